What follows belongs to an exercise in optimizing a design on an open flow for small area; a production flow would make more cautious choices. At most, simulation tests tie the RTL to the original design; equivalence was not proved. The runs stand in the order in which they began. Some may have run side by side, so a run need not build on the results above it, and the first need not be the original design. The series may have gaps, and a smaller design here may also do less where the tests do not look. Only the layout flow was run in runs 1 and 2; the RTL was not checked for function there. The clock cells of runs 14, 15 and 17 to 23 come from the design's own scripts or RTL, not from TritonCTS. The flow treats the clock pin as an ideal source. Dropping or thinning the clock tree relies on that and would not hold on a real chip.

### flow/constraint.sdc
create_clock -name core_clock -period 5.0 [get_ports {clk}]
set_input_delay 1.0000 -clock core_clock [delete_from_list [all_inputs] [get_ports {clk}]]
set_output_delay 1.0000 -clock core_clock [all_outputs]
set_load 0.01 [all_outputs]
### flow/config.mk
export PLATFORM = sky130hd
export DESIGN_NAME = DigitalSystemDesigning
export DESIGN_NICKNAME = DigitalSystemDesigning
export VERILOG_FILES = /design/flow/design.v
export SDC_FILE = /design/flow/constraint.sdc
export NUM_CORES = 4
export LEC_CHECK = 0
export CAP_MARGIN = 20
export CORE_MARGIN = 2
export CORE_UTILIZATION = 40
export PLACE_DENSITY = 0.6
export SLEW_MARGIN = 20
### flow/run.sh
#!/bin/bash
# synth_recipe.tcl (not shown) runs the flow's synth.tcl, then flattens the netlist and writes it again
# the make line also repeats each setting of config.mk as NAME=value (left out here)
make -C /OpenROAD-flow-scripts/flow DESIGN_CONFIG=/design/flow/config.mk WORK_HOME=/design/flow/orfs CLKGATE_MAP_FILE= SYNTH_SCRIPT=/design/flow/synth_recipe.tcl finish
### flow/design.v
module divide(
	clk,
	rst,
	clkout,
	tick
);
	input clk,rst;
	output clkout;
	output tick;
	reg clk_p;
	parameter WIDTH = 24;
	parameter N = 1000000;
	reg[WIDTH - 1:0] cnt_p;
	always@(posedge clk)
		begin
			if(!rst)
				begin
					if(cnt_p == (N - 1))
						cnt_p <= 0;
					else
						cnt_p <= cnt_p + 1;
				end
			else
				cnt_p <= 0;
		end
	always@(posedge clk)
		begin
			if(!rst)
				begin
					if(cnt_p < (N >> 1))
						clk_p <= 0;
					else
						clk_p <= 1;
				end
			else
				clk_p <= 0;
		end
	assign clkout = clk_p;
	assign tick = !rst && (cnt_p == (N >> 1));
endmodule
module DigitalSystemDesigning(
	clk,
	rst,
	sw,
	state_in,
	row,
	col_r,
	col_g,
	seg_row,
	seg_col
);
	input clk,rst,sw;
	output reg[7:0] row;
	output reg[7:0] col_r;
	output reg[7:0] col_g;
	output reg[7:0] seg_row;
	output reg[7:0] seg_col;
	input[3:0] state_in;
	wire[3:0] next_state;
	reg[3:0] current_state;
	reg[3:0] previous_state;
	reg[1:0] is_pending;
	reg[6:0] second_cnt;
	reg[6:0] second_cnt_ext;
	localparam GO = 4'b0000;
	localparam LEFT = 4'b0001;
	localparam RIGHT = 4'b0010;
	localparam STOP = 4'b0100;
	localparam OFF = 4'b1111;
	reg[31:0] cnt_breathing_1;
	reg[31:0] cnt_breathing_2;
	reg flag;
	localparam cnt_breathing_loop = 240;
	reg[2:0] cnt_decimalHz;
	reg[2:0] cnt_1Hz;
	reg[2:0] cnt_8Hz;
	reg[2:0] cnt_60Hz;
	reg[2:0] cnt_1000Hz;
	reg[2:0] cnt_2000Hz;
	reg[2:0] cnt_ultimate;
	reg[2:0] cnt_5s;
	reg[3:0] cnt_10s_l;
	reg[3:0] cnt_10s_r;
	parameter dp_decimalHz = 50_0000;
	parameter dp_1Hz = 5_0000;
	parameter dp_8Hz = 6250;
	parameter dp_60Hz = 833;
	parameter dp_1000Hz = 50;
	parameter dp_2000Hz = 25;
	wire clkout_decimalHz, tick_decimalHz;
	wire clkout_1Hz, tick_1Hz;
	wire clkout_8Hz, tick_8Hz;
	wire clkout_60Hz, tick_60Hz;
	wire clkout_1000Hz, tick_1000Hz;  
	wire clkout_2000Hz, tick_2000Hz;
	divide #(.WIDTH(22), .N(dp_decimalHz)) divide_decimalHz(
			.clk(clk), .rst(rst), .clkout(clkout_decimalHz), .tick(tick_decimalHz));
	divide #(.WIDTH(18), .N(dp_1Hz)) divide_1Hz(
			.clk(clk), .rst(rst), .clkout(clkout_1Hz), .tick(tick_1Hz));
	divide #(.WIDTH(18), .N(dp_8Hz)) divide_8Hz(
			.clk(clk), .rst(rst), .clkout(clkout_8Hz), .tick(tick_8Hz));
	divide #(.WIDTH(16), .N(dp_60Hz)) divide_60Hz(
			.clk(clk), .rst(rst), .clkout(clkout_60Hz), .tick(tick_60Hz));
	divide #(.WIDTH(6), .N(dp_1000Hz)) divide_1000Hz(
			.clk(clk), .rst(rst), .clkout(clkout_1000Hz), .tick(tick_1000Hz));
	divide #(.WIDTH(5), .N(dp_2000Hz)) divide_2000Hz(
			.clk(clk), .rst(rst), .clkout(clkout_2000Hz), .tick(tick_2000Hz));
	assign next_state = sw ? state_in : OFF;
	always@(posedge clk)
		if(rst)
			second_cnt <= 0;
		else if(tick_1Hz)
			begin
				if(!sw)
					second_cnt <= 0;
				else
					begin
						second_cnt <= second_cnt + 1;
						if(second_cnt == 99)
							second_cnt <= 0;
					end
			end
	always@(posedge clk)
		if(rst)
			second_cnt_ext <= 0;
		else if(tick_1Hz)
			begin
				if(!sw)
					second_cnt_ext <= 0;
				else if(is_pending == 2'b11)
					second_cnt_ext <= second_cnt_ext + 1;
				else if(is_pending == 2'b00)
					second_cnt_ext <= 0;
			end
	always@(posedge clk)
		if(rst)
			cnt_breathing_1 <= 0;
		else if(cnt_breathing_1 >= cnt_breathing_loop)
			cnt_breathing_1 <= 0;
		else
			cnt_breathing_1 <= cnt_breathing_1 + 1;
	always@(posedge clk)
		if(rst)
			begin
				cnt_breathing_2 <= 0;
				flag <= 1'b0;
			end
		else if(cnt_breathing_1 == cnt_breathing_loop)
			begin
				if(flag == 1'b0)
					begin
						if(cnt_breathing_2 >= cnt_breathing_loop - 1)
							flag <= 1'b1;
						else
							cnt_breathing_2 <= cnt_breathing_2 + 1'b1;
					end
				else
					begin
						if(cnt_breathing_2 <= 0)
							flag <= 1'b0;
						else
							cnt_breathing_2 <= cnt_breathing_2 - 1'b1;
					end
			end
	always@(posedge clk)
		if(rst)
			cnt_decimalHz <= 0;
		else if(tick_decimalHz)
			cnt_decimalHz <= cnt_decimalHz + 1;
	always@(posedge clk)
		if(rst)
			cnt_1Hz <= 0;
		else if(tick_1Hz)
			cnt_1Hz <= cnt_1Hz + 1;
	always@(posedge clk)
		if(rst)
			cnt_10s_l <= 0;
		else if(tick_1Hz)
			begin
				if(previous_state == LEFT)
					begin
						cnt_10s_l <= cnt_10s_l + 1;
						if(cnt_10s_l == 10)
							cnt_10s_l <= 0;
					end
				if(is_pending == 2'b00)
					cnt_10s_l <= 0;
			end
	always@(posedge clk)
		if(rst)
			cnt_10s_r <= 0;
		else if(tick_1Hz)
			begin
				if(previous_state == RIGHT)
					begin
						cnt_10s_r <= cnt_10s_r + 1;
						if(cnt_10s_r == 10)
							cnt_10s_r <= 0;
					end
				if(is_pending == 2'b00)
					cnt_10s_r <= 0;
			end
	always@(posedge clk)
		if(rst)
			cnt_5s <= 0;
		else if(tick_1Hz)
			begin
				if(previous_state == STOP)
					begin
						cnt_5s <= cnt_5s + 1;
						if(cnt_5s == 5)
							cnt_5s <= 0;
					end
				if(is_pending == 2'b00)
					cnt_5s <= 0;
			end
	always@(posedge clk)
		if(rst)
			cnt_8Hz <= 0;
		else if(tick_8Hz)
			cnt_8Hz <= cnt_8Hz + 1;
	always@(posedge clk)
		if(rst)
			cnt_60Hz <= 0;
		else if(tick_60Hz)
			cnt_60Hz <= cnt_60Hz + 1;
	always@(posedge clk)
		if(rst)
			cnt_1000Hz <= 0;
		else if(tick_1000Hz)
			cnt_1000Hz <= cnt_1000Hz + 1;
	always@(posedge clk)
		if(rst)
			cnt_2000Hz <= 0;
		else if(tick_2000Hz)
			cnt_2000Hz <= cnt_2000Hz + 1;
	always@(posedge clk)
		if(rst)
			cnt_ultimate <= 0;
		else
			cnt_ultimate <= cnt_ultimate + 1;
	always@(posedge clk)
		if(rst)
			begin
				previous_state <= GO;
				current_state <= GO;
				is_pending <= 2'b00;
			end
		else
		begin
			case(next_state)
				LEFT:
					begin
						previous_state <= LEFT;
						is_pending <= 2'b11;
					end
				RIGHT:
					begin
						previous_state <= RIGHT;
						is_pending <= 2'b11;
					end
				STOP:
					begin
						previous_state <= STOP;
						is_pending <= 2'b11;
					end
			endcase
			case(next_state)
				GO:
					begin
						case(previous_state)
							LEFT:
								begin
									if(is_pending == 2'b11 && cnt_10s_l != 10)
										current_state <= LEFT;
										previous_state <= LEFT;
									if(cnt_10s_l == 10 || is_pending == 2'b00)
										begin
											is_pending <= 2'b00;
											current_state <= GO;
										end
								end
							RIGHT:
								begin
									if(is_pending == 2'b11 && cnt_10s_r != 10)
										current_state <= RIGHT;
										previous_state <= RIGHT;
									if(cnt_10s_r == 10 || is_pending == 2'b00)
										begin
											is_pending <= 2'b00;
											current_state <= GO;
										end
								end
							STOP:
								begin
									if(is_pending == 2'b11 && cnt_5s != 5)
										current_state <= STOP;
										previous_state <= STOP;
									if(cnt_5s == 5 || is_pending == 2'b00)
										begin
											is_pending <= 2'b00;
											current_state <= GO;
										end
								end
							default:
								begin
									current_state <= GO;
								end
						endcase
					end
				LEFT:
					begin
						current_state <= LEFT;
					end
				RIGHT:
					begin
						current_state <= RIGHT;
					end
				STOP:
					begin
						current_state <= STOP;
						previous_state <= STOP;
					end
				OFF:
				   begin
						current_state <= OFF;
					end
			endcase
		end
	always@(posedge clk)
		if(rst)
			begin
				row <= 8'b1111_1111;
				col_r <= 8'b0000_0000;
				col_g <= 8'b0000_0000;
			end
		else
		begin
				case(current_state)
				GO:
					begin
						case(cnt_ultimate[2:0])
							default:
								col_r <= 8'b0000_0000;
						endcase
						if(cnt_breathing_1 > cnt_breathing_2)
							begin
								case(cnt_2000Hz[2:0])
									3'b000: row <= 8'b1111_1110;
									3'b001: row <= 8'b1111_1101;
									3'b010: row <= 8'b1111_1011;
									3'b011: row <= 8'b1111_0111;
									3'b100: row <= 8'b1110_1111;
									3'b101: row <= 8'b1101_1111;
									3'b110: row <= 8'b1011_1111;
									3'b111: row <= 8'b0111_1111;
								endcase
							case(cnt_8Hz[2:0])
								3'b000:
									case(row)
										8'b1111_1110: col_g <= 8'b1100_0011;
										8'b1111_1101: col_g <= 8'b0110_0110;
										8'b1111_1011: col_g <= 8'b0011_1100;
										8'b1111_0111: col_g <= 8'b0001_1000;
										8'b1110_1111: col_g <= 8'b1100_0011;
										8'b1101_1111: col_g <= 8'b0110_0110;
										8'b1011_1111: col_g <= 8'b0011_1100;
										8'b0111_1111: col_g <= 8'b0001_1000;
									endcase
								3'b001:
									case(row)
										8'b1111_1110: col_g <= 8'b0001_1000;
										8'b1111_1101: col_g <= 8'b1100_0011;
										8'b1111_1011: col_g <= 8'b0110_0110;
										8'b1111_0111: col_g <= 8'b0011_1100;
										8'b1110_1111: col_g <= 8'b0001_1000;
										8'b1101_1111: col_g <= 8'b1100_0011;
										8'b1011_1111: col_g <= 8'b0110_0110;
										8'b0111_1111: col_g <= 8'b0011_1100;
									endcase
								3'b010:
									case(row)
										8'b1111_1110: col_g <= 8'b0011_1100;
										8'b1111_1101: col_g <= 8'b0001_1000;
										8'b1111_1011: col_g <= 8'b1100_0011;
										8'b1111_0111: col_g <= 8'b0110_0110;
										8'b1110_1111: col_g <= 8'b0011_1100;
										8'b1101_1111: col_g <= 8'b0001_1000;
										8'b1011_1111: col_g <= 8'b1100_0011;
										8'b0111_1111: col_g <= 8'b0110_0110;
									endcase
								3'b011:
									case(row)
										8'b1111_1110: col_g <= 8'b0110_0110;
										8'b1111_1101: col_g <= 8'b0011_1100;
										8'b1111_1011: col_g <= 8'b0001_1000;
										8'b1111_0111: col_g <= 8'b1100_0011;
										8'b1110_1111: col_g <= 8'b0110_0110;
										8'b1101_1111: col_g <= 8'b0011_1100;
										8'b1011_1111: col_g <= 8'b0001_1000;
										8'b0111_1111: col_g <= 8'b1100_0011;
									endcase
								3'b100:
									case(row)
										8'b1111_1110: col_g <= 8'b1100_0011;
										8'b1111_1101: col_g <= 8'b0110_0110;
										8'b1111_1011: col_g <= 8'b0011_1100;
										8'b1111_0111: col_g <= 8'b0001_1000;
										8'b1110_1111: col_g <= 8'b1100_0011;
										8'b1101_1111: col_g <= 8'b0110_0110;
										8'b1011_1111: col_g <= 8'b0011_1100;
										8'b0111_1111: col_g <= 8'b0001_1000;
									endcase
								3'b101:
									case(row)
										8'b1111_1110: col_g <= 8'b0001_1000;
										8'b1111_1101: col_g <= 8'b1100_0011;
										8'b1111_1011: col_g <= 8'b0110_0110;
										8'b1111_0111: col_g <= 8'b0011_1100;
										8'b1110_1111: col_g <= 8'b0001_1000;
										8'b1101_1111: col_g <= 8'b1100_0011;
										8'b1011_1111: col_g <= 8'b0110_0110;
										8'b0111_1111: col_g <= 8'b0011_1100;
									endcase
								3'b110:
									case(row)
										8'b1111_1110: col_g <= 8'b0011_1100;
										8'b1111_1101: col_g <= 8'b0001_1000;
										8'b1111_1011: col_g <= 8'b1100_0011;
										8'b1111_0111: col_g <= 8'b0110_0110;
										8'b1110_1111: col_g <= 8'b0011_1100;
										8'b1101_1111: col_g <= 8'b0001_1000;
										8'b1011_1111: col_g <= 8'b1100_0011;
										8'b0111_1111: col_g <= 8'b0110_0110;
									endcase
								3'b111:
									case(row)
										8'b1111_1110: col_g <= 8'b0110_0110;
										8'b1111_1101: col_g <= 8'b0011_1100;
										8'b1111_1011: col_g <= 8'b0001_1000;
										8'b1111_0111: col_g <= 8'b1100_0011;
										8'b1110_1111: col_g <= 8'b0110_0110;
										8'b1101_1111: col_g <= 8'b0011_1100;
										8'b1011_1111: col_g <= 8'b0001_1000;
										8'b0111_1111: col_g <= 8'b1100_0011;
									endcase
							endcase
						end
					else
						begin
							case(cnt_2000Hz[2:0])
								3'b000: row <= 8'b1111_1110;
								3'b001: row <= 8'b1111_1101;
								3'b010: row <= 8'b1111_1011;
								3'b011: row <= 8'b1111_0111;
								3'b100: row <= 8'b1110_1111;
								3'b101: row <= 8'b1101_1111;
								3'b110: row <= 8'b1011_1111;
								3'b111: row <= 8'b0111_1111;
							endcase
							case(row)
								default: col_g <= 8'b0000_0000;
							endcase
						end
				end
			LEFT:
				begin
					case(cnt_1000Hz[2:0])
						default:
							col_r <= 8'b0000_0000;
					endcase
					case(cnt_1000Hz[2:0])
						3'b000: row <= 8'b1111_1110;
						3'b001: row <= 8'b1111_1101;
						3'b010: row <= 8'b1111_1011;
						3'b011: row <= 8'b1111_0111;
						3'b100: row <= 8'b1110_1111;
						3'b101: row <= 8'b1101_1111;
						3'b110: row <= 8'b1011_1111;
						3'b111: row <= 8'b0111_1111;
					endcase
					case(cnt_8Hz[2:0])
						3'b000:
							case(row)
								8'b1111_1110: col_g <= 8'b0000_1000;
								8'b1111_1101: col_g <= 8'b0000_1100;
								8'b1111_1011: col_g <= 8'b0000_0110;
								8'b1111_0111: col_g <= 8'b0111_1111;
								8'b1110_1111: col_g <= 8'b0111_1111;
								8'b1101_1111: col_g <= 8'b0000_0110;
								8'b1011_1111: col_g <= 8'b0000_1100;
								8'b0111_1111: col_g <= 8'b0000_1000;
							endcase
						3'b001:
							case(row)
								8'b1111_1110: col_g <= 8'b0000_0100;
								8'b1111_1101: col_g <= 8'b0000_0110;
								8'b1111_1011: col_g <= 8'b0000_0011;
								8'b1111_0111: col_g <= 8'b1011_1111;
								8'b1110_1111: col_g <= 8'b1011_1111;
								8'b1101_1111: col_g <= 8'b0000_0011;
								8'b1011_1111: col_g <= 8'b0000_0110;
								8'b0111_1111: col_g <= 8'b0000_0100;
							endcase
						3'b010:
							case(row)
								8'b1111_1110: col_g <= 8'b0000_0010;
								8'b1111_1101: col_g <= 8'b0000_0011;
								8'b1111_1011: col_g <= 8'b1000_0001;
								8'b1111_0111: col_g <= 8'b1101_1111;
								8'b1110_1111: col_g <= 8'b1101_1111;
								8'b1101_1111: col_g <= 8'b1000_0001;
								8'b1011_1111: col_g <= 8'b0000_0011;
								8'b0111_1111: col_g <= 8'b0000_0010;
							endcase
						3'b011:
							case(row)
								8'b1111_1110: col_g <= 8'b0000_0001;
								8'b1111_1101: col_g <= 8'b1000_0001;
								8'b1111_1011: col_g <= 8'b1100_0000;
								8'b1111_0111: col_g <= 8'b1110_1111;
								8'b1110_1111: col_g <= 8'b1110_1111;
								8'b1101_1111: col_g <= 8'b1100_0000;
								8'b1011_1111: col_g <= 8'b1000_0001;
								8'b0111_1111: col_g <= 8'b0000_0001;
							endcase
						3'b100:
							case(row)
								8'b1111_1110: col_g <= 8'b1000_0000;
								8'b1111_1101: col_g <= 8'b1100_0000;
								8'b1111_1011: col_g <= 8'b0110_0000;
								8'b1111_0111: col_g <= 8'b1111_0111;
								8'b1110_1111: col_g <= 8'b1111_0111;
								8'b1101_1111: col_g <= 8'b0110_0000;
								8'b1011_1111: col_g <= 8'b1100_0000;
								8'b0111_1111: col_g <= 8'b1000_0000;
							endcase
						3'b101:
							case(row)
								8'b1111_1110: col_g <= 8'b0100_0000;
								8'b1111_1101: col_g <= 8'b0110_0000;
								8'b1111_1011: col_g <= 8'b0011_0000;
								8'b1111_0111: col_g <= 8'b1111_1011;
								8'b1110_1111: col_g <= 8'b1111_1011;
								8'b1101_1111: col_g <= 8'b0011_0000;
								8'b1011_1111: col_g <= 8'b0110_0000;
								8'b0111_1111: col_g <= 8'b0100_0000;
							endcase
						3'b110:
							case(row)
								8'b1111_1110: col_g <= 8'b0010_0000;
								8'b1111_1101: col_g <= 8'b0011_0000;
								8'b1111_1011: col_g <= 8'b0001_1000;
								8'b1111_0111: col_g <= 8'b1111_1101;
								8'b1110_1111: col_g <= 8'b1111_1101;
								8'b1101_1111: col_g <= 8'b0001_1000;
								8'b1011_1111: col_g <= 8'b0011_0000;
								8'b0111_1111: col_g <= 8'b0010_0000;
							endcase
						3'b111:
							case(row)
								8'b1111_1110: col_g <= 8'b0001_0000;
								8'b1111_1101: col_g <= 8'b0001_1000;
								8'b1111_1011: col_g <= 8'b0000_1100;
								8'b1111_0111: col_g <= 8'b1111_1110;
								8'b1110_1111: col_g <= 8'b1111_1110;
								8'b1101_1111: col_g <= 8'b0000_1100;
								8'b1011_1111: col_g <= 8'b0001_1000;
								8'b0111_1111: col_g <= 8'b0001_0000;
							endcase
					endcase
				end
			RIGHT:
				begin
					case(cnt_1000Hz[2:0])
						default:
							col_r <= 8'b0000_0000;
					endcase
					case(cnt_1000Hz[2:0])
						3'b000: row <= 8'b1111_1110;
						3'b001: row <= 8'b1111_1101;
						3'b010: row <= 8'b1111_1011;
						3'b011: row <= 8'b1111_0111;
						3'b100: row <= 8'b1110_1111;
						3'b101: row <= 8'b1101_1111;
						3'b110: row <= 8'b1011_1111;
						3'b111: row <= 8'b0111_1111;
					endcase
					case(cnt_8Hz[2:0])
						3'b000:
							case(row)
								8'b1111_1110: col_g <= 8'b0001_0000;
								8'b1111_1101: col_g <= 8'b0011_0000;
								8'b1111_1011: col_g <= 8'b0110_0000;
								8'b1111_0111: col_g <= 8'b1111_1110;
								8'b1110_1111: col_g <= 8'b1111_1110;
								8'b1101_1111: col_g <= 8'b0110_0000;
								8'b1011_1111: col_g <= 8'b0011_0000;
								8'b0111_1111: col_g <= 8'b0001_0000;
							endcase
						3'b001:
							case(row)
								8'b1111_1110: col_g <= 8'b0010_0000;
								8'b1111_1101: col_g <= 8'b0110_0000;
								8'b1111_1011: col_g <= 8'b1100_0000;
								8'b1111_0111: col_g <= 8'b1111_1101;
								8'b1110_1111: col_g <= 8'b1111_1101;
								8'b1101_1111: col_g <= 8'b1100_0000;
								8'b1011_1111: col_g <= 8'b0110_0000;
								8'b0111_1111: col_g <= 8'b0010_0000;
							endcase
						3'b010:
							case(row)
								8'b1111_1110: col_g <= 8'b0100_0000;
								8'b1111_1101: col_g <= 8'b1100_0000;
								8'b1111_1011: col_g <= 8'b1000_0001;
								8'b1111_0111: col_g <= 8'b1111_1011;
								8'b1110_1111: col_g <= 8'b1111_1011;
								8'b1101_1111: col_g <= 8'b1000_0001;
								8'b1011_1111: col_g <= 8'b1100_0000;
								8'b0111_1111: col_g <= 8'b0100_0000;
							endcase
						3'b011:
							case(row)
								8'b1111_1110: col_g <= 8'b1000_0000;
								8'b1111_1101: col_g <= 8'b1000_0001;
								8'b1111_1011: col_g <= 8'b0000_0011;
								8'b1111_0111: col_g <= 8'b1111_0111;
								8'b1110_1111: col_g <= 8'b1111_0111;
								8'b1101_1111: col_g <= 8'b0000_0011;
								8'b1011_1111: col_g <= 8'b1000_0001;
								8'b0111_1111: col_g <= 8'b1000_0000;
							endcase
						3'b100:
							case(row)
								8'b1111_1110: col_g <= 8'b0000_0001;
								8'b1111_1101: col_g <= 8'b0000_0011;
								8'b1111_1011: col_g <= 8'b0000_0110;
								8'b1111_0111: col_g <= 8'b1110_1111;
								8'b1110_1111: col_g <= 8'b1110_1111;
								8'b1101_1111: col_g <= 8'b0000_0110;
								8'b1011_1111: col_g <= 8'b0000_0011;
								8'b0111_1111: col_g <= 8'b0000_0001;
							endcase
						3'b101:
							case(row)
								8'b1111_1110: col_g <= 8'b0000_0010;
								8'b1111_1101: col_g <= 8'b0000_0110;
								8'b1111_1011: col_g <= 8'b0000_1100;
								8'b1111_0111: col_g <= 8'b1101_1111;
								8'b1110_1111: col_g <= 8'b1101_1111;
								8'b1101_1111: col_g <= 8'b0000_1100;
								8'b1011_1111: col_g <= 8'b0000_0110;
								8'b0111_1111: col_g <= 8'b0000_0010;
							endcase
						3'b110:
							case(row)
								8'b1111_1110: col_g <= 8'b0000_0100;
								8'b1111_1101: col_g <= 8'b0000_1100;
								8'b1111_1011: col_g <= 8'b0001_1000;
								8'b1111_0111: col_g <= 8'b1011_1111;
								8'b1110_1111: col_g <= 8'b1011_1111;
								8'b1101_1111: col_g <= 8'b0001_1000;
								8'b1011_1111: col_g <= 8'b0000_1100;
								8'b0111_1111: col_g <= 8'b0000_0100;
							endcase
						3'b111:
							case(row)
								8'b1111_1110: col_g <= 8'b0000_1000;
								8'b1111_1101: col_g <= 8'b0001_1000;
								8'b1111_1011: col_g <= 8'b0011_0000;
								8'b1111_0111: col_g <= 8'b0111_1111;
								8'b1110_1111: col_g <= 8'b0111_1111;
								8'b1101_1111: col_g <= 8'b0011_0000;
								8'b1011_1111: col_g <= 8'b0001_1000;
								8'b0111_1111: col_g <= 8'b0000_1000;
							endcase
					endcase
				end
			STOP:
				begin
					case(cnt_1000Hz[2:0])
						3'b000: row <= 8'b1111_1110;
						3'b001: row <= 8'b1111_1101;
						3'b010: row <= 8'b1111_1011;
						3'b011: row <= 8'b1111_0111;
						3'b100: row <= 8'b1110_1111;
						3'b101: row <= 8'b1101_1111;
						3'b110: row <= 8'b1011_1111;
						3'b111: row <= 8'b0111_1111;
					endcase
					case(row)
						8'b1111_1110: col_r <= 8'b1000_0001;
						8'b1111_1101: col_r <= 8'b0100_0010;
						8'b1111_1011: col_r <= 8'b0010_0100;
						8'b1111_0111: col_r <= 8'b0001_1000;
						8'b1110_1111: col_r <= 8'b0001_1000;
						8'b1101_1111: col_r <= 8'b0010_0100;
						8'b1011_1111: col_r <= 8'b0100_0010;
						8'b0111_1111: col_r <= 8'b1000_0001;
					endcase
					case(row)
						8'b1111_1110: col_g <= 8'b0000_0000;
						8'b1111_1101: col_g <= 8'b0000_0000;
						8'b1111_1011: col_g <= 8'b0000_0000;
						8'b1111_0111: col_g <= 8'b0000_0000;
						8'b1110_1111: col_g <= 8'b0000_0000;
						8'b1101_1111: col_g <= 8'b0000_0000;
						8'b1011_1111: col_g <= 8'b0000_0000;
						8'b0111_1111: col_g <= 8'b0000_0000;
					endcase
				end
			OFF:
				begin
					case(cnt_1000Hz[2:0])
						3'b000: row <= 8'b1111_1110;
						3'b001: row <= 8'b1111_1101;
						3'b010: row <= 8'b1111_1011;
						3'b011: row <= 8'b1111_0111;
						3'b100: row <= 8'b1110_1111;
						3'b101: row <= 8'b1101_1111;
						3'b110: row <= 8'b1011_1111;
						3'b111: row <= 8'b0111_1111;
					endcase
					case(row)
						8'b1111_1110: col_r <= 8'b0000_0000;
						8'b1111_1101: col_r <= 8'b0000_0000;
						8'b1111_1011: col_r <= 8'b0000_0000;
						8'b1111_0111: col_r <= 8'b0000_0000;
						8'b1110_1111: col_r <= 8'b0000_0000;
						8'b1101_1111: col_r <= 8'b0000_0000;
						8'b1011_1111: col_r <= 8'b0000_0000;
						8'b0111_1111: col_r <= 8'b0000_0000;
					endcase
					case(row)
						8'b1111_1110: col_g <= 8'b0000_0000;
						8'b1111_1101: col_g <= 8'b0000_0000;
						8'b1111_1011: col_g <= 8'b0000_0000;
						8'b1111_0111: col_g <= 8'b0000_0000;
						8'b1110_1111: col_g <= 8'b0000_0000;
						8'b1101_1111: col_g <= 8'b0000_0000;
						8'b1011_1111: col_g <= 8'b0000_0000;
						8'b0111_1111: col_g <= 8'b0000_0000;
					endcase
				end
			endcase
		end
	reg[7:0] seg_row_n;
	reg[7:0] seg_col_n;
	always@(*)
		begin
			seg_row_n = clkout_1000Hz ? 8'b1011_1111 : 8'b0111_1111;
			seg_col_n = seg_col;
				case(seg_row_n)
					8'b0111_1111:
						case(second_cnt)
							7'b000_0000: seg_col_n = 8'b0000_0000;
							7'b000_0001: seg_col_n = 8'b0000_0000;
							7'b000_0010: seg_col_n = 8'b0000_0000;
							7'b000_0011: seg_col_n = 8'b0000_0000;
							7'b000_0100: seg_col_n = 8'b0000_0000;
							7'b000_0101: seg_col_n = 8'b0000_0000;
							7'b000_0110: seg_col_n = 8'b0000_0000;
							7'b000_0111: seg_col_n = 8'b0000_0000;
							7'b000_1000: seg_col_n = 8'b0000_0000;
							7'b000_1001: seg_col_n = 8'b0000_0000;
							7'b000_1010: seg_col_n = 8'b0110_0000;
							7'b000_1011: seg_col_n = 8'b0110_0000;
							7'b000_1100: seg_col_n = 8'b0110_0000;
							7'b000_1101: seg_col_n = 8'b0110_0000;
							7'b000_1110: seg_col_n = 8'b0110_0000;
							7'b000_1111: seg_col_n = 8'b0110_0000;
							7'b001_0000: seg_col_n = 8'b0110_0000;
							7'b001_0001: seg_col_n = 8'b0110_0000;
							7'b001_0010: seg_col_n = 8'b0110_0000;
							7'b001_0011: seg_col_n = 8'b0110_0000;
							7'b001_0100: seg_col_n = 8'b1101_1010;
							7'b001_0101: seg_col_n = 8'b1101_1010;
							7'b001_0110: seg_col_n = 8'b1101_1010;
							7'b001_0111: seg_col_n = 8'b1101_1010;
							7'b001_1000: seg_col_n = 8'b1101_1010;
							7'b001_1001: seg_col_n = 8'b1101_1010;
							7'b001_1010: seg_col_n = 8'b1101_1010;
							7'b001_1011: seg_col_n = 8'b1101_1010;
							7'b001_1100: seg_col_n = 8'b1101_1010;
							7'b001_1101: seg_col_n = 8'b1101_1010;
							7'b001_1110: seg_col_n = 8'b1111_0010;
							7'b001_1111: seg_col_n = 8'b1111_0010;
							7'b010_0000: seg_col_n = 8'b1111_0010;
							7'b010_0001: seg_col_n = 8'b1111_0010;
							7'b010_0010: seg_col_n = 8'b1111_0010;
							7'b010_0011: seg_col_n = 8'b1111_0010;
							7'b010_0100: seg_col_n = 8'b1111_0010;
							7'b010_0101: seg_col_n = 8'b1111_0010;
							7'b010_0110: seg_col_n = 8'b1111_0010;
							7'b010_0111: seg_col_n = 8'b1111_0010;
							7'b010_1000: seg_col_n = 8'b0110_0110;
							7'b010_1001: seg_col_n = 8'b0110_0110;
							7'b010_1010: seg_col_n = 8'b0110_0110;
							7'b010_1011: seg_col_n = 8'b0110_0110;
							7'b010_1100: seg_col_n = 8'b0110_0110;
							7'b010_1101: seg_col_n = 8'b0110_0110;
							7'b010_1110: seg_col_n = 8'b0110_0110;
							7'b010_1111: seg_col_n = 8'b0110_0110;
							7'b011_0000: seg_col_n = 8'b0110_0110;
							7'b011_0001: seg_col_n = 8'b0110_0110;
							7'b011_0010: seg_col_n = 8'b1011_0110;
							7'b011_0011: seg_col_n = 8'b1011_0110;
							7'b011_0100: seg_col_n = 8'b1011_0110;
							7'b011_0101: seg_col_n = 8'b1011_0110;
							7'b011_0110: seg_col_n = 8'b1011_0110;
							7'b011_0111: seg_col_n = 8'b1011_0110;
							7'b011_1000: seg_col_n = 8'b1011_0110;
							7'b011_1001: seg_col_n = 8'b1011_0110;
							7'b011_1010: seg_col_n = 8'b1011_0110;
							7'b011_1011: seg_col_n = 8'b1011_0110;
							7'b011_1100: seg_col_n = 8'b1011_1110;
							7'b011_1101: seg_col_n = 8'b1011_1110;
							7'b011_1110: seg_col_n = 8'b1011_1110;
							7'b011_1111: seg_col_n = 8'b1011_1110;
							7'b100_0000: seg_col_n = 8'b1011_1110;
							7'b100_0001: seg_col_n = 8'b1011_1110;
							7'b100_0010: seg_col_n = 8'b1011_1110;
							7'b100_0011: seg_col_n = 8'b1011_1110;
							7'b100_0100: seg_col_n = 8'b1011_1110;
							7'b100_0101: seg_col_n = 8'b1011_1110;
							7'b100_0110: seg_col_n = 8'b1110_0000;
							7'b100_0111: seg_col_n = 8'b1110_0000;
							7'b100_1000: seg_col_n = 8'b1110_0000;
							7'b100_1001: seg_col_n = 8'b1110_0000;
							7'b100_1010: seg_col_n = 8'b1110_0000;
							7'b100_1011: seg_col_n = 8'b1110_0000;
							7'b100_1100: seg_col_n = 8'b1110_0000;
							7'b100_1101: seg_col_n = 8'b1110_0000;
							7'b100_1110: seg_col_n = 8'b1110_0000;
							7'b100_1111: seg_col_n = 8'b1110_0000;
							7'b101_0000: seg_col_n = 8'b1111_1110;
							7'b101_0001: seg_col_n = 8'b1111_1110;
							7'b101_0010: seg_col_n = 8'b1111_1110;
							7'b101_0011: seg_col_n = 8'b1111_1110;
							7'b101_0100: seg_col_n = 8'b1111_1110;
							7'b101_0101: seg_col_n = 8'b1111_1110;
							7'b101_0110: seg_col_n = 8'b1111_1110;
							7'b101_0111: seg_col_n = 8'b1111_1110;
							7'b101_1000: seg_col_n = 8'b1111_1110;
							7'b101_1001: seg_col_n = 8'b1111_1110;
							7'b101_1010: seg_col_n = 8'b1111_0110;
							7'b101_1011: seg_col_n = 8'b1111_0110;
							7'b101_1100: seg_col_n = 8'b1111_0110;
							7'b101_1101: seg_col_n = 8'b1111_0110;
							7'b101_1110: seg_col_n = 8'b1111_0110;
							7'b101_1111: seg_col_n = 8'b1111_0110;
							7'b110_0000: seg_col_n = 8'b1111_0110;
							7'b110_0001: seg_col_n = 8'b1111_0110;
							7'b110_0010: seg_col_n = 8'b1111_0110;
							7'b110_0011: seg_col_n = 8'b1111_0110;	
						endcase
					8'b1011_1111:
						case(second_cnt)
							7'b000_0000: seg_col_n = 8'b1111_1100;
							7'b000_0001: seg_col_n = 8'b0110_0000;
							7'b000_0010: seg_col_n = 8'b1101_1010;
							7'b000_0011: seg_col_n = 8'b1111_0010;
							7'b000_0100: seg_col_n = 8'b0110_0110;
							7'b000_0101: seg_col_n = 8'b1011_0110;
							7'b000_0110: seg_col_n = 8'b1011_1110;
							7'b000_0111: seg_col_n = 8'b1110_0000;
							7'b000_1000: seg_col_n = 8'b1111_1110;
							7'b000_1001: seg_col_n = 8'b1111_0110;
							7'b000_1010: seg_col_n = 8'b1111_1100;
							7'b000_1011: seg_col_n = 8'b0110_0000;
							7'b000_1100: seg_col_n = 8'b1101_1010;
							7'b000_1101: seg_col_n = 8'b1111_0010;
							7'b000_1110: seg_col_n = 8'b0110_0110;
							7'b000_1111: seg_col_n = 8'b1011_0110;
							7'b001_0000: seg_col_n = 8'b1011_1110;
							7'b001_0001: seg_col_n = 8'b1110_0000;
							7'b001_0010: seg_col_n = 8'b1111_1110;
							7'b001_0011: seg_col_n = 8'b1111_0110;
							7'b001_0100: seg_col_n = 8'b1111_1100;
							7'b001_0101: seg_col_n = 8'b0110_0000;
							7'b001_0110: seg_col_n = 8'b1101_1010;
							7'b001_0111: seg_col_n = 8'b1111_0010;
							7'b001_1000: seg_col_n = 8'b0110_0110;
							7'b001_1001: seg_col_n = 8'b1011_0110;
							7'b001_1010: seg_col_n = 8'b1011_1110;
							7'b001_1011: seg_col_n = 8'b1110_0000;
							7'b001_1100: seg_col_n = 8'b1111_1110;
							7'b001_1101: seg_col_n = 8'b1111_0110;
							7'b001_1110: seg_col_n = 8'b1111_1100;
							7'b001_1111: seg_col_n = 8'b0110_0000;
							7'b010_0000: seg_col_n = 8'b1101_1010;
							7'b010_0001: seg_col_n = 8'b1111_0010;
							7'b010_0010: seg_col_n = 8'b0110_0110;
							7'b010_0011: seg_col_n = 8'b1011_0110;
							7'b010_0100: seg_col_n = 8'b1011_1110;
							7'b010_0101: seg_col_n = 8'b1110_0000;
							7'b010_0110: seg_col_n = 8'b1111_1110;
							7'b010_0111: seg_col_n = 8'b1111_0110;
							7'b010_1000: seg_col_n = 8'b1111_1100;
							7'b010_1001: seg_col_n = 8'b0110_0000;
							7'b010_1010: seg_col_n = 8'b1101_1010;
							7'b010_1011: seg_col_n = 8'b1111_0010;
							7'b010_1100: seg_col_n = 8'b0110_0110;
							7'b010_1101: seg_col_n = 8'b1011_0110;
							7'b010_1110: seg_col_n = 8'b1011_1110;
							7'b010_1111: seg_col_n = 8'b1110_0000;
							7'b011_0000: seg_col_n = 8'b1111_1110;
							7'b011_0001: seg_col_n = 8'b1111_0110;
							7'b011_0010: seg_col_n = 8'b1111_1100;
							7'b011_0011: seg_col_n = 8'b0110_0000;
							7'b011_0100: seg_col_n = 8'b1101_1010;
							7'b011_0101: seg_col_n = 8'b1111_0010;
							7'b011_0110: seg_col_n = 8'b0110_0110;
							7'b011_0111: seg_col_n = 8'b1011_0110;
							7'b011_1000: seg_col_n = 8'b1011_1110;
							7'b011_1001: seg_col_n = 8'b1110_0000;
							7'b011_1010: seg_col_n = 8'b1111_1110;
							7'b011_1011: seg_col_n = 8'b1111_0110;
							7'b011_1100: seg_col_n = 8'b1111_1100;
							7'b011_1101: seg_col_n = 8'b0110_0000;
							7'b011_1110: seg_col_n = 8'b1101_1010;
							7'b011_1111: seg_col_n = 8'b1111_0010;
							7'b100_0000: seg_col_n = 8'b0110_0110;
							7'b100_0001: seg_col_n = 8'b1011_0110;
							7'b100_0010: seg_col_n = 8'b1011_1110;
							7'b100_0011: seg_col_n = 8'b1110_0000;
							7'b100_0100: seg_col_n = 8'b1111_1110;
							7'b100_0101: seg_col_n = 8'b1111_0110;
							7'b100_0110: seg_col_n = 8'b1111_1100;
							7'b100_0111: seg_col_n = 8'b0110_0000;
							7'b100_1000: seg_col_n = 8'b1101_1010;
							7'b100_1001: seg_col_n = 8'b1111_0010;
							7'b100_1010: seg_col_n = 8'b0110_0110;
							7'b100_1011: seg_col_n = 8'b1011_0110;
							7'b100_1100: seg_col_n = 8'b1011_1110;
							7'b100_1101: seg_col_n = 8'b1110_0000;
							7'b100_1110: seg_col_n = 8'b1111_1110;
							7'b100_1111: seg_col_n = 8'b1111_0110;
							7'b101_0000: seg_col_n = 8'b1111_1100;
							7'b101_0001: seg_col_n = 8'b0110_0000;
							7'b101_0010: seg_col_n = 8'b1101_1010;
							7'b101_0011: seg_col_n = 8'b1111_0010;
							7'b101_0100: seg_col_n = 8'b0110_0110;
							7'b101_0101: seg_col_n = 8'b1011_0110;
							7'b101_0110: seg_col_n = 8'b1011_1110;
							7'b101_0111: seg_col_n = 8'b1110_0000;
							7'b101_1000: seg_col_n = 8'b1111_1110;
							7'b101_1001: seg_col_n = 8'b1111_0110;
							7'b101_1010: seg_col_n = 8'b1111_1100;
							7'b101_1011: seg_col_n = 8'b0110_0000;
							7'b101_1100: seg_col_n = 8'b1101_1010;
							7'b101_1101: seg_col_n = 8'b1111_0010;
							7'b101_1110: seg_col_n = 8'b0110_0110;
							7'b101_1111: seg_col_n = 8'b1011_0110;
							7'b110_0000: seg_col_n = 8'b1011_1110;
							7'b110_0001: seg_col_n = 8'b1110_0000;
							7'b110_0010: seg_col_n = 8'b1111_1110;
							7'b110_0011: seg_col_n = 8'b1111_0110;
						endcase
				endcase
		end
	always@(posedge clk)
		if(rst)
			begin
				seg_row <= 8'b1111_1111;
				seg_col <= 8'b0000_0000;
			end
		else if(!sw)
			begin
				seg_row <= 8'b1111_1111;
				seg_col <= 8'b0000_0000;
			end
		else
			begin
				seg_row <= seg_row_n;
				seg_col <= seg_col_n;
			end
endmodule
==> results of run 1 <==
layer usage:
layer | GRT usage | share of wire | up-vias
li1 | - | - | 5823
met1 | 0.263 | 0.48 | 5373
met2 | 0.311 | 0.45 | 290
met3 | 0.0323 | 0.042 | 52
met4 | 0.0681 | 0.024 | 0
met5 | 0 | 0 | -
layout by cell type (no fill, tap or decap), types with 15 or more instances in the layout:
cell / netlist / final
dfxtp_1: 195 / 195
nor2_1: 191 / 191
nand2_1: 151 / 151
a21oi_1: 115 / 115
ha_1: 89 / 89
inv_1: 82 / 82
o21ai_0: 76 / 75
nand3_1: 64 / 64
xor2_1: 41 / 41
xnor2_1: 39 / 39
clkdlybuf4s50_1: 0 / 38
nor3_1: 34 / 34
conb_1: 2 / 31
nand4_1: 29 / 29
nor4_1: 24 / 24
a21o_1: 24 / 24
and3_1: 23 / 23
nor2b_1: 22 / 22
a211oi_1: 17 / 17
clkbuf_16: 0 / 17
o21a_1: 15 / 15
flip-flops by register name, summed over array words and instances (netlist names), 2 cells and up, named ones only:
| register | count |
|---|---|
| col_g | 8 |
| divide_1Hz.cnt_p | 18 |
| seg_row | 2 |
| cnt_8Hz | 3 |
| cnt_2000Hz | 3 |
| divide_1000Hz.cnt_p | 6 |
| divide_2000Hz.cnt_p | 5 |
| current_state | 4 |
| col_r | 4 |
| seg_col | 7 |
| cnt_breathing_2 | 32 |
| second_cnt | 7 |
| cnt_breathing_1 | 32 |
| is_pending | 2 |
| cnt_1000Hz | 3 |
| row | 8 |
| cnt_10s_r | 4 |
| cnt_10s_l | 4 |
| divide_8Hz.cnt_p | 18 |
| cnt_5s | 3 |
| previous_state | 4 |
layout make-up:
cell class                 instances  area (um^2)
inverter                          84          315
timing repair buffer              50          470
tap                              402          503
clock inverter                    14          215
clock buffer                      18          429
multi-input combinational       1277         8160
sequential                       195         3900
fill                            3110        17500
tightest hold or removal path, stage by stage, from the launching register on:
cell      delay (ns)
dfxtp_1         0.31
a221oi_1        0.07
nand2_1         0.05
worst paths after layout:
check | startpoint | slack [ns] | end
worst min-delay path | flop | 0.45 | row[1]
worst max register to register | second_cnt[3] | 1.15 | seg_col[4]
worst max-delay path | second_cnt[3] | 1.15 | seg_col[4]
worst min register to register | flop | 0.45 | row[1]
cell families after synthesis:
family / count (synthesis) / synth area share
XOR/XNOR: 80 / 0.0550
buffers and inverters: 169 / 0.0641
AO/OA/AOI/OAI: 409 / 0.214
AND/OR/NAND/NOR: 656 / 0.261
flip-flops: 195 / 0.306
adder cells (fa/ha/maj): 90 / 0.0889
multiplexers: 11 / 0.00942
other: 2 / 0.000589
metrics by stage:
| step | cell area, um^2 | utilization | std cells |
|---|---|---|---|
| detailed placement | 13300 | 0.424 | 2008 |
| floorplan | 12900 | - | 1641 |
| global route | 14000 | 0.445 | 2040 |
| CTS | 14000 | 0.445 | 2040 |
| global placement | 13300 | 0.424 | 2008 |
| finish | 14000 | 0.445 | 2040 |
==> metrics.md, run 1 <==
| Metric | Value |
|---|---|
| Area leader, netlist | `dfxtp_1` |
| Area growth from synthesis to layout | `9.83%` |
| Delay-heaviest family, CP | `compound AO/OA/AOI/OAI gates` |
| Top cells by instance count after synthesis | `dfxtp_1, nor2_1, nand2_1` |
| CP Capture Type | `flop` |
| Synthesized instance count | `1,612` |
| Hold/Removal Path Class | `reg2reg` |
| Number of setup violations in the final report | `0` |
| Most common cell in the netlist | `dfxtp_1` |
| Clock sink total | `195` |
| Die outline width | `183 um` |
| Routability Congestion | `0.907` |
| Setup CP Type | `reg2reg` |
| CP max-delay cell | `dfxtp_1` |
| Initial core utilization | `0.405` |
| Synth area leaders | `dfxtp_1, ha_1, nor2_1, a21oi_1, nand2_1` |
| Dpl hpwl | `23,200 um` |
| WP data arrival | `4.20 ns` |
| Setup ws final | `1.15 ns` |
| Worst hold path depth | `2` |
| DRC viols | `0` |
| Crit path cell chain | `buf_4 -> or2_2 -> a21oi_1 -> o21bai_1 -> a221o_1 -> nand4bb_4 -> o41ai_2 -> a2111oi_0 -> a31o_1` |
| Maxcap violations | `0` |
| Pin slew with the least headroom to its limit | `1.08 ns` |
| Num CTS Buffers | `17` |
| Worst path buffer plus inverter count | `1` |
| Gr usage total | `0.194` |
| Crit path largest cell delay | `1.04 ns` |
| Register area share after synthesis | `0.306` |
| Routed WL per cell | `15.7 um` |
| Initial DRC count | `908` |
| Vias per cell | `5.66` |
| Final min period | `3.85 ns` |
| Row count | `65` |
| Hold Slack | `0.451 ns` |
| Layout cell share with drive strength beyond 1 | `0.0458` |
| Post-CTS Setup Bufs | `0` |
| Die Ht | `183 um` |
| DRT antenna net count | `0` |
| Tcrit/Tclk final | `0.770` |
| Critical Path RT | `5.35 ns` |
| DIE AREA | `33,300 um^2` |
| Top-area cell type share of the netlist area | `0.306` |
| F_max | `260 MHz` |
| DP Worst Slack | `1.20 ns` |
| Status | `timing/DRC/antenna clean` |
| FF-to-FF path depth | `9` |
| Post-synth EDFFs | `0` |
| Gr ovfl total | `0` |
| Drt pass-1 iters | `6` |
| Final Hold Viols | `0` |
| Post-synth cell types | `97` |
| Crit path depth | `9` |
| Post-Syn Area | `12,700 um^2` |
| Clock Pin Slew Worst Setup and Hold Paths | `0.08 ns` |
| CTS tree | `yes` |
| Synth warn | `7` |
| H-Tree Depth | `4` |
| CTS Hold Buffers Added | `0` |
| Clock latency (worst-skew pair) | `0.45 ns` |
| Post_cts resized | `0` |
| Core area | `31,500 um^2` |
| Startpoint types | `flop` |
| First-pass GRT wire length | `53,200 um` |
| Slew Limit Fails | `0` |
| N_diodes | `0` |
| CTS Buffer Depth | `2` |
| Total negative setup slack | `0 ns` |
| Total Wirelength | `32,000 um` |
| Via count | `11,500` |
| Most used flip-flop cell after synthesis | `dfxtp_1` |
| Largest net degree at the start of global routing | `67` |
| RSZ-0062 raised after global routing | `no` |
| # nets final | `1,722` |
| Initial antenna violation count | `0` |
| Async S/R FF share, synth | `0` |
| Vias in the first global route | `10,700` |
| Number of synthesized register bits | `195` |
| Port buffer count | `39` |
| Mapped Avg Cell Area | `7.91 um^2` |
| Slew margin rel. | `0.276` |
| CP max FO | `30` |
| Top-level port count | `47` |
| Root Buffer Master | `clkbuf_16` |
| Clk_skew | `0.0133 ns` |
Power of run 1 is not shown: the default activity estimate is doubtful for this run.
==> inputs of run 2 (changes only) <==
==> flow/design.v (replaced) <==
module DigitalSystemDesigning(
	clk,
	rst,
	sw,
	state_in,
	row,
	col_r,
	col_g,
	seg_row,
	seg_col
);
	input clk,rst,sw;
	input[3:0] state_in;
	output[7:0] row;
	output[7:0] col_r;
	output[7:0] col_g;
	output[7:0] seg_row;
	output[7:0] seg_col;
	localparam GO = 3'd0, LEFT = 3'd1, RIGHT = 3'd2, STOP = 3'd3, OFF = 3'd4, BLANK = 3'd5;
	localparam P_GO = 2'd0, P_L = 2'd1, P_R = 2'd2, P_S = 2'd3;
	reg[4:0] a;
	reg[7:0] c;
	reg[2:0] c8d;
	reg[2:0] e2;
	reg[2:0] e1;
	wire a_wrap = (a == 5'd24);
	always@(posedge clk)
		if(rst)
			a <= 0;
		else if(a_wrap)
			a <= 0;
		else
			a <= a + 1'b1;
	always@(posedge clk)
		if(rst)
			c <= 0;
		else if(a_wrap)
			c <= (c == 8'd249) ? 8'd0 : c + 1'b1;
	always@(posedge clk)
		if(rst)
			c8d <= 0;
		else if(a == 5'd1 && c == 8'd125)
			c8d <= c8d + 1'b1;
	always@(posedge clk)
		if(rst)
			e2 <= 0;
		else if(a == 5'd13)
			e2 <= e2 + 1'b1;
	always@(posedge clk)
		if(rst)
			e1 <= 0;
		else if(a == 5'd1 && c[0])
			e1 <= e1 + 1'b1;
	wire sec_base = (c == 8'd0) && (c8d == 3'd4);
	wire tick_1Hz = sec_base && (a == 5'd0);
	wire tick_1Hz_d = sec_base && (a == 5'd1);
	reg[7:0] b1d;
	reg[7:0] b2d;
	reg flagd;
	always@(posedge clk)
		if(rst)
			b1d <= 8'd240;
		else if(b1d == 8'd240)
			b1d <= 0;
		else
			b1d <= b1d + 1'b1;
	always@(posedge clk)
		if(rst)
			begin
				b2d <= 0;
				flagd <= 1'b1;
			end
		else if(b1d == 8'd240)
			begin
				if(!flagd)
					begin
						if(b2d == 8'd239)
							flagd <= 1'b1;
						else
							b2d <= b2d + 1'b1;
					end
				else
					begin
						if(b2d == 8'd0)
							flagd <= 1'b0;
						else
							b2d <= b2d - 1'b1;
					end
			end
	wire on_d = (b1d > b2d);
	wire[3:0] ns = sw ? state_in : 4'b1111;
	reg[2:0] cur;
	reg[1:0] prev;
	reg pend;
	reg[3:0] c10l;
	reg[3:0] c10r;
	reg[2:0] c5s;
	always@(posedge clk)
		if(rst)
			c10l <= 0;
		else if(tick_1Hz)
			begin
				if(!pend)
					c10l <= 0;
				else if(prev == P_L)
					c10l <= (c10l == 4'd10) ? 4'd0 : c10l + 1'b1;
			end
	always@(posedge clk)
		if(rst)
			c10r <= 0;
		else if(tick_1Hz)
			begin
				if(!pend)
					c10r <= 0;
				else if(prev == P_R)
					c10r <= (c10r == 4'd10) ? 4'd0 : c10r + 1'b1;
			end
	always@(posedge clk)
		if(rst)
			c5s <= 0;
		else if(tick_1Hz)
			begin
				if(!pend)
					c5s <= 0;
				else if(prev == P_S)
					c5s <= (c5s == 3'd5) ? 3'd0 : c5s + 1'b1;
			end
	reg keep;
	always@(*)
		case(prev)
			P_L: keep = pend && (c10l != 4'd10);
			P_R: keep = pend && (c10r != 4'd10);
			P_S: keep = pend && (c5s != 3'd5);
			default: keep = 1'b0;
		endcase
	always@(posedge clk)
		if(rst)
			begin
				cur <= GO;
				prev <= P_GO;
				pend <= 1'b0;
			end
		else
			case(ns)
				4'b0001:
					begin
						cur <= LEFT;
						prev <= P_L;
						pend <= 1'b1;
					end
				4'b0010:
					begin
						cur <= RIGHT;
						prev <= P_R;
						pend <= 1'b1;
					end
				4'b0100:
					begin
						cur <= STOP;
						prev <= P_S;
						pend <= 1'b1;
					end
				4'b1111:
					cur <= OFF;
				4'b0000:
					begin
						cur <= keep ? {1'b0, prev} : GO;
						pend <= keep;
					end
				default:
					;
			endcase
	reg[2:0] cur_d;
	always@(posedge clk)
		if(rst)
			cur_d <= BLANK;
		else
			cur_d <= cur;
	wire[2:0] idx = (cur_d == GO) ? e2 : e1;
	reg[2:0] rid;
	always@(posedge clk)
		if(rst)
			rid <= 0;
		else
			rid <= idx;
	assign row = (cur_d == BLANK) ? 8'hFF : ~(8'd1 << idx);
	reg[7:0] pat_go;
	always@(*)
		case(rid[1:0] - c8d[1:0])
			2'd0: pat_go = 8'b1100_0011;
			2'd1: pat_go = 8'b0110_0110;
			2'd2: pat_go = 8'b0011_1100;
			default: pat_go = 8'b0001_1000;
		endcase
	reg[7:0] pat_l;
	always@(*)
		case(rid[2] ? ~rid[1:0] : rid[1:0])
			2'd0: pat_l = 8'b0000_1000;
			2'd1: pat_l = 8'b0000_1100;
			2'd2: pat_l = 8'b0000_0110;
			default: pat_l = 8'b0111_1111;
		endcase
	wire[15:0] pat_l2 = {pat_l, pat_l} >> c8d;
	wire[7:0] arrow = pat_l2[7:0];
	wire[7:0] arrow_rev = {arrow[0], arrow[1], arrow[2], arrow[3], arrow[4], arrow[5], arrow[6], arrow[7]};
	reg[7:0] pat_x;
	always@(*)
		case(rid[2] ? ~rid[1:0] : rid[1:0])
			2'd0: pat_x = 8'b1000_0001;
			2'd1: pat_x = 8'b0100_0010;
			2'd2: pat_x = 8'b0010_0100;
			default: pat_x = 8'b0001_1000;
		endcase
	assign col_r = (cur_d == STOP) ? pat_x : 8'd0;
	assign col_g = (cur_d == GO) ? (on_d ? pat_go : 8'd0) :
		(cur_d == LEFT) ? arrow :
		(cur_d == RIGHT) ? arrow_rev : 8'd0;
	reg sr7, sr6;
	wire clk_p = (a == 5'd0) ? (!c[0] && cur_d != BLANK) : c[0];
	always@(posedge clk)
		if(rst || !sw)
			begin
				sr7 <= 1'b1;
				sr6 <= 1'b1;
			end
		else
			begin
				sr7 <= clk_p;
				sr6 <= !clk_p;
			end
	assign seg_row = {sr7, sr6, 6'b11_1111};
	wire swd = !(sr7 && sr6);
	reg[3:0] uni;
	reg[3:0] ten;
	always@(posedge clk)
		if(rst)
			begin
				uni <= 0;
				ten <= 0;
			end
		else if(tick_1Hz_d)
			begin
				if(!swd)
					begin
						uni <= 0;
						ten <= 0;
					end
				else if(uni == 4'd9)
					begin
						uni <= 0;
						ten <= (ten == 4'd9) ? 4'd0 : ten + 1'b1;
					end
				else
					uni <= uni + 1'b1;
			end
	wire[3:0] digit = sr6 ? ten : uni;
	reg[7:0] seg;
	always@(*)
		case(digit)
			4'd0: seg = sr6 ? 8'b0000_0000 : 8'b1111_1100;
			4'd1: seg = 8'b0110_0000;
			4'd2: seg = 8'b1101_1010;
			4'd3: seg = 8'b1111_0010;
			4'd4: seg = 8'b0110_0110;
			4'd5: seg = 8'b1011_0110;
			4'd6: seg = 8'b1011_1110;
			4'd7: seg = 8'b1110_0000;
			4'd8: seg = 8'b1111_1110;
			default: seg = 8'b1111_0110;
		endcase
	assign seg_col = swd ? seg : 8'd0;
endmodule
==> metrics.md, run 2 <==
| Metric | Value |
|---|---|
| Register area share after synthesis | `0.296` |
| Post-synth EDFFs | `0` |
| Final min period | `4.02 ns` |
| Hold/Removal Path Class | `reg2reg` |
| DP Worst Slack | `1.38 ns` |
| Most common cell in the netlist | `nor2_1` |
| Dpl hpwl | `7510 um` |
| Core area | `12,000 um^2` |
| Initial DRC count | `194` |
| Clock sink total | `72` |
| Number of synthesized register bits | `72` |
| Final Hold Viols | `0` |
| Most used flip-flop cell after synthesis | `dfxtp_1` |
| Post-CTS Setup Bufs | `0` |
| Via count | `4,182` |
| Synth area leaders | `dfxtp_1, ha_1, nor2_1, a21oi_1, xor2_1` |
| Mapped Avg Cell Area | `8.02 um^2` |
| Placed instance area | `5270 um^2` |
| Clock Pin Slew Worst Setup and Hold Paths | `0.06 ns` |
| Sequential Area | `1440 um^2` |
| WP data arrival | `3.02 ns` |
| DRT antenna net count | `0` |
| CP max FO | `8` |
| Vias per cell | `5.38` |
| Die outline width | `114 um` |
| Synth warn | `1` |
| Pin slew with the least headroom to its limit | `1.01 ns` |
| Top-level port count | `47` |
| Root Buffer Master | `clkbuf_16` |
| RSZ-0062 raised after global routing | `no` |
| CTS tree | `yes` |
| Gr ovfl total | `0` |
| Post_cts resized | `0` |
| Die Ht | `114 um` |
| DRC viols | `0` |
| Gr usage total | `0.161` |
| Total negative setup slack | `0 ns` |
| Area leader, netlist | `dfxtp_1` |
| N_diodes | `0` |
| Final Instance Area | `5560 um^2` |
| H-Tree Depth | `3` |
| Port buffer count | `39` |
| First-pass GRT wire length | `17,300 um` |
| Largest net degree at the start of global routing | `55` |
| Initial antenna violation count | `0` |
| Layout cell share with drive strength beyond 1 | `0.0618` |
| CTS Buffer Depth | `2` |
| Startpoint types | `flop` |
| Row count | `40` |
| Num CTS Buffers | `9` |
| Tcrit/Tclk final | `0.804` |
| Routability Congestion | `0.855` |
| Area of the multi-input gates | `3110 um^2` |
| Top cells by instance count after synthesis | `nor2_1, dfxtp_1, a21oi_1` |
| Vias in the first global route | `3,926` |
| Initial core utilization | `0.407` |
| Top-area cell type share of the netlist area | `0.296` |
| Synthesized instance count | `608` |
| DIE AREA | `13,100 um^2` |
| Slew Limit Fails | `0` |
| Setup CP Type | `reg2out` |
| Total Wirelength | `10,200 um` |
| Maxcap violations | `0` |
| Slew margin rel. | `0.328` |
| Async S/R FF share, synth | `0` |
| Post-synth cell types | `67` |
| Largest regs | `b1d (8), b2d (8), c (8)` |
| Most common cell after layout, fill and taps aside | `nor2_1` |
| CTS Hold Buffers Added | `0` |
| Hold Slack | `0.473 ns` |
| CP Capture Type | `output port` |
| F_max | `249 MHz` |
| Routed WL per cell | `13.0 um` |
| Clock latency (worst-skew pair) | `0.34 ns` |
| Status | `timing/DRC/antenna clean` |
| Fillcell total | `1,181` |
| Number of setup violations in the final report | `0` |
| Setup ws final | `0.978 ns` |
| Drt pass-1 iters | `4` |
| Commonest non-fill, non-tap cells in the layout | `nor2_1, dfxtp_1, a21oi_1, ha_1, clkdlybuf4s50_1` |
| Area growth from synthesis to layout | `14.1%` |
| # nets final | `674` |
| Clk_skew | `0.00648 ns` |
| Critical Path RT | `4.00 ns` |
| Post-Syn Area | `4870 um^2` |
==> run 2: cell count changes after synthesis, moves of 20 or more <==
cell | before | now
ha_1 | 89 | 40
a21oi_1 | 115 | 48
and3_1 | 23 | 2
xnor2_1 | 39 | 19
o21ai_0 | 76 | 31
nand2_1 | 151 | 33
inv_1 | 82 | 37
nor2_1 | 191 | 79
a21o_1 | 24 | 4
nand3_1 | 64 | 24
xor2_1 | 41 | 21
dfxtp_1 | 195 | 72
clkbuf_1 | 41 | 21
==> run 2: kinds of logic (layout without fill, tap and decap cells) <==
kind of cell               Yosys count  count (layout)  synth area share
and+or+nand+nor                    230             230             0.249
DFF                                 72              72             0.296
muxes                               10              10            0.0208
buffers and inverters               75              93            0.0696
AOI/OAI and AO/OA                  138             138             0.185
other                                2               7           0.00154
adders and majority gates           41              41             0.107
xor gates and xnor gates            40              40            0.0719
==> run 2: stage by stage <==
step           instances   util
4_1_cts              778  0.465
6_report             778  0.465
5_1_grt              778  0.465
3_3_place_gp         762  0.440
2_1_floorplan        613      -
3_5_place_dp         762  0.440
==> run 2: final timing paths <==
| path | endpoint | startpoint | slack [ns] | cells past startpoint |
|---|---|---|---|---|
| worst max-delay path | col_g[6] | cur_d[2] | 0.98 | 6 |
| worst min-delay path | cur_d[0] | cur[0] | 0.47 | 1 |
| worst max register to register | b2d[7] | flagd | 2.48 | 7 |
| worst min register to register | cur_d[0] | cur[0] | 0.47 | 1 |
==> run 2: area by class of cell <==
cell class              instances  share of cell area
well taps                     147              0.0331
clock inverters                 7              0.0128
clock buffers                   9              0.0405
inverters                      38              0.0256
repair buffers                 39              0.0693
multi-input cells             466               0.560
flip-flops and latches         72               0.259
==> run 2: critical path, stage by stage, from the launching register on <==
cell	delay [ns]
dfxtp_1	0.36
nor3_1	0.70
o21ai_0	0.19
a211oi_1	0.48
o21ai_0	0.25
o221ai_1	0.14
clkdlybuf4s50_1	0.57
==> run 2: per-layer routing <==
layer,vias to the layer above,share of wire,global-route usage
met5,-,0,0
met1,1942,0.49,0.203
met3,17,0.032,0.0371
met2,66,0.47,0.267
li1,2157,-,-
met4,0,0.016,0.0593
Power of run 2 is not shown: the default activity estimate is doubtful for this run.
==> inputs of run 3 (changes only) <==
--- a/flow/design.v
+++ b/flow/design.v
@@ -19,75 +19,89 @@
 	localparam GO = 3'd0, LEFT = 3'd1, RIGHT = 3'd2, STOP = 3'd3, OFF = 3'd4, BLANK = 3'd5;
 	localparam P_GO = 2'd0, P_L = 2'd1, P_R = 2'd2, P_S = 2'd3;
 	reg[4:0] a;
-	reg[7:0] c;
+	reg p;
+	reg[6:0] c;
 	reg[2:0] c8d;
 	reg[2:0] e2;
 	reg[2:0] e1;
-	wire a_wrap = (a == 5'd24);
+	wire a_0 = (a == 5'b00000);
+	wire a_1 = (a == 5'b00001);
+	wire a_13 = (a == 5'b10111);
+	wire a_24 = (a == 5'b10000);
+	wire c_0 = (c == 7'b0000000);
+	wire c_62 = (c == 7'b0000010);
 	always@(posedge clk)
 		if(rst)
 			a <= 0;
-		else if(a_wrap)
-			a <= 0;
-		else
-			a <= a + 1'b1;
+		else
+			a <= {a[3:0], a[4] ^ a[1] ^ (!a[2] && !a[3])};
 	always@(posedge clk)
 		if(rst)
 			c <= 0;
-		else if(a_wrap)
-			c <= (c == 8'd249) ? 8'd0 : c + 1'b1;
+		else if(a_24 && p)
+			c <= {c[5:0], c[6] ^ c[0] ^ (!c[0] && !c[1])};
 	always@(posedge clk)
 		if(rst)
 			c8d <= 0;
-		else if(a == 5'd1 && c == 8'd125)
+		else if(a_1 && p && c_62)
 			c8d <= c8d + 1'b1;
 	always@(posedge clk)
 		if(rst)
 			e2 <= 0;
-		else if(a == 5'd13)
+		else if(a_13)
 			e2 <= e2 + 1'b1;
 	always@(posedge clk)
 		if(rst)
 			e1 <= 0;
-		else if(a == 5'd1 && c[0])
+		else if(a_1 && p)
 			e1 <= e1 + 1'b1;
-	wire sec_base = (c == 8'd0) && (c8d == 3'd4);
-	wire tick_1Hz = sec_base && (a == 5'd0);
-	wire tick_1Hz_d = sec_base && (a == 5'd1);
+	wire sec_base = c_0 && (c8d == 3'd4);
+	wire tick_1Hz = sec_base && a_0 && p;
+	wire tick_1Hz_d = sec_base && a_1 && !p;
+	function [7:0] b_fwd(input [7:0] s);
+		b_fwd = {s[6:0], s[7] ^ s[0] ^ (s[1] && s[3] && !s[6])};
+	endfunction
+	function [7:0] b_bwd(input [7:0] s);
+		b_bwd = {s[0] ^ s[1] ^ (s[2] && s[4] && !s[7]), s[7:1]};
+	endfunction
 	reg[7:0] b1d;
 	reg[7:0] b2d;
 	reg flagd;
-	always@(posedge clk)
-		if(rst)
-			b1d <= 8'd240;
-		else if(b1d == 8'd240)
-			b1d <= 0;
-		else
-			b1d <= b1d + 1'b1;
-	always@(posedge clk)
-		if(rst)
-			begin
-				b2d <= 0;
+	reg on_d;
+	wire b_wrap = (b1d == 8'h80);
+	always@(posedge clk)
+		if(rst)
+			b1d <= 8'h80;
+		else
+			b1d <= b_fwd(b1d);
+	always@(posedge clk)
+		if(rst)
+			begin
+				b2d <= 8'h01;
 				flagd <= 1'b1;
 			end
-		else if(b1d == 8'd240)
+		else if(b_wrap)
 			begin
 				if(!flagd)
 					begin
-						if(b2d == 8'd239)
+						if(b2d == 8'h40)
 							flagd <= 1'b1;
 						else
-							b2d <= b2d + 1'b1;
+							b2d <= b_fwd(b2d);
 					end
 				else
 					begin
-						if(b2d == 8'd0)
+						if(b2d == 8'h01)
 							flagd <= 1'b0;
 						else
-							b2d <= b2d - 1'b1;
-					end
-			end
-	wire on_d = (b1d > b2d);
+							b2d <= b_bwd(b2d);
+					end
+			end
+	always@(posedge clk)
+		if(rst || b_wrap)
+			on_d <= 1'b0;
+		else if(b1d == b2d)
+			on_d <= 1'b1;
 	wire[3:0] ns = sw ? state_in : 4'b1111;
 	reg[2:0] cur;
 	reg[1:0] prev;
@@ -176,6 +190,11 @@
 			cur_d <= BLANK;
 		else
 			cur_d <= cur;
+	always@(posedge clk)
+		if(rst)
+			p <= 1'b0;
+		else if(a_0 && cur_d != BLANK)
+			p <= !p;
 	wire[2:0] idx = (cur_d == GO) ? e2 : e1;
 	reg[2:0] rid;
 	always@(posedge clk)
@@ -184,39 +203,25 @@
 		else
 			rid <= idx;
 	assign row = (cur_d == BLANK) ? 8'hFF : ~(8'd1 << idx);
-	reg[7:0] pat_go;
-	always@(*)
-		case(rid[1:0] - c8d[1:0])
-			2'd0: pat_go = 8'b1100_0011;
-			2'd1: pat_go = 8'b0110_0110;
-			2'd2: pat_go = 8'b0011_1100;
-			default: pat_go = 8'b0001_1000;
-		endcase
-	reg[7:0] pat_l;
-	always@(*)
-		case(rid[2] ? ~rid[1:0] : rid[1:0])
-			2'd0: pat_l = 8'b0000_1000;
-			2'd1: pat_l = 8'b0000_1100;
-			2'd2: pat_l = 8'b0000_0110;
-			default: pat_l = 8'b0111_1111;
-		endcase
-	wire[15:0] pat_l2 = {pat_l, pat_l} >> c8d;
-	wire[7:0] arrow = pat_l2[7:0];
+	wire[1:0] rm = rid[1:0] ^ {2{rid[2]}};
+	wire[1:0] gd = rid[1:0] - c8d[1:0];
+	wire g0 = (gd == 2'd0);
+	wire g1 = !gd[1];
+	wire g2 = gd[0] ^ gd[1];
+	wire g3 = gd[1];
+	wire[7:0] pat_go = {g0, g1, g2, g3, g3, g2, g1, g0};
+	wire tx = (rm == 2'd3);
+	wire[7:0] tl = {1'b0, tx, tx, tx, rm != 2'd2, rm != 2'd0, rm[1], tx};
+	wire[15:0] tl2 = {tl, tl} >> c8d;
+	wire[7:0] arrow = tl2[7:0];
 	wire[7:0] arrow_rev = {arrow[0], arrow[1], arrow[2], arrow[3], arrow[4], arrow[5], arrow[6], arrow[7]};
-	reg[7:0] pat_x;
-	always@(*)
-		case(rid[2] ? ~rid[1:0] : rid[1:0])
-			2'd0: pat_x = 8'b1000_0001;
-			2'd1: pat_x = 8'b0100_0010;
-			2'd2: pat_x = 8'b0010_0100;
-			default: pat_x = 8'b0001_1000;
-		endcase
+	wire[3:0] xr = 4'b0001 << rm;
+	wire[7:0] pat_x = {xr[0], xr[1], xr[2], xr[3], xr[3], xr[2], xr[1], xr[0]};
 	assign col_r = (cur_d == STOP) ? pat_x : 8'd0;
 	assign col_g = (cur_d == GO) ? (on_d ? pat_go : 8'd0) :
 		(cur_d == LEFT) ? arrow :
 		(cur_d == RIGHT) ? arrow_rev : 8'd0;
 	reg sr7, sr6;
-	wire clk_p = (a == 5'd0) ? (!c[0] && cur_d != BLANK) : c[0];
 	always@(posedge clk)
 		if(rst || !sw)
 			begin
@@ -225,8 +230,8 @@
 			end
 		else
 			begin
-				sr7 <= clk_p;
-				sr6 <= !clk_p;
+				sr7 <= p;
+				sr6 <= !p;
 			end
 	assign seg_row = {sr7, sr6, 6'b11_1111};
 	wire swd = !(sr7 && sr6);
--- a/flow/config.mk
+++ b/flow/config.mk
@@ -8,5 +8,6 @@
 export CAP_MARGIN = 20
 export CORE_MARGIN = 2
 export CORE_UTILIZATION = 40
+export CTS_BUF_LIST = sky130_fd_sc_hd__clkbuf_2 sky130_fd_sc_hd__clkbuf_4
 export PLACE_DENSITY = 0.6
 export SLEW_MARGIN = 20
==> metrics.md, run 3 <==
| Metric | Value |
|---|---|
| Mapped Avg Cell Area | `7.94 um^2` |
| Async S/R FF share, synth | `0` |
| Sequential Area | `1460 um^2` |
| Register area share after synthesis | `0.328` |
| DP Worst Slack | `1.50 ns` |
| Num CTS Buffers | `9` |
| Clock Pin Slew Worst Setup and Hold Paths | `0.12 ns` |
| Post-CTS Setup Bufs | `0` |
| Row count | `38` |
| CTS Hold Buffers Added | `0` |
| Maxcap violations | `0` |
| Slew Limit Fails | `0` |
| CP Capture Type | `output port` |
| Placed cells | `703` |
| Most used flip-flop cell after synthesis | `dfxtp_1` |
| DRC viols | `0` |
| Largest net degree at the start of global routing | `64` |
| Clk_skew | `0.0135 ns` |
| DIE AREA | `12,000 um^2` |
| Clock latency (worst-skew pair) | `0.42 ns` |
| Total negative setup slack | `0 ns` |
| CTS tree | `yes` |
| Most common cell in the netlist | `dfxtp_1` |
| Vias in the first global route | `3,367` |
| Clock sink total | `73` |
| Die Ht | `110 um` |
| Slew margin rel. | `0.308` |
| Setup CP Type | `reg2out` |
| CTS Buffer Depth | `2` |
| Routability Congestion | `0.937` |
| Layout cell share with drive strength beyond 1 | `0.0553` |
| Synth area leaders | `dfxtp_1, nor2_1, mux2i_1, ha_1, a21oi_1` |
| Initial antenna violation count | `0` |
| WP data arrival | `2.99 ns` |
| Total Wirelength | `9410 um` |
| Die outline width | `110 um` |
| Initial core utilization | `0.411` |
| Final Non-Filler Cells | `719` |
| H-Tree Depth | `3` |
| # nets final | `597` |
| RSZ-0062 raised after global routing | `no` |
| Setup ws final | `1.01 ns` |
| Gr ovfl total | `0` |
| Initial DRC count | `193` |
| Critical Path RT | `4.00 ns` |
| Most common cell after layout, fill and taps aside | `dfxtp_1` |
| Startpoint types | `flop` |
| Synthesized instance count | `561` |
| Final Hold Viols | `0` |
| Area of the multi-input gates | `2720 um^2` |
| Tcrit/Tclk final | `0.797` |
| N_diodes | `0` |
| Pin slew with the least headroom to its limit | `1.04 ns` |
| Post_cts resized | `0` |
| Core area | `10,800 um^2` |
| Top-area cell type share of the netlist area | `0.328` |
| Via count | `3,877` |
| Post-synth EDFFs | `0` |
| Drt pass-1 iters | `4` |
| Fillcell total | `1,093` |
| DRT antenna net count | `0` |
| First-pass GRT wire length | `15,500 um` |
| Number of synthesized register bits | `73` |
| Port buffer count | `39` |
| Post-synth cell types | `60` |
| Final min period | `3.99 ns` |
| Area growth from synthesis to layout | `10.8%` |
| Dpl hpwl | `6840 um` |
| Status | `timing/DRC/antenna clean` |
| Area leader, netlist | `dfxtp_1` |
| Root Buffer Master | `clkbuf_4` |
| Post-Syn Area | `4460 um^2` |
| Commonest non-fill, non-tap cells in the layout | `dfxtp_1, nor2_1, nand2_1, a21oi_1, clkdlybuf4s50_1` |
| Routed WL per cell | `13.1 um` |
| Layout Utilization | `0.456` |
| Vias per cell | `5.39` |
| F_max | `251 MHz` |
| Top cells by instance count after synthesis | `dfxtp_1, nor2_1, nand2_1` |
| Hold/Removal Path Class | `reg2reg` |
| Gr usage total | `0.160` |
| CP max FO | `16` |
| Largest regs | `b1d (8), b2d (8), c (7)` |
| Number of setup violations in the final report | `0` |
| Top-level port count | `47` |
| Synth warn | `1` |
==> run 3: cell count changes in the layout (fill, tap and decap cells not counted), sizes merged, moves of 7 or more <==
cell / before / now
nand2: 33 / 42
o211ai: 1 / 9
or3: 3 / 10
o221ai: 9 / 0
a21oi: 51 / 38
mux2i: 9 / 23
nor2b: 15 / 25
inv: 38 / 22
ha: 40 / 16
nor3: 15 / 8
nand3: 24 / 17
nor2: 80 / 64
==> run 3: final timing paths <==
kind / to / cells past startpoint / slack [ns] / start
min: cur_d[0] / 1 / 0.45 / cur[0]
max: col_g[0] / 9 / 1.01 / c8d[0]
max reg2reg: ten[3] / 7 / 2.50 / c8d[0]
min reg2reg: cur_d[0] / 1 / 0.45 / cur[0]
==> run 3: logic make-up after synthesis <==
family / count (synthesis) / share of synthesized area
buffers and inverters: 65 / 0.0665
adder cells (fa/ha/maj): 16 / 0.0449
other: 2 / 0.00169
AND/OR/NAND/NOR: 225 / 0.267
multiplexers: 25 / 0.0567
AO/OA/AOI/OAI: 125 / 0.177
XOR/XNOR: 30 / 0.0590
flip-flops: 73 / 0.328
==> run 3: final cells by class <==
class	instances	area share
Clock buffer	10	0.0152
Multi-Input combinational cell	428	0.550
Tap cell	140	0.0355
Timing Repair Buffer	40	0.0795
Clock inverter	6	0.00709
Sequential cell	73	0.296
Inverter	22	0.0167
==> run 3: layer usage <==
layer  track usage  wire length, um  part of all wire
met5             0                0                 0
met4        0.0479              106             0.011
met3        0.0445              335             0.036
met2         0.262             4360              0.46
met1         0.205             4610              0.49
==> run 3: critical path, stage by stage (launching register included) <==
cell	delay, ns
dfxtp_1	0.69
ha_1	0.25
xnor2_1	0.08
xnor2_1	0.25
inv_1	0.08
ha_1	0.19
and3_1	0.19
nor3_1	0.21
o22ai_1	0.13
clkdlybuf4s50_1	0.49
==> run 3: metrics by stage <==
| step | hold slack [ns] | instance area, um^2 |
|---|---|---|
| 6_report | 0.454 | 4940 |
| 5_1_grt | 0.479 | 4940 |
| 4_1_cts | 0.459 | 4940 |
| 3_5_place_dp | 0.441 | 4830 |
| 3_3_place_gp | 0.437 | 4830 |
| 2_1_floorplan | 0.418 | 4480 |
Power of run 3 is not shown: the default activity estimate is doubtful for this run.
==> inputs of run 4 (changes only) <==
--- a/flow/config.mk
+++ b/flow/config.mk
@@ -8,6 +8,5 @@
 export CAP_MARGIN = 20
 export CORE_MARGIN = 2
 export CORE_UTILIZATION = 40
-export CTS_BUF_LIST = sky130_fd_sc_hd__clkbuf_2 sky130_fd_sc_hd__clkbuf_4
 export PLACE_DENSITY = 0.6
 export SLEW_MARGIN = 20
==> metrics.md, run 4 <==
| Metric | Value |
|---|---|
| Synth warn | `1` |
| Crit path cell chain | `ha_1 -> xnor2_1 -> xnor2_1 -> inv_1 -> ha_1 -> and3_1 -> nor3_1 -> o22ai_1 -> clkdlybuf4s50_1` |
| Tcrit/Tclk final | `0.779` |
| WP data arrival | `2.89 ns` |
| Largest regs | `b1d (8), b2d (8), c (7)` |
| Clock latency (worst-skew pair) | `0.35 ns` |
| Setup CP Type | `reg2out` |
| N_diodes | `0` |
| Die outline width | `110 um` |
| Pin slew with the least headroom to its limit | `1.04 ns` |
| Mapped Avg Cell Area | `7.94 um^2` |
| Placed instance area | `4830 um^2` |
| Total negative setup slack | `0 ns` |
| Number of setup violations in the final report | `0` |
| H-Tree Depth | `3` |
| CTS Hold Buffers Added | `0` |
| Top cells by instance count after synthesis | `dfxtp_1, nor2_1, nand2_1` |
| Hold/Removal Path Class | `reg2reg` |
| Top-area cell type share of the netlist area | `0.328` |
| Most used flip-flop cell after synthesis | `dfxtp_1` |
| Number of synthesized register bits | `73` |
| Dpl hpwl | `6840 um` |
| DRC viols | `0` |
| Final Hold Viols | `0` |
| Clk_skew | `0.00997 ns` |
| Clock sink total | `73` |
| Register area share after synthesis | `0.328` |
| Slew margin rel. | `0.303` |
| Post-Syn Area | `4460 um^2` |
| DP Worst Slack | `1.50 ns` |
| Most common cell in the netlist | `dfxtp_1` |
| Largest net degree at the start of global routing | `64` |
| RSZ-0062 raised after global routing | `no` |
| Clock Pin Slew Worst Setup and Hold Paths | `0.08 ns` |
| Die Ht | `110 um` |
| DIE AREA | `12,000 um^2` |
| Crit path largest cell delay | `0.67 ns` |
| Root Buffer Master | `clkbuf_8` |
| Final Instance Area | `5000 um^2` |
| Fillcell total | `1,077` |
| DRT antenna net count | `0` |
| Num CTS Buffers | `9` |
| Synthesized instance count | `561` |
| Initial DRC count | `206` |
| Post-synth EDFFs | `0` |
| Commonest non-fill, non-tap cells in the layout | `dfxtp_1, nor2_1, nand2_1, a21oi_1, clkdlybuf4s50_1` |
| Status | `timing/DRC/antenna clean` |
| Final min period | `3.89 ns` |
| Via count | `3,866` |
| Startpoint types | `flop` |
| Post_cts resized | `0` |
| CP Capture Type | `output port` |
| First-pass GRT wire length | `15,500 um` |
| CTS tree | `yes` |
| Most common cell after layout, fill and taps aside | `dfxtp_1` |
| Initial antenna violation count | `0` |
| Gr ovfl total | `0` |
| Core area | `10,800 um^2` |
| Row count | `38` |
| Critical Path RT | `4.00 ns` |
| Drt pass-1 iters | `4` |
| Setup ws final | `1.11 ns` |
| Slew Limit Fails | `0` |
| Synth area leaders | `dfxtp_1, nor2_1, mux2i_1, ha_1, a21oi_1` |
| Vias per cell | `5.38` |
| CP max-delay cell | `dfxtp_1` |
| Top-level port count | `47` |
| # nets final | `597` |
| Vias in the first global route | `3,353` |
| Maxcap violations | `0` |
| Post-synth cell types | `60` |
| Layout Utilization | `0.461` |
| F_max | `257 MHz` |
| Layout cell share with drive strength beyond 1 | `0.0553` |
| CTS Buffer Depth | `2` |
| Area leader, netlist | `dfxtp_1` |
| Async S/R FF share, synth | `0` |
| Area growth from synthesis to layout | `12.2%` |
| Total Wirelength | `9440 um` |
| Routability Congestion | `0.937` |
| Post-CTS Setup Bufs | `0` |
| Port buffer count | `39` |
| Routed WL per cell | `13.1 um` |
| CP max FO | `16` |
| Initial core utilization | `0.411` |
| Gr usage total | `0.160` |
## run 4: cells by family after synthesis
group | Yosys count | share of synthesized area
adder cells (fa/ha/maj) | 16 | 0.0449
flip-flops | 73 | 0.328
multiplexers | 25 | 0.0567
AND/OR/NAND/NOR | 225 | 0.267
other | 2 | 0.00169
AO/OA/AOI/OAI | 125 | 0.177
buffers and inverters | 65 | 0.0665
XOR/XNOR | 30 | 0.0590
## run 4: routing by layer
layer | share of wire | track usage | up-vias
met2 | 0.46 | 0.262 | 63
li1 | - | - | 1985
met4 | 0.011 | 0.0398 | 0
met5 | 0 | 0 | -
met3 | 0.042 | 0.0498 | 11
met1 | 0.48 | 0.206 | 1807
## run 4: through the flow
step	hold slack, ns	instances
4_1_cts	0.453	719
6_report	0.443	719
3_3_place_gp	0.437	703
2_1_floorplan	0.418	566
3_5_place_dp	0.441	703
5_1_grt	0.467	719
## run 4: cell type report
cell class,count,area (um^2),area share
tap,140,175,0.0350
clock buffer,11,141,0.0283
inverter,22,82.6,0.0165
timing repair buffer,40,393,0.0785
multi-input combinational,428,2720,0.543
sequential,73,1460,0.292
clock inverter,5,31.3,0.00625
## run 4: worst paths after layout
| path | from | endpoint | slack (ns) | depth (start not counted) |
|---|---|---|---|---|
| setup / recovery | c8d[0] | col_g[0] | 1.11 | 9 |
| hold / removal | cur[0] | cur_d[0] | 0.44 | 1 |
| setup reg to reg | c8d[0] | ten[3] | 2.53 | 7 |
| hold reg to reg | cur[0] | cur_d[0] | 0.44 | 1 |
## run 4: worst max-delay path, delay by kind of cell, from the launching register on
family                   cells  cell delay (ns)
flip-flops                   1             0.67
buffers and inverters        2             0.57
adder cells (fa/ha/maj)      2             0.44
AND/OR/NAND/NOR              2             0.40
XOR/XNOR                     2             0.33
AO/OA/AOI/OAI                1             0.13
Power of run 4 is not shown: the default activity estimate is doubtful for this run.
==> inputs of run 5 (changes only) <==
==> flow/flow/run.sh (new file) <==
#!/bin/bash
# Standard ORFS layout with smaller port buffers, power (size) recovery after
# global routing, and a clock tree of small buffers without dummy loads.
set -euo pipefail
export BUFFER_PORTS_ARGS="-buffer_cell sky130_fd_sc_hd__buf_1"
export RECOVER_POWER=100
export CTS_ARGS="-sink_clustering_enable -repair_clock_nets -buf_list sky130_fd_sc_hd__clkbuf_4 -dont_use_dummy_load"
bash standard.sh > standard.log 2>&1
==> flow/standard.sh (new file) <==
#!/bin/bash
# synth_recipe.tcl (not shown) runs the flow's synth.tcl, then flattens the netlist and writes it again
# the make line also repeats each setting of config.mk as NAME=value (left out here)
make -C /OpenROAD-flow-scripts/flow DESIGN_CONFIG=/design/flow/config.mk WORK_HOME=/design/flow/orfs CLKGATE_MAP_FILE= SYNTH_SCRIPT=/design/flow/synth_recipe.tcl "${@:-finish}"
removed: flow/run.sh
==> metrics.md, run 5 <==
| Metric | Value |
|---|---|
| Maxcap violations | `1` |
| Post-CTS Setup Bufs | `0` |
| Vias per cell | `5.45` |
| Dpl hpwl | `6710 um` |
| WP data arrival | `2.67 ns` |
| Status | `finished with violations` |
| Die outline width | `110 um` |
| First-pass GRT wire length | `15,800 um` |
| Area leader, netlist | `dfxtp_1` |
| FF-to-FF path depth | `7` |
| Most common cell after layout, fill and taps aside | `dfxtp_1` |
| Core area | `10,800 um^2` |
| Largest regs | `b1d (8), b2d (8), c (7)` |
| Crit path largest cell delay | `0.88 ns` |
| Gr usage total | `0.164` |
| Layout cell share with drive strength beyond 1 | `0.0332` |
| Commonest non-fill, non-tap cells in the layout | `dfxtp_1, nor2_1, nand2_1, a21oi_1, buf_1` |
| Area growth from synthesis to layout | `4.04%` |
| Tcrit/Tclk final | `0.735` |
| # nets final | `597` |
| CTS Hold Buffers Added | `0` |
| Num CTS Buffers | `9` |
| Hold/Removal Path Class | `reg2reg` |
| F_max | `272 MHz` |
| H-Tree Depth | `3` |
| Initial antenna violation count | `0` |
| CTS Buffer Depth | `2` |
| Clk_skew | `0.0361 ns` |
| CP Capture Type | `output port` |
| Setup CP Type | `reg2out` |
| Post-synth cell types | `60` |
| Top-level port count | `47` |
| Pin slew with the least headroom to its limit | `1.55 ns` |
| Routed WL per cell | `12.9 um` |
| Async S/R FF share, synth | `0` |
| Via count | `3,881` |
| Top cells by instance count after synthesis | `dfxtp_1, nor2_1, nand2_1` |
| Initial core utilization | `0.411` |
| Total negative setup slack | `0 ns` |
| Routability Congestion | `0.971` |
| Drt pass-1 iters | `6` |
| Post-synth EDFFs | `0` |
| CTS tree | `yes` |
| Largest net degree at the start of global routing | `64` |
| Clock latency (worst-skew pair) | `0.44 ns` |
| DRT antenna net count | `0` |
| CP max-delay cell | `nor3_1` |
| Most used flip-flop cell after synthesis | `dfxtp_1` |
| Clock sink total | `73` |
| Most common cell in the netlist | `dfxtp_1` |
| N_diodes | `0` |
| Final Hold Viols | `0` |
| Number of synthesized register bits | `73` |
| Post-Syn Area | `4460 um^2` |
| Worst path buffer plus inverter count | `1` |
| Critical Path RT | `4.00 ns` |
| Synth area leaders | `dfxtp_1, nor2_1, mux2i_1, ha_1, a21oi_1` |
| Row count | `38` |
| Register area share after synthesis | `0.328` |
| Vias in the first global route | `3,537` |
| Delay-heaviest family, CP | `simple AND/OR/NAND/NOR gates` |
| RSZ-0062 raised after global routing | `no` |
| Slew Limit Fails | `16` |
| Post_cts resized | `0` |
| Root Buffer Master | `clkbuf_4` |
| Die Ht | `110 um` |
| Top-area cell type share of the netlist area | `0.328` |
| Startpoint types | `flop` |
| Slew margin rel. | `-0.0412` |
| DRC viols | `0` |
| Clock Pin Slew Worst Setup and Hold Paths | `0.12 ns` |
| SO Faults | `capacitance limit, slew limit` |
| Gr ovfl total | `0` |
| Number of setup violations in the final report | `0` |
| Final min period | `3.67 ns` |
| Initial DRC count | `204` |
| Crit path cell chain | `nor3_1 -> mux2i_1 -> nor2b_1 -> nand2_1 -> buf_1` |
| Total Wirelength | `9200 um` |
| Crit path depth | `5` |
| Layout Utilization | `0.428` |
| CP max FO | `9` |
| Synthesized instance count | `561` |
| Synth warn | `1` |
| DIE AREA | `12,000 um^2` |
| Mapped Avg Cell Area | `7.94 um^2` |
| Worst hold path depth | `1` |
| Port buffer count | `39` |
[run 5: cell counts after synthesis]
Identical to the previous run, type by type.
[run 5: per-layer routing]
| metal | up-vias | part of all wire | wire length [um] | global-route usage |
|---|---|---|---|---|
| met1 | 1797 | 0.46 | 4250 | 0.207 |
| met5 | - | 0 | 0 | 0 |
| met3 | 9 | 0.049 | 449 | 0.0474 |
| met2 | 79 | 0.48 | 4380 | 0.270 |
| li1 | 1996 | - | - | - |
| met4 | 0 | 0.012 | 107 | 0.0488 |
[run 5: path summary, 6_finish.rpt]
path                                from       end  slack [ns]
worst max-delay path            cur_d[0]    row[6]        1.33
worst min-delay path              cur[0]  cur_d[0]        0.46
worst max register to register    b2d[1]    b2d[0]        2.38
worst min register to register    cur[0]  cur_d[0]        0.46
[run 5: cells by family (layout without fill, tap and decap cells)]
logic type	Yosys count	in the layout	share of synthesized area
simple gates	225	225	0.267
compound gates	125	125	0.177
flops	73	73	0.328
buf+inv	65	71	0.0665
xor+xnor	30	30	0.0590
mux	25	25	0.0567
fa+ha+maj	16	16	0.0449
other cells	2	7	0.00169
[run 5: final cells by class]
type | instances | area [um^2]
Inverter | 22 | 82.6
Sequential cell | 73 | 1460
Clock buffer | 9 | 67.6
Timing Repair Buffer | 40 | 154
Fill cell | 1095 | 6200
Tap cell | 140 | 175
Multi-Input combinational cell | 428 | 2700
[run 5: stage by stage]
step                setup slack (ns)  hold WS, ns  std cells  instance area [um^2]
finish                          1.33        0.456        712                  4640
global route                    1.12        0.482        712                  4640
floorplan                       2.03        0.418        566                  4480
global placement                1.98        0.446        703                  4590
detailed placement              1.86        0.453        703                  4590
CTS                             1.39        0.467        712                  4660
Power of run 5 is not shown: the default activity estimate is doubtful for this run.
==> inputs of run 6 (changes only) <==
==> flow/flow/run.sh (replaced) <==
#!/bin/bash
# Standard ORFS layout with smaller port buffers and a clock tree of small
# buffers without dummy loads.
set -euo pipefail
export BUFFER_PORTS_ARGS="-buffer_cell sky130_fd_sc_hd__buf_1"
export CTS_ARGS="-sink_clustering_enable -repair_clock_nets -buf_list sky130_fd_sc_hd__clkbuf_4 -dont_use_dummy_load"
bash standard.sh > standard.log 2>&1
==> metrics.md, run 6 <==
| Metric | Value |
|---|---|
| Status | `timing/DRC/antenna clean` |
| Critical Path RT | `4.00 ns` |
| CTS tree | `yes` |
| Post_cts resized | `0` |
| Layout Utilization | `0.430` |
| Number of setup violations in the final report | `0` |
| Final Non-Filler Cells | `713` |
| Tcrit/Tclk final | `0.721` |
| Area growth from synthesis to layout | `4.60%` |
| Layout cell share with drive strength beyond 1 | `0.0455` |
| Most used flip-flop cell after synthesis | `dfxtp_1` |
| H-Tree Depth | `3` |
| WP data arrival | `2.60 ns` |
| Post-synth cell types | `60` |
| Top-level port count | `47` |
| CTS Buffer Depth | `2` |
| Die Ht | `110 um` |
| Gr usage total | `0.164` |
| Most common cell after layout, fill and taps aside | `dfxtp_1` |
| Clk_skew | `0.0361 ns` |
| Vias per cell | `5.43` |
| Root Buffer Master | `clkbuf_4` |
| Largest net degree at the start of global routing | `64` |
| Clock sink total | `73` |
| Routed WL per cell | `12.9 um` |
| Mapped Avg Cell Area | `7.94 um^2` |
| Largest regs | `b1d (8), b2d (8), c (7)` |
| Port buffer count | `39` |
| Placed cells | `703` |
| CTS Hold Buffers Added | `0` |
| Final Instance Area | `4660 um^2` |
| Most common cell in the netlist | `dfxtp_1` |
| Hold/Removal Path Class | `reg2reg` |
| Final min period | `3.60 ns` |
| First-pass GRT wire length | `15,800 um` |
| Worst R2R Setup Slack | `2.55 ns` |
| Synthesized instance count | `561` |
| DIE AREA | `12,000 um^2` |
| Routability Congestion | `0.971` |
| DRC viols | `0` |
| Dpl hpwl | `6710 um` |
| Pin slew with the least headroom to its limit | `1.03 ns` |
| Async S/R FF share, synth | `0` |
| Via count | `3,874` |
| Clock Pin Slew Worst Setup and Hold Paths | `0.12 ns` |
| Post-Syn Area | `4460 um^2` |
| Worst hold path depth | `1` |
| RSZ-0062 raised after global routing | `no` |
| Startpoint types | `flop` |
| Sequential Area | `1460 um^2` |
| Synth area leaders | `dfxtp_1, nor2_1, mux2i_1, ha_1, a21oi_1` |
| Initial DRC count | `277` |
| Commonest non-fill, non-tap cells in the layout | `dfxtp_1, nor2_1, nand2_1, a21oi_1, buf_1` |
| Fillcell total | `1,092` |
| Num CTS Buffers | `9` |
| Clock latency (worst-skew pair) | `0.43 ns` |
| Top-area cell type share of the netlist area | `0.328` |
| F_max | `278 MHz` |
| Top cells by instance count after synthesis | `dfxtp_1, nor2_1, nand2_1` |
| FF-to-FF path depth | `7` |
| Row count | `38` |
| Drt pass-1 iters | `5` |
| Core area | `10,800 um^2` |
| Number of synthesized register bits | `73` |
| Placed instance area | `4590 um^2` |
| Synth warn | `1` |
| Gr ovfl total | `0` |
| Register area share after synthesis | `0.328` |
| CP Capture Type | `output port` |
| Initial antenna violation count | `0` |
| Total negative setup slack | `0 ns` |
| DRT antenna net count | `0` |
| Post-CTS Setup Bufs | `0` |
| Setup CP Type | `reg2out` |
| Total Wirelength | `9210 um` |
| Final Hold Viols | `0` |
| Vias in the first global route | `3,537` |
| CP max FO | `10` |
| Slew margin rel. | `0.312` |
| Post-synth EDFFs | `0` |
| Maxcap violations | `0` |
| Area leader, netlist | `dfxtp_1` |
| Initial core utilization | `0.411` |
| Area of the multi-input gates | `2720 um^2` |
| # nets final | `597` |
| Die outline width | `110 um` |
| Slew Limit Fails | `0` |
## run 6: cell count changes in the layout (fill, tap and decap cells not counted), sizes merged
cell / delta
diode: +1
clkbuf: -2
buf: +2
## run 6: critical path, cell delays in order (launching register included)
cell and delay, ns:
dfxtp_1 0.55, inv_1 0.14, ha_1 0.21, xnor2_1 0.14
xnor2_1 0.23, inv_1 0.07, ha_1 0.19, and3_1 0.19
nor3_1 0.20, o22ai_1 0.13, buf_1 0.14
## run 6: kinds of logic (layout without fill, tap and decap cells)
family / Yosys count / after routing / share of synthesized area
flip-flops: 73 / 73 / 0.328
AND/OR/NAND/NOR: 225 / 225 / 0.267
AO/OA/AOI/OAI: 125 / 125 / 0.177
other: 2 / 8 / 0.00169
buffers and inverters: 65 / 71 / 0.0665
adder cells (fa/ha/maj): 16 / 16 / 0.0449
multiplexers: 25 / 25 / 0.0567
XOR/XNOR: 30 / 30 / 0.0590
## run 6: layer usage
metal / up-vias / routed length [um] / track usage
met5: - / 0 / 0
met4: 0 / 114 / 0.0488
met3: 12 / 419 / 0.0474
met2: 73 / 4390 / 0.270
met1: 1793 / 4290 / 0.207
li1: 1996 / - / -
## run 6: worst paths after layout
kind	start	to
setup reg to reg	c8d[0]	ten[3]
hold reg to reg	cur[0]	cur_d[0]
hold / removal	cur[0]	cur_d[0]
setup / recovery	rid[0]	col_g[7]
## run 6: area by class of cell
type                            count  share of cell area
Antenna cell                        1            0.000537
Clock buffer                        9              0.0145
Inverter                           22              0.0177
Multi-Input combinational cell    428               0.583
Sequential cell                    73               0.313
Tap cell                          140              0.0376
Timing Repair Buffer               40              0.0333
## run 6: per-stage QoR
step,hold slack (ns),setup WS (ns)
after floorplan,0.418,2.03
after global routing,0.482,1.14
after CTS,0.467,1.39
after global placement,0.446,1.98
after detailed placement,0.453,1.86
final,0.456,1.40
Power of run 6 is not shown: the default activity estimate is doubtful for this run.
==> inputs of run 7 (changes only) <==
==> flow/flow/run.sh (replaced) <==
#!/bin/bash
# ORFS layout (standard.sh) with three changes:
# - synthesis maps logic with an area-oriented ABC script (flow/abc_area.script,
#   selected by ABC_AREA=1 from a private copy of the ORFS scripts folder) and
#   leaves adders to ABC instead of mapping them to half/full adder cells;
#   registers are untouched, so they keep the standard synthesis's names
# - ports are buffered with sky130_fd_sc_hd__buf_1
# - the clock tree uses sky130_fd_sc_hd__clkbuf_8 cells without dummy loads
set -euo pipefail
W=$(pwd)
rm -rf "$W/scripts"
cp -r "$FLOW_HOME/scripts" "$W/scripts"
cp "$W/flow/abc_area.script" "$W/scripts/abc_area.script"
export SCRIPTS_DIR="$W/scripts"
export ABC_AREA=1
export ADDER_MAP_FILE=
export BUFFER_PORTS_ARGS="-buffer_cell sky130_fd_sc_hd__buf_1"
export CTS_ARGS="-sink_clustering_enable -repair_clock_nets -buf_list sky130_fd_sc_hd__clkbuf_8 -dont_use_dummy_load"
bash standard.sh > standard.log 2>&1
==> flow/flow/abc_area.script (new file) <==
strash
balance
rewrite
refactor
balance
rewrite
rewrite -z
balance
refactor -z
rewrite -z
balance
balance
rewrite
refactor
balance
rewrite
rewrite -z
balance
refactor -z
rewrite -z
balance
dch -f
amap
==> metrics.md, run 7 <==
| Metric | Value |
|---|---|
| Worst path buffer plus inverter count | `4` |
| Total Wirelength | `8150 um` |
| Clk_skew | `0.0190 ns` |
| H-Tree Depth | `3` |
| WP data arrival | `2.62 ns` |
| Largest net degree at the start of global routing | `52` |
| Most common cell in the netlist | `nor2_1` |
| Synth warn | `1` |
| Initial antenna violation count | `0` |
| Clock latency (worst-skew pair) | `0.34 ns` |
| Number of synthesized register bits | `73` |
| M1 GR Usage | `0.209` |
| Root Buffer Master | `clkbuf_8` |
| CTS tree | `yes` |
| CP dominant cell by count | `clkinv_1` |
| Post-synth cell types | `43` |
| GR Util met2 | `0.286` |
| Clock Pin Slew Worst Setup and Hold Paths | `0.08 ns` |
| CTS Buffer Depth | `2` |
| Slew Limit Fails | `0` |
| Met3 Resource Use GR | `0.0487` |
| CP max-delay cell | `nor2_1` |
| Via count | `3,579` |
| Top cells by instance count after synthesis | `nor2_1, dfxtp_1, clkinv_1` |
| Hold/Removal Path Class | `reg2reg` |
| Clock sink total | `73` |
| Most used flip-flop cell after synthesis | `dfxtp_1` |
| Initial core utilization | `0.406` |
| Post-Syn Area | `3680 um^2` |
| Pin slew with the least headroom to its limit | `0.748 ns` |
| Mapped Avg Cell Area | `7.47 um^2` |
| Post-synth EDFFs | `0` |
| Layout cell share with drive strength beyond 1 | `0.0206` |
| Drt pass-1 iters | `5` |
| Commonest non-fill, non-tap cells in the layout | `nor2_1, dfxtp_1, clkinv_1, buf_1, nor3_1` |
| Area growth from synthesis to layout | `9.21%` |
| Port buffer count | `39` |
| Post-CTS Setup Bufs | `0` |
| Tcrit/Tclk final | `0.724` |
| Routed WL per cell | `12.6 um` |
| Number of setup violations in the final report | `0` |
| Num CTS Buffers | `9` |
| Die outline width | `99.9 um` |
| Row count | `35` |
| Core area | `9060 um^2` |
| # nets final | `543` |
| Initial DRC count | `178` |
| Final Hold Viols | `0` |
| DIE AREA | `9990 um^2` |
| Gr usage total | `0.169` |
| Area leader, netlist | `dfxtp_1` |
| Final min period | `3.62 ns` |
| Async S/R FF share, synth | `0` |
| Slew margin rel. | `0.499` |
| Startpoint types | `flop` |
| Vias in the first global route | `3,111` |
| F_max | `276 MHz` |
| Gr busiest metal | `met2` |
| Maxcap violations | `0` |
| Most common cell after layout, fill and taps aside | `nor2_1` |
| RSZ-0062 raised after global routing | `no` |
| DRC viols | `0` |
| DRT antenna net count | `0` |
| Die Ht | `99.9 um` |
| CTS Hold Buffers Added | `0` |
| Critical Path RT | `4.00 ns` |
| Top-level port count | `47` |
| Setup CP Type | `reg2out` |
| CP max FO | `9` |
| Synthesized instance count | `493` |
| Dpl hpwl | `6070 um` |
| Vias per cell | `5.55` |
| Delay-heaviest family, CP | `compound AO/OA/AOI/OAI gates` |
| Status | `timing/DRC/antenna clean` |
| N_diodes | `0` |
| Largest regs | `b1d (8), b2d (8), c (7)` |
| Register area share after synthesis | `0.397` |
| Crit path largest cell delay | `0.43 ns` |
| First-pass GRT wire length | `13,800 um` |
| Gr ovfl total | `0` |
| Top-area cell type share of the netlist area | `0.397` |
| Crit path cell chain | `clkinv_1 -> o22ai_1 -> clkinv_1 -> nor2_1 -> clkinv_1 -> a21oi_1 -> o22ai_1 -> o221ai_1 -> buf_1` |
| Post_cts resized | `0` |
| CP Capture Type | `output port` |
| Total negative setup slack | `0 ns` |
| Routability Congestion | `0.799` |
| Synth area leaders | `dfxtp_1, nor2_1, clkinv_1, nor3_1, o22ai_1` |
-- run 7: stage by stage --
step | utilization | instance area [um^2] | instances | setup slack (ns) | hold WS (ns)
2_1_floorplan | - | 3700 | 498 | 2.10 | 0.397
3_3_place_gp | 0.430 | 3900 | 636 | 1.82 | 0.442
3_5_place_dp | 0.430 | 3900 | 636 | 1.80 | 0.445
4_1_cts | 0.444 | 4020 | 645 | 1.40 | 0.450
5_1_grt | 0.444 | 4020 | 645 | 1.00 | 0.482
6_report | 0.444 | 4020 | 645 | 1.38 | 0.447
-- run 7: path summary, 6_finish.rpt --
kind / cells after the start / end / startpoint / slack [ns]
setup / recovery: 9 / col_g[7] / rid[0] / 1.38
hold / removal: 2 / a[2] / a[1] / 0.45
hold reg to reg: 2 / a[2] / a[1] / 0.45
setup reg to reg: 10 / c10l[3] / c8d[2] / 1.83
-- run 7: layout make-up --
| type | count | area, um^2 |
|---|---|---|
| clock buffer | 9 | 124 |
| fill | 937 | 5040 |
| inverter | 71 | 267 |
| multi-input combinational | 341 | 1880 |
| sequential | 73 | 1460 |
| tap | 111 | 139 |
| timing repair buffer | 40 | 155 |
-- run 7: cells by family after synthesis --
| kind of cell | share of synthesized area |
|---|---|
| and+or+nand+nor | 0.258 |
| AOI/OAI and AO/OA | 0.242 |
| buffers and inverters | 0.0989 |
| DFF | 0.397 |
| other | 0.00204 |
| xor gates and xnor gates | 0.00238 |
-- run 7: tightest hold or removal path, delay by kind of cell (launching register included) --
family,cells,cell delay [ns]
flip-flops,1,0.31
buffers and inverters,1,0.07
AND/OR/NAND/NOR,1,0.04
-- run 7: layer usage --
metal | part of all wire | up-vias
met5 | 0 | -
met4 | 0.010 | 0
met3 | 0.042 | 8
met2 | 0.48 | 71
met1 | 0.47 | 1649
li1 | - | 1851
Power of run 7 is not shown: the default activity estimate is doubtful for this run.
==> inputs of run 8 (changes only) <==
--- a/flow/flow/run.sh
+++ b/flow/flow/run.sh
@@ -5,7 +5,7 @@
 #   leaves adders to ABC instead of mapping them to half/full adder cells;
 #   registers are untouched, so they keep the standard synthesis's names
 # - ports are buffered with sky130_fd_sc_hd__buf_1
-# - the clock tree uses sky130_fd_sc_hd__clkbuf_8 cells without dummy loads
+# - the clock tree uses sky130_fd_sc_hd__clkbuf_4 cells without dummy loads
 set -euo pipefail
 W=$(pwd)
 rm -rf "$W/scripts"
@@ -15,5 +15,5 @@
 export ABC_AREA=1
 export ADDER_MAP_FILE=
 export BUFFER_PORTS_ARGS="-buffer_cell sky130_fd_sc_hd__buf_1"
-export CTS_ARGS="-sink_clustering_enable -repair_clock_nets -buf_list sky130_fd_sc_hd__clkbuf_8 -dont_use_dummy_load"
+export CTS_ARGS="-sink_clustering_enable -repair_clock_nets -buf_list sky130_fd_sc_hd__clkbuf_4 -dont_use_dummy_load"
 bash standard.sh > standard.log 2>&1
==> metrics.md, run 8 <==
| Metric | Value |
|---|---|
| Status | `timing/DRC/antenna clean` |
| CTS tree | `yes` |
| Vias in the first global route | `3,123` |
| First-pass GRT wire length | `13,800 um` |
| WP data arrival | `2.71 ns` |
| CTS Buffer Depth | `2` |
| Initial core utilization | `0.406` |
| Total Wirelength | `8130 um` |
| Vias per cell | `5.57` |
| Die Ht | `99.9 um` |
| Number of synthesized register bits | `73` |
| DIE AREA | `9990 um^2` |
| Sequential Area | `1460 um^2` |
| Top-area cell type share of the netlist area | `0.397` |
| Clock latency (worst-skew pair) | `0.42 ns` |
| DRT antenna net count | `0` |
| Core area | `9060 um^2` |
| Area growth from synthesis to layout | `7.68%` |
| RR Startpoint | `c8d[2]` |
| Worst hold path depth | `2` |
| Final Hold Viols | `0` |
| CTS Hold Buffers Added | `0` |
| Setup ws final | `1.29 ns` |
| Hold/Removal Path Class | `reg2reg` |
| Die outline width | `99.9 um` |
| Slew Limit Fails | `0` |
| Area of the multi-input gates | `1880 um^2` |
| Gr ovfl total | `0` |
| Drt pass-1 iters | `4` |
| Synth area leaders | `dfxtp_1, nor2_1, clkinv_1, nor3_1, o22ai_1` |
| Fillcell total | `948` |
| Hold wc startpoint | `a[1]` |
| Post_cts resized | `0` |
| F_max | `270 MHz` |
| Synthesized instance count | `493` |
| N_diodes | `0` |
| Worst R2R Setup Slack | `1.81 ns` |
| Post-Syn Area | `3680 um^2` |
| Routability Congestion | `0.799` |
| Area leader, netlist | `dfxtp_1` |
| FF-to-FF path depth | `10` |
| Port buffer count | `39` |
| Most common cell after layout, fill and taps aside | `nor2_1` |
| Largest regs | `b1d (8), b2d (8), c (7)` |
| Maxcap violations | `0` |
| CP max FO | `9` |
| Pin slew with the least headroom to its limit | `0.737 ns` |
| Slew margin rel. | `0.506` |
| Routed WL per cell | `12.6 um` |
| CP Capture Type | `output port` |
| Hold EP | `a[2]` |
| Initial antenna violation count | `0` |
| Most common cell in the netlist | `nor2_1` |
| Number of setup violations in the final report | `0` |
| Async S/R FF share, synth | `0` |
| Largest net degree at the start of global routing | `52` |
| Clock Pin Slew Worst Setup and Hold Paths | `0.11 ns` |
| Initial DRC count | `180` |
| Mapped Avg Cell Area | `7.47 um^2` |
| Layout cell share with drive strength beyond 1 | `0.0206` |
| Root Buffer Master | `clkbuf_4` |
| Register area share after synthesis | `0.397` |
| Post-synth cell types | `43` |
| Row count | `35` |
| Top cells by instance count after synthesis | `nor2_1, dfxtp_1, clkinv_1` |
| Synth warn | `1` |
| Num CTS Buffers | `9` |
| DRC viols | `0` |
| R2R Path End | `c10l[3]` |
| H-Tree Depth | `3` |
| Setup CP Type | `reg2out` |
| Top-level port count | `47` |
| Startpoint types | `flop` |
| Critical Path RT | `4.00 ns` |
| Total negative setup slack | `0 ns` |
| DP Worst Slack | `1.80 ns` |
| Most used flip-flop cell after synthesis | `dfxtp_1` |
| Clk_skew | `0.0329 ns` |
| Post-synth EDFFs | `0` |
| # nets final | `543` |
| Final min period | `3.71 ns` |
| Via count | `3,591` |
| Gr usage total | `0.168` |
| Clock sink total | `73` |
| Tcrit/Tclk final | `0.742` |
| Dpl hpwl | `6070 um` |
| Commonest non-fill, non-tap cells in the layout | `nor2_1, dfxtp_1, clkinv_1, buf_1, nor3_1` |
| Post-CTS Setup Bufs | `0` |
| RSZ-0062 raised after global routing | `no` |
## run 8: worst max path at each step
stage	startpoint	to	slack, ns
2_1_floorplan	rid[0]	col_g[7]	2.10
4_1_cts	rid[0]	col_g[7]	1.31
3_3_place_gp	rid[0]	col_g[2]	1.82
5_1_grt	rid[0]	col_g[2]	0.91
6_report	rid[0]	col_g[7]	1.29
3_5_place_dp	rid[0]	col_g[7]	1.80
## run 8: logic make-up after synthesis
group	share of synthesized area
DFF	0.397
buffers and inverters	0.0989
and+or+nand+nor	0.258
AOI/OAI and AO/OA	0.242
other	0.00204
xor gates and xnor gates	0.00238
## run 8: area by class of cell
| class | count | share of cell area |
|---|---|---|
| clock buffer | 9 | 0.0170 |
| inverter | 71 | 0.0672 |
| multi-input combinational | 341 | 0.473 |
| sequential | 73 | 0.369 |
| tap | 111 | 0.0350 |
| timing repair buffer | 40 | 0.0391 |
## run 8: per-stage QoR
step	cells	hold WS [ns]	util	instance area, um^2
finish	645	0.445	0.437	3970
global route	645	0.470	0.437	3970
CTS	645	0.443	0.437	3970
detailed placement	636	0.445	0.430	3900
global placement	636	0.442	0.430	3900
floorplan	498	0.397	-	3700
## run 8: per-layer routing
layer	GRT usage	vias up	wire length [um]
li1	-	1847	-
met1	0.208	1663	3820
met2	0.282	67	3820
met3	0.0446	14	330
met4	0.0611	0	147
met5	0	-	0
## run 8: critical path, cell delays in order (launching register included)
cell and delay (ns):
dfxtp_1 0.36, clkinv_1 0.08, o22ai_1 0.36, clkinv_1 0.18, nor2_1 0.43, clkinv_1 0.16, a21oi_1 0.20, o22ai_1 0.13
o221ai_1 0.22, buf_1 0.17
Power of run 8 is not shown: the default activity estimate is doubtful for this run.
==> inputs of run 9 (changes only) <==
--- a/flow/design.v
+++ b/flow/design.v
@@ -98,7 +98,7 @@
 					end
 			end
 	always@(posedge clk)
-		if(rst || b_wrap)
+		if(b_wrap)
 			on_d <= 1'b0;
 		else if(b1d == b2d)
 			on_d <= 1'b1;
@@ -137,20 +137,22 @@
 				if(!pend)
 					c5s <= 0;
 				else if(prev == P_S)
-					c5s <= (c5s == 3'd5) ? 3'd0 : c5s + 1'b1;
+					c5s <= {c5s[1:0], !c5s[2]};
 			end
 	reg keep;
 	always@(*)
 		case(prev)
 			P_L: keep = pend && (c10l != 4'd10);
 			P_R: keep = pend && (c10r != 4'd10);
-			P_S: keep = pend && (c5s != 3'd5);
+			P_S: keep = pend && (c5s != 3'b100);
 			default: keep = 1'b0;
 		endcase
-	always@(posedge clk)
-		if(rst)
-			begin
-				cur <= GO;
+	reg[1:0] m;
+	localparam M_GO = 2'd0, M_OFF = 2'd1, M_ACT = 2'd2;
+	always@(posedge clk)
+		if(rst)
+			begin
+				m <= M_GO;
 				prev <= P_GO;
 				pend <= 1'b0;
 			end
@@ -158,32 +160,34 @@
 			case(ns)
 				4'b0001:
 					begin
-						cur <= LEFT;
+						m <= M_ACT;
 						prev <= P_L;
 						pend <= 1'b1;
 					end
 				4'b0010:
 					begin
-						cur <= RIGHT;
+						m <= M_ACT;
 						prev <= P_R;
 						pend <= 1'b1;
 					end
 				4'b0100:
 					begin
-						cur <= STOP;
+						m <= M_ACT;
 						prev <= P_S;
 						pend <= 1'b1;
 					end
 				4'b1111:
-					cur <= OFF;
+					m <= M_OFF;
 				4'b0000:
 					begin
-						cur <= keep ? {1'b0, prev} : GO;
+						m <= keep ? M_ACT : M_GO;
 						pend <= keep;
 					end
 				default:
 					;
 			endcase
+	always@(*)
+		cur = (m == M_ACT) ? {1'b0, prev} : (m == M_OFF) ? OFF : GO;
 	reg[2:0] cur_d;
 	always@(posedge clk)
 		if(rst)
@@ -198,10 +202,7 @@
 	wire[2:0] idx = (cur_d == GO) ? e2 : e1;
 	reg[2:0] rid;
 	always@(posedge clk)
-		if(rst)
-			rid <= 0;
-		else
-			rid <= idx;
+		rid <= idx;
 	assign row = (cur_d == BLANK) ? 8'hFF : ~(8'd1 << idx);
 	wire[1:0] rm = rid[1:0] ^ {2{rid[2]}};
 	wire[1:0] gd = rid[1:0] - c8d[1:0];
--- a/flow/flow/run.sh
+++ b/flow/flow/run.sh
@@ -5,7 +5,7 @@
 #   leaves adders to ABC instead of mapping them to half/full adder cells;
 #   registers are untouched, so they keep the standard synthesis's names
 # - ports are buffered with sky130_fd_sc_hd__buf_1
-# - the clock tree uses sky130_fd_sc_hd__clkbuf_4 cells without dummy loads
+# - the clock tree uses sky130_fd_sc_hd__clkbuf_8 cells without dummy loads
 set -euo pipefail
 W=$(pwd)
 rm -rf "$W/scripts"
@@ -15,5 +15,5 @@
 export ABC_AREA=1
 export ADDER_MAP_FILE=
 export BUFFER_PORTS_ARGS="-buffer_cell sky130_fd_sc_hd__buf_1"
-export CTS_ARGS="-sink_clustering_enable -repair_clock_nets -buf_list sky130_fd_sc_hd__clkbuf_4 -dont_use_dummy_load"
+export CTS_ARGS="-sink_clustering_enable -repair_clock_nets -buf_list sky130_fd_sc_hd__clkbuf_8 -dont_use_dummy_load"
 bash standard.sh > standard.log 2>&1
==> metrics.md, run 9 <==
| Metric | Value |
|---|---|
| Status | `timing/DRC/antenna clean` |
| Top-level port count | `47` |
| Slew margin rel. | `0.483` |
| Post-CTS Setup Bufs | `0` |
| Pin slew with the least headroom to its limit | `0.771 ns` |
| Final Hold Viols | `0` |
| Setup CP Type | `reg2out` |
| Final min period | `3.61 ns` |
| Initial DRC count | `113` |
| Area of the multi-input gates | `1810 um^2` |
| Most used flip-flop cell after synthesis | `dfxtp_1` |
| Post_cts resized | `0` |
| Slew Limit Fails | `0` |
| Maxcap violations | `0` |
| Fillcell total | `893` |
| Post-Synth XOR/XNOR Area | `0` |
| Area growth from synthesis to layout | `9.35%` |
| Total negative setup slack | `0 ns` |
| Clock Pin Slew Worst Setup and Hold Paths | `0.06 ns` |
| Mapped Avg Cell Area | `7.44 um^2` |
| Number of synthesized register bits | `72` |
| Commonest non-fill, non-tap cells in the layout | `nor2_1, dfxtp_1, clkinv_1, buf_1, nor3_1` |
| Die Ht | `98.7 um` |
| Gr ovfl total | `0` |
| DIE AREA | `9740 um^2` |
| Via count | `3,452` |
| Post-Synth Simple-Gate Area | `0.265` |
| Layout cell share with drive strength beyond 1 | `0.0210` |
| Adder-cell share of the synthesized area | `0` |
| CTS Hold Buffers Added | `0` |
| Post-synth EDFFs | `0` |
| # nets final | `532` |
| WP data arrival | `2.61 ns` |
| Most common cell in the netlist | `nor2_1` |
| Initial core utilization | `0.411` |
| First-pass GRT wire length | `14,100 um` |
| Register area share after synthesis | `0.402` |
| RSZ-0062 raised after global routing | `no` |
| Clk_skew | `0.0115 ns` |
| Die outline width | `98.7 um` |
| CTS Buffer Depth | `2` |
| Clock latency (worst-skew pair) | `0.33 ns` |
| Critical Path RT | `4.00 ns` |
| N_diodes | `0` |
| DRT antenna net count | `0` |
| Routability Congestion | `0.914` |
| Most common cell after layout, fill and taps aside | `nor2_1` |
| Dpl hpwl | `6050 um` |
| Hold/Removal Path Class | `reg2reg` |
| Gr usage total | `0.172` |
| Synthesized instance count | `482` |
| CTS tree | `yes` |
| Clock sink total | `72` |
| Synth Area in Compound Gates | `0.232` |
| Core area | `8720 um^2` |
| CP max FO | `7` |
| Num CTS Buffers | `9` |
| Routed WL per cell | `12.6 um` |
| Startpoint types | `flop` |
| DRC viols | `0` |
| Largest net degree at the start of global routing | `49` |
| Vias per cell | `5.47` |
| Tcrit/Tclk final | `0.722` |
| Async S/R FF share, synth | `0` |
| Post-synth cell types | `39` |
| F_max | `277 MHz` |
| Sequential Area | `1440 um^2` |
| Initial antenna violation count | `0` |
| Total Wirelength | `7980 um` |
| Post-Syn Area | `3590 um^2` |
| Top-area cell type share of the netlist area | `0.402` |
| Area leader, netlist | `dfxtp_1` |
| H-Tree Depth | `3` |
| Synth warn | `1` |
| Root Buffer Master | `clkbuf_8` |
| Mux cell area share after synthesis | `0` |
| Number of setup violations in the final report | `0` |
| Row count | `34` |
| Synth area leaders | `dfxtp_1, nor2_1, clkinv_1, o22ai_1, nor3_1` |
| Largest regs | `b1d (8), b2d (8), c (7)` |
| CP Capture Type | `output port` |
| Port buffer count | `39` |
| Largest family of logic cells by synthesized area | `simple AND/OR/NAND/NOR gates` |
| Vias in the first global route | `3,136` |
| Drt pass-1 iters | `4` |
| Top cells by instance count after synthesis | `nor2_1, dfxtp_1, clkinv_1` |
run 9: worst paths after layout:
check	start	end	slack [ns]	cells past startpoint
max	rid[2]	col_g[4]	1.39	9
min	a[2]	a[3]	0.45	2
max reg2reg	c8d[2]	ten[3]	1.85	9
min reg2reg	a[2]	a[3]	0.45	2
run 9: critical path: stages, from the launching register on:
cell and delay, ns:
dfxtp_1 0.35, clkinv_1 0.10, o22ai_1 0.36, clkinv_1 0.21, nor2_1 0.36, clkinv_1 0.19
a21oi_1 0.21, o21ai_0 0.13, o221ai_1 0.21, buf_1 0.17
run 9: area by class of cell:
cell class,instances,share of cell area
clock buffers,9,0.0316
repair buffers,40,0.0396
flip-flops and latches,72,0.367
inverters,68,0.0651
well taps,108,0.0344
multi-input cells,334,0.462
run 9: layer usage:
layer,vias up,GRT usage,part of all wire
met5,-,0,0
li1,1803,-,-
met3,12,0.0298,0.043
met2,84,0.264,0.44
met1,1553,0.241,0.50
met4,0,0.0695,0.017
run 9: cells by family (layout without fill, tap and decap cells):
family / after synthesis / count (layout)
AO/OA/AOI/OAI: 122 / 122
buffers and inverters: 81 / 117
flip-flops: 72 / 72
other: 2 / 7
AND/OR/NAND/NOR: 205 / 205
run 9: stage by stage:
step / util / setup slack, ns / area [um^2] / hold WS [ns] / cells
CTS: 0.450 / 1.40 / 3920 / 0.447 / 631
global placement: 0.436 / 1.85 / 3800 / 0.442 / 622
global route: 0.450 / 1.05 / 3920 / 0.474 / 631
finish: 0.450 / 1.39 / 3920 / 0.454 / 631
floorplan: - / 2.12 / 3610 / 0.426 / 487
detailed placement: 0.436 / 1.75 / 3800 / 0.450 / 622
Power of run 9 is not shown: the default activity estimate is doubtful for this run.
==> inputs of run 10 (changes only) <==
--- a/flow/flow/run.sh
+++ b/flow/flow/run.sh
@@ -15,5 +15,5 @@
 export ABC_AREA=1
 export ADDER_MAP_FILE=
 export BUFFER_PORTS_ARGS="-buffer_cell sky130_fd_sc_hd__buf_1"
-export CTS_ARGS="-sink_clustering_enable -repair_clock_nets -buf_list sky130_fd_sc_hd__clkbuf_8 -dont_use_dummy_load"
+export CTS_ARGS="-sink_clustering_enable -repair_clock_nets -buf_list sky130_fd_sc_hd__clkbuf_16 -sink_clustering_size 100 -sink_clustering_max_diameter 500 -dont_use_dummy_load"
 bash standard.sh > standard.log 2>&1
==> metrics.md, run 10 <==
| Metric | Value |
|---|---|
| Area leader, netlist | `dfxtp_1` |
| Largest net degree at the start of global routing | `49` |
| Tcrit/Tclk final | `0.718` |
| Final Hold Viols | `0` |
| CTS tree | `yes` |
| F_max | `278 MHz` |
| Placed instance area | `3800 um^2` |
| Area growth from synthesis to layout | `12.2%` |
| Most common cell after layout, fill and taps aside | `nor2_1` |
| FF-to-FF path depth | `9` |
| Gr ovfl total | `0` |
| Post-synth EDFFs | `0` |
| DRT antenna net count | `0` |
| Post-CTS Setup Bufs | `0` |
| Drt pass-1 iters | `4` |
| Vias per cell | `5.50` |
| Clk_skew | `0.00960 ns` |
| Placed cells | `622` |
| Routability Congestion | `0.914` |
| N_diodes | `0` |
| Slew Limit Fails | `0` |
| # nets final | `532` |
| Die outline width | `98.7 um` |
| Slew margin rel. | `0.494` |
| Final min period | `3.59 ns` |
| Mux cell area share after synthesis | `0` |
| Initial core utilization | `0.411` |
| Status | `timing/DRC/antenna clean` |
| Startpoint types | `flop` |
| Initial antenna violation count | `0` |
| Async S/R FF share, synth | `0` |
| Post_cts resized | `0` |
| DRC viols | `0` |
| Total Wirelength | `7980 um` |
| WP data arrival | `2.59 ns` |
| Vias in the first global route | `3,143` |
| Routed WL per cell | `12.7 um` |
| Worst R2R Setup Slack | `1.82 ns` |
| Final Non-Filler Cells | `631` |
| Number of synthesized register bits | `72` |
| Synth area leaders | `dfxtp_1, nor2_1, clkinv_1, o22ai_1, nor3_1` |
| Port buffer count | `39` |
| Synth warn | `1` |
| CTS Buffer Depth | `2` |
| Core area | `8720 um^2` |
| Total negative setup slack | `0 ns` |
| Synthesized instance count | `482` |
| Largest family of logic cells by synthesized area | `simple AND/OR/NAND/NOR gates` |
| Top-level port count | `47` |
| Worst hold path depth | `2` |
| First-pass GRT wire length | `14,000 um` |
| Die Ht | `98.7 um` |
| Post-Synth Simple-Gate Area | `0.265` |
| Clock sink total | `72` |
| Most common cell in the netlist | `nor2_1` |
| Layout cell share with drive strength beyond 1 | `0.0210` |
| Num CTS Buffers | `9` |
| Root Buffer Master | `clkbuf_16` |
| Critical Path RT | `4.00 ns` |
| Row count | `34` |
| Maxcap violations | `0` |
| Clock latency (worst-skew pair) | `0.32 ns` |
| Clock Pin Slew Worst Setup and Hold Paths | `0.05 ns` |
| Commonest non-fill, non-tap cells in the layout | `nor2_1, dfxtp_1, clkinv_1, buf_1, nor3_1` |
| Top-area cell type share of the netlist area | `0.402` |
| Largest regs | `b1d (8), b2d (8), c (7)` |
| Dpl hpwl | `6050 um` |
| Synth Area in Compound Gates | `0.232` |
| Pin slew with the least headroom to its limit | `0.755 ns` |
| Hold Slack | `0.452 ns` |
| Setup CP Type | `reg2out` |
| Post-Synth XOR/XNOR Area | `0` |
| H-Tree Depth | `3` |
| CP Capture Type | `output port` |
| Hold/Removal Path Class | `reg2reg` |
| Number of setup violations in the final report | `0` |
| Top cells by instance count after synthesis | `nor2_1, dfxtp_1, clkinv_1` |
| DIE AREA | `9740 um^2` |
| Mapped Avg Cell Area | `7.44 um^2` |
| Post-synth cell types | `39` |
| CTS Hold Buffers Added | `0` |
| Final Instance Area | `4020 um^2` |
| Adder-cell share of the synthesized area | `0` |
| Register area share after synthesis | `0.402` |
| Post-Syn Area | `3590 um^2` |
| Via count | `3,472` |
| CP max FO | `7` |
| Initial DRC count | `171` |
| Gr usage total | `0.173` |
| Most used flip-flop cell after synthesis | `dfxtp_1` |
| RSZ-0062 raised after global routing | `no` |
[run 10: cell counts after synthesis]
Identical to the previous run, type by type.
[run 10: per-layer routing]
metal,vias up,track usage,wire length [um],part of all wire
met5,-,0,0,0
met4,0,0.0790,125,0.016
met3,10,0.0319,394,0.049
met2,88,0.261,3470,0.43
met1,1564,0.240,4000,0.50
li1,1810,-,-,-
[run 10: cell type report]
cell class | instances | area [um^2]
fill | 866 | 4700
multi-input combinational | 334 | 1810
sequential | 72 | 1440
inverter | 68 | 255
clock buffer | 9 | 225
timing repair buffer | 40 | 155
tap | 108 | 135
[run 10: logic make-up (layout without fill, tap and decap cells)]
group	Yosys count	count (layout)
other	2	7
AO/OA/AOI/OAI	122	122
buffers and inverters	81	117
AND/OR/NAND/NOR	205	205
flip-flops	72	72
[run 10: stage by stage]
stage	utilization	setup slack, ns
2_1_floorplan	-	2.12
3_3_place_gp	0.436	1.85
3_5_place_dp	0.436	1.75
4_1_cts	0.461	1.41
5_1_grt	0.461	1.06
6_report	0.461	1.41
[run 10: critical path, stage by stage, from the launching register on]
cell and delay [ns]:
dfxtp_1 0.35, clkinv_1 0.10, o22ai_1 0.36, clkinv_1 0.21, nor2_1 0.35, clkinv_1 0.18
a21oi_1 0.22, o21ai_0 0.13, o221ai_1 0.21, buf_1 0.17
[run 10: final timing paths]
check	start	endpoint
max	rid[2]	col_g[4]
max reg2reg	c8d[2]	ten[3]
min reg2reg	a[2]	a[3]
min	a[2]	a[3]
Power of run 10 is not shown: the default activity estimate is doubtful for this run.
==> inputs of run 11 (changes only) <==
--- a/flow/flow/run.sh
+++ b/flow/flow/run.sh
@@ -15,5 +15,5 @@
 export ABC_AREA=1
 export ADDER_MAP_FILE=
 export BUFFER_PORTS_ARGS="-buffer_cell sky130_fd_sc_hd__buf_1"
-export CTS_ARGS="-sink_clustering_enable -repair_clock_nets -buf_list sky130_fd_sc_hd__clkbuf_16 -sink_clustering_size 100 -sink_clustering_max_diameter 500 -dont_use_dummy_load"
+export CTS_ARGS="-sink_clustering_enable -repair_clock_nets -buf_list sky130_fd_sc_hd__clkbuf_8 -dont_use_dummy_load"
 bash standard.sh > standard.log 2>&1
==> flow/flow/abc_area.script (replaced) <==
strash
&get -n
&deepsyn -T 120
&put
dch -f
amap
==> metrics.md, run 11 <==
| Metric | Value |
|---|---|
| Status | `timing/DRC/antenna clean` |
| Fillcell total | `894` |
| Post_cts resized | `0` |
| Core area | `8590 um^2` |
| Top cells by instance count after synthesis | `nor2_1, dfxtp_1, clkinv_1` |
| Pin slew with the least headroom to its limit | `0.778 ns` |
| Routed WL per cell | `12.4 um` |
| Gr ovfl total | `0` |
| Hold/Removal Path Class | `reg2reg` |
| RSZ-0062 raised after global routing | `no` |
| F_max | `278 MHz` |
| Post-synth cell types | `35` |
| CTS tree | `yes` |
| Total Wirelength | `7730 um` |
| Total negative setup slack | `0 ns` |
| Vias per cell | `5.29` |
| DRC viols | `0` |
| Most used flip-flop cell after synthesis | `dfxtp_1` |
| Top-level port count | `47` |
| Startpoint types | `flop` |
| Number of synthesized register bits | `72` |
| Routability Congestion | `0.878` |
| Row count | `34` |
| WP data arrival | `2.59 ns` |
| Number of setup violations in the final report | `0` |
| Dpl hpwl | `5920 um` |
| Via count | `3,309` |
| Initial DRC count | `136` |
| Die outline width | `97.5 um` |
| Clk_skew | `0.0289 ns` |
| Gr usage total | `0.168` |
| Most common cell in the netlist | `nor2_1` |
| CTS Buffer Depth | `2` |
| Final Hold Viols | `0` |
| Num CTS Buffers | `9` |
| Clock latency (worst-skew pair) | `0.35 ns` |
| N_diodes | `0` |
| Area growth from synthesis to layout | `9.55%` |
| Slew Limit Fails | `0` |
| Setup CP Type | `reg2out` |
| Post-synth EDFFs | `0` |
| Async S/R FF share, synth | `0` |
| Clock sink total | `72` |
| Post-Syn Area | `3500 um^2` |
| Register area share after synthesis | `0.412` |
| Largest net degree at the start of global routing | `21` |
| Vias in the first global route | `3,054` |
| Root Buffer Master | `clkbuf_8` |
| Final Non-Filler Cells | `626` |
| Mapped Avg Cell Area | `7.33 um^2` |
| Post-CTS Setup Bufs | `0` |
| Critical Path RT | `4.00 ns` |
| DRT antenna net count | `0` |
| Synth area leaders | `dfxtp_1, nor2_1, clkinv_1, o22ai_1, nand2_1` |
| Synth warn | `1` |
| # nets final | `527` |
| DIE AREA | `9510 um^2` |
| Final min period | `3.59 ns` |
| CTS Hold Buffers Added | `0` |
| Most common cell after layout, fill and taps aside | `nor2_1` |
| CP Capture Type | `output port` |
| Worst R2R Setup Slack | `1.72 ns` |
| Synthesized instance count | `477` |
| Die Ht | `97.5 um` |
| H-Tree Depth | `3` |
| Slew margin rel. | `0.476` |
| Maxcap violations | `0` |
| Clock Pin Slew Worst Setup and Hold Paths | `0.06 ns` |
| Port buffer count | `39` |
| Top-area cell type share of the netlist area | `0.412` |
| Initial core utilization | `0.407` |
| Area leader, netlist | `dfxtp_1` |
| Drt pass-1 iters | `4` |
| First-pass GRT wire length | `13,200 um` |
| CP max FO | `5` |
| Tcrit/Tclk final | `0.718` |
| Layout cell share with drive strength beyond 1 | `0.0193` |
| Placed cells | `617` |
| Largest regs | `b1d (8), b2d (8), c (7)` |
| Initial antenna violation count | `0` |
| Commonest non-fill, non-tap cells in the layout | `nor2_1, dfxtp_1, clkinv_1, buf_1, nand2_1` |
-- run 11: changes by cell type after synthesis, moves of 4 or more --
| cell | before | now |
|---|---|---|
| a22oi_1 | 14 | 1 |
| o21ai_0 | 15 | 27 |
| a21oi_1 | 22 | 12 |
| a221oi_1 | 2 | 6 |
| nor4b_1 | 4 | 0 |
| nor3_1 | 28 | 23 |
| a32oi_1 | 4 | 0 |
| o22a_1 | 4 | 0 |
| a211oi_1 | 9 | 15 |
| nand2_1 | 22 | 38 |
| o21a_1 | 0 | 6 |
-- run 11: worst max-delay path, stage by stage (launching register included) --
cell      delay (ns)
dfxtp_1         0.33
clkinv_1        0.12
o21ai_0         0.42
nand2_1         0.13
nand2_1         0.11
nand2_1         0.07
nor3_1          0.24
nor2_1          0.07
a21oi_1         0.17
nor2_1          0.06
a21oi_1         0.17
nor2_1          0.06
nor2_1          0.08
o21ai_0         0.08
buf_1           0.15
-- run 11: through the flow --
| stage | instance area [um^2] | worst slack (ns) | util | hold slack [ns] |
|---|---|---|---|---|
| CTS | 3830 | 1.42 | 0.446 | 0.418 |
| floorplan | 3520 | 2.10 | - | 0.394 |
| global placement | 3710 | 1.80 | 0.431 | 0.412 |
| detailed placement | 3710 | 1.79 | 0.431 | 0.416 |
| global route | 3830 | 0.980 | 0.446 | 0.459 |
| finish | 3830 | 1.41 | 0.446 | 0.413 |
-- run 11: cells by family after synthesis --
logic type / after synthesis / synth area share
flops: 72 / 0.412
compound gates: 114 / 0.216
buf+inv: 79 / 0.0987
simple gates: 210 / 0.270
other cells: 2 / 0.00215
-- run 11: final cells by class --
cell class	instances	area [um^2]	share of cell area
clock buffer	9	124	0.0323
inverter	66	248	0.0647
multi-input combinational	331	1730	0.451
tap	108	135	0.0353
sequential	72	1440	0.376
timing repair buffer	40	154	0.0402
-- run 11: layer usage --
layer / wire [um] / vias to the layer above / GRT usage / part of all wire
li1: - / 1742 / - / -
met1: 3770 / 1488 / 0.210 / 0.49
met2: 3530 / 67 / 0.275 / 0.46
met3: 327 / 12 / 0.0460 / 0.042
met4: 109 / 0 / 0.0630 / 0.014
met5: 0 / - / 0 / 0
-- run 11: final timing paths --
path,from,to,cells past startpoint
max reg2reg,c8d[2],ten[3],15
min reg2reg,p,sr6,1
max,rid[1],col_g[2],14
min,p,sr6,1
Power of run 11 is not shown: the default activity estimate is doubtful for this run.
==> inputs of run 12 (changes only) <==
--- a/flow/flow/run.sh
+++ b/flow/flow/run.sh
@@ -15,5 +15,5 @@
 export ABC_AREA=1
 export ADDER_MAP_FILE=
 export BUFFER_PORTS_ARGS="-buffer_cell sky130_fd_sc_hd__buf_1"
-export CTS_ARGS="-sink_clustering_enable -repair_clock_nets -buf_list sky130_fd_sc_hd__clkbuf_8 -dont_use_dummy_load"
+export CTS_ARGS="-sink_clustering_enable -repair_clock_nets -buf_list sky130_fd_sc_hd__clkbuf_16 -sink_clustering_size 100 -sink_clustering_max_diameter 500 -sink_buffer_max_cap_derate 1.0 -dont_use_dummy_load"
 bash standard.sh > standard.log 2>&1
==> flow/flow/abc_area.script (replaced) <==
strash
balance
rewrite
refactor
balance
rewrite
rewrite -z
balance
refactor -z
rewrite -z
balance
balance
rewrite
refactor
balance
rewrite
rewrite -z
balance
refactor -z
rewrite -z
balance
dch -f
amap
==> metrics.md, run 12 <==
| Metric | Value |
|---|---|
| Initial core utilization | `0.411` |
| Setup CP Type | `reg2out` |
| Top cells by instance count after synthesis | `nor2_1, dfxtp_1, clkinv_1` |
| Slew Limit Fails | `0` |
| Via count | `3,472` |
| Drt pass-1 iters | `4` |
| Most common cell after layout, fill and taps aside | `nor2_1` |
| First-pass GRT wire length | `14,000 um` |
| Synthesized instance count | `482` |
| Vias in the first global route | `3,143` |
| Clock Pin Slew Worst Setup and Hold Paths | `0.05 ns` |
| RSZ-0062 raised after global routing | `no` |
| Clk_skew | `0.00960 ns` |
| Clock sink total | `72` |
| Num CTS Buffers | `9` |
| # nets final | `532` |
| Routability Congestion | `0.914` |
| Post-Syn Area | `3590 um^2` |
| Core area | `8720 um^2` |
| Total Wirelength | `7980 um` |
| Clock latency (worst-skew pair) | `0.32 ns` |
| Routed WL per cell | `12.7 um` |
| Number of setup violations in the final report | `0` |
| Synth area leaders | `dfxtp_1, nor2_1, clkinv_1, o22ai_1, nor3_1` |
| Hold/Removal Path Class | `reg2reg` |
| Crit path cell chain | `clkinv_1 -> o22ai_1 -> clkinv_1 -> nor2_1 -> clkinv_1 -> a21oi_1 -> o21ai_0 -> o221ai_1 -> buf_1` |
| Tcrit/Tclk final | `0.718` |
| Worst path buffer plus inverter count | `4` |
| DRC viols | `0` |
| Pin slew with the least headroom to its limit | `0.755 ns` |
| Register area share after synthesis | `0.402` |
| Delay-heaviest family, CP | `compound AO/OA/AOI/OAI gates` |
| Most used flip-flop cell after synthesis | `dfxtp_1` |
| DRT antenna net count | `0` |
| H-Tree Depth | `3` |
| CP max-delay cell | `o22ai_1` |
| Crit path largest cell delay | `0.36 ns` |
| Largest net degree at the start of global routing | `49` |
| Post-synth EDFFs | `0` |
| Post-synth cell types | `39` |
| Slew margin rel. | `0.494` |
| Top-level port count | `47` |
| Die outline width | `98.7 um` |
| Total negative setup slack | `0 ns` |
| DIE AREA | `9740 um^2` |
| Area leader, netlist | `dfxtp_1` |
| Mapped Avg Cell Area | `7.44 um^2` |
| Final min period | `3.59 ns` |
| Status | `timing/DRC/antenna clean` |
| CP dominant cell by count | `clkinv_1` |
| Startpoint types | `flop` |
| Die Ht | `98.7 um` |
| Gr usage total | `0.173` |
| WP data arrival | `2.59 ns` |
| F_max | `278 MHz` |
| Top-area cell type share of the netlist area | `0.402` |
| Critical Path RT | `4.00 ns` |
| Initial DRC count | `171` |
| Layout Utilization | `0.461` |
| Largest regs | `b1d (8), b2d (8), c (7)` |
| CTS Hold Buffers Added | `0` |
| Initial antenna violation count | `0` |
| DP Worst Slack | `1.75 ns` |
| Layout cell share with drive strength beyond 1 | `0.0210` |
| Dpl hpwl | `6050 um` |
| Commonest non-fill, non-tap cells in the layout | `nor2_1, dfxtp_1, clkinv_1, buf_1, nor3_1` |
| Post-CTS Setup Bufs | `0` |
| Maxcap violations | `0` |
| Row count | `34` |
| Root Buffer Master | `clkbuf_16` |
| CTS Buffer Depth | `2` |
| Port buffer count | `39` |
| Async S/R FF share, synth | `0` |
| Post_cts resized | `0` |
| N_diodes | `0` |
| Gr ovfl total | `0` |
| Area growth from synthesis to layout | `12.2%` |
| Vias per cell | `5.50` |
| Setup ws final | `1.41 ns` |
| CTS tree | `yes` |
| Most common cell in the netlist | `nor2_1` |
| CP max FO | `7` |
| CP Capture Type | `output port` |
| Final Hold Viols | `0` |
| Fillcell total | `866` |
| Synth warn | `1` |
| Number of synthesized register bits | `72` |
run 12: cell type report:
cell class                      instances  area (um^2)  share of cell area
Tap cell                              108          135              0.0336
Sequential cell                        72         1440               0.358
Multi-Input combinational cell        334         1810               0.450
Timing Repair Buffer                   40          155              0.0386
Inverter                               68          255              0.0634
Clock buffer                            9          225              0.0560
run 12: final timing paths:
kind          start        to  slack, ns  cells past startpoint
max          rid[2]  col_g[4]       1.41                      9
min            a[2]      a[3]       0.45                      2
min reg2reg    a[2]      a[3]       0.45                      2
max reg2reg  c8d[2]    ten[3]       1.82                      9
run 12: logic make-up (layout without fill, tap and decap cells):
| family | after synthesis | in the layout | synth area share |
|---|---|---|---|
| AOI/OAI and AO/OA | 122 | 122 | 0.232 |
| buffers and inverters | 81 | 117 | 0.0984 |
| DFF | 72 | 72 | 0.402 |
| other | 2 | 7 | 0.00209 |
| and+or+nand+nor | 205 | 205 | 0.265 |
run 12: layer usage:
| layer | track usage | share of wire |
|---|---|---|
| met1 | 0.240 | 0.50 |
| met2 | 0.261 | 0.43 |
| met3 | 0.0319 | 0.049 |
| met4 | 0.0790 | 0.016 |
| met5 | 0 | 0 |
run 12: worst reg2reg max path: stages (launching register included):
cell	delay, ns
dfxtp_1	0.56
clkinv_1	0.28
or3_1	0.41
or3_1	0.37
nor3_1	0.39
o21ai_0	0.29
nor2_1	0.21
and2_0	0.20
nand2_1	0.08
a221oi_1	0.28
run 12: per-stage QoR:
stage,hold WS [ns],cells,cell area (um^2)
4_1_cts,0.451,631,4020
6_report,0.452,631,4020
5_1_grt,0.471,631,4020
2_1_floorplan,0.426,487,3610
3_5_place_dp,0.450,622,3800
3_3_place_gp,0.442,622,3800
Power of run 12 is not shown: the default activity estimate is doubtful for this run.
==> inputs of run 13 (changes only) <==
--- a/flow/design.v
+++ b/flow/design.v
@@ -58,50 +58,53 @@
 	wire sec_base = c_0 && (c8d == 3'd4);
 	wire tick_1Hz = sec_base && a_0 && p;
 	wire tick_1Hz_d = sec_base && a_1 && !p;
-	function [7:0] b_fwd(input [7:0] s);
-		b_fwd = {s[6:0], s[7] ^ s[0] ^ (s[1] && s[3] && !s[6])};
+	function [7:0] b_step(input [7:0] s);
+		b_step = {s[6:0], s[7] ^ s[0] ^ (s[1] && s[3] && !s[6])};
 	endfunction
-	function [7:0] b_bwd(input [7:0] s);
-		b_bwd = {s[0] ^ s[1] ^ (s[2] && s[4] && !s[7]), s[7:1]};
-	endfunction
-	reg[7:0] b1d;
-	reg[7:0] b2d;
-	reg flagd;
+	reg[7:0] b1;
+	reg[7:0] y;
+	reg flag;
+	wire b1_0 = (b1 == 8'h01);
+	wire b1_240 = (b1 == 8'h80);
+	wire y_0 = (y == 8'h01);
+	wire y_239 = (y == 8'h40);
+	always@(posedge clk)
+		if(rst)
+			b1 <= 8'h01;
+		else
+			b1 <= b_step(b1);
+	always@(posedge clk)
+		if(rst)
+			begin
+				y <= 8'h80;
+				flag <= 1'b0;
+			end
+		else if(b1_240)
+			begin
+				if(!flag)
+					begin
+						if(y_0)
+							begin
+								flag <= 1'b1;
+								y <= b_step(y);
+							end
+					end
+				else
+					begin
+						if(y_239)
+							begin
+								flag <= 1'b0;
+								y <= b_step(y);
+							end
+						else
+							y <= b_step(b_step(y));
+					end
+			end
+		else
+			y <= b_step(y);
 	reg on_d;
-	wire b_wrap = (b1d == 8'h80);
-	always@(posedge clk)
-		if(rst)
-			b1d <= 8'h80;
-		else
-			b1d <= b_fwd(b1d);
-	always@(posedge clk)
-		if(rst)
-			begin
-				b2d <= 8'h01;
-				flagd <= 1'b1;
-			end
-		else if(b_wrap)
-			begin
-				if(!flagd)
-					begin
-						if(b2d == 8'h40)
-							flagd <= 1'b1;
-						else
-							b2d <= b_fwd(b2d);
-					end
-				else
-					begin
-						if(b2d == 8'h01)
-							flagd <= 1'b0;
-						else
-							b2d <= b_bwd(b2d);
-					end
-			end
-	always@(posedge clk)
-		if(b_wrap)
-			on_d <= 1'b0;
-		else if(b1d == b2d)
-			on_d <= 1'b1;
+	always@(posedge clk)
+		on_d <= y_0 || (on_d && !b1_0);
 	wire[3:0] ns = sw ? state_in : 4'b1111;
 	reg[2:0] cur;
 	reg[1:0] prev;
==> flow/flow/run.sh (replaced) <==
#!/bin/bash
# ORFS layout (standard.sh) with three changes:
# - synthesis maps logic with an area-oriented ABC script (flow/abc_area.script,
#   selected by ABC_AREA=1 from a private copy of the ORFS scripts folder) and
#   leaves adders to ABC instead of mapping them to half/full adder cells;
#   registers are untouched, so they keep the standard synthesis's names
# - ports are buffered with sky130_fd_sc_hd__buf_1
# - the clock tree uses sky130_fd_sc_hd__clkbuf_4 cells without dummy loads
set -euo pipefail
W=$(pwd)
rm -rf "$W/scripts"
cp -r "$FLOW_HOME/scripts" "$W/scripts"
cp "$W/flow/abc_area.script" "$W/scripts/abc_area.script"
export SCRIPTS_DIR="$W/scripts"
export ABC_AREA=1
export ADDER_MAP_FILE=
export BUFFER_PORTS_ARGS="-buffer_cell sky130_fd_sc_hd__buf_1"
export CTS_ARGS="-sink_clustering_enable -repair_clock_nets -buf_list sky130_fd_sc_hd__clkbuf_4 -dont_use_dummy_load"
bash standard.sh > standard.log 2>&1
--- a/flow/config.mk
+++ b/flow/config.mk
@@ -7,6 +7,6 @@
 export LEC_CHECK = 0
 export CAP_MARGIN = 20
 export CORE_MARGIN = 2
-export CORE_UTILIZATION = 40
-export PLACE_DENSITY = 0.6
+export CORE_UTILIZATION = 70
+export PLACE_DENSITY = 0.75
 export SLEW_MARGIN = 20
==> metrics.md, run 13 <==
| Metric | Value |
|---|---|
| Clock sink total | `72` |
| Tcrit/Tclk final | `0.747` |
| Gr usage total | `0.277` |
| Largest net degree at the start of global routing | `49` |
| Crit path largest cell delay | `0.37 ns` |
| Number of synthesized register bits | `72` |
| CTS Hold Buffers Added | `0` |
| Initial DRC count | `206` |
| RSZ-0062 raised after global routing | `no` |
| DIE AREA | `5670 um^2` |
| Slew Limit Fails | `0` |
| Area leader, netlist | `dfxtp_1` |
| Post-CTS Setup Bufs | `0` |
| F_max | `268 MHz` |
| Routed WL per cell | `12.3 um` |
| CTS tree | `yes` |
| DRT antenna net count | `0` |
| Dpl hpwl | `5600 um` |
| Delay-heaviest family, CP | `compound AO/OA/AOI/OAI gates` |
| # nets final | `533` |
| Post-Syn Area | `3560 um^2` |
| Top-level port count | `47` |
| Hold Slack | `0.451 ns` |
| Post-synth cell types | `39` |
| Hold/Removal Path Class | `reg2reg` |
| Vias in the first global route | `2,942` |
| RR Startpoint | `c8d[2]` |
| Synth area leaders | `dfxtp_1, nor2_1, clkinv_1, nor3_1, o21ai_0` |
| Initial antenna violation count | `0` |
| Status | `timing/DRC/antenna clean` |
| Number of setup violations in the final report | `0` |
| Clk_skew | `0.0341 ns` |
| Via count | `3,452` |
| CP max-delay cell | `nor2_1` |
| Row count | `25` |
| Setup ws final | `1.26 ns` |
| Commonest non-fill, non-tap cells in the layout | `nor2_1, dfxtp_1, clkinv_1, buf_1, nor3_1` |
| Startpoint types | `flop` |
| Mapped Avg Cell Area | `7.37 um^2` |
| Maxcap violations | `0` |
| Initial core utilization | `0.739` |
| Final min period | `3.74 ns` |
| Post_cts resized | `0` |
| Setup crit start | `rid[2]` |
| Die outline width | `75.3 um` |
| Top-area cell type share of the netlist area | `0.405` |
| Critical Path RT | `4.00 ns` |
| Root Buffer Master | `clkbuf_4` |
| Clock Pin Slew Worst Setup and Hold Paths | `0.10 ns` |
| CP max FO | `7` |
| Most common cell after layout, fill and taps aside | `nor2_1` |
| WP data arrival | `2.74 ns` |
| Routability Congestion | `0.903` |
| First-pass GRT wire length | `12,200 um` |
| Largest regs | `b1 (8), y (8), c (7)` |
| Num CTS Buffers | `9` |
| Hold wc startpoint | `b1[5]` |
| Async S/R FF share, synth | `0` |
| Fillcell total | `388` |
| Setup CP Type | `reg2out` |
| Core area | `4820 um^2` |
| Clock latency (worst-skew pair) | `0.41 ns` |
| Register area share after synthesis | `0.405` |
| Worst path buffer plus inverter count | `4` |
| Synth warn | `1` |
| Top cells by instance count after synthesis | `nor2_1, dfxtp_1, clkinv_1` |
| Port buffer count | `39` |
| Gr ovfl total | `0` |
| Area growth from synthesis to layout | `6.40%` |
| Total Wirelength | `7260 um` |
| Final Hold Viols | `0` |
| DP Worst Slack | `1.73 ns` |
| Layout cell share with drive strength beyond 1 | `0.0210` |
| CTS Buffer Depth | `2` |
| Vias per cell | `5.84` |
| Crit path cell chain | `clkinv_1 -> o22ai_1 -> clkinv_1 -> nor2_1 -> clkinv_1 -> a21oi_1 -> o21ai_0 -> o221ai_1 -> buf_1` |
| N_diodes | `0` |
| Drt pass-1 iters | `5` |
| Post-synth EDFFs | `0` |
| DRC viols | `0` |
| H-Tree Depth | `3` |
| CP Capture Type | `output port` |
| Total negative setup slack | `0 ns` |
| Synthesized instance count | `483` |
| Die Ht | `75.3 um` |
| CP dominant cell by count | `clkinv_1` |
| Most used flip-flop cell after synthesis | `dfxtp_1` |
| Most common cell in the netlist | `nor2_1` |
-- run 13: cell count changes after synthesis, moves of 7 or more --
cell and delta:
o22ai_1 -11, o21ai_0 +9, nor2_1 -7, nand2_1 +7
nor3_1 +9
-- run 13: final timing paths --
check,to,slack (ns),cells after the start
worst max-delay path,col_g[4],1.26,9
worst min register to register,b1[6],0.45,1
worst min-delay path,b1[6],0.45,1
worst max register to register,ten[3],2.07,8
-- run 13: final cells by class --
class,count,area [um^2],area share
clock buffer,9,67.6,0.0178
inverter,69,259,0.0684
multi-input combinational,334,1780,0.470
sequential,72,1440,0.381
tap,67,83.8,0.0221
timing repair buffer,40,155,0.0410
-- run 13: per-stage QoR --
step                 util  std cells  cell area, um^2
finish              0.786        591             3790
global route        0.786        591             3790
CTS                 0.786        591             3790
detailed placement  0.772        582             3720
global placement    0.772        582             3720
floorplan               -        488             3580
-- run 13: metal layers --
| layer | GRT usage | share of wire | vias up |
|---|---|---|---|
| li1 | - | - | 1790 |
| met1 | 0.343 | 0.45 | 1549 |
| met2 | 0.473 | 0.49 | 101 |
| met3 | 0.0794 | 0.047 | 12 |
| met4 | 0.0780 | 0.010 | 0 |
| met5 | 0 | 0 | - |
-- run 13: cell families (layout without fill, tap and decap cells) --
logic type             count (synthesis)  count (layout)  synth area share
buffers and inverters                 82             118             0.100
other                                  2               7           0.00211
AO/OA/AOI/OAI                        113             113             0.214
flip-flops                            72              72             0.405
AND/OR/NAND/NOR                      214             214             0.279
-- run 13: worst register-to-register path: stages, from the launching register on --
cell	delay (ns)
dfxtp_1	0.57
clkinv_1	0.32
or4_1	0.62
nor3_1	0.31
o21ai_0	0.25
nor2_1	0.20
and2_0	0.20
nand2_1	0.09
a221oi_1	0.27
Power of run 13 is not shown: the default activity estimate is doubtful for this run.
==> inputs of run 14 (changes only) <==
--- a/flow/flow/run.sh
+++ b/flow/flow/run.sh
@@ -11,9 +11,11 @@
 rm -rf "$W/scripts"
 cp -r "$FLOW_HOME/scripts" "$W/scripts"
 cp "$W/flow/abc_area.script" "$W/scripts/abc_area.script"
+cp "$W/flow/cts.tcl" "$W/scripts/cts.tcl"
 export SCRIPTS_DIR="$W/scripts"
 export ABC_AREA=1
 export ADDER_MAP_FILE=
 export BUFFER_PORTS_ARGS="-buffer_cell sky130_fd_sc_hd__buf_1"
-export CTS_ARGS="-sink_clustering_enable -repair_clock_nets -buf_list sky130_fd_sc_hd__clkbuf_4 -dont_use_dummy_load"
+export FLOW_CLOCK_BUF=sky130_fd_sc_hd__clkbuf_8
+export FLOW_CLOCK_GROUPS=4
 bash standard.sh > standard.log 2>&1
==> flow/flow/cts.tcl (new file) <==
utl::set_metrics_stage "cts__{}"
source $::env(SCRIPTS_DIR)/load.tcl
source $::env(SCRIPTS_DIR)/lec_check.tcl
erase_non_stage_variables cts
load_design 3_place.odb 3_place.sdc
source_step_tcl PRE CTS

# Clone clock tree inverters next to register loads
# so cts does not try to buffer the inverted clocks.
repair_clock_inverters

proc save_progress { stage } {
  puts "Run 'make gui_$stage.odb' to load progress snapshot"
  orfs_write_db $::env(RESULTS_DIR)/$stage.odb
  orfs_write_sdc $::env(RESULTS_DIR)/$stage.sdc
}

# Run CTS
set cts_args [list \
  -sink_clustering_enable \
  -repair_clock_nets]

append_env_var cts_args CTS_BUF_DISTANCE -distance_between_buffers 1
append_env_var cts_args CTS_CLUSTER_SIZE -sink_clustering_size 1
append_env_var cts_args CTS_CLUSTER_DIAMETER -sink_clustering_max_diameter 1
append_env_var cts_args CTS_BUF_LIST -buf_list 1
append_env_var cts_args CTS_LIB_NAME -library 1


if { [env_var_exists_and_non_empty CTS_ARGS] } {
  set cts_args $::env(CTS_ARGS)
}

set_dont_use $::env(DONT_USE_CELLS)

proc my_clock_buffers { } {
  set db [ord::get_db]
  set block [ord::get_db_block]
  set master [$db findMaster $::env(FLOW_CLOCK_BUF)]
  set ngroups $::env(FLOW_CLOCK_GROUPS)
  set src [lindex [get_property [lindex [all_clocks] 0] sources] 0]
  set bterm [$block findBTerm [get_property $src name]]
  set clknet [$bterm getNet]
  set sinks {}
  foreach it [$clknet getITerms] {
    set loc [[$it getInst] getLocation]
    lappend sinks [list $it [lindex $loc 0] [lindex $loc 1]]
  }
  set groups [list $sinks]
  if { $ngroups >= 2 } {
    set s [lsort -integer -index 1 $sinks]
    set h [expr { [llength $s] / 2 }]
    set groups [list [lrange $s 0 [expr { $h - 1 }]] [lrange $s $h end]]
  }
  if { $ngroups >= 4 } {
    set g4 {}
    foreach g $groups {
      set s [lsort -integer -index 2 $g]
      set h [expr { [llength $s] / 2 }]
      lappend g4 [lrange $s 0 [expr { $h - 1 }]] [lrange $s $h end]
    }
    set groups $g4
  }
  set k 0
  foreach g $groups {
    set inst [odb::dbInst_create $block $master "clkbuf_bench_$k"]
    set newnet [odb::dbNet_create $block "clknet_bench_$k"]
    $newnet setSigType CLOCK
    set sx 0
    set sy 0
    foreach e $g {
      set it [lindex $e 0]
      $it disconnect
      $it connect $newnet
      set sx [expr { $sx + [lindex $e 1] }]
      set sy [expr { $sy + [lindex $e 2] }]
    }
    set n [llength $g]
    [$inst findITerm A] connect $clknet
    [$inst findITerm X] connect $newnet
    $inst setLocation [expr { $sx / $n }] [expr { $sy / $n }]
    $inst setPlacementStatus PLACED
    puts "flow: clock buffer $k ($::env(FLOW_CLOCK_BUF)) drives $n sinks"
    incr k
  }
  set_propagated_clock [all_clocks]
}
my_clock_buffers

utl::push_metrics_stage "cts__{}__pre_repair_timing"
log_cmd estimate_parasitics -placement
if { $::env(DETAILED_METRICS) } {
  report_metrics 4 "cts pre-repair-timing"
}
utl::pop_metrics_stage

set_placement_padding -global \
  -left $::env(CELL_PAD_IN_SITES_DETAIL_PLACEMENT) \
  -right $::env(CELL_PAD_IN_SITES_DETAIL_PLACEMENT)

set result [catch { detailed_placement } msg]
if { $result != 0 } {
  save_progress 4_1_error
  error "Detailed placement failed in CTS: $msg"
}

log_cmd estimate_parasitics -placement

if { $::env(CTS_SNAPSHOTS) } {
  save_progress 4_1_pre_repair_hold_setup
}

if { !$::env(SKIP_CTS_REPAIR_TIMING) } {
  if { $::env(EQUIVALENCE_CHECK) } {
    write_eqy_verilog 4_before_rsz.v
  }
  if { $::env(LEC_CHECK) } {
    write_lec_verilog 4_before_rsz_lec.v
  }

  repair_timing_helper

  if { $::env(EQUIVALENCE_CHECK) } {
    run_equivalence_test
  }
  if { $::env(LEC_CHECK) } {
    write_lec_verilog 4_after_rsz_lec.v
    run_lec_test 4_rsz 4_before_rsz_lec.v 4_after_rsz_lec.v
  }

  set result [catch { detailed_placement } msg]
  if { $result != 0 } {
    save_progress 4_1_error
    error "Detailed placement failed in CTS: $msg"
  }

  check_placement -verbose
}

report_metrics 4 "cts final"

source_step_tcl POST CTS

orfs_write_db $::env(RESULTS_DIR)/4_1_cts.odb
orfs_write_sdc $::env(RESULTS_DIR)/4_cts.sdc
==> metrics.md, run 14 <==
| Metric | Value |
|---|---|
| Tcrit/Tclk final | `0.702` |
| FF-to-FF path depth | `8` |
| Post-synth EDFFs | `0` |
| Via count | `3,443` |
| Slew Limit Fails | `0` |
| Hold wc startpoint | `a[2]` |
| Synthesized instance count | `483` |
| CP dominant cell by count | `clkinv_1` |
| Initial core utilization | `0.739` |
| Number of setup violations in the final report | `0` |
| Worst path buffer plus inverter count | `4` |
| Most common cell after layout, fill and taps aside | `nor2_1` |
| Post-CTS Setup Bufs | `0` |
| Setup CP Type | `reg2out` |
| RSZ-0062 raised after global routing | `no` |
| CP max FO | `7` |
| Vias in the first global route | `2,940` |
| DRT antenna net count | `0` |
| Vias per cell | `5.88` |
| Maxcap violations | `0` |
| Most common cell in the netlist | `nor2_1` |
| Final Hold Viols | `0` |
| Register area share after synthesis | `0.405` |
| Hold Slack | `0.452 ns` |
| Routability Congestion | `0.903` |
| Worst hold path depth | `2` |
| Clock Pin Slew Worst Setup and Hold Paths | `0.10 ns` |
| Post-Synth XOR/XNOR Area | `0` |
| Port buffer count | `39` |
| RR Startpoint | `c8d[2]` |
| Mapped Avg Cell Area | `7.37 um^2` |
| Row count | `25` |
| Top-level port count | `47` |
| N_diodes | `0` |
| Worst R2R Setup Slack | `2.08 ns` |
| R2R Path End | `c10r[3]` |
| CP Capture Type | `output port` |
| Largest regs | `b1 (8), y (8), c (7)` |
| Adder-cell share of the synthesized area | `0` |
| Area leader, netlist | `dfxtp_1` |
| Post-synth cell types | `39` |
| Drt pass-1 iters | `5` |
| Largest family of logic cells by synthesized area | `simple AND/OR/NAND/NOR gates` |
| Crit path largest cell delay | `0.37 ns` |
| Routed WL per cell | `12.3 um` |
| Total Wirelength | `7200 um` |
| DIE AREA | `5670 um^2` |
| Delay-heaviest family, CP | `compound AO/OA/AOI/OAI gates` |
| Die outline width | `75.3 um` |
| Core area | `4820 um^2` |
| Number of synthesized register bits | `72` |
| Top cells by instance count after synthesis | `nor2_1, dfxtp_1, clkinv_1` |
| Die Ht | `75.3 um` |
| Most used flip-flop cell after synthesis | `dfxtp_1` |
| Synth Area in Compound Gates | `0.214` |
| Final Non-Filler Cells | `586` |
| # nets final | `528` |
| First-pass GRT wire length | `12,200 um` |
| Area growth from synthesis to layout | `6.05%` |
| Total negative setup slack | `0 ns` |
| Placed cells | `582` |
| Layout cell share with drive strength beyond 1 | `0.0116` |
| Post-Synth Simple-Gate Area | `0.279` |
| Crit path cell chain | `clkinv_1 -> o22ai_1 -> clkinv_1 -> nor2_1 -> clkinv_1 -> a21oi_1 -> o21ai_0 -> o221ai_1 -> buf_1` |
| F_max | `285 MHz` |
| Commonest non-fill, non-tap cells in the layout | `nor2_1, dfxtp_1, clkinv_1, buf_1, nor3_1` |
| CTS Hold Buffers Added | `0` |
| Top-area cell type share of the netlist area | `0.405` |
| Gr ovfl total | `0` |
| Critical Path RT | `4.00 ns` |
| Post_cts resized | `0` |
| Status | `timing/DRC/antenna clean` |
| Initial DRC count | `191` |
| Mux cell area share after synthesis | `0` |
| Synth warn | `1` |
| CP max-delay cell | `dfxtp_1` |
| Largest net degree at the start of global routing | `49` |
| Async S/R FF share, synth | `0` |
| Gr usage total | `0.263` |
| Startpoint types | `flop` |
| Clk_skew | `0.00624 ns` |
| Initial antenna violation count | `0` |
| Final min period | `3.51 ns` |
| DRC viols | `0` |
| Hold EP | `a[3]` |
| Dpl hpwl | `5600 um` |
| Clock latency (worst-skew pair) | `0.16 ns` |
| Hold/Removal Path Class | `reg2reg` |
| WP data arrival | `2.51 ns` |
| Synth area leaders | `dfxtp_1, nor2_1, clkinv_1, nor3_1, o21ai_0` |
| Post-Syn Area | `3560 um^2` |
==> run 14: cell type report <==
| class | count | area (um^2) |
|---|---|---|
| Multi-Input combinational cell | 334 | 1780 |
| Sequential cell | 72 | 1440 |
| Buffer | 4 | 55.1 |
| Fill cell | 389 | 1040 |
| Inverter | 69 | 259 |
| Timing Repair Buffer | 40 | 155 |
| Tap cell | 67 | 83.8 |
==> run 14: metrics by stage <==
stage | setup WS, ns | instance area [um^2] | util
6_report | 1.49 | 3770 | 0.784
3_5_place_dp | 1.73 | 3720 | 0.772
2_1_floorplan | 2.12 | 3580 | -
3_3_place_gp | 1.91 | 3720 | 0.772
4_1_cts | 1.53 | 3770 | 0.784
5_1_grt | 1.19 | 3770 | 0.784
==> run 14: worst max path at each step <==
stage | start | endpoint | slack, ns | depth (start not counted)
2_1_floorplan | rid[2] | col_g[4] | 2.12 | 8
3_3_place_gp | rid[2] | col_g[4] | 1.91 | 9
3_5_place_dp | rid[2] | col_g[4] | 1.73 | 9
4_1_cts | rid[2] | col_g[4] | 1.53 | 9
5_1_grt | rid[2] | col_g[4] | 1.19 | 9
6_report | rid[2] | col_g[4] | 1.49 | 9
==> run 14: cell families after synthesis <==
kind of cell,count (synthesis)
DFF,72
and+or+nand+nor,214
AOI/OAI and AO/OA,113
other,2
buffers and inverters,82
==> run 14: layer usage <==
layer,GRT usage,wire length (um),part of all wire,vias to the layer above
met5,0,0,0,-
met4,0.0468,65,0.0090,0
met3,0.0119,264,0.037,8
met2,0.485,3580,0.50,94
met1,0.348,3300,0.46,1563
li1,-,-,-,1778
==> run 14: worst reg2reg max path: cells and delay by family, from the launching register on <==
kind	cells	cell delay [ns]
AO/OA/AOI/OAI	2	0.37
AND/OR/NAND/NOR	5	1.58
buffers and inverters	1	0.32
flip-flops	1	0.57
Power of run 14 is not shown: the default activity estimate is doubtful for this run.
==> inputs of run 15 (changes only) <==
==> flow/flow/abc_area.script (replaced) <==
strash
&get -n
&deepsyn -T 120
&put
dch -f
amap
==> metrics.md, run 15 <==
| Metric | Value |
|---|---|
| Slew margin rel. | `0.469` |
| WP data arrival | `2.52 ns` |
| Synth area leaders | `dfxtp_1, nor2_1, clkinv_1, o21ai_0, nor3_1` |
| F_max | `284 MHz` |
| Via count | `3,251` |
| Post-Synth Simple-Gate Area | `0.267` |
| Most common cell in the netlist | `nor2_1` |
| Clock latency (worst-skew pair) | `0.16 ns` |
| CP Capture Type | `output port` |
| Gr ovfl total | `0` |
| Final Instance Area | `3650 um^2` |
| Row count | `25` |
| WL met1 | `3190 um` |
| Post-synth EDFFs | `0` |
| # nets final | `509` |
| Metal3 WL | `263 um` |
| Mapped Avg Cell Area | `7.40 um^2` |
| Initial antenna violation count | `0` |
| Placed instance area | `3590 um^2` |
| Post-Synth XOR/XNOR Area | `0` |
| Dpl hpwl | `5300 um` |
| Startpoint types | `flop` |
| Total Wirelength | `6850 um` |
| Commonest non-fill, non-tap cells in the layout | `nor2_1, dfxtp_1, clkinv_1, buf_1, o21ai_0` |
| N_diodes | `0` |
| DRT antenna net count | `0` |
| Gr usage total | `0.246` |
| Top cells by instance count after synthesis | `nor2_1, dfxtp_1, clkinv_1` |
| Status | `timing/DRC/antenna clean` |
| Register area share after synthesis | `0.420` |
| Vias in the first global route | `2,775` |
| Number of synthesized register bits | `72` |
| Most common cell after layout, fill and taps aside | `nor2_1` |
| Vias per cell | `5.73` |
| Synth Area in Compound Gates | `0.216` |
| RSZ-0062 raised after global routing | `no` |
| Area leader, netlist | `dfxtp_1` |
| Drt pass-1 iters | `5` |
| Final min period | `3.52 ns` |
| Hold Slack | `0.446 ns` |
| Largest family of logic cells by synthesized area | `simple AND/OR/NAND/NOR gates` |
| Die outline width | `74.0 um` |
| First-pass GRT wire length | `11,300 um` |
| DRC viols | `0` |
| Tcrit/Tclk final | `0.703` |
| Die Ht | `74.0 um` |
| Top sig layer | `met4` |
| Setup CP Type | `reg2out` |
| Final Hold Viols | `0` |
| Top-area cell type share of the netlist area | `0.420` |
| Largest net degree at the start of global routing | `27` |
| DIE AREA | `5480 um^2` |
| Final Non-Filler Cells | `567` |
| Maxcap violations | `0` |
| Post-CTS Setup Bufs | `0` |
| Synthesized instance count | `464` |
| Clk_skew | `0.00905 ns` |
| Initial core utilization | `0.727` |
| CP max FO | `6` |
| CTS Hold Buffers Added | `0` |
| Largest regs | `b1 (8), y (8), c (7)` |
| Core area | `4720 um^2` |
| Clock Pin Slew Worst Setup and Hold Paths | `0.10 ns` |
| Most used flip-flop cell after synthesis | `dfxtp_1` |
| Number of setup violations in the final report | `0` |
| Slew Limit Fails | `0` |
| Mux cell area share after synthesis | `0` |
| Synth warn | `1` |
| Hold/Removal Path Class | `reg2reg` |
| Critical Path RT | `4.00 ns` |
| Met2 Wirelength | `3320 um` |
| Post_cts resized | `0` |
| Post-Syn Area | `3430 um^2` |
| Pin slew with the least headroom to its limit | `0.788 ns` |
| Async S/R FF share, synth | `0` |
| Port buffer count | `39` |
| Top-level port count | `47` |
| Area growth from synthesis to layout | `6.23%` |
| Routability Congestion | `1.00` |
| Layout cell share with drive strength beyond 1 | `0.0100` |
| Routed WL per cell | `12.1 um` |
| Adder-cell share of the synthesized area | `0` |
| Placed cells | `563` |
| Post-synth cell types | `35` |
| Total negative setup slack | `0 ns` |
| Initial DRC count | `211` |
## run 15: changes by cell type after synthesis, moves of 5 or more
| cell | before | now |
|---|---|---|
| o21ai_0 | 24 | 37 |
| o21a_1 | 1 | 6 |
| nor3_1 | 37 | 31 |
| o221ai_1 | 10 | 2 |
| a22oi_1 | 9 | 1 |
| nor2_1 | 89 | 74 |
| clkinv_1 | 69 | 61 |
| o22ai_1 | 14 | 21 |
| nand2_1 | 29 | 34 |
## run 15: final timing paths
| kind | from | to | cells after the start | slack, ns |
|---|---|---|---|---|
| worst max register to register | a[3] | ten[1] | 14 | 1.83 |
| worst max-delay path | rid[1] | col_g[5] | 10 | 1.48 |
| worst min register to register | a[2] | a[3] | 2 | 0.45 |
| worst min-delay path | a[2] | a[3] | 2 | 0.45 |
## run 15: cell families after synthesis
group,after synthesis
flip-flops,72
AO/OA/AOI/OAI,118
AND/OR/NAND/NOR,198
buffers and inverters,74
other,2
## run 15: routing by layer
metal	vias up	track usage
met5	-	0
met4	0	0.0444
met3	10	0.0136
met2	76	0.447
met1	1480	0.327
li1	1685	-
## run 15: layout make-up
type                            instances  area (um^2)
Buffer                                  4         55.1
Multi-Input combinational cell        323         1680
Sequential cell                        72         1440
Timing Repair Buffer                   40          154
Fill cell                             375         1080
Inverter                               61          229
Tap cell                               67         83.8
## run 15: worst max-delay path, stage by stage (launching register included)
cell and delay (ns):
dfxtp_1 0.36, clkinv_1 0.12, o21ai_0 0.55, o21ai_0 0.31, nor2_1 0.24, nor2_1 0.09, a211oi_1 0.29, nor2_1 0.07
nor2_1 0.10, o21ai_0 0.08, buf_1 0.15
## run 15: per-stage QoR
stage / worst slack (ns) / utilization
floorplan: 2.10 / -
global placement: 1.80 / 0.761
detailed placement: 1.74 / 0.761
CTS: 1.54 / 0.772
global route: 1.17 / 0.772
finish: 1.48 / 0.772
Power of run 15 is not shown: the default activity estimate is doubtful for this run.
==> inputs of run 16 (changes only) <==
==> flow/flow/abc_area.script (replaced) <==
strash
balance
rewrite
refactor
balance
rewrite
rewrite -z
balance
refactor -z
rewrite -z
balance
balance
rewrite
refactor
balance
rewrite
rewrite -z
balance
refactor -z
rewrite -z
balance
dch -f
amap
--- a/flow/config.mk
+++ b/flow/config.mk
@@ -7,6 +7,6 @@
 export LEC_CHECK = 0
 export CAP_MARGIN = 20
 export CORE_MARGIN = 2
-export CORE_UTILIZATION = 70
-export PLACE_DENSITY = 0.75
+export CORE_UTILIZATION = 85
+export PLACE_DENSITY = 0.9
 export SLEW_MARGIN = 20
==> metrics.md, run 16 <==
| Metric | Value |
|---|---|
| Status | `stopped before the end` |
| Failing step | `global placement without I/O` |
| First error | `[ERROR GPL-0301] Utilization 104.056 % exceeds 100%.` |
| Post-Syn Area | `3560 um^2` |
| Post-synth cell types | `39` |
| Synthesized instance count | `483` |
| Row count | `23` |
| Top cells by instance count after synthesis | `nor2_1, dfxtp_1, clkinv_1` |
| Async S/R FF share, synth | `0` |
| Register area share after synthesis | `0.405` |
| Die Ht | `68.7 um` |
| Number of synthesized register bits | `72` |
| Initial core utilization | `0.884` |
| Synth area leaders | `dfxtp_1, nor2_1, clkinv_1, nor3_1, o21ai_0` |
| Most common cell in the netlist | `nor2_1` |
| Mapped Avg Cell Area | `7.37 um^2` |
| Synth warn | `1` |
| Post-synth EDFFs | `0` |
| Top-area cell type share of the netlist area | `0.405` |
| Most used flip-flop cell after synthesis | `dfxtp_1` |
| Area leader, netlist | `dfxtp_1` |
| Die outline width | `68.7 um` |
-- run 16: cell count changes after synthesis, sizes merged, moves of 4 or more --
cell    before  now
nor3        31   37
a221oi       1    5
a31oi        2    6
o22ai       21   14
o21ai       37   24
a32oi        0    4
clkinv      61   69
a22oi        1    9
o21a         6    1
nand2       34   29
nor2        74   89
o221ai       2   10
-- run 16: kinds of logic after synthesis --
family	synth area share
AOI/OAI and AO/OA	0.214
and+or+nand+nor	0.279
other	0.00211
buffers and inverters	0.100
DFF	0.405
==> inputs of run 17 (changes only) <==
--- a/flow/design.v
+++ b/flow/design.v
@@ -109,6 +109,7 @@
 	reg[2:0] cur;
 	reg[1:0] prev;
 	reg pend;
+	localparam T10 = 4'b0010;
 	reg[3:0] c10l;
 	reg[3:0] c10r;
 	reg[2:0] c5s;
@@ -120,7 +121,7 @@
 				if(!pend)
 					c10l <= 0;
 				else if(prev == P_L)
-					c10l <= (c10l == 4'd10) ? 4'd0 : c10l + 1'b1;
+					c10l <= (c10l == T10) ? 4'd0 : {c10l[2:0], !(c10l[3] ^ c10l[2])};
 			end
 	always@(posedge clk)
 		if(rst)
@@ -130,7 +131,7 @@
 				if(!pend)
 					c10r <= 0;
 				else if(prev == P_R)
-					c10r <= (c10r == 4'd10) ? 4'd0 : c10r + 1'b1;
+					c10r <= (c10r == T10) ? 4'd0 : {c10r[2:0], !(c10r[3] ^ c10r[2])};
 			end
 	always@(posedge clk)
 		if(rst)
@@ -145,8 +146,8 @@
 	reg keep;
 	always@(*)
 		case(prev)
-			P_L: keep = pend && (c10l != 4'd10);
-			P_R: keep = pend && (c10r != 4'd10);
+			P_L: keep = pend && (c10l != T10);
+			P_R: keep = pend && (c10r != T10);
 			P_S: keep = pend && (c5s != 3'b100);
 			default: keep = 1'b0;
 		endcase
--- a/flow/flow/run.sh
+++ b/flow/flow/run.sh
@@ -18,4 +18,5 @@
 export BUFFER_PORTS_ARGS="-buffer_cell sky130_fd_sc_hd__buf_1"
 export FLOW_CLOCK_BUF=sky130_fd_sc_hd__clkbuf_8
 export FLOW_CLOCK_GROUPS=4
+export SKIP_REPAIR_TIE_FANOUT=1
 bash standard.sh > standard.log 2>&1
--- a/flow/config.mk
+++ b/flow/config.mk
@@ -7,6 +7,6 @@
 export LEC_CHECK = 0
 export CAP_MARGIN = 20
 export CORE_MARGIN = 2
-export CORE_UTILIZATION = 85
-export PLACE_DENSITY = 0.9
+export CORE_UTILIZATION = 70
+export PLACE_DENSITY = 0.75
 export SLEW_MARGIN = 20
==> metrics.md, run 17 <==
| Metric | Value |
|---|---|
| Post-synth cell types | `38` |
| Largest regs | `b1 (8), y (8), c (7)` |
| Synthesized instance count | `478` |
| Drt pass-1 iters | `5` |
| Mapped Avg Cell Area | `7.43 um^2` |
| Hold EP | `b1[4]` |
| N_diodes | `0` |
| Number of synthesized register bits | `72` |
| Final Hold Viols | `0` |
| WP data arrival | `2.56 ns` |
| Post-Syn Area | `3550 um^2` |
| F_max | `281 MHz` |
| DIE AREA | `5660 um^2` |
| Die outline width | `75.2 um` |
| Register area share after synthesis | `0.406` |
| Most used flip-flop cell after synthesis | `dfxtp_1` |
| Initial core utilization | `0.737` |
| Top cells by instance count after synthesis | `nor2_1, dfxtp_1, clkinv_1` |
| Largest net degree at the start of global routing | `53` |
| Slew Limit Fails | `0` |
| Top-level port count | `47` |
| Top-area cell type share of the netlist area | `0.406` |
| Total Wirelength | `7600 um` |
| Routability Congestion | `0.915` |
| Status | `timing/DRC/antenna clean` |
| Most common cell after layout, fill and taps aside | `nor2_1` |
| Commonest non-fill, non-tap cells in the layout | `nor2_1, dfxtp_1, clkinv_1, buf_1, nand2_1` |
| Die Ht | `75.2 um` |
| R2R Path End | `ten[3]` |
| Via count | `3,462` |
| Core area | `4820 um^2` |
| CP Capture Type | `output port` |
| Initial DRC count | `180` |
| Area leader, netlist | `dfxtp_1` |
| Vias in the first global route | `3,093` |
| Layout cell share with drive strength beyond 1 | `0.0118` |
| Area growth from synthesis to layout | `5.53%` |
| Post_cts resized | `0` |
| RR Startpoint | `c8d[2]` |
| Startpoint types | `flop` |
| Synth warn | `1` |
| Pin slew with the least headroom to its limit | `0.549 ns` |
| Hold/Removal Path Class | `reg2reg` |
| Post-CTS Setup Bufs | `0` |
| Worst hold path depth | `2` |
| Setup CP Type | `reg2out` |
| Final min period | `3.56 ns` |
| CTS Hold Buffers Added | `0` |
| Port buffer count | `39` |
| Vias per cell | `6.01` |
| RSZ-0062 raised after global routing | `no` |
| Clock latency (worst-skew pair) | `0.16 ns` |
| Most common cell in the netlist | `nor2_1` |
| Routed WL per cell | `13.2 um` |
| FF-to-FF path depth | `11` |
| CP max FO | `7` |
| Clock Pin Slew Worst Setup and Hold Paths | `0.10 ns` |
| Clk_skew | `0.00678 ns` |
| Initial antenna violation count | `0` |
| Row count | `25` |
| Slew margin rel. | `0.631` |
| Async S/R FF share, synth | `0` |
| Gr usage total | `0.272` |
| # nets final | `518` |
| Gr ovfl total | `0` |
| Dpl hpwl | `5790 um` |
| DRT antenna net count | `0` |
| Worst R2R Setup Slack | `2.14 ns` |
| Tcrit/Tclk final | `0.712` |
| Number of setup violations in the final report | `0` |
| DRC viols | `0` |
| Post-synth EDFFs | `0` |
| Hold wc startpoint | `b1[3]` |
| Maxcap violations | `0` |
| First-pass GRT wire length | `12,700 um` |
| Critical Path RT | `4.00 ns` |
| Total negative setup slack | `0 ns` |
| Synth area leaders | `dfxtp_1, nor2_1, clkinv_1, nor3_1, o22ai_1` |
[run 17: changes by cell type after synthesis, moves of 4 or more]
| cell | previous run | this run |
|---|---|---|
| nor3_1 | 37 | 29 |
| nor2_1 | 89 | 82 |
| a211oi_1 | 5 | 10 |
| a21oi_1 | 17 | 22 |
| o22ai_1 | 14 | 19 |
| a31oi_1 | 6 | 10 |
[run 17: layout make-up]
type	count	area (um^2)
multi-input combinational	324	1750
timing repair buffer	40	155
sequential	72	1440
tap	67	83.8
buffer	4	55.1
inverter	69	259
fill	394	1070
[run 17: per-layer routing]
metal	up-vias	routed length [um]	track usage
li1	1754	-	-
met4	0	46	0.0331
met5	-	0	0
met1	1601	3370	0.343
met2	100	3830	0.521
met3	7	346	0.0174
[run 17: worst max-delay path by stage]
| stage | slack, ns | from | depth (start not counted) | to |
|---|---|---|---|---|
| detailed placement | 1.70 | rid[2] | 9 | col_g[4] |
| global placement | 1.88 | rid[2] | 9 | col_g[4] |
| CTS | 1.49 | rid[2] | 9 | col_g[4] |
| floorplan | 2.11 | rid[2] | 8 | col_g[4] |
| global route | 1.22 | rid[2] | 9 | col_g[6] |
| finish | 1.44 | rid[2] | 9 | col_g[4] |
[run 17: critical path: stages, from the launching register on]
cell and delay [ns]:
dfxtp_1 0.38, clkinv_1 0.09, o22ai_1 0.44, clkinv_1 0.20
nor2_1 0.26, clkinv_1 0.21, o22ai_1 0.24, o22ai_1 0.14
o221ai_1 0.23, buf_1 0.19
[run 17: cell families (layout without fill, tap and decap cells)]
group | Yosys count | in the layout | share of synthesized area
other | 2 | 2 | 0.00211
flip-flops | 72 | 72 | 0.406
buffers and inverters | 82 | 113 | 0.100
AO/OA/AOI/OAI | 126 | 126 | 0.238
AND/OR/NAND/NOR | 196 | 196 | 0.254
[run 17: through the flow]
stage                     hold slack (ns)   util  cell area, um^2  std cells  worst slack, ns
after global routing                0.475  0.778             3750        576             1.22
after detailed placement            0.436  0.766             3690        572             1.70
after floorplan                     0.410      -             3550        478             2.11
after global placement              0.426  0.766             3690        572             1.88
after CTS                           0.456  0.778             3750        576             1.49
final                               0.457  0.778             3750        576             1.44
Power of run 17 is not shown: the default activity estimate is doubtful for this run.
==> inputs of run 18 (changes only) <==
==> flow/flow/run.sh (replaced) <==
#!/bin/bash
# Layout flow: the standard ORFS flow (standard.sh) run with a private copy
# of the ORFS scripts folder in which two files are replaced:
#  - abc_area.script (selected by ABC_AREA=1): an area-oriented ABC script for
#    the combinational logic; adders are also left to ABC (ADDER_MAP_FILE
#    empty). Registers are mapped as in the standard synthesis and keep its
#    cell types and names.
#  - cts.tcl: in place of TritonCTS's H-tree, the clock port drives four
#    clkbuf_8 buffers, each driving the registers of one quarter of them
#    (split at the median x, then at the median y), placed at their centre.
#    The rest of the step (timing repair, detailed placement) is unchanged.
# Ports are buffered with buf_1 cells, and the tie cells are not split per port.
# The output of each tool goes to standard.log and ORFS's logs under orfs/logs.
set -euo pipefail
W=$(pwd)
rm -rf "$W/scripts"
cp -r "$FLOW_HOME/scripts" "$W/scripts"
cp "$W/flow/abc_area.script" "$W/scripts/abc_area.script"
cp "$W/flow/cts.tcl" "$W/scripts/cts.tcl"
export SCRIPTS_DIR="$W/scripts"
export ABC_AREA=1
export ADDER_MAP_FILE=
export BUFFER_PORTS_ARGS="-buffer_cell sky130_fd_sc_hd__buf_1"
export FLOW_CLOCK_BUF=sky130_fd_sc_hd__clkbuf_8
export FLOW_CLOCK_GROUPS=4
export SKIP_REPAIR_TIE_FANOUT=1
bash standard.sh > standard.log 2>&1
==> flow/flow/abc_area.script (replaced) <==
strash
&get -n
&deepsyn -T 120
&put
dch -f
amap
==> metrics.md, run 18 <==
| Metric | Value |
|---|---|
| Slew Limit Fails | `0` |
| GR Util met2 | `0.449` |
| Tcrit/Tclk final | `0.675` |
| Die outline width | `74.5 um` |
| Area leader, netlist | `dfxtp_1` |
| Top-area cell type share of the netlist area | `0.414` |
| Initial DRC count | `137` |
| Met3 Resource Use GR | `0.0176` |
| Area growth from synthesis to layout | `5.61%` |
| Vias in the first global route | `2,853` |
| Synth warn | `1` |
| Hold Slack | `0.447 ns` |
| Clk_skew | `0.00794 ns` |
| Post-synth cell types | `37` |
| Vias per cell | `5.66` |
| Dpl hpwl | `5320 um` |
| Top-level port count | `47` |
| DRT antenna net count | `0` |
| Setup CP Type | `reg2out` |
| DP Worst Slack | `1.84 ns` |
| Status | `timing/DRC/antenna clean` |
| Routability Congestion | `0.949` |
| Initial antenna violation count | `0` |
| Post-synth EDFFs | `0` |
| Setup ws final | `1.63 ns` |
| Die Ht | `74.5 um` |
| Port buffer count | `39` |
| Drt pass-1 iters | `4` |
| Initial core utilization | `0.732` |
| Commonest non-fill, non-tap cells in the layout | `clkinv_1, dfxtp_1, nor2_1, buf_1, nor3_1` |
| Hold/Removal Path Class | `reg2reg` |
| Gr usage total | `0.244` |
| N_diodes | `0` |
| Post-CTS Setup Bufs | `0` |
| CP Capture Type | `output port` |
| Row count | `25` |
| Routed WL per cell | `12.2 um` |
| Number of setup violations in the final report | `0` |
| Most used flip-flop cell after synthesis | `dfxtp_1` |
| Clock latency (worst-skew pair) | `0.16 ns` |
| WP data arrival | `2.37 ns` |
| Mapped Avg Cell Area | `7.42 um^2` |
| CTS Hold Buffers Added | `0` |
| Layout cell share with drive strength beyond 1 | `0.0100` |
| F_max | `296 MHz` |
| Total negative setup slack | `0 ns` |
| Post-Syn Area | `3480 um^2` |
| Final Instance Area | `3680 um^2` |
| Number of synthesized register bits | `72` |
| RSZ-0062 raised after global routing | `no` |
| Synth area leaders | `dfxtp_1, clkinv_1, nor2_1, nor3_1, o21ai_0` |
| Gr ovfl total | `0` |
| Largest regs | `b1 (8), y (8), c (7)` |
| Async S/R FF share, synth | `0` |
| Post_cts resized | `0` |
| FF-to-FF path depth | `14` |
| DIE AREA | `5550 um^2` |
| Core area | `4750 um^2` |
| M1 GR Usage | `0.316` |
| DRC viols | `0` |
| Maxcap violations | `0` |
| Final min period | `3.37 ns` |
| Top cells by instance count after synthesis | `clkinv_1, dfxtp_1, nor2_1` |
| Worst hold path depth | `1` |
| Most common cell in the netlist | `clkinv_1` |
| Pin slew with the least headroom to its limit | `0.853 ns` |
| Slew margin rel. | `0.425` |
| Total Wirelength | `6910 um` |
| Register area share after synthesis | `0.414` |
| Clock Pin Slew Worst Setup and Hold Paths | `0.11 ns` |
| CP max FO | `6` |
| Critical Path RT | `4.00 ns` |
| Gr busiest metal | `met2` |
| First-pass GRT wire length | `11,400 um` |
| Placed instance area | `3620 um^2` |
| Most common cell after layout, fill and taps aside | `clkinv_1` |
| # nets final | `509` |
| Startpoint types | `flop` |
| Synthesized instance count | `469` |
| Largest net degree at the start of global routing | `31` |
| Final Hold Viols | `0` |
| Via count | `3,207` |
-- run 18: cell count changes after synthesis, moves of 5 or more --
cell / delta
a211oi_1: -6
a21oi_1: -11
a22oi_1: -7
a31oi_1: -5
a32oi_1: -5
clkinv_1: +7
nor2_1: -18
nor3_1: +6
o21a_1: +10
o21ai_0: +13
o221ai_1: -7
o22a_1: +9
-- run 18: worst paths after layout --
path | start | endpoint | slack (ns)
max reg2reg | c8d[2] | ten[3] | 1.84
max | rid[1] | col_g[3] | 1.63
min reg2reg | p | sr6 | 0.45
min | p | sr6 | 0.45
-- run 18: critical path, stage by stage (launching register included) --
cell      delay [ns]
dfxtp_1         0.38
clkinv_1        0.13
o22ai_1         0.39
clkinv_1        0.21
nor3_1          0.21
nor3_1          0.10
o21ai_0         0.26
o21a_1          0.19
nor2_1          0.05
nor2_1          0.08
o21ai_0         0.08
buf_1           0.15
-- run 18: layout make-up --
cell class              count  area, um^2
repair buffers             40         154
fillers                   376        1080
well taps                  67        83.8
flip-flops and latches     72        1440
inverters                  76         285
multi-input cells         308        1660
plain buffers               4        55.1
-- run 18: through the flow --
stage                     cells  utilization
after floorplan             469            -
after global placement      563        0.762
after detailed placement    563        0.762
after CTS                   567        0.773
after global routing        567        0.773
final                       567        0.773
-- run 18: per-layer routing --
layer | vias to the layer above | wire length, um
met5 | - | 0
met4 | 0 | 58
met3 | 6 | 211
met2 | 59 | 3360
met1 | 1467 | 3290
li1 | 1675 | -
-- run 18: kinds of logic after synthesis --
| kind of cell | share of synthesized area |
|---|---|
| buf+inv | 0.110 |
| simple gates | 0.254 |
| other cells | 0.00216 |
| flops | 0.414 |
| compound gates | 0.219 |
Power of run 18 is not shown: the default activity estimate is doubtful for this run.
==> inputs of run 19 (changes only) <==
--- a/flow/design.v
+++ b/flow/design.v
@@ -109,7 +109,6 @@
 	reg[2:0] cur;
 	reg[1:0] prev;
 	reg pend;
-	localparam T10 = 4'b0010;
 	reg[3:0] c10l;
 	reg[3:0] c10r;
 	reg[2:0] c5s;
@@ -121,7 +120,7 @@
 				if(!pend)
 					c10l <= 0;
 				else if(prev == P_L)
-					c10l <= (c10l == T10) ? 4'd0 : {c10l[2:0], !(c10l[3] ^ c10l[2])};
+					c10l <= (c10l == 4'd10) ? 4'd0 : c10l + 1'b1;
 			end
 	always@(posedge clk)
 		if(rst)
@@ -131,7 +130,7 @@
 				if(!pend)
 					c10r <= 0;
 				else if(prev == P_R)
-					c10r <= (c10r == T10) ? 4'd0 : {c10r[2:0], !(c10r[3] ^ c10r[2])};
+					c10r <= (c10r == 4'd10) ? 4'd0 : c10r + 1'b1;
 			end
 	always@(posedge clk)
 		if(rst)
@@ -146,8 +145,8 @@
 	reg keep;
 	always@(*)
 		case(prev)
-			P_L: keep = pend && (c10l != T10);
-			P_R: keep = pend && (c10r != T10);
+			P_L: keep = pend && (c10l != 4'd10);
+			P_R: keep = pend && (c10r != 4'd10);
 			P_S: keep = pend && (c5s != 3'b100);
 			default: keep = 1'b0;
 		endcase
==> metrics.md, run 19 <==
| Metric | Value |
|---|---|
| Synth warn | `1` |
| Hold/Removal Path Class | `reg2reg` |
| Startpoint types | `flop` |
| Layout Utilization | `0.770` |
| Post-Syn Area | `3440 um^2` |
| Die outline width | `74.1 um` |
| Clk_skew | `0.00698 ns` |
| Top-level port count | `47` |
| Tcrit/Tclk final | `0.681` |
| Final Hold Viols | `0` |
| Setup CP Type | `reg2out` |
| Via count | `3,297` |
| Mux cell area share after synthesis | `0` |
| Post-synth cell types | `36` |
| CP max FO | `8` |
| Synthesized instance count | `472` |
| Post_cts resized | `0` |
| Initial DRC count | `208` |
| Crit path cell chain | `clkinv_1 -> a21oi_1 -> clkinv_1 -> a221oi_1 -> nor2_1 -> a21oi_1 -> o21a_1 -> nor2_1 -> nor2_1 -> o21ai_0 -> buf_1` |
| Most common cell after layout, fill and taps aside | `nor2_1` |
| Worst hold path depth | `2` |
| Final min period | `3.41 ns` |
| Top-area cell type share of the netlist area | `0.419` |
| Most used flip-flop cell after synthesis | `dfxtp_1` |
| Row count | `25` |
| Hold wc startpoint | `a[2]` |
| Post-synth EDFFs | `0` |
| Most common cell in the netlist | `nor2_1` |
| CP Capture Type | `output port` |
| Sequential Area | `1440 um^2` |
| Clock latency (worst-skew pair) | `0.16 ns` |
| First-pass GRT wire length | `12,000 um` |
| Status | `timing/DRC/antenna clean` |
| RR Startpoint | `c8d[2]` |
| Die Ht | `74.1 um` |
| Crit path largest cell delay | `0.43 ns` |
| Critical Path RT | `4.00 ns` |
| Synth Area in Compound Gates | `0.209` |
| CP dominant cell by count | `nor2_1` |
| Layout cell share with drive strength beyond 1 | `0.00994` |
| Drt pass-1 iters | `5` |
| Total Wirelength | `6960 um` |
| Clock Pin Slew Worst Setup and Hold Paths | `0.10 ns` |
| Initial core utilization | `0.729` |
| Hold EP | `a[3]` |
| Area of the multi-input gates | `1640 um^2` |
| Pin slew with the least headroom to its limit | `0.786 ns` |
| WP data arrival | `2.41 ns` |
| Final Instance Area | `3640 um^2` |
| Total negative setup slack | `0 ns` |
| Gr ovfl total | `0` |
| F_max | `294 MHz` |
| Port buffer count | `39` |
| Worst R2R Setup Slack | `1.75 ns` |
| Placed instance area | `3580 um^2` |
| Gr usage total | `0.261` |
| Core area | `4720 um^2` |
| Number of setup violations in the final report | `0` |
| FF-to-FF path depth | `15` |
| Vias in the first global route | `2,880` |
| DRC viols | `0` |
| Commonest non-fill, non-tap cells in the layout | `nor2_1, dfxtp_1, clkinv_1, nand2_1, buf_1` |
| Adder-cell share of the synthesized area | `0` |
| # nets final | `512` |
| Async S/R FF share, synth | `0` |
| DIE AREA | `5500 um^2` |
| Area growth from synthesis to layout | `5.67%` |
| Routability Congestion | `0.939` |
| Post-Synth XOR/XNOR Area | `0` |
| Initial antenna violation count | `0` |
| Vias per cell | `5.78` |
| Routed WL per cell | `12.2 um` |
| Post-Synth Simple-Gate Area | `0.266` |
| CTS Hold Buffers Added | `0` |
| Dpl hpwl | `5430 um` |
| Area leader, netlist | `dfxtp_1` |
| Post-CTS Setup Bufs | `0` |
| Fillcell total | `361` |
| DRT antenna net count | `0` |
| Register area share after synthesis | `0.419` |
| Maxcap violations | `0` |
| Number of synthesized register bits | `72` |
| Slew Limit Fails | `0` |
| Slew margin rel. | `0.470` |
| CP max-delay cell | `a221oi_1` |
| Synth area leaders | `dfxtp_1, nor2_1, clkinv_1, nor3_1, nand2_1` |
| Largest net degree at the start of global routing | `29` |
| Top cells by instance count after synthesis | `nor2_1, dfxtp_1, clkinv_1` |
| Largest regs | `b1 (8), y (8), c (7)` |
| Mapped Avg Cell Area | `7.30 um^2` |
| Largest family of logic cells by synthesized area | `simple AND/OR/NAND/NOR gates` |
| N_diodes | `0` |
| RSZ-0062 raised after global routing | `no` |
| R2R Path End | `ten[1]` |
run 19: cell count changes in the layout (fill, tap and decap cells not counted), moves of 4 or more:
cell and change:
nor2_1 +20, a21oi_1 +13, o22a_1 -11, nand2_1 +7
o21ai_0 -7, or2_0 -7, clkinv_1 -6, nor3_1 -5
o21a_1 -5, a31oi_1 -4
run 19: logic make-up (layout without fill, tap and decap cells):
group,after synthesis,count (layout)
and+or+nand+nor,203,203
AOI/OAI and AO/OA,112,112
buffers and inverters,83,114
DFF,72,72
other,2,2
run 19: area by class of cell:
class | instances | area share
Buffer | 4 | 0.0151
Sequential cell | 72 | 0.396
Inverter | 70 | 0.0722
Tap cell | 67 | 0.0230
Multi-Input combinational cell | 317 | 0.451
Timing Repair Buffer | 40 | 0.0423
run 19: routing by layer:
metal  share of wire  vias to the layer above  track usage  wire length, um
met5               0                        -            0                0
met3           0.045                       12      0.00949              314
met1            0.46                     1499        0.360             3200
met4           0.014                        0       0.0465               96
li1                -                     1691            -                -
met2            0.48                       95        0.464             3350
run 19: per-stage QoR:
step	worst slack, ns	hold slack [ns]	std cells
global route	1.32	0.469	570
global placement	1.84	0.425	566
detailed placement	1.81	0.429	566
finish	1.59	0.444	570
floorplan	2.10	0.410	472
CTS	1.61	0.444	570
run 19: worst max path at each step:
stage	start	end	cells past startpoint
2_1_floorplan	c8d[0]	col_g[5]	9
3_3_place_gp	c8d[0]	col_g[5]	10
3_5_place_dp	c8d[0]	col_g[5]	10
4_1_cts	c8d[0]	col_g[5]	10
5_1_grt	c8d[0]	col_g[5]	11
6_report	c8d[0]	col_g[7]	11
run 19: worst max-delay path, delay by kind of cell, from the launching register on:
family	cells	cell delay, ns
buffers and inverters	3	0.52
AND/OR/NAND/NOR	3	0.22
flip-flops	1	0.40
AO/OA/AOI/OAI	5	1.11
Power of run 19 is not shown: the default activity estimate is doubtful for this run.
==> inputs of run 20 (changes only) <==
==> flow/flow/run.sh (replaced) <==
#!/bin/bash
# Layout flow: the standard ORFS flow (standard.sh) run with private copies
# of the ORFS scripts folder in which two files are replaced:
#  - abc_area.script (selected by ABC_AREA=1): an area-oriented ABC script for
#    the combinational logic (ABC's &deepsyn, then area mapping); adders are
#    also left to ABC (ADDER_MAP_FILE empty). Synthesis runs once for each of
#    four &deepsyn random seeds, and the flow goes on with the smallest
#    netlist. Registers are mapped as in the standard synthesis and keep its
#    cell types and names.
#  - cts.tcl: in place of TritonCTS's H-tree, the clock port drives four
#    clkbuf_8 buffers, each driving the registers of one quarter of them
#    (split at the median x, then at the median y), placed at their centre.
#    The rest of the step (timing repair, detailed placement) is unchanged.
# Ports are buffered with buf_1 cells, and the tie cells are not split per port.
# Each synthesis run logs to synth_s<seed>.log, the rest to standard.log, and
# ORFS's own logs are under orfs/logs.
set -euo pipefail
W=$(pwd)
export ABC_AREA=1
export ADDER_MAP_FILE=
export BUFFER_PORTS_ARGS="-buffer_cell sky130_fd_sc_hd__buf_1"
export FLOW_CLOCK_BUF=sky130_fd_sc_hd__clkbuf_8
export FLOW_CLOCK_GROUPS=4
export SKIP_REPAIR_TIE_FANOUT=1
SEEDS="0 1 2 3"
for s in $SEEDS; do
  rm -rf "$W/scripts_s$s" "$W/orfs_s$s"
  cp -r "$FLOW_HOME/scripts" "$W/scripts_s$s"
  sed "s/SEED/$s/" "$W/flow/abc_area.script" > "$W/scripts_s$s/abc_area.script"
  cp "$W/flow/cts.tcl" "$W/scripts_s$s/cts.tcl"
  sed "s#WORK_HOME=$W/orfs #WORK_HOME=$W/orfs_s$s #" "$W/standard.sh" > "$W/standard_s$s.sh"
  grep -q "WORK_HOME=$W/orfs_s$s " "$W/standard_s$s.sh"
  (SCRIPTS_DIR="$W/scripts_s$s" NUM_CORES=1 bash "$W/standard_s$s.sh" synth > "$W/synth_s$s.log" 2>&1) &
done
wait
best=""
best_area=""
for s in $SEEDS; do
  stat="$W/orfs_s$s/reports/$FLOW_PLATFORM/DigitalSystemDesigning/base/synth_stat.txt"
  area=$(awk '/Chip area for module/ {print $NF}' "$stat")
  echo "seed $s: synthesized area $area"
  if [[ -z "$best" ]] || awk -v a="$area" -v b="$best_area" 'BEGIN {exit !(a < b)}'; then
    best=$s
    best_area=$area
  fi
done
echo "using seed $best"
rm -rf "$W/orfs"
mv "$W/orfs_s$best" "$W/orfs"
export SCRIPTS_DIR="$W/scripts_s$best"
bash standard.sh > standard.log 2>&1
==> flow/flow/abc_area.script (replaced) <==
strash
&get -n
&deepsyn -T 120 -S SEED
&put
dch -f
amap
==> metrics.md, run 20 <==
| Metric | Value |
|---|---|
| Most common cell after layout, fill and taps aside | `nor2_1` |
| Hold wc startpoint | `a[2]` |
| Dpl hpwl | `5430 um` |
| Critical Path RT | `4.00 ns` |
| Number of synthesized register bits | `72` |
| Core area | `4720 um^2` |
| Gr usage total | `0.261` |
| Startpoint types | `flop` |
| Synth area leaders | `dfxtp_1, nor2_1, clkinv_1, nor3_1, nand2_1` |
| WP data arrival | `2.41 ns` |
| Hold Slack | `0.444 ns` |
| CP dominant cell by count | `nor2_1` |
| Crit path cell chain | `clkinv_1 -> a21oi_1 -> clkinv_1 -> a221oi_1 -> nor2_1 -> a21oi_1 -> o21a_1 -> nor2_1 -> nor2_1 -> o21ai_0 -> buf_1` |
| Tcrit/Tclk final | `0.681` |
| Setup CP Type | `reg2out` |
| N_diodes | `0` |
| Row count | `25` |
| CTS Hold Buffers Added | `0` |
| Synth warn | `1` |
| R2R Path End | `ten[1]` |
| Clock latency (worst-skew pair) | `0.16 ns` |
| Routability Congestion | `0.939` |
| Die outline width | `74.1 um` |
| Die Ht | `74.1 um` |
| Mapped Avg Cell Area | `7.30 um^2` |
| Layout cell share with drive strength beyond 1 | `0.00994` |
| Vias per cell | `5.78` |
| RSZ-0062 raised after global routing | `no` |
| Total Wirelength | `6960 um` |
| Routed WL per cell | `12.2 um` |
| Slew Limit Fails | `0` |
| Async S/R FF share, synth | `0` |
| Slew margin rel. | `0.470` |
| Area growth from synthesis to layout | `5.67%` |
| Most common cell in the netlist | `nor2_1` |
| Initial antenna violation count | `0` |
| Post-CTS Setup Bufs | `0` |
| Placed instance area | `3580 um^2` |
| Drt pass-1 iters | `5` |
| First-pass GRT wire length | `12,000 um` |
| Initial core utilization | `0.729` |
| DRC viols | `0` |
| Port buffer count | `39` |
| Top cells by instance count after synthesis | `nor2_1, dfxtp_1, clkinv_1` |
| CP max FO | `8` |
| Clk_skew | `0.00698 ns` |
| Largest regs | `b1 (8), y (8), c (7)` |
| Synthesized instance count | `472` |
| Commonest non-fill, non-tap cells in the layout | `nor2_1, dfxtp_1, clkinv_1, nand2_1, buf_1` |
| Layout Utilization | `0.770` |
| Hold/Removal Path Class | `reg2reg` |
| FF-to-FF path depth | `15` |
| # nets final | `512` |
| Maxcap violations | `0` |
| Hold EP | `a[3]` |
| Most used flip-flop cell after synthesis | `dfxtp_1` |
| Largest net degree at the start of global routing | `29` |
| Top-level port count | `47` |
| Pin slew with the least headroom to its limit | `0.786 ns` |
| CP max-delay cell | `a221oi_1` |
| Total negative setup slack | `0 ns` |
| Final Hold Viols | `0` |
| Vias in the first global route | `2,880` |
| F_max | `294 MHz` |
| DRT antenna net count | `0` |
| Status | `timing/DRC/antenna clean` |
| Register area share after synthesis | `0.419` |
| Final min period | `3.41 ns` |
| Initial DRC count | `208` |
| Post-synth cell types | `36` |
| RR Startpoint | `c8d[2]` |
| Number of setup violations in the final report | `0` |
| Via count | `3,297` |
| Final Instance Area | `3640 um^2` |
| Top-area cell type share of the netlist area | `0.419` |
| Clock Pin Slew Worst Setup and Hold Paths | `0.10 ns` |
| CP Capture Type | `output port` |
| Crit path largest cell delay | `0.43 ns` |
| Post-Syn Area | `3440 um^2` |
| DIE AREA | `5500 um^2` |
| Gr ovfl total | `0` |
| Area leader, netlist | `dfxtp_1` |
| Post_cts resized | `0` |
| Post-synth EDFFs | `0` |
| Worst hold path depth | `2` |
| Worst R2R Setup Slack | `1.75 ns` |
run 20: cell counts in the layout (fill, tap and decap cells not counted):
Identical to the previous run, type by type.
run 20: cells by family after synthesis:
group                  count (synthesis)  share of synthesized area
AOI/OAI and AO/OA                    112                      0.209
other                                  2                    0.00218
DFF                                   72                      0.419
and+or+nand+nor                      203                      0.266
buffers and inverters                 83                      0.105
run 20: through the flow:
step                instances  setup WS (ns)
finish                    570           1.59
floorplan                 472           2.10
CTS                       570           1.61
global placement          566           1.84
detailed placement        566           1.81
global route              570           1.32
run 20: worst max-delay path by stage:
| stage | cells after the start | endpoint | slack [ns] | from |
|---|---|---|---|---|
| CTS | 10 | col_g[5] | 1.61 | c8d[0] |
| finish | 11 | col_g[7] | 1.59 | c8d[0] |
| detailed placement | 10 | col_g[5] | 1.81 | c8d[0] |
| global route | 11 | col_g[5] | 1.32 | c8d[0] |
| floorplan | 9 | col_g[5] | 2.10 | c8d[0] |
| global placement | 10 | col_g[5] | 1.84 | c8d[0] |
run 20: per-layer routing:
layer  part of all wire  track usage  vias to the layer above  wire (um)
met4              0.014       0.0465                        0         96
met2               0.48        0.464                       95       3350
li1                   -            -                     1691          -
met5                  0            0                        -          0
met3              0.045      0.00949                       12        314
met1               0.46        0.360                     1499       3200
run 20: layout make-up:
cell class	count	area (um^2)
multi-input combinational	317	1640
sequential	72	1440
fill	361	1080
inverter	70	263
timing repair buffer	40	154
tap	67	83.8
buffer	4	55.1
run 20: worst max-delay path, delay by kind of cell, from the launching register on:
kind | cells | cell delay (ns)
compound gates | 5 | 1.11
buf+inv | 3 | 0.52
flops | 1 | 0.40
simple gates | 3 | 0.22
Power of run 20 is not shown: the default activity estimate is doubtful for this run.
==> inputs of run 21 (changes only) <==
--- a/flow/design.v
+++ b/flow/design.v
@@ -109,6 +109,7 @@
 	reg[2:0] cur;
 	reg[1:0] prev;
 	reg pend;
+	localparam T10 = 4'b0010;
 	reg[3:0] c10l;
 	reg[3:0] c10r;
 	reg[2:0] c5s;
@@ -120,7 +121,7 @@
 				if(!pend)
 					c10l <= 0;
 				else if(prev == P_L)
-					c10l <= (c10l == 4'd10) ? 4'd0 : c10l + 1'b1;
+					c10l <= (c10l == T10) ? 4'd0 : {c10l[2:0], !(c10l[3] ^ c10l[2])};
 			end
 	always@(posedge clk)
 		if(rst)
@@ -130,7 +131,7 @@
 				if(!pend)
 					c10r <= 0;
 				else if(prev == P_R)
-					c10r <= (c10r == 4'd10) ? 4'd0 : c10r + 1'b1;
+					c10r <= (c10r == T10) ? 4'd0 : {c10r[2:0], !(c10r[3] ^ c10r[2])};
 			end
 	always@(posedge clk)
 		if(rst)
@@ -145,8 +146,8 @@
 	reg keep;
 	always@(*)
 		case(prev)
-			P_L: keep = pend && (c10l != 4'd10);
-			P_R: keep = pend && (c10r != 4'd10);
+			P_L: keep = pend && (c10l != T10);
+			P_R: keep = pend && (c10r != T10);
 			P_S: keep = pend && (c5s != 3'b100);
 			default: keep = 1'b0;
 		endcase
==> metrics.md, run 21 <==
| Metric | Value |
|---|---|
| Status | `timing/DRC/antenna clean` |
| Placed cells | `559` |
| Tcrit/Tclk final | `0.718` |
| F_max | `279 MHz` |
| Final min period | `3.59 ns` |
| Post-synth EDFFs | `0` |
| Core area | `4720 um^2` |
| First-pass GRT wire length | `11,700 um` |
| RSZ-0062 raised after global routing | `no` |
| DIE AREA | `5500 um^2` |
| Area growth from synthesis to layout | `5.67%` |
| Initial DRC count | `173` |
| Crit path largest cell delay | `0.44 ns` |
| Largest net degree at the start of global routing | `28` |
| DRC viols | `0` |
| Area leader, netlist | `dfxtp_1` |
| Number of setup violations in the final report | `0` |
| Slew Limit Fails | `0` |
| Synthesized instance count | `465` |
| Via count | `3,269` |
| CTS Hold Buffers Added | `0` |
| DRT antenna net count | `0` |
| Gr usage total | `0.252` |
| Final Non-Filler Cells | `563` |
| N_diodes | `0` |
| Row count | `25` |
| Post_cts resized | `0` |
| CP Capture Type | `output port` |
| Vias per cell | `5.81` |
| Vias in the first global route | `2,825` |
| Crit path cell chain | `clkinv_1 -> or2_0 -> o21a_1 -> nor2_1 -> a31oi_1 -> nor3_1 -> clkinv_1 -> o311ai_0 -> nor2_1 -> o22ai_1 -> a21oi_1 -> o21ai_0 -> buf_1` |
| Routed WL per cell | `12.6 um` |
| Fillcell total | `386` |
| Largest regs | `b1 (8), y (8), c (7)` |
| Gr ovfl total | `0` |
| Number of synthesized register bits | `72` |
| Delay-heaviest family, CP | `simple AND/OR/NAND/NOR gates` |
| Layout cell share with drive strength beyond 1 | `0.0101` |
| Mapped Avg Cell Area | `7.41 um^2` |
| Maxcap violations | `0` |
| Final Hold Viols | `0` |
| Critical Path RT | `4.00 ns` |
| Top-area cell type share of the netlist area | `0.418` |
| Commonest non-fill, non-tap cells in the layout | `clkinv_1, dfxtp_1, nor2_1, buf_1` |
| Register area share after synthesis | `0.418` |
| Synth warn | `1` |
| Routability Congestion | `0.939` |
| Synth area leaders | `dfxtp_1, clkinv_1, nor2_1, o22ai_1, nor3_1` |
| Total Wirelength | `7080 um` |
| CP max-delay cell | `dfxtp_1` |
| Hold/Removal Path Class | `reg2reg` |
| Pin slew with the least headroom to its limit | `0.873 ns` |
| Top-level port count | `47` |
| Slew margin rel. | `0.412` |
| Post-synth cell types | `35` |
| Dpl hpwl | `5390 um` |
| Worst path buffer plus inverter count | `3` |
| # nets final | `505` |
| Drt pass-1 iters | `5` |
| Die Ht | `74.2 um` |
| Total negative setup slack | `0 ns` |
| Initial core utilization | `0.729` |
| CP max FO | `7` |
| Die outline width | `74.2 um` |
| Post-Syn Area | `3440 um^2` |
| Top cells by instance count after synthesis | `clkinv_1, dfxtp_1, nor2_1` |
| WP data arrival | `2.59 ns` |
| Clk_skew | `0.0105 ns` |
| Most common cell after layout, fill and taps aside | `clkinv_1` |
| Setup CP Type | `reg2out` |
| Post-CTS Setup Bufs | `0` |
| Initial antenna violation count | `0` |
| Clock Pin Slew Worst Setup and Hold Paths | `0.11 ns` |
| Clock latency (worst-skew pair) | `0.16 ns` |
| Startpoint types | `flop` |
| Most used flip-flop cell after synthesis | `dfxtp_1` |
| Most common cell in the netlist | `clkinv_1` |
| Async S/R FF share, synth | `0` |
| Port buffer count | `39` |
-- run 21: final timing paths --
kind	start	to	slack [ns]	cells after the start
max reg2reg	c[0]	ten[1]	1.97	13
min	a[2]	a[3]	0.44	2
min reg2reg	a[2]	a[3]	0.44	2
max	sr6	seg_col[6]	1.41	13
-- run 21: routing by layer --
metal	global-route usage	vias up	wire (um)	part of all wire
met5	0	-	0	0
met4	0.0364	0	87	0.012
met3	0.00949	12	328	0.046
met2	0.463	102	3370	0.48
met1	0.339	1481	3300	0.47
li1	-	1674	-	-
-- run 21: through the flow --
step / instance area [um^2] / hold WS (ns) / util / setup slack [ns]
4_1_cts: 3640 / 0.446 / 0.771 / 1.46
6_report: 3640 / 0.438 / 0.771 / 1.41
5_1_grt: 3640 / 0.460 / 0.771 / 1.18
3_3_place_gp: 3580 / 0.425 / 0.759 / 1.83
2_1_floorplan: 3440 / 0.407 / - / 1.50
3_5_place_dp: 3580 / 0.431 / 0.759 / 1.66
-- run 21: worst register-to-register path: cells and delay by family (launching register included) --
family | cells | cell delay (ns)
buf+inv | 1 | 0.11
flops | 1 | 0.35
simple gates | 9 | 1.86
compound gates | 3 | 0.58
-- run 21: kinds of logic (layout without fill, tap and decap cells) --
family / Yosys count / after routing / synth area share
buf+inv: 90 / 121 / 0.112
compound gates: 119 / 119 / 0.222
other cells: 2 / 2 / 0.00218
flops: 72 / 72 / 0.418
simple gates: 182 / 182 / 0.246
-- run 21: area by class of cell --
| class | instances | area (um^2) | area share |
|---|---|---|---|
| Inverter | 77 | 289 | 0.0794 |
| Buffer | 4 | 55.1 | 0.0151 |
| Sequential cell | 72 | 1440 | 0.396 |
| Multi-Input combinational cell | 303 | 1620 | 0.444 |
| Timing Repair Buffer | 40 | 154 | 0.0423 |
| Tap cell | 67 | 83.8 | 0.0230 |
Power of run 21 is not shown: the default activity estimate is doubtful for this run.
==> inputs of run 22 (changes only) <==
--- a/flow/design.v
+++ b/flow/design.v
@@ -109,7 +109,6 @@
 	reg[2:0] cur;
 	reg[1:0] prev;
 	reg pend;
-	localparam T10 = 4'b0010;
 	reg[3:0] c10l;
 	reg[3:0] c10r;
 	reg[2:0] c5s;
@@ -121,7 +120,7 @@
 				if(!pend)
 					c10l <= 0;
 				else if(prev == P_L)
-					c10l <= (c10l == T10) ? 4'd0 : {c10l[2:0], !(c10l[3] ^ c10l[2])};
+					c10l <= (c10l == 4'd10) ? 4'd0 : c10l + 1'b1;
 			end
 	always@(posedge clk)
 		if(rst)
@@ -131,7 +130,7 @@
 				if(!pend)
 					c10r <= 0;
 				else if(prev == P_R)
-					c10r <= (c10r == T10) ? 4'd0 : {c10r[2:0], !(c10r[3] ^ c10r[2])};
+					c10r <= (c10r == 4'd10) ? 4'd0 : c10r + 1'b1;
 			end
 	always@(posedge clk)
 		if(rst)
@@ -146,8 +145,8 @@
 	reg keep;
 	always@(*)
 		case(prev)
-			P_L: keep = pend && (c10l != T10);
-			P_R: keep = pend && (c10r != T10);
+			P_L: keep = pend && (c10l != 4'd10);
+			P_R: keep = pend && (c10r != 4'd10);
 			P_S: keep = pend && (c5s != 3'b100);
 			default: keep = 1'b0;
 		endcase
--- a/flow/flow/run.sh
+++ b/flow/flow/run.sh
@@ -4,7 +4,8 @@
 #  - abc_area.script (selected by ABC_AREA=1): an area-oriented ABC script for
 #    the combinational logic (ABC's &deepsyn, then area mapping); adders are
 #    also left to ABC (ADDER_MAP_FILE empty). Synthesis runs once for each of
-#    four &deepsyn random seeds, and the flow goes on with the smallest
+#    eight &deepsyn random seeds (four at a time; &deepsyn stops after 1000
+#    steps without improvement), and the flow goes on with the smallest
 #    netlist. Registers are mapped as in the standard synthesis and keep its
 #    cell types and names.
 #  - cts.tcl: in place of TritonCTS's H-tree, the clock port drives four
@@ -22,17 +23,19 @@
 export FLOW_CLOCK_BUF=sky130_fd_sc_hd__clkbuf_8
 export FLOW_CLOCK_GROUPS=4
 export SKIP_REPAIR_TIE_FANOUT=1
-SEEDS="0 1 2 3"
-for s in $SEEDS; do
-  rm -rf "$W/scripts_s$s" "$W/orfs_s$s"
-  cp -r "$FLOW_HOME/scripts" "$W/scripts_s$s"
-  sed "s/SEED/$s/" "$W/flow/abc_area.script" > "$W/scripts_s$s/abc_area.script"
-  cp "$W/flow/cts.tcl" "$W/scripts_s$s/cts.tcl"
-  sed "s#WORK_HOME=$W/orfs #WORK_HOME=$W/orfs_s$s #" "$W/standard.sh" > "$W/standard_s$s.sh"
-  grep -q "WORK_HOME=$W/orfs_s$s " "$W/standard_s$s.sh"
-  (SCRIPTS_DIR="$W/scripts_s$s" NUM_CORES=1 bash "$W/standard_s$s.sh" synth > "$W/synth_s$s.log" 2>&1) &
+SEEDS="0 1 2 3 4 5 6 7"
+for batch in "0 1 2 3" "4 5 6 7"; do
+  for s in $batch; do
+    rm -rf "$W/scripts_s$s" "$W/orfs_s$s"
+    cp -r "$FLOW_HOME/scripts" "$W/scripts_s$s"
+    sed "s/SEED/$s/" "$W/flow/abc_area.script" > "$W/scripts_s$s/abc_area.script"
+    cp "$W/flow/cts.tcl" "$W/scripts_s$s/cts.tcl"
+    sed "s#WORK_HOME=$W/orfs #WORK_HOME=$W/orfs_s$s #" "$W/standard.sh" > "$W/standard_s$s.sh"
+    grep -q "WORK_HOME=$W/orfs_s$s " "$W/standard_s$s.sh"
+    (SCRIPTS_DIR="$W/scripts_s$s" bash "$W/standard_s$s.sh" synth > "$W/synth_s$s.log" 2>&1) &
+  done
+  wait
 done
-wait
 best=""
 best_area=""
 for s in $SEEDS; do
==> flow/flow/abc_area.script (replaced) <==
strash
&get -n
&deepsyn -J 1000 -T 900 -S SEED
&put
dch -f
amap
==> metrics.md, run 22 <==
| Metric | Value |
|---|---|
| Status | `timing/DRC/antenna clean` |
| Most common cell in the netlist | `nor2_1` |
| Hold/Removal Path Class | `reg2reg` |
| Post-CTS Setup Bufs | `0` |
| CTS Hold Buffers Added | `0` |
| Area growth from synthesis to layout | `5.69%` |
| Hold EP | `a[3]` |
| DRC viols | `0` |
| Top-level port count | `47` |
| Largest net degree at the start of global routing | `27` |
| Top cells by instance count after synthesis | `nor2_1, dfxtp_1, clkinv_1` |
| Routability Congestion | `0.987` |
| First-pass GRT wire length | `11,700 um` |
| Commonest non-fill, non-tap cells in the layout | `nor2_1, dfxtp_1, clkinv_1, buf_1, o21ai_0` |
| Post-synth EDFFs | `0` |
| Row count | `25` |
| Startpoint types | `flop` |
| Final Non-Filler Cells | `562` |
| Vias per cell | `5.71` |
| Total Wirelength | `6950 um` |
| Final Hold Viols | `0` |
| Slew Limit Fails | `0` |
| Synth area leaders | `dfxtp_1, nor2_1, clkinv_1, o21ai_0, nor3_1` |
| Vias in the first global route | `2,812` |
| Clk_skew | `0.00591 ns` |
| Register area share after synthesis | `0.420` |
| Largest regs | `b1 (8), y (8), c (7)` |
| Area leader, netlist | `dfxtp_1` |
| Layout Utilization | `0.768` |
| Post_cts resized | `0` |
| Dpl hpwl | `5340 um` |
| Pin slew with the least headroom to its limit | `0.814 ns` |
| Crit path cell chain | `clkinv_1 -> o21ai_0 -> nand2_1 -> nor2_1 -> clkinv_1 -> o21ai_0 -> a21oi_1 -> o21a_1 -> nor2_1 -> nor2_1 -> o21ai_0 -> buf_1` |
| Critical Path RT | `4.00 ns` |
| Worst R2R Setup Slack | `1.72 ns` |
| Tcrit/Tclk final | `0.697` |
| Layout cell share with drive strength beyond 1 | `0.0101` |
| Clock Pin Slew Worst Setup and Hold Paths | `0.10 ns` |
| Clock latency (worst-skew pair) | `0.16 ns` |
| Top-area cell type share of the netlist area | `0.420` |
| Drt pass-1 iters | `5` |
| Port buffer count | `39` |
| Initial DRC count | `187` |
| Hold wc startpoint | `a[2]` |
| Number of setup violations in the final report | `0` |
| Most common cell after layout, fill and taps aside | `nor2_1` |
| Placed cells | `558` |
| Gr usage total | `0.254` |
| Die Ht | `74.0 um` |
| N_diodes | `0` |
| FF-to-FF path depth | `15` |
| Slew margin rel. | `0.452` |
| Async S/R FF share, synth | `0` |
| Die outline width | `74.0 um` |
| Setup ws final | `1.52 ns` |
| Synth warn | `1` |
| DIE AREA | `5480 um^2` |
| DRT antenna net count | `0` |
| Synthesized instance count | `464` |
| Final min period | `3.48 ns` |
| Gr ovfl total | `0` |
| CP Capture Type | `output port` |
| CP max-delay cell | `o21ai_0` |
| Number of synthesized register bits | `72` |
| Initial core utilization | `0.727` |
| Routed WL per cell | `12.4 um` |
| Crit path largest cell delay | `0.49 ns` |
| Worst hold path depth | `2` |
| R2R Path End | `ten[1]` |
| Setup CP Type | `reg2out` |
| CP max FO | `5` |
| DP Worst Slack | `1.76 ns` |
| Maxcap violations | `0` |
| Core area | `4720 um^2` |
| Via count | `3,211` |
| Initial antenna violation count | `0` |
| Most used flip-flop cell after synthesis | `dfxtp_1` |
| Post-Syn Area | `3430 um^2` |
| WP data arrival | `2.48 ns` |
| RR Startpoint | `c8d[2]` |
| # nets final | `504` |
| F_max | `287 MHz` |
| Total negative setup slack | `0 ns` |
| RSZ-0062 raised after global routing | `no` |
| Post-synth cell types | `35` |
| Mapped Avg Cell Area | `7.40 um^2` |
run 22: per-stage QoR:
step                hold WS (ns)  area [um^2]
floorplan                  0.410         3430
global placement           0.420         3570
detailed placement         0.432         3570
CTS                        0.448         3630
global route               0.464         3630
finish                     0.444         3630
run 22: kinds of logic after synthesis:
| kind of cell | count (synthesis) | synth area share |
|---|---|---|
| AO/OA/AOI/OAI | 118 | 0.216 |
| buffers and inverters | 74 | 0.0951 |
| flip-flops | 72 | 0.420 |
| other | 2 | 0.00219 |
| AND/OR/NAND/NOR | 198 | 0.267 |
run 22: worst max path at each step:
stage	from	endpoint	slack [ns]	depth (start not counted)
final	rid[1]	col_g[3]	1.52	12
after global routing	rid[1]	col_g[5]	1.25	10
after CTS	rid[1]	col_g[3]	1.55	12
after detailed placement	rid[1]	col_g[3]	1.76	12
after global placement	rid[1]	col_g[3]	1.79	12
after floorplan	rid[1]	col_g[2]	2.10	8
run 22: metal layers:
metal | track usage | vias to the layer above | share of wire
met2 | 0.472 | 79 | 0.49
met4 | 0.0182 | 0 | 0.0027
li1 | - | 1668 | -
met3 | 0.0149 | 2 | 0.041
met1 | 0.340 | 1462 | 0.47
met5 | 0 | - | 0
run 22: area by class of cell:
cell class / instances / area, um^2
tap: 67 / 83.8
inverter: 61 / 229
buffer: 4 / 55.1
multi-input combinational: 318 / 1670
sequential: 72 / 1440
fill: 379 / 1090
timing repair buffer: 40 / 154
run 22: worst max-delay path, delay by kind of cell, from the launching register on:
| kind | cells | cell delay, ns |
|---|---|---|
| AND/OR/NAND/NOR | 4 | 0.46 |
| flip-flops | 1 | 0.36 |
| AO/OA/AOI/OAI | 5 | 1.07 |
| buffers and inverters | 3 | 0.45 |
Power of run 22 is not shown: the default activity estimate is doubtful for this run.
==> inputs of run 23 (changes only) <==
--- a/flow/flow/run.sh
+++ b/flow/flow/run.sh
@@ -4,7 +4,7 @@
 #  - abc_area.script (selected by ABC_AREA=1): an area-oriented ABC script for
 #    the combinational logic (ABC's &deepsyn, then area mapping); adders are
 #    also left to ABC (ADDER_MAP_FILE empty). Synthesis runs once for each of
-#    eight &deepsyn random seeds (four at a time; &deepsyn stops after 1000
+#    twelve &deepsyn random seeds (four at a time; &deepsyn stops after 1000
 #    steps without improvement), and the flow goes on with the smallest
 #    netlist. Registers are mapped as in the standard synthesis and keep its
 #    cell types and names.
@@ -23,8 +23,8 @@
 export FLOW_CLOCK_BUF=sky130_fd_sc_hd__clkbuf_8
 export FLOW_CLOCK_GROUPS=4
 export SKIP_REPAIR_TIE_FANOUT=1
-SEEDS="0 1 2 3 4 5 6 7"
-for batch in "0 1 2 3" "4 5 6 7"; do
+SEEDS="0 1 2 3 4 5 6 7 8 9 10 11"
+for batch in "0 1 2 3" "4 5 6 7" "8 9 10 11"; do
   for s in $batch; do
     rm -rf "$W/scripts_s$s" "$W/orfs_s$s"
     cp -r "$FLOW_HOME/scripts" "$W/scripts_s$s"
@@ -40,6 +40,10 @@
 best_area=""
 for s in $SEEDS; do
   stat="$W/orfs_s$s/reports/$FLOW_PLATFORM/DigitalSystemDesigning/base/synth_stat.txt"
+  if [[ ! -f "$stat" || ! -f "$W/orfs_s$s/results/$FLOW_PLATFORM/DigitalSystemDesigning/base/1_synth.odb" ]]; then
+    echo "seed $s: synthesis failed"
+    continue
+  fi
   area=$(awk '/Chip area for module/ {print $NF}' "$stat")
   echo "seed $s: synthesized area $area"
   if [[ -z "$best" ]] || awk -v a="$area" -v b="$best_area" 'BEGIN {exit !(a < b)}'; then
==> metrics.md, run 23 <==
| Metric | Value |
|---|---|
| Post-Synth XOR/XNOR Area | `0` |
| Adder-cell share of the synthesized area | `0` |
| Most used flip-flop cell after synthesis | `dfxtp_1` |
| Most common cell in the netlist | `nor2_1` |
| RSZ-0062 raised after global routing | `no` |
| Dpl hpwl | `5340 um` |
| Port buffer count | `39` |
| Die Ht | `73.8 um` |
| Core area | `4720 um^2` |
| Synthesized instance count | `460` |
| Delay-heaviest family, CP | `compound AO/OA/AOI/OAI gates` |
| Mapped Avg Cell Area | `7.42 um^2` |
| Routability Congestion | `0.945` |
| Vias per cell | `5.73` |
| Synth area leaders | `dfxtp_1, nor2_1, clkinv_1, o22ai_1, o21ai_0` |
| Drt pass-1 iters | `4` |
| Post-CTS Setup Bufs | `0` |
| Vias in the first global route | `2,740` |
| Slew Limit Fails | `0` |
| Largest net degree at the start of global routing | `19` |
| Number of synthesized register bits | `72` |
| Layout cell share with drive strength beyond 1 | `0.0102` |
| Gr usage total | `0.255` |
| Pin slew with the least headroom to its limit | `0.885 ns` |
| Post-Synth Simple-Gate Area | `0.246` |
| Top-area cell type share of the netlist area | `0.422` |
| Area leader, netlist | `dfxtp_1` |
| Total Wirelength | `6860 um` |
| Row count | `25` |
| Synth Area in Compound Gates | `0.219` |
| F_max | `292 MHz` |
| Post-synth cell types | `34` |
| Routed WL per cell | `12.3 um` |
| Largest regs | `b1 (8), y (8), c (7)` |
| DRC viols | `0` |
| Tcrit/Tclk final | `0.684` |
| Slew margin rel. | `0.403` |
| Commonest non-fill, non-tap cells in the layout | `nor2_1, clkinv_1, dfxtp_1, buf_1, nand2_1` |
| Initial DRC count | `200` |
| Critical Path RT | `4.00 ns` |
| Die outline width | `73.8 um` |
| Crit path largest cell delay | `0.49 ns` |
| CP max FO | `8` |
| Total negative setup slack | `0 ns` |
| Area growth from synthesis to layout | `5.72%` |
| Clock Pin Slew Worst Setup and Hold Paths | `0.10 ns` |
| Async S/R FF share, synth | `0` |
| Gr ovfl total | `0` |
| Startpoint types | `flop` |
| Via count | `3,200` |
| Mux cell area share after synthesis | `0` |
| Top cells by instance count after synthesis | `nor2_1, clkinv_1, dfxtp_1` |
| Most common cell after layout, fill and taps aside | `nor2_1` |
| Synth warn | `1` |
| Status | `timing/DRC/antenna clean` |
| Final min period | `3.42 ns` |
| First-pass GRT wire length | `11,600 um` |
| Initial antenna violation count | `0` |
| CTS Hold Buffers Added | `0` |
| Hold/Removal Path Class | `reg2reg` |
| CP max-delay cell | `dfxtp_1` |
| Register area share after synthesis | `0.422` |
| Post-synth EDFFs | `0` |
| Initial core utilization | `0.723` |
| # nets final | `500` |
| DRT antenna net count | `0` |
| Top-level port count | `47` |
| DIE AREA | `5450 um^2` |
| Clock latency (worst-skew pair) | `0.16 ns` |
| Post-Syn Area | `3410 um^2` |
| CP Capture Type | `output port` |
| WP data arrival | `2.42 ns` |
| Worst path buffer plus inverter count | `3` |
| Setup CP Type | `reg2out` |
| Maxcap violations | `0` |
| Clk_skew | `0.00424 ns` |
| Largest family of logic cells by synthesized area | `simple AND/OR/NAND/NOR gates` |
| Final Hold Viols | `0` |
| Crit path cell chain | `clkinv_1 -> o22ai_1 -> nand2_1 -> a31oi_1 -> a21oi_1 -> a31oi_1 -> nor2_1 -> clkinv_1 -> o2111a_1 -> buf_1` |
| Number of setup violations in the final report | `0` |
| N_diodes | `0` |
| Post_cts resized | `0` |
[run 23: cells by family after synthesis]
| family | Yosys count |
|---|---|
| AO/OA/AOI/OAI | 114 |
| buffers and inverters | 88 |
| flip-flops | 72 |
| other | 2 |
| AND/OR/NAND/NOR | 184 |
[run 23: routing by layer]
layer | routed length [um] | GRT usage | share of wire | up-vias
met5 | 0 | 0 | 0 | -
met4 | 72 | 0.0263 | 0.010 | 0
met3 | 274 | 0.0178 | 0.040 | 8
met2 | 3300 | 0.462 | 0.48 | 73
met1 | 3210 | 0.343 | 0.47 | 1461
li1 | - | - | - | 1658
[run 23: worst paths after layout]
| kind | cells past startpoint | start | slack [ns] | end |
|---|---|---|---|---|
| worst max-delay path | 10 | sr6 | 1.58 | seg_col[3] |
| worst min-delay path | 2 | a[2] | 0.44 | a[3] |
| worst max register to register | 12 | a[3] | 1.96 | ten[1] |
| worst min register to register | 2 | a[2] | 0.44 | a[3] |
[run 23: layout make-up]
| type | instances | area, um^2 |
|---|---|---|
| Buffer | 4 | 55.1 |
| Inverter | 75 | 282 |
| Sequential cell | 72 | 1440 |
| Timing Repair Buffer | 40 | 154 |
| Tap cell | 67 | 83.8 |
| Multi-Input combinational cell | 300 | 1590 |
| Fill cell | 376 | 1110 |
[run 23: worst register-to-register path, delay by kind of cell (launching register included)]
family / cells / cell delay, ns
compound gates: 2 / 0.38
flops: 1 / 0.33
simple gates: 10 / 2.18
[run 23: stage by stage]
stage | hold slack, ns | instance area (um^2) | util | cells | worst slack (ns)
global route | 0.465 | 3610 | 0.764 | 558 | 1.25
floorplan | 0.410 | 3410 | - | 460 | 2.19
CTS | 0.439 | 3610 | 0.764 | 558 | 1.64
detailed placement | 0.429 | 3550 | 0.752 | 554 | 1.84
global placement | 0.424 | 3550 | 0.752 | 554 | 1.91
finish | 0.440 | 3610 | 0.764 | 558 | 1.58
Power of run 23 is not shown: the default activity estimate is doubtful for this run.

==> static timing again, ports no longer ideal <==
Ports are ideal in the flow. The routed layouts listed here were re-timed in OpenROAD. Step 1, drivers: a clkbuf_16 drives clk and a buf_2 each remaining input, both assumed. Step 2 times the ports against the registers' clock, not the clock port: input delays grow and output delays shrink by t, the midpoint of the rising clock arrivals with the driver on. Three values: ideal, step 1, step 2; two values: the first two.
run	shift t [ns]	setup WS [ns]	hold WS [ns]	worst slew at a driven data input, ns
run 1	0.490	1.150 / 1.150 / 1.150	0.451 / 0.451 / 0.451	0.03
run 2	0.368	0.978 / 0.942 / 1.310	0.473 / 0.473 / 0.473	0.03
run 3	0.447	1.013 / 0.984 / 1.431	0.454 / 0.454 / 0.454	0.06
run 4	0.381	1.106 / 1.072 / 1.453	0.443 / 0.443 / 0.443	0.05
run 5	0.448	1.325 / 1.295 / 1.743	0.456 / 0.456 / 0.456	0.05
run 6	0.445	1.397 / 1.368 / 1.813	0.456 / 0.456 / 0.456	0.05
run 7	0.364	1.382 / 1.349 / 1.714	0.447 / 0.447 / 0.447	0.03
run 8	0.429	1.292 / 1.262 / 1.692	0.445 / 0.445 / 0.445	0.03
run 9	0.360	1.391 / 1.359 / 1.719	0.454 / 0.454 / 0.454	0.04
run 10	0.351	1.409 / 1.372 / 1.723	0.452 / 0.452 / 0.452	0.04
run 11	0.368	1.409 / 1.379 / 1.721	0.413 / 0.413 / 0.413	0.04
run 12	0.351	1.409 / 1.372 / 1.723	0.452 / 0.452 / 0.452	0.04
run 13	0.421	1.263 / 1.239 / 1.660	0.451 / 0.451 / 0.451	0.04
run 14	0.214	1.490 / 1.434 / 1.648	0.452 / 0.452 / 0.452	0.04
run 15	0.210	1.483 / 1.428 / 1.639	0.446 / 0.446 / 0.446	0.03
run 17	0.212	1.439 / 1.384 / 1.597	0.457 / 0.457 / 0.457	0.04
run 18	0.212	1.626 / 1.573 / 1.785	0.447 / 0.447 / 0.447	0.03
run 19	0.212	1.594 / 1.539 / 1.751	0.444 / 0.444 / 0.444	0.03
run 20	0.212	1.594 / 1.539 / 1.751	0.444 / 0.444 / 0.444	0.03
run 21	0.213	1.410 / 1.355 / 1.569	0.438 / 0.438 / 0.438	0.03
run 22	0.212	1.516 / 1.463 / 1.675	0.444 / 0.444 / 0.444	0.03
run 23	0.211	1.579 / 1.525 / 1.736	0.440 / 0.440 / 0.440	0.03
